This design comes from an exercise in tuning for small area, a short achievable clock period and few clock cycles on the open sky130 flow, not from production work.
RTL that was checked went through simulation tests only; none was proved equivalent to the original.
Order is by start time. A run may have started before the one above it ended, and the first run may already hold edits.
Not every run is shown, and edits may drop behaviour that the tests do not exercise.
Only the layout flow was run in runs 2, 3, 5, 7 and 8; the RTL was not checked for function there.
No activity file was given, so power comes from the tool's default toggle rates.

==> design.v <==
`timescale 1ns / 1ps
module Mips16(clk, reset, imem_addr, imem_data, dmem_addr, dmem_wdata, dmem_we,
              dmem_rdata, dout, wb_en, wb_reg, halted);
input clk, reset;
input [15:0] imem_data, dmem_rdata;
output [8:0] imem_addr, dmem_addr;
output [15:0] dmem_wdata, dout;
output dmem_we, wb_en, halted;
output [2:0] wb_reg;
wire [15:0] inst_if_id, write_data, rd1, rd2, alu_result, sign_ext;
wire [8:0] pc1_if_id;
wire valid_if_id;
wire zero, pc_src, stall, stop;
wire regwrite, alusrc, branch, bne, memwrite, memtoreg, halt, use_rs, use_rt;
wire [2:0] dest, rs, rt;
wire [8:0] branch_target;
reg [2:0] write_reg_mem_wb;
reg regwrite_mem_wb;
reg stop_fetch;
IF i_f(
	.clk(clk),
	.reset(reset),
	.pc_src(pc_src),
	.branch_address(branch_target),
	.stall(stall),
	.stop(stop),
	.flush(pc_src),
	.imem_addr(imem_addr),
	.imem_data(imem_data),
	.inst_if_id(inst_if_id),
	.pc1_if_id(pc1_if_id),
	.valid_if_id(valid_if_id));
ID i_d(
	.clk(clk),
	.reset(reset),
	.sign_ext(sign_ext),
	.rd_data1(rd1),
	.rd_data2(rd2),
	.instin(inst_if_id),
	.valid(valid_if_id),
	.writedata(write_data),
	.regwrite_in(regwrite_mem_wb),
	.write_reg(write_reg_mem_wb),
	.regwrite(regwrite),
	.dest(dest),
	.alusrc(alusrc),
	.branch(branch),
	.bne(bne),
	.memwrite(memwrite),
	.memtoreg(memtoreg),
	.halt(halt),
	.use_rs(use_rs),
	.use_rt(use_rt),
	.rs(rs),
	.rt(rt));
reg [15:0] sign_ext_id_ex, rd1_id_ex, rd2_id_ex;
reg [8:0] pc1_id_ex;
reg [3:0] funtc;
reg [2:0] opc;
reg [2:0] rs_id_ex, rt_id_ex, write_reg_id_ex;
reg alusrc_id_ex, regwrite_id_ex, branch_id_ex, bne_id_ex, memwrite_id_ex,
    memtoreg_id_ex, halt_id_ex, use_rs_id_ex, use_rt_id_ex;
assign stall = memtoreg_id_ex && regwrite_id_ex &&
               ((use_rs && rs == write_reg_id_ex) || (use_rt && rt == write_reg_id_ex));
assign stop = stop_fetch || (halt && !pc_src);
always @(posedge clk) begin
	if (reset || pc_src || stall) begin
		regwrite_id_ex <= 1'b0;
		branch_id_ex <= 1'b0;
		memwrite_id_ex <= 1'b0;
		memtoreg_id_ex <= 1'b0;
		halt_id_ex <= 1'b0;
	end
	else begin
		regwrite_id_ex <= regwrite;
		branch_id_ex <= branch;
		memwrite_id_ex <= memwrite;
		memtoreg_id_ex <= memtoreg;
		halt_id_ex <= halt;
	end
	sign_ext_id_ex <= sign_ext;
	rd1_id_ex <= rd1;
	rd2_id_ex <= rd2;
	pc1_id_ex <= pc1_if_id;
	opc <= inst_if_id[15:13];
	funtc <= inst_if_id[3:0];
	alusrc_id_ex <= alusrc;
	bne_id_ex <= bne;
	use_rs_id_ex <= use_rs;
	use_rt_id_ex <= use_rt;
	rs_id_ex <= rs;
	rt_id_ex <= rt;
	write_reg_id_ex <= dest;
end
always @(posedge clk) begin
	if (reset)
		stop_fetch <= 1'b0;
	else if (stop)
		stop_fetch <= 1'b1;
end
wire [1:0] fwdALU1, fwdALU2;  
reg [2:0] write_reg_ex_mem;
reg regwrite_ex_mem;
reg [15:0] aluresult_ex_mem;
forwarding_unit fwd (.regwrite_ex_mem(regwrite_ex_mem),
							.regwrite_mem_wb(regwrite_mem_wb),
							.rs_id_ex(rs_id_ex),
							.rt_id_ex(rt_id_ex),
							.rd_ex_mem(write_reg_ex_mem),
							.rd_mem_wb(write_reg_mem_wb),
							.fwdALU1(fwdALU1),
							.fwdALU2(fwdALU2));
reg [15:0] data_1, data_2, rd_2;
always @* begin
	data_1 = rd1_id_ex;
	rd_2 = rd2_id_ex;
	if (use_rs_id_ex && fwdALU1 == 1)
		data_1 = aluresult_ex_mem;
	else if (use_rs_id_ex && fwdALU1 == 2)
		data_1 = write_data;
	if (use_rt_id_ex && fwdALU2 == 1)
		rd_2 = aluresult_ex_mem;
	else if (use_rt_id_ex && fwdALU2 == 2)
		rd_2 = write_data;
	data_2 = rd_2;
	if (alusrc_id_ex)
		data_2 = sign_ext_id_ex;
end
ALU alu(
	.data_1(data_1),
	.data_2(data_2),
	.opcode(opc),
	.funct(funtc),
	.alu_result(alu_result),
	.zero(zero)
	);
assign pc_src = branch_id_ex & (zero ^ bne_id_ex);
assign branch_target = pc1_id_ex + sign_ext_id_ex[8:0];
reg [15:0] rd2_ex_mem;
reg memwrite_ex_mem, memtoreg_ex_mem, halt_ex_mem;
always @(posedge clk) begin
	if (reset) begin
		regwrite_ex_mem <= 1'b0;
		memwrite_ex_mem <= 1'b0;
		memtoreg_ex_mem <= 1'b0;
		halt_ex_mem <= 1'b0;
	end
	else begin
		regwrite_ex_mem <= regwrite_id_ex;
		memwrite_ex_mem <= memwrite_id_ex;
		memtoreg_ex_mem <= memtoreg_id_ex;
		halt_ex_mem <= halt_id_ex;
	end
	write_reg_ex_mem <= write_reg_id_ex;
	aluresult_ex_mem <= alu_result;
	rd2_ex_mem <= rd_2;
end
assign dmem_addr = aluresult_ex_mem[8:0];
assign dmem_wdata = rd2_ex_mem;
assign dmem_we = memwrite_ex_mem;
reg [15:0] memdata_mem_wb, aluresult_mem_wb;
reg memtoreg_mem_wb, halted_r;
always @(posedge clk) begin
	if (reset) begin
		regwrite_mem_wb <= 1'b0;
		halted_r <= 1'b0;
	end
	else begin
		regwrite_mem_wb <= regwrite_ex_mem;
		if (halt_ex_mem)
			halted_r <= 1'b1;
	end
	memdata_mem_wb <= dmem_rdata;
	aluresult_mem_wb <= aluresult_ex_mem;
	write_reg_mem_wb <= write_reg_ex_mem;
	memtoreg_mem_wb <= memtoreg_ex_mem;
end
WB w_b(
	.memtoreg(memtoreg_mem_wb),
	.rd_data_mem(memdata_mem_wb),
	.rd_data_alu(aluresult_mem_wb),
	.write_data(write_data));
assign dout = write_data;
assign wb_en = regwrite_mem_wb;
assign wb_reg = write_reg_mem_wb;
assign halted = halted_r;
endmodule
`timescale 1ns / 1ps
module IF(clk, reset, pc_src, branch_address, stall, stop, flush,
          imem_addr, imem_data, inst_if_id, pc1_if_id, valid_if_id);
	input clk, reset, pc_src, stall, stop, flush;
	input [8:0] branch_address;
	input [15:0] imem_data;
	output [8:0] imem_addr;
	output [15:0] inst_if_id;
	output [8:0] pc1_if_id;
	output valid_if_id;
	reg [8:0] counter;
	reg [15:0] inst_if_id;
	reg [8:0] pc1_if_id;
	reg valid_if_id;
	wire [8:0] next_address = counter + 9'd1;
	assign imem_addr = counter;
	always @(posedge clk) begin
		if (reset)
			counter <= 9'b000000000;
		else if (pc_src)
			counter <= branch_address;
		else if (!(stall || stop))
			counter <= next_address;
	end
	always @(posedge clk) begin
		if (reset || flush || (stop && !stall)) begin
			valid_if_id <= 1'b0;
			inst_if_id <= 16'h0000;
		end
		else if (!stall) begin
			valid_if_id <= 1'b1;
			inst_if_id <= imem_data;
			pc1_if_id <= next_address;
		end
	end
endmodule
`timescale 1ns / 1ps
module ID(
	clk,
	reset,
	sign_ext,
	rd_data1,
	rd_data2,
	instin,
	valid,
	writedata,
	regwrite_in,
	write_reg,
	regwrite,
	dest,
	alusrc,
	branch,
	bne,
	memwrite,
	memtoreg,
	halt,
	use_rs,
	use_rt,
	rs,
	rt);
input clk, reset, regwrite_in, valid;
input [15:0] instin;
input [15:0] writedata;
input [2:0] write_reg;
output [15:0] sign_ext;
output [15:0] rd_data1, rd_data2;
output regwrite, alusrc, branch, bne, memwrite, memtoreg, halt, use_rs, use_rt;
output [2:0] dest, rs, rt;
wire [2:0] op, rd;
wire [3:0] func;
wire [6:0] immediate;
reg [15:0] regdata, regdata2;
reg [15:0] sign_ext, rd_data1, rd_data2;
reg regwrite, alusrc, branch, bne, memwrite, memtoreg, halt, use_rs, use_rt;
reg [2:0] dest;
reg [15:0] a, b, c, d, e, f, g;
assign op = instin[15:13];
assign rs = instin[12:10];
assign rt = instin[9:7];
assign rd = instin[6:4];
assign func = instin[3:0];
assign immediate = instin[6:0];
always @* begin
	sign_ext[15:7] = 9'b000000000;
	sign_ext[6:0] = immediate;
	if(immediate[6] == 1)
		sign_ext[15:7] = 9'b111111111;
end
always @* begin
	regdata = 16'h0000;
	regdata2 = 16'h0000;
	case(rs)
		3'b000: regdata = 16'h0000;
		3'b001: regdata = a;
		3'b010: regdata = b;
		3'b011: regdata = c;
		3'b100: regdata = d;
		3'b101: regdata = e;
		3'b110: regdata = f;
		3'b111: regdata = g;
	endcase
	case(rt)
		3'b000: regdata2 = 16'h0000;
		3'b001: regdata2 = a;
		3'b010: regdata2 = b;
		3'b011: regdata2 = c;
		3'b100: regdata2 = d;
		3'b101: regdata2 = e;
		3'b110: regdata2 = f;
		3'b111: regdata2 = g;
	endcase
	if (regwrite_in && write_reg != 3'b000 && write_reg == rs)
		regdata = writedata;
	if (regwrite_in && write_reg != 3'b000 && write_reg == rt)
		regdata2 = writedata;
end
always @* begin
	rd_data1 = regdata;
	rd_data2 = regdata2;
	if(op == 3'b000 && (func == 4'b0000 || func == 4'b0111)) begin
		rd_data1[15:3] = 13'b0000000000000;
		rd_data1[2:0] = rs;
	end
end
always @(posedge clk) begin
	if(reset) begin
		a <= 16'h0000;
		b <= 16'h0000;
		c <= 16'h0000;
		d <= 16'h0000;
		e <= 16'h0000;
		f <= 16'h0000;
		g <= 16'h0000;
	end
	else if(regwrite_in == 1) begin
		case(write_reg)
			3'b001: a <= writedata;
			3'b010: b <= writedata;
			3'b011: c <= writedata;
			3'b100: d <= writedata;
			3'b101: e <= writedata;
			3'b110: f <= writedata;
			3'b111: g <= writedata;
			default: ;
		endcase
	end
end
always @* begin
	regwrite = 0;
	alusrc = 0;
	branch = 0;
	bne = 0;
	memwrite = 0;
	memtoreg = 0;
	halt = 0;
	use_rs = 0;
	use_rt = 0;
	dest = rt;
	case(op)
		3'b000: begin
			dest = rd;
			if (func == 4'b1111)
				halt = 1;
			else begin
				regwrite = 1;
				use_rt = !func[3];
				use_rs = !func[3] && !(func == 4'b0000 || func == 4'b0111);
			end
		end
		3'b001, 3'b010, 3'b011: begin
			alusrc = 1;
			regwrite = 1;
			use_rs = 1;
		end
		3'b100, 3'b101: begin
			branch = 1;
			bne = op[0];
			use_rs = 1;
			use_rt = 1;
		end
		3'b110: begin
			alusrc = 1;
			regwrite = 1;
			memtoreg = 1;
			use_rs = 1;
		end
		3'b111: begin
			alusrc = 1;
			memwrite = 1;
			use_rs = 1;
			use_rt = 1;
		end
	endcase
	if (!valid) begin
		regwrite = 0;
		branch = 0;
		memwrite = 0;
		memtoreg = 0;
		halt = 0;
		use_rs = 0;
		use_rt = 0;
	end
	if (dest == 3'b000)
		regwrite = 0;
end
endmodule
`timescale 1ns / 1ps
module ALU(data_1, data_2, opcode, funct, alu_result, zero);
input [15:0] data_1, data_2;
input [2:0] opcode;
input [3:0] funct;
output [15:0] alu_result;
output zero;
reg add;
always @* begin
	add = 0;
	if ((opcode == 3'b000 && funct == 4'b0001) || (opcode == 3'b001) || (opcode == 3'b110) || (opcode == 3'b111)) begin
		add = 1;
	end
end
wire [15:0] adder_out = add ? (data_1 + data_2) : (data_1 - data_2);
wire [15:0] mem_adder_out = data_1 + data_2;
reg [15:0] alu_result;
always @* begin
	alu_result = 16'h0000;
	if ((opcode == 3'b000 && (funct == 4'b0001 || funct == 4'b0010)) || (opcode == 3'b001) || (opcode == 3'b100) || (opcode == 3'b101)) begin
		alu_result = adder_out;
	end
	else if (opcode == 3'b000 && funct == 4'b0011) begin
		alu_result = (data_1 & data_2);
	end
	else if ((opcode == 3'b000 && funct == 4'b0100) || (opcode == 3'b010)) begin
		alu_result = (data_1 | data_2);
	end
	else if (opcode == 3'b000 && funct == 4'b0101) begin
		alu_result = (data_1 ^ data_2);
	end
	else if ((opcode == 3'b000 && funct == 4'b0110) || (opcode == 3'b011)) begin
		if (data_1 < data_2) begin
			alu_result = 16'h0001;
		end
		else begin
			alu_result = 16'h0000;
		end
	end
	else if (opcode == 3'b000 && funct == 4'b0000) begin
		alu_result = (data_2 << data_1);
	end
	else if (opcode == 3'b000 && funct == 4'b0111) begin
		alu_result = (data_2 >> data_1);
	end
	else if (opcode == 3'b110 || opcode == 3'b111) begin
		alu_result = mem_adder_out;
	end
end
reg zero;
always @* begin
	zero = 1'b0;
	if (alu_result == 16'h0000) begin
		zero = 1'b1;
	end
end
endmodule
`timescale 1ns / 1ps
module WB(
	memtoreg,
	rd_data_mem,
	rd_data_alu,
	write_data
    );
input memtoreg;
input [15:0] rd_data_mem, rd_data_alu;
output [15:0] write_data;
reg[15:0] write_data;
always @* begin
	write_data = rd_data_alu;
	case(memtoreg)
		1'b1:
			write_data = rd_data_mem;
	endcase
end
endmodule
`timescale 1ns / 1ps
module forwarding_unit(regwrite_ex_mem, regwrite_mem_wb, rs_id_ex, rt_id_ex,
                       rd_ex_mem, rd_mem_wb, fwdALU1, fwdALU2);
input regwrite_ex_mem, regwrite_mem_wb;
input [2:0] rs_id_ex, rt_id_ex, rd_ex_mem, rd_mem_wb;
output [1:0] fwdALU1, fwdALU2;
reg [1:0] fwdALU1, fwdALU2;
always @* begin
	fwdALU1 = 2'd0;
	fwdALU2 = 2'd0;
	if (regwrite_ex_mem && rd_ex_mem != 3'b000 && rd_ex_mem == rs_id_ex)
		fwdALU1 = 2'd1;
	else if (regwrite_mem_wb && rd_mem_wb != 3'b000 && rd_mem_wb == rs_id_ex)
		fwdALU1 = 2'd2;
	if (regwrite_ex_mem && rd_ex_mem != 3'b000 && rd_ex_mem == rt_id_ex)
		fwdALU2 = 2'd1;
	else if (regwrite_mem_wb && rd_mem_wb != 3'b000 && rd_mem_wb == rt_id_ex)
		fwdALU2 = 2'd2;
end
endmodule
==> run.sh <==
#!/bin/bash
# synth_recipe.tcl (not shown) runs the flow's synth.tcl, then flattens the netlist and writes it again
# the make line also repeats each setting of config.mk as NAME=value (left out here)
make -C /OpenROAD-flow-scripts/flow DESIGN_CONFIG=/design/flow/config.mk WORK_HOME=/design/flow/orfs CLKGATE_MAP_FILE= SYNTH_SCRIPT=/design/flow/synth_recipe.tcl finish
==> config.mk <==
export PLATFORM = sky130hd
export DESIGN_NAME = Mips16
export DESIGN_NICKNAME = Mips16
export VERILOG_FILES = /design/flow/design.v
export SDC_FILE = /design/flow/constraint.sdc
export NUM_CORES = 4
export LEC_CHECK = 0
export CAP_MARGIN = 20
export CORE_MARGIN = 2
export CORE_UTILIZATION = 40
export SLEW_MARGIN = 20
==> constraint.sdc <==
create_clock -name core_clock -period 7.0 [get_ports {clk}]
set_input_delay 1.4000 -clock core_clock [delete_from_list [all_inputs] [get_ports {clk}]]
set_output_delay 1.4000 -clock core_clock [all_outputs]
set_load 0.01 [all_outputs]
==> results.txt, run 1 <==
* Mean Syn Cell Area at 8.74 um2
* GPL Wtd Cong at 0.993
* Net Sw Frac at 0.315
* CTS max path bufs at 3
* Crit path largest cell delay at 0.61 ns
* CTS tree: yes
* DRT Wirelength at 66200 um
* FF-to-FF setup slack at 0.44 ns
* DIE HEIGHT at 212 um
* Fin nets at 2104
* Ys flop type: dfxtp_1
* Iteration-0 DRC Markers at 1853
* MaxCap Viol Count at 0
* Worst reg2reg endpoint: i_f.counter[2]$_SDFFE_PP0P_
* Synth cell types at 100
* Internal power at 3.19 mW
* Leak Pwr at 7.28 nW
* Flop pwr share at 0.402
* Mapped Area at 17300 um2
* CP startpoint kind: flop
* R2r startpoint: write_reg_ex_mem[2]$_DFF_P_
* Fmax at 153 MHz
* Antenna fix cells at 0
* CTS Root Cell: clkbuf_16
* Clock power share at 0.392
* Initial DRT Pass Iterations at 7
* Comb power frac at 0.207
* Starting Density at 0.403
* CP Max Fanout at 16
* Fillcell total at 4080
* Number of flops mapped to enable cells by yosys at 9
* RSZ-0062 raised after global routing: no
* Synth area leader: dfxtp_1
* Worst-Skew Late Latency at 0.54 ns
* Die area at 44900 um2
* WS Path Type: flop to flop
* Drt wl/cell at 25.3 um
* Number of global-route vias before repair at 15100
* H-tree levels at 2
* Area grow syn2layout at 15.2%
* CP max-delay cell: o31ai_2
* Largest net degree at the start of global routing at 92
* Post-route minimum period at 6.56 ns
* HP Class: flop to flop
* DRC at 0
* Syn Inst Count at 1977
* Hold path endpoint: pc1_id_ex[1]$_DFF_P_
* Antenna violations before repair at 1
* Clock-pin slew on the worst setup and hold paths at 0.06 ns
* Hold path depth at 0
* Final Hold Fails at 0
* Hold Buf Count CTS at 0
* Cell Count, Final, Fillers Out at 2618
* Gr usage total at 0.291
* Synth Net Count at 2071
* Worst vdd ir at 0.162 mV
* Required @ worst endpoint at 7.42 ns
* Port bufs at 89
* Post-DP HPWL at 48200 um
* Crit-path cells: xor2_1 -> or4_1 -> a31oi_1 -> o31ai_2 -> inv_1 -> fa_1 -> nor2b_1 -> o2111ai_1 -> nand3b_1 -> or3_1 -> o211ai_1 -> o21ai_0 -> a21o_1 -> a211oi_1 -> o21ai_1 -> nor3_1 -> and4_1 -> nand4b_2 -> mux2i_4 -> buf_4 -> mux2_2
* Synth async-reset ratio at 0
* Fin crit share at 0.936
* PD cells at 234 nW/um2
* Critical Path AT at 6.98 ns
* Detail Route Antenna Nets at 0
* Via count at 16000
* Total grt overflow at 0
* Min-Delay Startpoint: i_f.pc1_if_id[1]$_DFFE_PP_
* Setup violations, final at 0
* Io pins at 90
* Worst Setup End Kind: flop
* Fin. max-slew vios at 0
* Vias/cell at 6.11
* Die W at 212 um
* Seq/Total Area, Yosys at 0.346
* Synth area leaders: dfxtp_1 (33%), a211oi_1 (5.4%), nor2_1 (5.1%), ha_1 (4.2%), mux2i_1 (4.0%)
* Worst rel slew slack at 0.252
* Final Skew at 0.0164 ns
* Total core area at 42900 um2
* CTS Buf Count at 35
* Yosys reg bits at 294
* FP Rows at 76
* Placed Cells at 2558
* First-pass GRT wire length at 98400 um
* Setup tns final at 0 ns
* Synthesis Warnings at 6
* Status: complete, no violations
* Worst-Margin Slew at 1.12 ns
* Total power at 4.66 mW
* Share of layout cells above drive strength 1 at 0.136
* Post-synth top area share at 0.330
* R2R depth at 21
* NetSw at 1.47 mW
* CTS sink count at 294
## metrics by stage
| step | util | hold WS (ns) | setup slack (ns) | instance area [um2] |
|---|---|---|---|---|
| floorplan | - | 0.310 | 0.472 | 17300 |
| global placement | 0.438 | 0.326 | 0.694 | 18800 |
| detailed placement | 0.438 | 0.332 | 0.522 | 18800 |
| CTS | 0.464 | 0.345 | 0.487 | 19900 |
| global route | 0.464 | 0.349 | 0.0408 | 19900 |
| finish | 0.464 | 0.343 | 0.445 | 19900 |
## power by group through the flow
stage | Clock [mW] | Combinational (mW) | Sequential, mW
after global routing | 1.93 | 1.02 | 1.88
after global placement | 0 | 0.941 | 1.91
after detailed placement | 0 | 0.935 | 1.91
final | 1.83 | 0.963 | 1.87
after CTS | 1.86 | 0.941 | 1.87
after floorplan | 0 | 0.571 | 1.85
## worst max path at each step
stage,from,to,slack [ns]
floorplan,write_reg_ex_mem[1]$_DFF_P_,i_f.pc1_if_id[0]$_DFFE_PP_,0.47
global placement,memtoreg_mem_wb$_DFF_P_,i_f.counter[2]$_SDFFE_PP0P_,0.69
detailed placement,write_reg_mem_wb[2]$_DFF_P_,i_f.counter[1]$_SDFFE_PP0P_,0.52
CTS,write_reg_mem_wb[2]$_DFF_P_,i_f.counter[1]$_SDFFE_PP0P_,0.49
global route,write_reg_mem_wb[2]$_DFF_P_,i_f.pc1_if_id[4]$_DFFE_PP_,0.04
finish,write_reg_ex_mem[2]$_DFF_P_,i_f.counter[2]$_SDFFE_PP0P_,0.44
## per-layer routing
layer | vias to the layer above | GRT usage | share of wire
li1 | 7380 | - | -
met1 | 7722 | 0.399 | 0.43
met2 | 737 | 0.445 | 0.44
met3 | 152 | 0.0558 | 0.080
met4 | 0 | 0.130 | 0.049
met5 | - | 0 | 0
## Yosys cell counts (9+ instances only)
| cell | count |
|---|---|
| mux4_2 | 19 |
| mux2_2 | 35 |
| o31ai_1 | 28 |
| mux2i_1 | 69 |
| a31oi_1 | 46 |
| a22oi_1 | 39 |
| nor2_1 | 236 |
| ha_1 | 58 |
| nand4_1 | 10 |
| nand3_1 | 22 |
| nor4_1 | 32 |
| o22ai_1 | 30 |
| a22o_1 | 9 |
| buf_4 | 13 |
| nor4_2 | 22 |
| o21ai_0 | 86 |
| nand2b_1 | 17 |
| a21o_1 | 16 |
| and3_1 | 13 |
| buf_2 | 22 |
| inv_1 | 78 |
| a211oi_1 | 125 |
| a221oi_1 | 21 |
| o211ai_1 | 15 |
| and2_1 | 14 |
| a21oi_1 | 79 |
| xor2_1 | 21 |
| nor2b_1 | 25 |
| dfxtp_1 | 285 |
| buf_1 | 17 |
| edfxtp_1 | 9 |
| nor3_1 | 26 |
| nand2_1 | 120 |
| xnor2_1 | 42 |
| clkbuf_1 | 103 |
## cell usage in the layout, fill, tap and decap left out, types with 10 or more instances in the layout
cell type / count
mux2i_1: 69
xnor2_1: 42
clkbuf_16: 35
nor2_1: 229
nand4_1: 10
a21o_1: 16
nand3_1: 22
a211oi_1: 124
nand2b_1: 17
and2_1: 14
a21oi_1: 79
mux4_2: 19
xor2_1: 21
o21ai_0: 86
o31ai_1: 27
and3_1: 13
a31oi_1: 46
clkdlybuf4s50_1: 88
o211ai_1: 15
nor4_1: 31
nor3_1: 25
nor4_2: 23
a22oi_1: 39
inv_1: 78
o22ai_1: 30
mux2_2: 35
ha_1: 58
dfxtp_1: 281
nor2b_1: 24
nand2_1: 120
buf_4: 70
a221oi_1: 21
## logic make-up after synthesis
group,synth area share
AO/OA/AOI/OAI,0.245
XOR/XNOR,0.0319
adder cells (fa/ha/maj),0.0443
buffers and inverters,0.0603
flip-flops,0.346
multiplexers,0.106
AND/OR/NAND/NOR,0.167
## flip-flops by register name, summed over array words and instances (netlist names), 4 cells and up
| signal | cells |
|---|---|
| i_d.d | 16 |
| memdata_mem_wb | 16 |
| i_d.f | 16 |
| i_d.c | 16 |
| i_d.e | 16 |
| i_f.pc1_if_id | 9 |
| pc1_id_ex | 9 |
| rd2_ex_mem | 16 |
| sign_ext_id_ex | 4 |
| i_d.g | 16 |
| i_f.counter | 9 |
| i_f.inst_if_id | 16 |
| rd1_id_ex | 16 |
| aluresult_mem_wb | 16 |
| i_d.a | 16 |
| rd2_id_ex | 16 |
| aluresult_ex_mem | 16 |
| i_d.b | 16 |
## critical path: cells and delay by family (launching register included)
kind | cells | cell delay [ns]
buffers and inverters | 2 | 0.48
AND/OR/NAND/NOR | 7 | 1.85
multiplexers | 2 | 0.61
AO/OA/AOI/OAI | 8 | 2.13
adder cells (fa/ha/maj) | 1 | 0.50
XOR/XNOR | 1 | 0.32
flip-flops | 1 | 0.52
## area by class of cell
| type | count | area [um2] | area share |
|---|---|---|---|
| sequential | 294 | 5980 | 0.300 |
| inverter | 83 | 312 | 0.0156 |
| multi-input combinational | 1438 | 10300 | 0.520 |
| clock inverter | 11 | 124 | 0.00622 |
| timing repair buffer | 158 | 1410 | 0.0706 |
| tap | 585 | 732 | 0.0368 |
| clock buffer | 49 | 1010 | 0.0506 |
## repair_timing
action                                  4_1_cts  5_1_grt
resized for setup                             0        2
setup buffers                                 0        0
endpoints found under the setup margin        0       11
Testbench counts, summed over its fixed seeds: cycles 18,817.
==> inputs of run 2 (changes only) <==
==> design.v (replaced) <==
`timescale 1ns / 1ps
module Mips16(clk, reset, imem_addr, imem_data, dmem_addr, dmem_wdata, dmem_we,
              dmem_rdata, dout, wb_en, wb_reg, halted);
input clk, reset;
input [15:0] imem_data, dmem_rdata;
output [8:0] imem_addr, dmem_addr;
output [15:0] dmem_wdata, dout;
output dmem_we, wb_en, halted;
output [2:0] wb_reg;
localparam FN_ZERO = 4'd0, FN_SUM = 4'd1, FN_AND = 4'd2, FN_OR = 4'd3, FN_XOR = 4'd4,
           FN_SLT = 4'd5, FN_SLL = 4'd6, FN_SRL = 4'd7, FN_LW = 4'd8;
reg [8:0]  pc;           
reg        halted_r;
reg [15:0] e_a, e_b;     
reg [6:0]  e_imm;        
reg [3:0]  e_fn;
reg        e_sub, e_we, e_sw, e_br, e_bne, e_pred, e_halt;
reg [2:0]  e_dst;
reg [8:0]  e_alt;        
reg        wb_en_r;
reg [2:0]  wb_reg_r;
reg [15:0] dout_r;
reg [15:0] rf [1:7];
reg [7:1]  rf_ok;
wire [16:0] sum = {1'b0, e_a} + {1'b0, e_sub ? ~e_b : e_b} + {16'h0000, e_sub};
wire        ltu = !sum[16];
reg  [15:0] res;
always @* begin
	case (e_fn)
		FN_SUM: res = sum[15:0];
		FN_AND: res = e_a & e_b;
		FN_OR:  res = e_a | e_b;
		FN_XOR: res = e_a ^ e_b;
		FN_SLT: res = {15'h0000, ltu};
		FN_SLL: res = e_b << e_imm[2:0];
		FN_SRL: res = e_b >> e_imm[2:0];
		FN_LW:  res = dmem_rdata;
		default: res = 16'h0000;
	endcase
end
assign dmem_addr  = e_a[8:0] + {{2{e_imm[6]}}, e_imm};
assign dmem_wdata = e_b;
assign dmem_we    = e_sw;
wire br_taken = (e_a == e_b) ^ e_bne;
wire redirect = e_br && (br_taken != e_pred);
wire kill     = redirect || e_halt || halted_r;
wire [2:0] f_op   = imem_data[15:13];
wire [2:0] f_rs   = imem_data[12:10];
wire [2:0] f_rt   = imem_data[9:7];
wire [2:0] f_rd   = imem_data[6:4];
wire [3:0] f_func = imem_data[3:0];
wire [6:0] f_imm  = imem_data[6:0];
wire       f_isr  = (f_op == 3'b000);
wire       f_halt = f_isr && (f_func == 4'b1111);
wire       f_isimm = (f_op == 3'b001) || (f_op == 3'b010) || (f_op == 3'b011);
wire       f_lw   = (f_op == 3'b110);
wire       f_br   = (f_op[2:1] == 2'b10);
wire [2:0] f_dst  = f_isr ? f_rd : f_rt;
wire       f_we   = ((f_isr && !f_halt) || f_isimm || f_lw) && (f_dst != 3'b000);
wire       f_pred = f_br && ((f_rs == f_rt) ? !f_op[0] : (f_imm[6] | f_op[0]));
wire [8:0] f_off  = {{2{f_imm[6]}}, f_imm};
wire [8:0] f_pc1  = pc + 9'd1;
wire [8:0] f_tgt  = f_pc1 + f_off;
reg  [3:0] f_fn;
always @* begin
	case (f_op)
		3'b000: case (f_func)
			4'd0: f_fn = FN_SLL;
			4'd1, 4'd2: f_fn = FN_SUM;
			4'd3: f_fn = FN_AND;
			4'd4: f_fn = FN_OR;
			4'd5: f_fn = FN_XOR;
			4'd6: f_fn = FN_SLT;
			4'd7: f_fn = FN_SRL;
			default: f_fn = FN_ZERO;
		endcase
		3'b001: f_fn = FN_SUM;
		3'b010: f_fn = FN_OR;
		3'b011: f_fn = FN_SLT;
		3'b110: f_fn = FN_LW;
		default: f_fn = FN_ZERO;
	endcase
end
wire f_sub = f_isr ? f_func[1] : (f_op == 3'b011);
reg [15:0] f_a, f_b;
integer i;
always @* begin
	f_a = 16'h0000;
	f_b = 16'h0000;
	for (i = 1; i < 8; i = i + 1) begin
		if (f_rs == i && rf_ok[i]) f_a = f_a | rf[i];
		if (f_rt == i && rf_ok[i]) f_b = f_b | rf[i];
	end
	if (e_we && e_dst == f_rs) f_a = res;
	if (e_we && e_dst == f_rt) f_b = res;
	if (f_isimm) f_b = {{9{f_imm[6]}}, f_imm};
end
always @(posedge clk) begin
	if (reset) begin
		pc <= 9'd0;
		halted_r <= 1'b0;
		e_we <= 1'b0;
		e_sw <= 1'b0;
		e_br <= 1'b0;
		e_halt <= 1'b0;
		wb_en_r <= 1'b0;
		rf_ok <= 7'd0;
	end else begin
		if (redirect)
			pc <= e_alt;
		else if (!kill)
			pc <= f_pred ? f_tgt : f_pc1;
		if (e_halt)
			halted_r <= 1'b1;
		e_we <= f_we && !kill;
		e_sw <= (f_op == 3'b111) && !kill;
		e_br <= f_br && !kill;
		e_halt <= f_halt && !kill;
		wb_en_r <= e_we;
		if (e_we)
			rf_ok[e_dst] <= 1'b1;
	end
	e_a <= f_a;
	e_b <= f_b;
	e_imm <= f_isr ? {4'b0000, f_rs} : f_imm;
	e_fn <= f_fn;
	e_sub <= f_sub;
	e_bne <= f_op[0];
	e_pred <= f_pred;
	e_dst <= f_dst;
	e_alt <= f_pred ? f_pc1 : f_tgt;
	wb_reg_r <= e_dst;
	dout_r <= res;
	if (e_we)
		rf[e_dst] <= res;
end
assign imem_addr = pc;
assign dout = dout_r;
assign wb_en = wb_en_r;
assign wb_reg = wb_reg_r;
assign halted = halted_r;
endmodule
==> flow/run.sh (new file) <==
#!/bin/bash
# Layout flow: the standard flow (standard synthesis unchanged), with the
# port buffers made from sky130_fd_sc_hd__buf_2 instead of the default cell.
# Each step's full output goes to its own log in this folder.
set -euo pipefail
export BUFFER_PORTS_ARGS="-buffer_cell sky130_fd_sc_hd__buf_2"
bash standard.sh synth > synth.log 2>&1
bash standard.sh > layout.log 2>&1
==> standard.sh (new file) <==
#!/bin/bash
# synth_recipe.tcl (not shown) runs the flow's synth.tcl, then flattens the netlist and writes it again
# the make line also repeats each setting of config.mk as NAME=value (left out here)
make -C /OpenROAD-flow-scripts/flow DESIGN_CONFIG=/design/flow/config.mk WORK_HOME=/design/flow/orfs CLKGATE_MAP_FILE= SYNTH_SCRIPT=/design/flow/synth_recipe.tcl "${@:-finish}"
--- a/config.mk
+++ b/config.mk
@@ -8,4 +8,5 @@
 export CAP_MARGIN = 20
 export CORE_MARGIN = 2
 export CORE_UTILIZATION = 40
+export SETUP_SLACK_MARGIN = 2.5
 export SLEW_MARGIN = 20
removed: run.sh
==> run 2 against run 1 <==
Net effect: setup slack improved by 2.4 ns; die area shrank 26%; total power shrank 27%; synthesized cell count down 37%; clock skew about the same; sequential power decreased by about 20%; first-iteration DRC count fell by 23%.
==> results.txt, run 2 <==
* Ys flop type: edfxtp_1
* CTS Root Cell: clkbuf_16
* CTS Buf Count at 24
* Die W at 183 um
* CP Max Fanout at 36
* R2r startpoint: e_b[12]$_DFF_P_
* Most common cell after layout, fill and taps aside: edfxtp_1
* Fin. max-slew vios at 0
* Fin nets at 1386
* Crit path largest cell delay at 0.40 ns
* Min-Delay Startpoint: e_alt[1]$_DFF_P_
* First-pass GRT wire length at 60700 um
* Via count at 10700
* Crit-path cells: buf_12 -> ha_1 -> inv_1 -> fa_1 -> nor2b_1 -> o21ai_0 -> a21boi_1 -> o21ai_0 -> a21oi_1 -> xnor2_1 -> buf_2
* Synth top cells by count: edfxtp_1 (112), dfxtp_1 (99), ha_1 (76)
* Share of layout cells above drive strength 1 at 0.165
* CP Launch Point: e_imm[0]$_DFF_P_
* CP dominant cell by count: o21ai_0
* Largest net degree at the start of global routing at 37
* Seq/Total Area, Yosys at 0.418
* Detail Route Antenna Nets at 0
* Synth async-reset ratio at 0
* Post-Place Setup Slack at 3.03 ns
* Fin crit share at 0.601
* Initial DRT Pass Iterations at 10
* Critical Path AT at 2.80 ns
* Largest register FFs at 112
* Most frequent cells in the layout: edfxtp_1 (112), dfxtp_1 (97), buf_2 (89), ha_1 (76), nor2_1 (74)
* WS Path Type: flop to output port
* Worst vdd ir at 0.175 mV
* Iteration-0 DRC Markers at 1424
* CP Buf/Inv Count at 3
* Clock-pin slew on the worst setup and hold paths at 0.06 ns
* Clock power share at 0.370
* Drt wl/cell at 23.6 um
* Post-route minimum period at 4.20 ns
* Yosys reg bits at 211
* Setup tns final at 0 ns
* DRT Wirelength at 39900 um
* HP Class: flop to flop
* Setup violations, final at 0
* CP max-delay cell: fa_1
* CP startpoint kind: flop
* Worst Setup End Kind: output port
* CTS max path bufs at 3
* H-tree levels at 1
* NetSw at 0.987 mW
* Gr usage total at 0.235
* Antenna violations before repair at 1
* FP Rows at 65
* Slack of the critical path at 2.80 ns
* Synth area leader: edfxtp_1
* Syn Inst Count at 1238
* Worst rel slew slack at 0.251
* CTS sink count at 211
* DIE HEIGHT at 183 um
* Synth Net Count at 1351
* Synth area leaders: edfxtp_1 (26%), dfxtp_1 (16%), ha_1 (7.4%), a22oi_1 (3.2%), mux4_2 (3.2%)
* Number of flops mapped to enable cells by yosys at 112
* Worst-Margin Slew at 1.12 ns
* PD cells at 238 nW/um2
* Required @ worst endpoint at 5.60 ns
* Final Skew at 0.0164 ns
* Mean Syn Cell Area at 10.3 um2
* Internal power at 2.42 mW
* Port bufs at 89
* Placed Cells at 1649
* Net Sw Frac at 0.290
* Final Hold Fails at 0
* Vias/cell at 6.33
* Post-DP HPWL at 27500 um
* CP top delay family: compound AO/OA/AOI/OAI gates
* Total power at 3.41 mW
* GPL Wtd Cong at 0.911
* Die area at 33400 um2
* Post-synth top area share at 0.263
* Flop pwr share at 0.438
* Mapped Area at 12800 um2
* CTS tree: yes
* Io pins at 90
* Status: complete, no violations
* Synth cell types at 94
* Total grt overflow at 0
* MaxCap Viol Count at 0
* Worst-Skew Late Latency at 0.53 ns
* Area grow syn2layout at 12.1%
* Hold Buf Count CTS at 0
* Starting Density at 0.406
* Synthesis Warnings at 1
* Leak Pwr at 5.53 nW
* Reg with most FFs: rf
* DRC at 0
* Cell Count, Final, Fillers Out at 1693
* Total core area at 31500 um2
* RSZ-0062 raised after global routing: no
* Count leader, synth: edfxtp_1
* Number of global-route vias before repair at 10200
* Comb power frac at 0.192
* Antenna fix cells at 0
* Fmax at 238 MHz
==> run 2: area by class of cell <==
type                       instances  area, um2
clock buffer                      31        668
clock inverter                    13        130
inverter                          63        236
sequential                       211       5350
fill                            2937      17200
timing repair buffer             115        653
multi-input combinational        858       6790
tap                              402        503
==> run 2: cells by family (layout without fill, tap and decap cells) <==
group                      after synthesis  in the layout  synth area share
AOI/OAI and AO/OA                      352            352             0.206
and+or+nand+nor                        318            318             0.135
DFF                                    211            211             0.418
buffers and inverters                  169            222            0.0546
adders and majority gates               79             79            0.0791
muxes                                   55             55            0.0703
xor gates and xnor gates                54             54            0.0370
==> run 2: layer usage <==
layer,up-vias,wire (um),track usage
li1,4864,-,-
met1,5198,17000,0.324
met2,575,18500,0.383
met3,86,3360,0.0313
met4,0,1100,0.0761
met5,-,0,0
==> run 2: path summary, 6_finish.rpt <==
| kind | to | slack (ns) | cells after the start |
|---|---|---|---|
| min | pc[1]$_SDFFE_PP0P_ | 0.44 | 2 |
| min reg2reg | pc[1]$_SDFFE_PP0P_ | 0.44 | 2 |
| max | dmem_addr[8] | 2.80 | 11 |
| max reg2reg | pc[7]$_SDFFE_PP0P_ | 3.44 | 8 |
==> run 2: power groups by stage <==
stage               Clock [mW]  Combinational, mW  Sequential, mW
finish                    1.26              0.652            1.49
detailed placement           0              0.643            1.52
CTS                       1.27              0.647            1.49
floorplan                    0              0.454            1.49
global placement             0              0.635            1.52
global route              1.32              0.716            1.50
==> run 2: worst min-delay path, stage by stage, from the launching register on <==
cell,delay [ns]
dfxtp_1,0.29
nand2_1,0.05
a21oi_1,0.05
==> run 2: through the flow <==
step | cell area [um2] | hold WS, ns | util
4_1_cts | 14300 | 0.436 | 0.455
5_1_grt | 14300 | 0.446 | 0.455
3_3_place_gp | 13500 | 0.425 | 0.429
2_1_floorplan | 12800 | 0.329 | -
6_report | 14300 | 0.437 | 0.455
3_5_place_dp | 13500 | 0.428 | 0.429
==> run 2: repair_timing <==
action	4_1_cts	5_1_grt
gates resized for setup	2	4
buffers inserted	0	0
endpoints found under the hold margin	0	0
setup endpoints to repair	1	2
==> inputs of run 3 (changes only) <==
==> run.sh (new file) <==
#!/bin/bash
# synth_recipe.tcl (not shown) runs the flow's synth.tcl, then flattens the netlist and writes it again
# the make line also repeats each setting of config.mk as NAME=value (left out here)
make -C /OpenROAD-flow-scripts/flow DESIGN_CONFIG=/design/flow/config.mk WORK_HOME=/design/flow/orfs CLKGATE_MAP_FILE= SYNTH_SCRIPT=/design/flow/synth_recipe.tcl finish
removed: flow/run.sh
removed: standard.sh
==> run 3 against run 2 <==
Net effect: largest power group unchanged; register-to-register slack worse by 0.10 ns; synthesized area unchanged; global-route usage shrank 0.052 points; setup slack worse by 0.10 ns; clock skew up 0.0011 ns; still clean; highest routed layer unchanged; synthesized cell count did not move; sequential power about the same.
==> results.txt, run 3 <==
* Post-layout util at 0.471
* FP Rows at 65
* Most common cell after layout, fill and taps aside: edfxtp_1
* WS Path Type: flop to output port
* Comb power frac at 0.202
* Die W at 183 um
* Total core area at 31500 um2
* Synthesis Warnings at 1
* Io pins at 90
* Ys flop type: edfxtp_1
* Synth area leader: edfxtp_1
* Synth area leaders: edfxtp_1 (26%), dfxtp_1 (16%), ha_1 (7.4%), a22oi_1 (3.2%), mux4_2 (3.2%)
* PD cells at 234 nW/um2
* Largest register FFs at 112
* CTS Root Cell: clkbuf_16
* Worst vdd ir at 0.172 mV
* Area grow syn2layout at 16.0%
* Vias/cell at 6.27
* CP startpoint kind: flop
* CTS Buf Count at 24
* Leak Pwr at 5.54 nW
* GPL Wtd Cong at 0.916
* CTS sink count at 211
* Critical Path AT at 2.91 ns
* Drt wl/cell at 23.6 um
* Die area at 33400 um2
* Antenna fix cells at 0
* Setup tns final at 0 ns
* Final Skew at 0.0175 ns
* HP Class: flop to flop
* Clock-pin slew on the worst setup and hold paths at 0.06 ns
* Mapped Area at 12800 um2
* MaxCap Viol Count at 0
* CTS max path bufs at 3
* Via count at 10600
* Reg with most FFs: rf
* Starting Density at 0.406
* Fin crit share at 0.615
* DRC at 0
* Largest net degree at the start of global routing at 35
* DIE HEIGHT at 183 um
* First-pass GRT wire length at 61000 um
* RSZ-0062 raised after global routing: no
* R2r startpoint: e_b[12]$_DFF_P_
* Synth Net Count at 1351
* Synth top cells by count: edfxtp_1 (112), dfxtp_1 (99), ha_1 (76)
* Iteration-0 DRC Markers at 1548
* H-tree levels at 1
* Count leader, synth: edfxtp_1
* Net Sw Frac at 0.280
* Setup violations, final at 0
* Clock power share at 0.366
* Number of flops mapped to enable cells by yosys at 112
* Synth cell types at 94
* CP Max Fanout at 13
* Fin nets at 1387
* Initial DRT Pass Iterations at 9
* Antenna violations before repair at 0
* Syn Inst Count at 1238
* NetSw at 0.971 mW
* Internal power at 2.49 mW
* Mean Syn Cell Area at 10.3 um2
* Required @ worst endpoint at 5.60 ns
* Detail Route Antenna Nets at 0
* CP Launch Point: e_imm[1]$_DFF_P_
* Port bufs at 89
* Post-route minimum period at 4.31 ns
* Share of layout cells above drive strength 1 at 0.0967
* Min-Delay Startpoint: e_alt[3]$_DFF_P_
* Yosys reg bits at 211
* Worst Setup End Kind: output port
* Total grt overflow at 0
* Fmax at 232 MHz
* Seq/Total Area, Yosys at 0.418
* Most frequent cells in the layout: edfxtp_1 (112), dfxtp_1 (96), clkdlybuf4s50_1 (87), ha_1 (76), nor2_1 (74)
* Post-synth top area share at 0.263
* Post-DP HPWL at 27200 um
* Synth async-reset ratio at 0
* Worst-Skew Late Latency at 0.52 ns
* CTS tree: yes
* DRT Wirelength at 40000 um
* Final Hold Fails at 0
* Flop pwr share at 0.433
* Status: complete, no violations
* Number of global-route vias before repair at 10200
* Worst rel slew slack at 0.311
* Gr usage total at 0.234
* Worst-Margin Slew at 1.03 ns
* Fin. max-slew vios at 0
[run 3: cells by family after synthesis]
| group | after synthesis | share of synthesized area |
|---|---|---|
| AO/OA/AOI/OAI | 352 | 0.206 |
| AND/OR/NAND/NOR | 318 | 0.135 |
| flip-flops | 211 | 0.418 |
| buffers and inverters | 169 | 0.0546 |
| adder cells (fa/ha/maj) | 79 | 0.0791 |
| multiplexers | 55 | 0.0703 |
| XOR/XNOR | 54 | 0.0370 |
[run 3: per-stage QoR]
step                      hold slack [ns]  setup slack, ns  instances  power (mW)  cell area, um2
after floorplan                     0.329             3.28       1238        1.94           12800
after global placement              0.423             2.71       1647        2.20           13900
after detailed placement            0.427             2.67       1647        2.20           13900
after CTS                           0.436             2.56       1693        3.47           14800
after global routing                0.448             2.56       1694        3.60           14800
final                               0.433             2.69       1694        3.46           14800
[run 3: per-layer routing]
metal	vias to the layer above	global-route usage	part of all wire
li1	4856	-	-
met1	5162	0.320	0.42
met2	524	0.383	0.46
met3	79	0.0395	0.094
met4	0	0.0684	0.025
met5	-	0	0
[run 3: worst max-delay path: stages, from the launching register on]
cell	delay, ns
dfxtp_2	0.49
ha_1	0.29
a21o_1	0.18
a21oi_1	0.19
nand2b_1	0.13
a21boi_0	0.10
o211ai_1	0.22
xnor2_1	0.19
clkdlybuf4s50_1	0.60
[run 3: repair_timing]
action,CTS,global route
pin swaps,0,2
hold buffers,0,0
resized for setup,5,4
buffers inserted,1,1
endpoints found under the setup margin,4,2
cloned,1,0
[run 3: final timing paths]
kind | cells past startpoint | to | slack [ns]
setup / recovery | 8 | dmem_addr[7] | 2.69
hold / removal | 2 | pc[3]$_SDFFE_PP0P_ | 0.43
setup reg to reg | 8 | pc[7]$_SDFFE_PP0P_ | 3.34
hold reg to reg | 2 | pc[3]$_SDFFE_PP0P_ | 0.43
[run 3: power groups by stage]
stage | logic (mW) | clock network [mW] | registers, mW
after floorplan | 0.454 | 0 | 1.49
after global placement | 0.680 | 0 | 1.52
after detailed placement | 0.685 | 0 | 1.52
after CTS | 0.696 | 1.28 | 1.50
after global routing | 0.766 | 1.33 | 1.51
final | 0.700 | 1.27 | 1.50
[run 3: layout make-up]
class	instances	area, um2
clock buffers	34	701
clock inverters	10	109
fillers	2872	16700
inverters	63	236
multi-input cells	858	6790
flip-flops and latches	211	5350
well taps	402	503
repair buffers	116	1140
==> inputs of run 4 (changes only) <==
--- a/design.v
+++ b/design.v
@@ -13,6 +13,7 @@
 reg        halted_r;
 reg [15:0] e_a, e_b;     
 reg [6:0]  e_imm;        
+reg [2:0]  e_sh;         
 reg [3:0]  e_fn;
 reg        e_sub, e_we, e_sw, e_br, e_bne, e_pred, e_halt;
 reg [2:0]  e_dst;
@@ -22,7 +23,7 @@
 reg [15:0] dout_r;
 reg [15:0] rf [1:7];
 reg [7:1]  rf_ok;
-wire [16:0] sum = {1'b0, e_a} + {1'b0, e_sub ? ~e_b : e_b} + {16'h0000, e_sub};
+wire [16:0] sum = {1'b0, e_a} + {1'b0, e_b} + {16'h0000, e_sub};
 wire        ltu = !sum[16];
 reg  [15:0] res;
 always @* begin
@@ -32,8 +33,8 @@
 		FN_OR:  res = e_a | e_b;
 		FN_XOR: res = e_a ^ e_b;
 		FN_SLT: res = {15'h0000, ltu};
-		FN_SLL: res = e_b << e_imm[2:0];
-		FN_SRL: res = e_b >> e_imm[2:0];
+		FN_SLL: res = e_b << e_sh;
+		FN_SRL: res = e_b >> e_sh;
 		FN_LW:  res = dmem_rdata;
 		default: res = 16'h0000;
 	endcase
@@ -81,7 +82,7 @@
 		default: f_fn = FN_ZERO;
 	endcase
 end
-wire f_sub = f_isr ? f_func[1] : (f_op == 3'b011);
+wire f_sub = (f_isr && (f_func == 4'd2 || f_func == 4'd6)) || (f_op == 3'b011);
 reg [15:0] f_a, f_b;
 integer i;
 always @* begin
@@ -94,6 +95,7 @@
 	if (e_we && e_dst == f_rs) f_a = res;
 	if (e_we && e_dst == f_rt) f_b = res;
 	if (f_isimm) f_b = {{9{f_imm[6]}}, f_imm};
+	if (f_sub) f_b = ~f_b;
 end
 always @(posedge clk) begin
 	if (reset) begin
@@ -122,7 +124,8 @@
 	end
 	e_a <= f_a;
 	e_b <= f_b;
-	e_imm <= f_isr ? {4'b0000, f_rs} : f_imm;
+	e_imm <= f_imm;
+	e_sh <= f_rs;
 	e_fn <= f_fn;
 	e_sub <= f_sub;
 	e_bne <= f_op[0];
==> flow/run.sh (new file) <==
#!/bin/bash
# Layout flow: the standard flow (standard synthesis unchanged), with the
# port buffers made from sky130_fd_sc_hd__buf_2 instead of the default cell.
# Each step's full output goes to its own log in this folder.
set -euo pipefail
export BUFFER_PORTS_ARGS="-buffer_cell sky130_fd_sc_hd__buf_2"
bash standard.sh synth > synth.log 2>&1
bash standard.sh > layout.log 2>&1
==> standard.sh (new file) <==
#!/bin/bash
# synth_recipe.tcl (not shown) runs the flow's synth.tcl, then flattens the netlist and writes it again
# the make line also repeats each setting of config.mk as NAME=value (left out here)
make -C /OpenROAD-flow-scripts/flow DESIGN_CONFIG=/design/flow/config.mk WORK_HOME=/design/flow/orfs CLKGATE_MAP_FILE= SYNTH_SCRIPT=/design/flow/synth_recipe.tcl "${@:-finish}"
--- a/config.mk
+++ b/config.mk
@@ -8,5 +8,6 @@
 export CAP_MARGIN = 20
 export CORE_MARGIN = 2
 export CORE_UTILIZATION = 40
-export SETUP_SLACK_MARGIN = 2.5
+export CTS_BUF_LIST = sky130_fd_sc_hd__clkbuf_8
+export SETUP_SLACK_MARGIN = 3
 export SLEW_MARGIN = 20
removed: run.sh
==> run 4 against run 3 <==
Net effect: still clean on timing, DRC and antenna; sequential share of layout area increased by 2.8 points; synthesized cell count decreased by 2.1%; hold slack improved by 0.027 ns; final area decreased by 6.2%; critical path depth increased by 3; via count decreased by 1.3%; total power decreased by 5.4%; non-clock buffer count decreased by 6; count of clock-buffer cells in the layout increased by 3; final cell count decreased by 0.41%; global-route usage decreased by 0.14 points; critical path type unchanged; highest routed layer unchanged.
==> results.txt, run 4 <==
* Most common cell after layout, fill and taps aside: edfxtp_1
* Count leader, synth: edfxtp_1
* Synth async-reset ratio at 0
* Crit path largest cell delay at 0.37 ns
* Hold Buf Count CTS at 0
* Io pins at 90
* Drt wl/cell at 23.1 um
* Fin crit share at 0.554
* Worst-Margin Slew at 1.13 ns
* Synth area leader: edfxtp_1
* Total power at 3.28 mW
* Post-DP HPWL at 26900 um
* Slack of the critical path at 3.12 ns
* Ys flop type: edfxtp_1
* Largest net degree at the start of global routing at 35
* Die W at 180 um
* Final Skew at 0.0242 ns
* Post-layout util at 0.455
* Critical Path AT at 2.48 ns
* Internal power at 2.31 mW
* Detail Route Antenna Nets at 0
* Crit-path cells: ha_4 -> inv_1 -> fa_2 -> inv_2 -> a21oi_1 -> o21bai_1 -> a21o_1 -> a21oi_2 -> o21ai_1 -> xnor2_1 -> buf_2
* Fin nets at 1366
* Fillcell total at 2891
* Setup violations, final at 0
* Cell Count, Final, Fillers Out at 1687
* Die area at 32500 um2
* Placed Cells at 1620
* Total core area at 30600 um2
* Yosys reg bits at 214
* Status: complete, no violations
* Number of global-route vias before repair at 10100
* CP max-delay cell: fa_2
* CTS tree: yes
* MaxCap Viol Count at 0
* Most frequent cells in the layout: edfxtp_1 (112), dfxtp_1 (100), buf_2 (89), nor2_1 (73), nand2_1 (72)
* HP Class: flop to flop
* Worst Setup End Kind: output port
* RSZ-0062 raised after global routing: yes
* Worst rel slew slack at 0.241
* Largest register FFs at 112
* First-pass GRT wire length at 59900 um
* Setup tns final at 0 ns
* WS Path Type: flop to output port
* Mean Syn Cell Area at 10.2 um2
* Post-route cell area at 13900 um2
* Reg with most FFs: rf
* DRT Wirelength at 38900 um
* DIE HEIGHT at 180 um
* Synth area leaders: edfxtp_1 (27%), dfxtp_1 (16%), ha_1 (6.2%), mux4_2 (3.8%), xnor2_1 (3.0%)
* NetSw at 0.972 mW
* Share of layout cells above drive strength 1 at 0.173
* Placed Instance Area at 13100 um2
* Vias/cell at 6.21
* CTS Root Cell: clkbuf_8
* CTS max path bufs at 3
* Fin. max-slew vios at 0
* Worst vdd ir at 0.149 mV
* Synth top cells by count: edfxtp_1 (112), dfxtp_1 (102), nor2_1 (73)
* Worst-Skew Late Latency at 0.54 ns
* Post-synth top area share at 0.271
* Post-Place Setup Slack at 3.11 ns
* Syn Inst Count at 1212
* Comb power frac at 0.185
* Fmax at 258 MHz
* Total grt overflow at 0
* DRC at 0
* Clock power share at 0.354
* Gr usage total at 0.233
* Synth Net Count at 1312
* CP startpoint kind: flop
* Required @ worst endpoint at 5.60 ns
* Port bufs at 89
* Starting Density at 0.406
* Iteration-0 DRC Markers at 1545
* Net Sw Frac at 0.296
* Hold slack final at 0.460 ns
* PD cells at 236 nW/um2
* Area grow syn2layout at 12.0%
* CP Max Fanout at 2
* Via count at 10500
* Leak Pwr at 5.33 nW
* H-tree levels at 2
* Mapped Area at 12400 um2
* CTS Buf Count at 37
* Post-route minimum period at 3.88 ns
* CTS sink count at 214
* Initial DRT Pass Iterations at 6
* Final Hold Fails at 0
* Antenna violations before repair at 2
* Synthesis Warnings at 1
* GPL Wtd Cong at 0.910
* Flop pwr share at 0.461
* Seq/Total Area, Yosys at 0.435
* Clock-pin slew on the worst setup and hold paths at 0.05 ns
* Number of flops mapped to enable cells by yosys at 112
* FP Rows at 64
* Synth cell types at 82
==> run 4: changes by cell type in the layout (fill, tap and decap cells not counted), sizes merged, moves of 9 or more <==
| cell | change |
|---|---|
| and3 | +14 |
| buf | +84 |
| clkdlybuf4s50 | -87 |
| ha | -14 |
| inv | +9 |
| nand2 | +17 |
| o21ai | -9 |
| xnor2 | +14 |
| xor2 | -16 |
==> run 4: worst max-delay path: cells and delay by family (launching register included) <==
kind | cells | cell delay (ns)
flip-flops | 1 | 0.36
AO/OA/AOI/OAI | 5 | 0.71
XOR/XNOR | 1 | 0.13
adder cells (fa/ha/maj) | 2 | 0.50
buffers and inverters | 3 | 0.26
==> run 4: cell families (layout without fill, tap and decap cells) <==
group,count (synthesis),in the layout,synth area share
AO/OA/AOI/OAI,355,355,0.210
XOR/XNOR,52,52,0.0367
adder cells (fa/ha/maj),66,66,0.0689
buffers and inverters,155,232,0.0525
flip-flops,214,214,0.435
multiplexers,44,44,0.0571
other,0,2,0
AND/OR/NAND/NOR,326,326,0.139
==> run 4: metal layers <==
metal  global-route usage  up-vias  share of wire
met5                    0        -              0
met4               0.0835        0          0.029
met3               0.0426       97          0.089
met2                0.369      556           0.46
met1                0.320     5036           0.42
li1                     -     4794              -
==> run 4: power by group through the flow <==
stage | clock (mW) | sequential (mW) | combinational [mW]
after floorplan | 0 | 1.51 | 0.410
after global placement | 0 | 1.53 | 0.588
after detailed placement | 0 | 1.53 | 0.592
after CTS | 1.19 | 1.51 | 0.597
after global routing | 1.24 | 1.52 | 0.667
final | 1.16 | 1.51 | 0.607
==> run 4: cell type report <==
type	instances	area (um2)	area share
timing repair buffer	110	603	0.0434
sequential	214	5410	0.389
tap	396	495	0.0356
inverter	60	225	0.0162
clock inverter	25	233	0.0167
multi-input combinational	843	6430	0.462
clock buffer	37	509	0.0366
antenna	2	5.00	0.000360
==> run 4: timing repair <==
item,CTS,global route
pin swaps,3,6
buffers inserted,1,2
endpoints found under the setup margin,3,2
resized for setup,6,5
==> run 4: path summary, 6_finish.rpt <==
path	cells past startpoint	to	slack (ns)	start
worst min register to register	2	pc[3]$_SDFFE_PP0P_	0.46	e_alt[3]$_DFF_P_
worst min-delay path	2	pc[3]$_SDFFE_PP0P_	0.46	e_alt[3]$_DFF_P_
worst max-delay path	11	dmem_addr[8]	3.12	e_a[0]$_DFF_P_
worst max register to register	10	e_a[8]$_DFF_P_	3.31	e_b[0]$_DFF_P_
Testbench counts for the RTL of run 4, summed over its fixed seeds: cycles 15,823.
==> inputs of run 5 (changes only) <==
--- a/design.v
+++ b/design.v
@@ -39,7 +39,7 @@
 		default: res = 16'h0000;
 	endcase
 end
-assign dmem_addr  = e_a[8:0] + {{2{e_imm[6]}}, e_imm};
+ALU_addr agen(.base(e_a[8:0]), .off(e_imm), .addr(dmem_addr));
 assign dmem_wdata = e_b;
 assign dmem_we    = e_sw;
 wire br_taken = (e_a == e_b) ^ e_bne;
@@ -143,3 +143,10 @@
 assign wb_reg = wb_reg_r;
 assign halted = halted_r;
 endmodule
+`timescale 1ns / 1ps
+module ALU_addr(base, off, addr);
+input  [8:0] base;
+input  [6:0] off;
+output [8:0] addr;
+assign addr = base + {{2{off[6]}}, off};
+endmodule
==> flow/run.sh (replaced) <==
#!/bin/bash
# Layout flow: the standard synthesis (standard.sh synth, unchanged), then
# the standard ORFS layout with two changes: port buffers made from
# sky130_fd_sc_hd__buf_2, and the resizer allowed to change a cell's footprint
# when it sizes cells for timing (MATCH_CELL_FOOTPRINT=0).
# Each step's full output goes to its own log in this folder.
set -euo pipefail
export BUFFER_PORTS_ARGS="-buffer_cell sky130_fd_sc_hd__buf_2"
bash standard.sh synth > synth.log 2>&1
sed 's/ CLKGATE_MAP_FILE= / CLKGATE_MAP_FILE= MATCH_CELL_FOOTPRINT=0 /' standard.sh > standard_layout.sh
grep -q 'MATCH_CELL_FOOTPRINT=0' standard_layout.sh
bash standard_layout.sh > layout.log 2>&1
--- a/config.mk
+++ b/config.mk
@@ -11,3 +11,4 @@
 export CTS_BUF_LIST = sky130_fd_sc_hd__clkbuf_8
 export SETUP_SLACK_MARGIN = 3
 export SLEW_MARGIN = 20
+export SYNTH_HIERARCHICAL = 1
==> run 5 against run 4 <==
Net effect: still clean; register-to-register slack better by 0.38 ns; maximum frequency is 0.30% lower; first-iteration DRC count is 7.9% lower; synthesized cell count is 2.5% lower; critical endpoint is now dmem_addr[6]; largest power group unchanged.
==> results.txt, run 5 <==
* Multiplexer share of the synthesized area at 0.0656
* R2R depth at 9
* Seq/Total Area, Yosys at 0.436
* Slack of the critical path at 3.11 ns
* H-tree levels at 2
* Synth Net Count at 1279
* Io pins at 90
* Number of global-route vias before repair at 9953
* Total core area at 30600 um2
* Leak Pwr at 5.44 nW
* Min-Delay Startpoint: e_alt[4]$_DFF_P_
* Largest net degree at the start of global routing at 36
* Fin nets at 1332
* Worst-Margin Slew at 1.09 ns
* Final Hold Fails at 0
* Antenna fix cells at 0
* Fmax at 257 MHz
* Post-Synth Adder-Cell Area at 0.0660
* Mean Syn Cell Area at 10.5 um2
* Starting Density at 0.405
* R2r startpoint: e_b[13]$_DFF_P_
* Detail Route Antenna Nets at 0
* Synth cell types at 86
* Initial DRT Pass Iterations at 6
* Number of post-CTS setup repair buffers at 0
* CTS tree: yes
* Worst rel slew slack at 0.276
* Iteration-0 DRC Markers at 1423
* Fillcell total at 2910
* Synth area leaders: edfxtp_1 (27%), dfxtp_1 (16%), ha_1 (6.0%), a22oi_1 (3.0%), mux4_2 (2.7%)
* CTS Buf Count at 37
* Register Area at 5410 um2
* Required @ worst endpoint at 5.60 ns
* Compound-Gate Fraction of Synth Area at 0.209
* Hold path depth at 2
* FF-to-FF setup slack at 3.69 ns
* Ys flop type: edfxtp_1
* Most frequent cells in the layout: edfxtp_1 (112), dfxtp_1 (101), buf_2 (89), nor2_1 (64), inv_1 (60)
* First-pass GRT wire length at 59500 um
* Count leader, synth: edfxtp_1
* Die area at 32400 um2
* Main combinational cell family by area after synthesis: compound AO/OA/AOI/OAI gates
* DRT Wirelength at 38900 um
* Critical Path AT at 2.49 ns
* Multi-input gate area at 6450 um2
* CP startpoint kind: flop
* Hold path endpoint: pc[4]$_SDFFE_PP0P_
* Antenna violations before repair at 0
* Total grt overflow at 0
* Worst vdd ir at 0.160 mV
* WS Path Type: flop to output port
* FP Rows at 64
* Reg with most FFs: rf
* Post-route minimum period at 3.89 ns
* Worst Setup End Kind: output port
* DRC at 0
* Simple-gate share of the synthesized area at 0.138
* MaxCap Viol Count at 0
* PD cells at 238 nW/um2
* RSZ-0062 raised after global routing: no
* Drt wl/cell at 23.4 um
* Post-synth top area share at 0.271
* Number of flops mapped to enable cells by yosys at 112
* Worst reg2reg endpoint: pc[8]$_SDFFE_PP0P_
* Post-Place Setup Slack at 3.46 ns
* Synth area leader: edfxtp_1
* CTS sink count at 214
* Vias/cell at 6.19
* Share of layout cells above drive strength 1 at 0.168
* Port bufs at 89
* Via count at 10300
* Hold slack final at 0.464 ns
* Setup tns final at 0 ns
* Synth top cells by count: edfxtp_1 (112), dfxtp_1 (102), nor2_1 (65)
* Synth Area in XOR/XNOR at 0.0360
* Synthesis Warnings at 7
* HP Class: flop to flop
* Gr usage total at 0.232
* Fin. max-slew vios at 0
* Area grow syn2layout at 11.8%
* Worst-Skew Late Latency at 0.55 ns
* GPL Wtd Cong at 0.982
* Clock-pin slew on the worst setup and hold paths at 0.06 ns
* Most common cell after layout, fill and taps aside: edfxtp_1
* Yosys reg bits at 214
* Setup violations, final at 0
* DIE HEIGHT at 180 um
* Final Skew at 0.0335 ns
* Syn Inst Count at 1182
* Die W at 180 um
* Synth async-reset ratio at 0
* Largest register FFs at 112
* CP Max Fanout at 4
* CTS max path bufs at 3
* Post-DP HPWL at 26600 um
* Status: complete, no violations
* Fin crit share at 0.556
* CTS Root Cell: clkbuf_8
* Mapped Area at 12400 um2
* Hold Buf Count CTS at 0
==> run 5: kinds of logic (layout without fill, tap and decap cells) <==
group | Yosys count | after routing
fa+ha+maj | 63 | 63
mux | 50 | 50
xor+xnor | 51 | 51
compound gates | 352 | 352
simple gates | 307 | 307
flops | 214 | 214
buf+inv | 145 | 225
==> run 5: critical path, stage by stage (launching register included) <==
cell and delay [ns]:
dfxtp_1 0.39, ha_1 0.28, fa_1 0.40, a21o_2 0.25, a21oi_4 0.19, o21ai_0 0.13
xor2_1 0.16, buf_2 0.15
==> run 5: stage by stage <==
stage	instances	total power, mW	utilization	area, um2
finish	1658	3.30	0.453	13900
global route	1658	3.45	0.453	13900
CTS	1658	3.32	0.453	13900
detailed placement	1592	2.17	0.428	13100
global placement	1592	2.16	0.428	13100
floorplan	1182	1.95	-	12400
==> run 5: worst max-delay path by stage <==
stage | start | to | slack [ns] | cells past startpoint
2_1_floorplan | imem_data[0] | pc[8]$_SDFFE_PP0P_ | 3.82 | 9
3_3_place_gp | imem_data[0] | pc[8]$_SDFFE_PP0P_ | 3.47 | 10
3_5_place_dp | imem_data[0] | pc[8]$_SDFFE_PP0P_ | 3.46 | 10
4_1_cts | e_a[0]$_DFF_P_ | dmem_addr[6] | 3.09 | 7
5_1_grt | e_a[0]$_DFF_P_ | dmem_addr[6] | 3.02 | 7
6_report | e_a[0]$_DFF_P_ | dmem_addr[6] | 3.11 | 7
==> run 5: per-module statistics from Yosys, one instance, submodules excluded <==
module,copies in the design,area [um2],cells,flip-flops and latches
ALU_addr,1,345,41,0
Mips16,1,12100,1141,214
==> run 5: what timing repair did <==
action / in CTS / in global routing
endpoints found under the hold margin: 0 / 0
resized for setup: 0 / 1
setup endpoints to repair: 0 / 1
==> run 5: area by class of cell <==
| type | instances | share of cell area |
|---|---|---|
| Multi-Input combinational cell | 823 | 0.465 |
| Sequential cell | 214 | 0.390 |
| Clock buffer | 42 | 0.0417 |
| Timing Repair Buffer | 105 | 0.0408 |
| Tap cell | 396 | 0.0357 |
| Inverter | 54 | 0.0146 |
| Clock inverter | 24 | 0.0122 |
==> run 5: layer usage <==
metal / track usage / share of wire
met1: 0.321 / 0.43
met2: 0.366 / 0.45
met3: 0.0396 / 0.087
met4: 0.0861 / 0.029
met5: 0 / 0
==> run 5: report_power, final <==
group | leakage (nW) | total [mW] | internal (mW) | switching (mW)
Sequential | 1.88 | 1.52 | 1.43 | 0.0938
Combinational | 3.15 | 0.632 | 0.253 | 0.379
Clock | 0.404 | 1.14 | 0.628 | 0.516
Total | 5.44 | 3.30 | 2.31 | 0.988
==> inputs of run 6 (changes only) <==
--- a/design.v
+++ b/design.v
@@ -12,7 +12,7 @@
 reg [8:0]  pc;           
 reg        halted_r;
 reg [15:0] e_a, e_b;     
-reg [6:0]  e_imm;        
+reg [8:0]  e_addr;       
 reg [2:0]  e_sh;         
 reg [3:0]  e_fn;
 reg        e_sub, e_we, e_sw, e_br, e_bne, e_pred, e_halt;
@@ -39,12 +39,13 @@
 		default: res = 16'h0000;
 	endcase
 end
-ALU_addr agen(.base(e_a[8:0]), .off(e_imm), .addr(dmem_addr));
+assign dmem_addr  = e_addr;
 assign dmem_wdata = e_b;
 assign dmem_we    = e_sw;
 wire br_taken = (e_a == e_b) ^ e_bne;
 wire redirect = e_br && (br_taken != e_pred);
 wire kill     = redirect || e_halt || halted_r;
+wire stall;
 wire [2:0] f_op   = imem_data[15:13];
 wire [2:0] f_rs   = imem_data[12:10];
 wire [2:0] f_rt   = imem_data[9:7];
@@ -60,6 +61,8 @@
 wire       f_we   = ((f_isr && !f_halt) || f_isimm || f_lw) && (f_dst != 3'b000);
 wire       f_pred = f_br && ((f_rs == f_rt) ? !f_op[0] : (f_imm[6] | f_op[0]));
 wire [8:0] f_off  = {{2{f_imm[6]}}, f_imm};
+wire       f_mem  = (f_op[2:1] == 2'b11);
+assign     stall  = f_mem && e_we && (e_dst == f_rs);
 wire [8:0] f_pc1  = pc + 9'd1;
 wire [8:0] f_tgt  = f_pc1 + f_off;
 reg  [3:0] f_fn;
@@ -83,20 +86,23 @@
 	endcase
 end
 wire f_sub = (f_isr && (f_func == 4'd2 || f_func == 4'd6)) || (f_op == 3'b011);
-reg [15:0] f_a, f_b;
+reg [15:0] f_ra, f_a, f_b;
 integer i;
 always @* begin
-	f_a = 16'h0000;
+	f_ra = 16'h0000;
 	f_b = 16'h0000;
 	for (i = 1; i < 8; i = i + 1) begin
-		if (f_rs == i && rf_ok[i]) f_a = f_a | rf[i];
+		if (f_rs == i && rf_ok[i]) f_ra = f_ra | rf[i];
 		if (f_rt == i && rf_ok[i]) f_b = f_b | rf[i];
 	end
+	f_a = f_ra;
 	if (e_we && e_dst == f_rs) f_a = res;
 	if (e_we && e_dst == f_rt) f_b = res;
 	if (f_isimm) f_b = {{9{f_imm[6]}}, f_imm};
 	if (f_sub) f_b = ~f_b;
 end
+wire [8:0] f_addr;
+ALU_addr agen(.base(f_ra[8:0]), .off(f_imm), .addr(f_addr));
 always @(posedge clk) begin
 	if (reset) begin
 		pc <= 9'd0;
@@ -110,12 +116,12 @@
 	end else begin
 		if (redirect)
 			pc <= e_alt;
-		else if (!kill)
+		else if (!kill && !stall)
 			pc <= f_pred ? f_tgt : f_pc1;
 		if (e_halt)
 			halted_r <= 1'b1;
-		e_we <= f_we && !kill;
-		e_sw <= (f_op == 3'b111) && !kill;
+		e_we <= f_we && !kill && !stall;
+		e_sw <= (f_op == 3'b111) && !kill && !stall;
 		e_br <= f_br && !kill;
 		e_halt <= f_halt && !kill;
 		wb_en_r <= e_we;
@@ -124,7 +130,7 @@
 	end
 	e_a <= f_a;
 	e_b <= f_b;
-	e_imm <= f_imm;
+	e_addr <= f_addr;
 	e_sh <= f_rs;
 	e_fn <= f_fn;
 	e_sub <= f_sub;
==> run 6 against run 5 <==
Net effect: hold slack lost 0.040 ns; flip-flop and latch count grew 2; critical endpoint is now e_addr[6]$_DFF_P_; non-clock buffer count grew 7; via count grew 1.1%; core utilization grew 0.45 points; combinational power shrank 5.1%.
==> results.txt, run 6 <==
* CP Max Fanout at 16
* Final Skew at 0.0220 ns
* Detail Route Antenna Nets at 0
* DRC at 0
* Number of flops mapped to enable cells by yosys at 112
* Post-layout util at 0.458
* Synth Net Count at 1289
* Hold Buf Count CTS at 0
* Fmax at 261 MHz
* Main combinational cell family by area after synthesis: compound AO/OA/AOI/OAI gates
* Reg with most FFs: rf
* CTS Root Cell: clkbuf_8
* First-pass GRT wire length at 58500 um
* Worst-Skew Late Latency at 0.54 ns
* Compound-Gate Fraction of Synth Area at 0.212
* Synthesis Warnings at 7
* Number of global-route vias before repair at 9963
* Synth top cells by count: edfxtp_1 (112), dfxtp_1 (104), nand2_1 (77)
* Setup violations, final at 0
* CTS sink count at 216
* Synth async-reset ratio at 0
* Die W at 181 um
* MaxCap Viol Count at 0
* Required @ worst endpoint at 7.41 ns
* Number of post-CTS setup repair buffers at 0
* CP startpoint kind: primary input
* Drt wl/cell at 22.9 um
* Post-synth top area share at 0.270
* WS Path Type: primary input to flop
* CTS tree: yes
* Most common cell after layout, fill and taps aside: edfxtp_1
* Leak Pwr at 5.42 nW
* Io pins at 90
* Most frequent cells in the layout: edfxtp_1 (112), dfxtp_1 (103), buf_2 (89), nand2_1 (77), nor2_1 (74)
* Fin nets at 1349
* Yosys reg bits at 216
* Fillcell total at 2912
* Synth cell types at 88
* Antenna violations before repair at 0
* Antenna fix cells at 0
* Synth area leader: edfxtp_1
* Vias/cell at 6.20
* Share of layout cells above drive strength 1 at 0.183
* Port bufs at 89
* Final Hold Fails at 0
* Worst Setup End Kind: flop
* Ys flop type: edfxtp_1
* Largest register FFs at 112
* CTS Buf Count at 38
* Iteration-0 DRC Markers at 1272
* Status: complete, no violations
* Total core area at 30700 um2
* Mean Syn Cell Area at 10.5 um2
* Post-Synth Adder-Cell Area at 0.0656
* Initial DRT Pass Iterations at 8
* Post-route minimum period at 3.83 ns
* Setup tns final at 0 ns
* CTS max path bufs at 3
* # resized after CTS at 0
* Mapped Area at 12500 um2
* Syn Inst Count at 1192
* Critical Path AT at 4.24 ns
* Area grow syn2layout at 12.5%
* Worst-Margin Slew at 1.09 ns
* Worst rel slew slack at 0.269
* Placed Instance Area at 13200 um2
* Fin. max-slew vios at 0
* RSZ-0062 raised after global routing: no
* Synth area leaders: edfxtp_1 (27%), dfxtp_1 (17%), ha_1 (5.9%), a22oi_1 (4.0%), mux4_2 (3.2%)
* Total grt overflow at 0
* HP Class: flop to flop
* Gr usage total at 0.228
* Largest net degree at the start of global routing at 35
* Starting Density at 0.407
* GPL Wtd Cong at 0.930
* Via count at 10400
* Hold slack final at 0.424 ns
* Count leader, synth: edfxtp_1
* Synth Area in XOR/XNOR at 0.0351
* Fin crit share at 0.547
* H-tree levels at 2
* Post-DP HPWL at 26400 um
* Total power at 3.35 mW
* FP Rows at 64
* Seq/Total Area, Yosys at 0.437
* DIE HEIGHT at 181 um
* Clock-pin slew on the worst setup and hold paths at 0.06 ns
* PD cells at 239 nW/um2
* Post-route cell area at 14000 um2
* Die area at 32600 um2
* Multiplexer share of the synthesized area at 0.0693
* DRT Wirelength at 38300 um
* Worst vdd ir at 0.111 mV
* Simple-gate share of the synthesized area at 0.129
==> run 6: final timing paths <==
path | depth (start not counted) | endpoint | slack, ns | from
hold / removal | 2 | pc[2]$_SDFFE_PP0P_ | 0.42 | e_alt[2]$_DFF_P_
hold reg to reg | 2 | pc[2]$_SDFFE_PP0P_ | 0.42 | e_alt[2]$_DFF_P_
setup reg to reg | 9 | e_a[0]$_DFF_P_ | 3.31 | e_b[0]$_DFF_P_
setup / recovery | 10 | e_addr[6]$_DFF_P_ | 3.17 | imem_data[10]
==> run 6: power by group <==
part	total [mW]	internal (mW)	switching, mW	leakage, nW
Combinational	0.600	0.239	0.360	3.07
Sequential	1.52	1.44	0.0856	1.89
Clock	1.23	0.710	0.521	0.458
Total	3.35	2.39	0.967	5.42
==> run 6: critical path, cell delays in order <==
cell,delay (ns)
buf_2,0.22
and4b_1,0.50
a222oi_1,0.50
nand3_1,0.18
ha_1,0.28
fa_1,0.41
a21o_2,0.23
a21oi_2,0.21
o21ai_0,0.15
xor2_1,0.16
==> run 6: metal layers <==
metal | track usage | up-vias | part of all wire
met5 | 0 | - | 0
met4 | 0.0803 | 0 | 0.032
met3 | 0.0374 | 95 | 0.080
met2 | 0.369 | 532 | 0.46
met1 | 0.308 | 5020 | 0.43
li1 | - | 4740 | -
==> run 6: cell type report <==
| type | count | area, um2 | share of cell area |
|---|---|---|---|
| Sequential cell | 216 | 5450 | 0.388 |
| Timing Repair Buffer | 112 | 622 | 0.0443 |
| Inverter | 63 | 236 | 0.0168 |
| Clock inverter | 21 | 176 | 0.0126 |
| Clock buffer | 46 | 633 | 0.0451 |
| Multi-Input combinational cell | 821 | 6430 | 0.458 |
| Tap cell | 396 | 495 | 0.0353 |
==> run 6: Yosys stat by module (local to each module, per instance) <==
module,times used,flip-flops and latches
Mips16,1,216
ALU_addr,1,0
==> run 6: cells by family (layout without fill, tap and decap cells) <==
group                      after synthesis  in the layout
muxes                                   51             51
AOI/OAI and AO/OA                      344            344
and+or+nand+nor                        313            313
DFF                                    216            216
xor gates and xnor gates                50             50
buffers and inverters                  155            242
adders and majority gates               63             63
==> run 6: through the flow <==
stage                     instances  setup slack, ns
final                          1675             3.17
after floorplan                1192             3.10
after detailed placement       1606             2.72
after global placement         1606             2.78
after CTS                      1673             3.25
after global routing           1675             3.08
Testbench counts for the RTL of run 6, summed over its fixed seeds: cycles 15,929.
==> inputs of run 7 (changes only) <==
--- a/design.v
+++ b/design.v
@@ -12,7 +12,7 @@
 reg [8:0]  pc;           
 reg        halted_r;
 reg [15:0] e_a, e_b;     
-reg [8:0]  e_addr;       
+reg [6:0]  e_imm;        
 reg [2:0]  e_sh;         
 reg [3:0]  e_fn;
 reg        e_sub, e_we, e_sw, e_br, e_bne, e_pred, e_halt;
@@ -39,13 +39,12 @@
 		default: res = 16'h0000;
 	endcase
 end
-assign dmem_addr  = e_addr;
+ALU_addr agen(.base(e_a[8:0]), .off(e_imm), .addr(dmem_addr));
 assign dmem_wdata = e_b;
 assign dmem_we    = e_sw;
 wire br_taken = (e_a == e_b) ^ e_bne;
 wire redirect = e_br && (br_taken != e_pred);
 wire kill     = redirect || e_halt || halted_r;
-wire stall;
 wire [2:0] f_op   = imem_data[15:13];
 wire [2:0] f_rs   = imem_data[12:10];
 wire [2:0] f_rt   = imem_data[9:7];
@@ -61,8 +60,6 @@
 wire       f_we   = ((f_isr && !f_halt) || f_isimm || f_lw) && (f_dst != 3'b000);
 wire       f_pred = f_br && ((f_rs == f_rt) ? !f_op[0] : (f_imm[6] | f_op[0]));
 wire [8:0] f_off  = {{2{f_imm[6]}}, f_imm};
-wire       f_mem  = (f_op[2:1] == 2'b11);
-assign     stall  = f_mem && e_we && (e_dst == f_rs);
 wire [8:0] f_pc1  = pc + 9'd1;
 wire [8:0] f_tgt  = f_pc1 + f_off;
 reg  [3:0] f_fn;
@@ -86,23 +83,20 @@
 	endcase
 end
 wire f_sub = (f_isr && (f_func == 4'd2 || f_func == 4'd6)) || (f_op == 3'b011);
-reg [15:0] f_ra, f_a, f_b;
+reg [15:0] f_a, f_b;
 integer i;
 always @* begin
-	f_ra = 16'h0000;
+	f_a = 16'h0000;
 	f_b = 16'h0000;
 	for (i = 1; i < 8; i = i + 1) begin
-		if (f_rs == i && rf_ok[i]) f_ra = f_ra | rf[i];
+		if (f_rs == i && rf_ok[i]) f_a = f_a | rf[i];
 		if (f_rt == i && rf_ok[i]) f_b = f_b | rf[i];
 	end
-	f_a = f_ra;
 	if (e_we && e_dst == f_rs) f_a = res;
 	if (e_we && e_dst == f_rt) f_b = res;
 	if (f_isimm) f_b = {{9{f_imm[6]}}, f_imm};
 	if (f_sub) f_b = ~f_b;
 end
-wire [8:0] f_addr;
-ALU_addr agen(.base(f_ra[8:0]), .off(f_imm), .addr(f_addr));
 always @(posedge clk) begin
 	if (reset) begin
 		pc <= 9'd0;
@@ -116,12 +110,12 @@
 	end else begin
 		if (redirect)
 			pc <= e_alt;
-		else if (!kill && !stall)
+		else if (!kill)
 			pc <= f_pred ? f_tgt : f_pc1;
 		if (e_halt)
 			halted_r <= 1'b1;
-		e_we <= f_we && !kill && !stall;
-		e_sw <= (f_op == 3'b111) && !kill && !stall;
+		e_we <= f_we && !kill;
+		e_sw <= (f_op == 3'b111) && !kill;
 		e_br <= f_br && !kill;
 		e_halt <= f_halt && !kill;
 		wb_en_r <= e_we;
@@ -130,7 +124,7 @@
 	end
 	e_a <= f_a;
 	e_b <= f_b;
-	e_addr <= f_addr;
+	e_imm <= f_imm;
 	e_sh <= f_rs;
 	e_fn <= f_fn;
 	e_sub <= f_sub;
--- a/config.mk
+++ b/config.mk
@@ -7,8 +7,8 @@
 export LEC_CHECK = 0
 export CAP_MARGIN = 20
 export CORE_MARGIN = 2
-export CORE_UTILIZATION = 40
-export CTS_BUF_LIST = sky130_fd_sc_hd__clkbuf_8
+export CORE_UTILIZATION = 55
+export CTS_BUF_LIST = sky130_fd_sc_hd__clkbuf_4
 export SETUP_SLACK_MARGIN = 3
 export SLEW_MARGIN = 20
 export SYNTH_HIERARCHICAL = 1
==> run 7 against run 6 <==
Net effect: die area decreased by 27%; clock skew increased by 0.068 ns; largest cell class unchanged; setup slack got worse by 0.040 ns; register-to-register slack improved by 0.37 ns; highest routed layer unchanged; synthesized cell count decreased by 0.84%; final area decreased by 2.5%; largest power group unchanged; core utilization increased by 17 points; count of clock-buffer cells in the layout increased by 35; first-iteration DRC count increased by 10%; synthesized area decreased by 0.60%; flip-flop and latch count decreased by 2; combinational power increased by 6.2%.
==> results.txt, run 7 <==
* H-tree levels at 2
* NetSw at 0.987 mW
* CTS tree: yes
* Crit path largest cell delay at 0.40 ns
* Vias/cell at 6.71
* Clock-pin slew on the worst setup and hold paths at 0.06 ns
* Synth top cells by count: edfxtp_1 (112), dfxtp_1 (102), nor2_1 (65)
* Worst-Skew Late Latency at 0.72 ns
* Critical Path AT at 2.47 ns
* Crit-path cells: ha_2 -> fa_1 -> a21o_2 -> a21oi_4 -> o21ai_1 -> xor2_1 -> buf_2
* Total grt overflow at 0
* Post-DP HPWL at 26700 um
* Initial DRT Pass Iterations at 8
* Die area at 23800 um2
* CTS sink count at 214
* Io pins at 90
* Flop pwr share at 0.476
* CP startpoint kind: flop
* Setup tns final at 0 ns
* Seq/Total Area, Yosys at 0.436
* Mapped Area at 12400 um2
* Multi-input gate area at 6430 um2
* Number of post-CTS setup repair buffers at 0
* DRT Wirelength at 39300 um
* Required @ worst endpoint at 5.60 ns
* CP Max Fanout at 4
* Fin nets at 1355
* DIE HEIGHT at 154 um
* Internal power at 2.22 mW
* Total power at 3.20 mW
* Die W at 154 um
* Port bufs at 89
* Post-route minimum period at 3.87 ns
* Starting Density at 0.565
* First-pass GRT wire length at 59700 um
* Reg with most FFs: rf
* HP Class: flop to flop
* Synth Net Count at 1279
* Fillcell total at 1894
* FP Rows at 54
* Setup violations, final at 0
* Via count at 10600
* Ys flop type: edfxtp_1
* CTS Buf Count at 56
* WS Path Type: flop to output port
* CTS Root Cell: clkbuf_4
* Share of layout cells above drive strength 1 at 0.189
* Largest net degree at the start of global routing at 36
* Yosys reg bits at 214
* Largest register FFs at 112
* Drt wl/cell at 24.8 um
* Detail Route Antenna Nets at 0
* Most frequent cells in the layout: edfxtp_1 (112), dfxtp_1 (100), buf_2 (89), clkbuf_4 (81), nor2_1 (65)
* Antenna violations before repair at 1
* Final Skew at 0.0900 ns
* DRC at 0
* Synth cell types at 86
* Syn Inst Count at 1182
* Hold Buf Count CTS at 0
* Most common cell after layout, fill and taps aside: edfxtp_1
* MaxCap Viol Count at 0
* Worst-Margin Slew at 1.06 ns
* Fin crit share at 0.553
* Fin. max-slew vios at 0
* Count leader, synth: edfxtp_1
* CP max-delay cell: fa_1
* Number of flops mapped to enable cells by yosys at 112
* Worst rel slew slack at 0.294
* Status: complete, no violations
* Synthesis Warnings at 7
* Final Hold Fails at 0
* Worst vdd ir at 0.173 mV
* Synth async-reset ratio at 0
* Total core area at 22000 um2
* Mean Syn Cell Area at 10.5 um2
* Synth area leaders: edfxtp_1 (27%), dfxtp_1 (16%), ha_1 (6.0%), a22oi_1 (3.0%), mux4_2 (2.7%)
* RSZ-0062 raised after global routing: yes
* Gr usage total at 0.328
* Number of global-route vias before repair at 9948
* Register Area at 5410 um2
* Leak Pwr at 5.46 nW
* Worst Setup End Kind: output port
* CTS max path bufs at 3
* GPL Wtd Cong at 0.935
* PD cells at 234 nW/um2
* Comb power frac at 0.199
* Net Sw Frac at 0.308
* Clock power share at 0.326
* Synth area leader: edfxtp_1
* Iteration-0 DRC Markers at 1404
* Fmax at 258 MHz
* Post-synth top area share at 0.271
* Area grow syn2layout at 10.4%
-- run 7: cell types whose count changed in the layout (fill, tap and decap cells not counted), sizes merged, moves of 11 or more --
cell / delta
clkbuf: +35
nand2: -21
a22oi: -17
nand3: -11
o21ai: +12
inv: -19
a22o: +12
-- run 7: kinds of logic (layout without fill, tap and decap cells) --
group / Yosys count / after routing / share of synthesized area
other cells: 0 / 3 / 0
mux: 50 / 50 / 0.0656
fa+ha+maj: 63 / 63 / 0.0660
simple gates: 307 / 307 / 0.138
flops: 214 / 214 / 0.436
buf+inv: 145 / 261 / 0.0501
xor+xnor: 51 / 51 / 0.0360
compound gates: 352 / 352 / 0.209
-- run 7: per-module statistics from Yosys, one instance, submodules excluded --
module / copies in the design / cell area, um2 / cells / flops+latches
Mips16: 1 / 12100 / 1141 / 214
ALU_addr: 1 / 345 / 41 / 0
-- run 7: metrics by stage --
stage                     area, um2   util  setup WS (ns)  hold slack, ns  instances
after floorplan               12400      -           3.82           0.326       1182
after detailed placement      13000  0.591           3.41           0.452       1480
final                         13700  0.624           3.13           0.468       1581
after CTS                     13700  0.623           3.01           0.474       1578
after global routing          13700  0.623           2.98           0.502       1580
after global placement        13000  0.591           3.48           0.446       1480
-- run 7: what timing repair did --
item	in CTS	in global routing
resized for setup	2	2
pin swaps	0	1
setup endpoints to repair	2	3
-- run 7: layer usage --
metal / GRT usage / share of wire / vias to the layer above
met5: 0 / 0 / -
met4: 0.132 / 0.033 / 0
met3: 0.0530 / 0.097 / 108
met2: 0.498 / 0.44 / 647
met1: 0.470 / 0.42 / 5071
li1: - / - / 4787
-- run 7: worst max-delay path: cells and delay by family, from the launching register on --
family | cells | cell delay [ns]
xor+xnor | 1 | 0.16
buf+inv | 1 | 0.14
flops | 1 | 0.36
fa+ha+maj | 2 | 0.63
compound gates | 3 | 0.51
-- run 7: final timing paths --
| check | start | end | slack (ns) | cells past startpoint |
|---|---|---|---|---|
| max reg2reg | e_b[10]$_DFF_P_ | pc[8]$_SDFFE_PP0P_ | 3.68 | 9 |
| max | e_a[0]$_DFF_P_ | dmem_addr[6] | 3.13 | 7 |
| min | e_alt[1]$_DFF_P_ | pc[1]$_SDFFE_PP0P_ | 0.47 | 2 |
| min reg2reg | e_alt[1]$_DFF_P_ | pc[1]$_SDFFE_PP0P_ | 0.47 | 2 |
-- run 7: final cells by class --
| cell class | instances | area share |
|---|---|---|
| inverter | 54 | 0.0148 |
| antenna | 3 | 0.000548 |
| multi-input combinational | 823 | 0.470 |
| sequential | 214 | 0.395 |
| tap | 280 | 0.0256 |
| timing repair buffer | 109 | 0.0435 |
| clock inverter | 17 | 0.00640 |
| clock buffer | 81 | 0.0444 |
-- run 7: power groups by stage --
stage               clock, mW  sequential [mW]  combinational [mW]
floorplan                   0             1.52               0.426
CTS                      1.07             1.52               0.628
global placement            0             1.55               0.620
finish                   1.04             1.52               0.637
global route             1.13             1.53               0.696
detailed placement          0             1.55               0.624
==> inputs of run 8 (changes only) <==
--- a/config.mk
+++ b/config.mk
@@ -7,8 +7,8 @@
 export LEC_CHECK = 0
 export CAP_MARGIN = 20
 export CORE_MARGIN = 2
-export CORE_UTILIZATION = 55
-export CTS_BUF_LIST = sky130_fd_sc_hd__clkbuf_4
-export SETUP_SLACK_MARGIN = 3
+export CORE_UTILIZATION = 50
+export CTS_BUF_LIST = sky130_fd_sc_hd__clkbuf_8
+export SETUP_SLACK_MARGIN = 3.6
 export SLEW_MARGIN = 20
 export SYNTH_HIERARCHICAL = 1
==> run 8 against run 7 <==
Net effect: still clean; die area increased by 9.7%; via count decreased by 1.5%; sequential power about the same; final cell count increased by 0.82%; flip-flop and latch count unchanged; sequential share of layout area decreased by 0.56 points; highest routed layer is now met5.
==> results.txt, run 8 <==
* Worst rel slew slack at 0.306
* Number of global-route vias before repair at 10000
* Share of layout cells above drive strength 1 at 0.183
* Synth Net Count at 1279
* Mean Syn Cell Area at 10.5 um2
* CTS Root Cell: clkbuf_8
* Post-layout util at 0.572
* Post-synth top area share at 0.271
* Setup violations, final at 0
* CTS Buf Count at 37
* CP Max Fanout at 3
* R2R depth at 9
* Reg with most FFs: rf
* Io pins at 90
* CP startpoint kind: flop
* RSZ-0062 raised after global routing: yes
* Hold path depth at 2
* Fin nets at 1339
* Clock-pin slew on the worst setup and hold paths at 0.06 ns
* Synth cell types at 86
* Antenna fix cells at 0
* Port bufs at 89
* Hold slack final at 0.461 ns
* Ys flop type: edfxtp_1
* CTS tree: yes
* First-pass GRT wire length at 60100 um
* Worst Setup End Kind: output port
* Fin. max-slew vios at 0
* DIE HEIGHT at 161 um
* HP Class: flop to flop
* WS Path Type: flop to output port
* Leak Pwr at 5.49 nW
* FP Rows at 57
* Starting Density at 0.510
* Cell Count, Final, Fillers Out at 1594
* Worst-Margin Slew at 1.04 ns
* Seq/Total Area, Yosys at 0.436
* Area grow syn2layout at 12.3%
* Drt wl/cell at 25.0 um
* Number of flops mapped to enable cells by yosys at 112
* Iteration-0 DRC Markers at 1382
* Placed Instance Area at 13000 um2
* Synth area leaders: edfxtp_1 (27%), dfxtp_1 (16%), ha_1 (6.0%), a22oi_1 (3.0%), mux4_2 (2.7%)
* Post-DP HPWL at 26900 um
* Yosys reg bits at 214
* Crit-path cells: ha_4 -> fa_2 -> a21o_4 -> a21oi_4 -> buf_4 -> xnor2_1 -> buf_2
* Hold Buf Count CTS at 0
* Detail Route Antenna Nets at 0
* Initial DRT Pass Iterations at 7
* Final Skew at 0.0429 ns
* Die area at 26100 um2
* Worst vdd ir at 0.137 mV
* DRT Wirelength at 39800 um
* Setup tns final at 0 ns
* Fmax at 271 MHz
* Post-route minimum period at 3.69 ns
* Critical Path AT at 2.29 ns
* Synth top cells by count: edfxtp_1 (112), dfxtp_1 (102), nor2_1 (65)
* GPL Wtd Cong at 0.930
* Vias/cell at 6.56
* MaxCap Viol Count at 0
* Synthesis Warnings at 7
* Crit path largest cell delay at 0.37 ns
* H-tree levels at 2
* Total core area at 24300 um2
* Largest register FFs at 112
* Fin crit share at 0.528
* CTS max path bufs at 3
* Syn Inst Count at 1182
* PD cells at 232 nW/um2
* Mapped Area at 12400 um2
* Count leader, synth: edfxtp_1
* Status: complete, no violations
* Final Hold Fails at 0
* Total grt overflow at 0
* Post-route cell area at 13900 um2
* Most frequent cells in the layout: edfxtp_1 (112), dfxtp_1 (95), buf_2 (89), inv_1 (71), nor2_1 (64)
* Worst-Skew Late Latency at 0.54 ns
* Synth async-reset ratio at 0
* Placed Cells at 1521
* Largest net degree at the start of global routing at 36
* DRC at 0
* Most common cell after layout, fill and taps aside: edfxtp_1
* Die W at 161 um
* CP max-delay cell: dfxtp_4
* Gr usage total at 0.301
* Required @ worst endpoint at 5.60 ns
* Antenna violations before repair at 1
* CTS sink count at 214
* Via count at 10500
* Synth area leader: edfxtp_1
==> run 8: cell families after synthesis <==
family	share of synthesized area
AOI/OAI and AO/OA	0.209
xor gates and xnor gates	0.0360
adders and majority gates	0.0660
buffers and inverters	0.0501
DFF	0.436
muxes	0.0656
and+or+nand+nor	0.138
==> run 8: worst max-delay path, delay by kind of cell (launching register included) <==
kind	cells	cell delay, ns
adder cells (fa/ha/maj)	2	0.51
AO/OA/AOI/OAI	2	0.42
flip-flops	1	0.37
buffers and inverters	2	0.31
XOR/XNOR	1	0.13
==> run 8: per-stage QoR <==
step | setup slack [ns] | total power, mW
5_1_grt | 3.25 | 3.37
6_report | 3.31 | 3.23
3_3_place_gp | 3.40 | 2.17
4_1_cts | 3.30 | 3.24
2_1_floorplan | 3.82 | 1.95
3_5_place_dp | 3.35 | 2.17
==> run 8: routing by layer <==
metal  vias up  part of all wire  GRT usage
li1       4723                 -          -
met1      5036              0.43      0.427
met2       608              0.45      0.459
met3        86             0.094     0.0603
met4         4             0.029      0.103
met5         -           0.00093    0.00947
==> run 8: path summary, 6_finish.rpt <==
path,start,endpoint,slack [ns]
worst max-delay path,e_a[0]$_DFF_P_,dmem_addr[4],3.31
worst min-delay path,e_alt[1]$_DFF_P_,pc[1]$_SDFFE_PP0P_,0.46
worst max register to register,e_b[11]$_DFF_P_,e_b[14]$_DFF_P_,3.69
worst min register to register,e_alt[1]$_DFF_P_,pc[1]$_SDFFE_PP0P_,0.46
==> run 8: layout make-up <==
class	count	area, um2
Timing Repair Buffer	112	622
Sequential cell	214	5420
Clock buffer	42	578
Clock inverter	25	114
Tap cell	324	405
Inverter	54	203
Fill cell	2135	10400
Multi-Input combinational cell	823	6580
==> run 8: timing repair <==
action	in CTS	in global routing
gates resized for setup	25	8
setup endpoints to repair	5	19
pin swaps	13	4
setup buffers	5	1
==> run 8: power by group <==
| part | internal (mW) | switching, mW | total (mW) |
|---|---|---|---|
| sequential | 1.43 | 0.0965 | 1.53 |
| clock | 0.551 | 0.502 | 1.05 |
| combinational | 0.260 | 0.391 | 0.651 |
| total | 2.24 | 0.990 | 3.23 |
==> run 8: Yosys stat by module (local to each module, per instance) <==
module | flops+latches | copies in the design | cell area (um2) | cells inside
ALU_addr | 0 | 1 | 345 | 41
Mips16 | 214 | 1 | 12100 | 1141
==> inputs of run 9 (changes only) <==
--- a/design.v
+++ b/design.v
@@ -12,7 +12,7 @@
 reg [8:0]  pc;           
 reg        halted_r;
 reg [15:0] e_a, e_b;     
-reg [6:0]  e_imm;        
+reg [8:0]  e_addr;       
 reg [2:0]  e_sh;         
 reg [3:0]  e_fn;
 reg        e_sub, e_we, e_sw, e_br, e_bne, e_pred, e_halt;
@@ -39,12 +39,13 @@
 		default: res = 16'h0000;
 	endcase
 end
-ALU_addr agen(.base(e_a[8:0]), .off(e_imm), .addr(dmem_addr));
+assign dmem_addr  = e_addr;
 assign dmem_wdata = e_b;
 assign dmem_we    = e_sw;
 wire br_taken = (e_a == e_b) ^ e_bne;
 wire redirect = e_br && (br_taken != e_pred);
 wire kill     = redirect || e_halt || halted_r;
+wire stall;
 wire [2:0] f_op   = imem_data[15:13];
 wire [2:0] f_rs   = imem_data[12:10];
 wire [2:0] f_rt   = imem_data[9:7];
@@ -60,6 +61,8 @@
 wire       f_we   = ((f_isr && !f_halt) || f_isimm || f_lw) && (f_dst != 3'b000);
 wire       f_pred = f_br && ((f_rs == f_rt) ? !f_op[0] : (f_imm[6] | f_op[0]));
 wire [8:0] f_off  = {{2{f_imm[6]}}, f_imm};
+wire       f_mem  = (f_op[2:1] == 2'b11);
+assign     stall  = f_mem && e_we && (e_dst == f_rs);
 wire [8:0] f_pc1  = pc + 9'd1;
 wire [8:0] f_tgt  = f_pc1 + f_off;
 reg  [3:0] f_fn;
@@ -83,20 +86,23 @@
 	endcase
 end
 wire f_sub = (f_isr && (f_func == 4'd2 || f_func == 4'd6)) || (f_op == 3'b011);
-reg [15:0] f_a, f_b;
+reg [15:0] f_ra, f_a, f_b;
 integer i;
 always @* begin
-	f_a = 16'h0000;
+	f_ra = 16'h0000;
 	f_b = 16'h0000;
 	for (i = 1; i < 8; i = i + 1) begin
-		if (f_rs == i && rf_ok[i]) f_a = f_a | rf[i];
+		if (f_rs == i && rf_ok[i]) f_ra = f_ra | rf[i];
 		if (f_rt == i && rf_ok[i]) f_b = f_b | rf[i];
 	end
+	f_a = f_ra;
 	if (e_we && e_dst == f_rs) f_a = res;
 	if (e_we && e_dst == f_rt) f_b = res;
 	if (f_isimm) f_b = {{9{f_imm[6]}}, f_imm};
 	if (f_sub) f_b = ~f_b;
 end
+wire [8:0] f_addr;
+ALU_addr agen(.base(f_ra[8:0]), .off(f_imm), .addr(f_addr));
 always @(posedge clk) begin
 	if (reset) begin
 		pc <= 9'd0;
@@ -110,12 +116,12 @@
 	end else begin
 		if (redirect)
 			pc <= e_alt;
-		else if (!kill)
+		else if (!kill && !stall)
 			pc <= f_pred ? f_tgt : f_pc1;
 		if (e_halt)
 			halted_r <= 1'b1;
-		e_we <= f_we && !kill;
-		e_sw <= (f_op == 3'b111) && !kill;
+		e_we <= f_we && !kill && !stall;
+		e_sw <= (f_op == 3'b111) && !kill && !stall;
 		e_br <= f_br && !kill;
 		e_halt <= f_halt && !kill;
 		wb_en_r <= e_we;
@@ -124,7 +130,7 @@
 	end
 	e_a <= f_a;
 	e_b <= f_b;
-	e_imm <= f_imm;
+	e_addr <= f_addr;
 	e_sh <= f_rs;
 	e_fn <= f_fn;
 	e_sub <= f_sub;
--- a/config.mk
+++ b/config.mk
@@ -9,6 +9,6 @@
 export CORE_MARGIN = 2
 export CORE_UTILIZATION = 50
 export CTS_BUF_LIST = sky130_fd_sc_hd__clkbuf_8
-export SETUP_SLACK_MARGIN = 3.6
+export SETUP_SLACK_MARGIN = 4.0
 export SLEW_MARGIN = 20
 export SYNTH_HIERARCHICAL = 1
==> run 9 against run 8 <==
Net effect: core utilization grew 2.9 points; still clean; maximum frequency is 15% higher; via count is 3.0% higher; synthesized area grew 0.61%; final area grew 5.3%; setup slack better by 0.49 ns; sequential share of layout area down 1.6 points; sequential power is essentially flat.
==> results.txt, run 9 <==
* Status: complete, no violations
* Post-synth top area share at 0.270
* Initial DRT Pass Iterations at 7
* Vias/cell at 6.59
* CTS tree: yes
* Antenna fix cells at 0
* CP startpoint kind: primary input
* DRT Wirelength at 40000 um
* Yosys reg bits at 216
* Mapped Area at 12500 um2
* Fin crit share at 0.458
* Synthesis Warnings at 7
* Reg with most FFs: rf
* Fin. max-slew vios at 0
* CTS Root Cell: clkbuf_8
* Fin nets at 1381
* Number of global-route vias before repair at 10200
* Via count at 10800
* DRC at 0
* Largest register FFs at 112
* Synth cell types at 88
* Worst-Skew Late Latency at 0.54 ns
* Io pins at 90
* Setup tns final at 0 ns
* CTS max path bufs at 3
* Worst-Margin Slew at 1.16 ns
* HP Class: flop to flop
* Synth async-reset ratio at 0
* Final Skew at 0.0265 ns
* MaxCap Viol Count at 0
* Hold Buf Count CTS at 0
* Die W at 162 um
* Iteration-0 DRC Markers at 1502
* Synth top cells by count: edfxtp_1 (112), dfxtp_1 (104), nand2_1 (77)
* Area grow syn2layout at 17.5%
* H-tree levels at 2
* Port bufs at 89
* CP Max Fanout at 5
* Detail Route Antenna Nets at 0
* Synth area leader: edfxtp_1
* Gr usage total at 0.303
* Most common cell after layout, fill and taps aside: edfxtp_1
* CTS Buf Count at 38
* CTS sink count at 216
* Share of layout cells above drive strength 1 at 0.252
* Setup violations, final at 0
* Required @ worst endpoint at 7.41 ns
* WS Path Type: primary input to flop
* Antenna violations before repair at 0
* Most frequent cells in the layout: edfxtp_1 (112), buf_2 (86), dfxtp_1 (85), nand2_1 (75)
* Syn Inst Count at 1192
* Hold slack final at 0.424 ns
* Final Hold Fails at 0
* Synth area leaders: edfxtp_1 (27%), dfxtp_1 (17%), ha_1 (5.9%), a22oi_1 (4.0%), mux4_2 (3.2%)
* Ys flop type: edfxtp_1
* Starting Density at 0.511
* Fillcell total at 2078
* First-pass GRT wire length at 61300 um
* Drt wl/cell at 24.5 um
* Largest net degree at the start of global routing at 35
* Synth Net Count at 1289
* FP Rows at 57
* PD cells at 230 nW/um2
* Number of flops mapped to enable cells by yosys at 112
* Total core area at 24400 um2
* Die area at 26200 um2
* GPL Wtd Cong at 0.930
* Post-route minimum period at 3.20 ns
* DIE HEIGHT at 162 um
* Clock-pin slew on the worst setup and hold paths at 0.06 ns
* Worst vdd ir at 0.176 mV
* Leak Pwr at 5.65 nW
* Critical Path AT at 3.61 ns
* Mean Syn Cell Area at 10.5 um2
* Worst rel slew slack at 0.224
* Post-DP HPWL at 27100 um
* Fmax at 312 MHz
* Total grt overflow at 0
* Seq/Total Area, Yosys at 0.437
* RSZ-0062 raised after global routing: yes
* Worst Setup End Kind: flop
* Count leader, synth: edfxtp_1
## run 9: final cells by class
type | instances | area [um2] | share of cell area
inverters | 63 | 244 | 0.0166
repair buffers | 144 | 1000 | 0.0685
clock buffers | 45 | 619 | 0.0423
multi-input cells | 821 | 6770 | 0.462
flip-flops and latches | 216 | 5470 | 0.373
clock inverters | 22 | 145 | 0.00990
well taps | 324 | 405 | 0.0277
## run 9: critical path, cell delays in order
cell and delay (ns):
buf_12 0.10, and4b_4 0.22, a222oi_1 0.38, nand3_1 0.25, ha_4 0.23, fa_2 0.36
a21o_4 0.23, a21oi_4 0.20, o31ai_4 0.10, xnor2_1 0.14
## run 9: logic make-up (layout without fill, tap and decap cells)
kind of cell               count (synthesis)  after routing  synth area share
AOI/OAI and AO/OA                        344            344             0.212
and+or+nand+nor                          313            313             0.129
DFF                                      216            216             0.437
buffers and inverters                    155            274            0.0528
adders and majority gates                 63             63            0.0656
muxes                                     51             51            0.0693
xor gates and xnor gates                  50             50            0.0351
## run 9: worst paths after layout
path | startpoint | end | slack, ns | depth (start not counted)
setup / recovery | imem_data[10] | e_addr[8]$_DFF_P_ | 3.80 | 10
hold / removal | e_alt[3]$_DFF_P_ | pc[3]$_SDFFE_PP0P_ | 0.42 | 2
setup reg to reg | e_b[0]$_DFF_P_ | e_a[0]$_DFF_P_ | 4.10 | 9
hold reg to reg | e_alt[3]$_DFF_P_ | pc[3]$_SDFFE_PP0P_ | 0.42 | 2
## run 9: modules after synthesis (local to each module, per instance)
module	cell area (um2)	cells
ALU_addr	345	41
Mips16	12100	1151
## run 9: what timing repair did
item                       4_1_cts  5_1_grt
resized for setup               61       37
hold endpoints to repair         0        0
gates cloned                     3        0
buffers inserted                24        4
pin swaps                       11       14
setup endpoints to repair      105       86
## run 9: power breakdown
part / internal (mW) / total, mW / switching [mW]
Clock: 0.657 / 1.17 / 0.515
Combinational: 0.277 / 0.659 / 0.382
Sequential: 1.44 / 1.53 / 0.0929
## run 9: stage by stage
step	instance area (um2)	instances	total power, mW	util	setup slack (ns)
floorplan	12600	1192	1.94	-	3.50
global placement	13200	1537	2.14	0.542	2.95
detailed placement	13200	1537	2.15	0.542	2.87
CTS	14500	1631	3.35	0.593	3.89
global route	14700	1635	3.51	0.601	3.72
finish	14700	1635	3.37	0.601	3.80
## run 9: metal layers
metal | share of wire | track usage
met5 | 0 | 0
met1 | 0.45 | 0.453
met3 | 0.093 | 0.0480
met4 | 0.025 | 0.0877
met2 | 0.44 | 0.454
Testbench counts for the RTL of run 9, summed over its fixed seeds: cycles 15,929.
==> inputs of run 10 (changes only) <==
--- a/config.mk
+++ b/config.mk
@@ -9,6 +9,6 @@
 export CORE_MARGIN = 2
 export CORE_UTILIZATION = 50
 export CTS_BUF_LIST = sky130_fd_sc_hd__clkbuf_8
-export SETUP_SLACK_MARGIN = 4.0
+export SETUP_SLACK_MARGIN = 4.4
 export SLEW_MARGIN = 20
 export SYNTH_HIERARCHICAL = 1
==> run 10 against run 9 <==
Net effect: still clean on timing, DRC and antenna; non-clock buffer count is 98 higher; via count increased by 6.2%; final cell count is 6.5% higher; global-route usage is 1.1 points higher; synthesized area did not move; register-to-register slack improved by 0.22 ns; die area did not move; core utilization is 8.0 points higher; routed wire length grew 9.4%; setup slack improved by 0.11 ns; first-iteration DRC count is 10% higher; maximum frequency up 3.5%; largest power group unchanged.
==> results.txt, run 10 <==
* Comb power frac at 0.238
* Worst vdd ir at 0.233 mV
* Clock power share at 0.332
* RSZ-0062 raised after global routing: yes
* Synth cell types at 88
* Area grow syn2layout at 33.0%
* Synth async-reset ratio at 0
* Placed Cells at 1530
* Seq/Total Area, Yosys at 0.437
* Post-synth top area share at 0.270
* Post-Place Setup Slack at 2.88 ns
* FP Rows at 57
* Detail Route Antenna Nets at 0
* Worst reg2reg endpoint: e_a[0]$_DFF_P_
* Count leader, synth: edfxtp_1
* Post-route minimum period at 3.09 ns
* Setup tns final at 0 ns
* Final Skew at 0.0375 ns
* Synth area leader: edfxtp_1
* Total grt overflow at 0
* NetSw at 1.08 mW
* Flop pwr share at 0.430
* Final Hold Fails at 0
* Port bufs at 89
* Mapped Area at 12500 um2
* CP Buf/Inv Count at 2
* Synth top cells by count: edfxtp_1 (112), dfxtp_1 (104), nand2_1 (77)
* Gr usage total at 0.314
* H-tree levels at 2
* Net Sw Frac at 0.303
* DRT Wirelength at 43800 um
* Reg with most FFs: rf
* CTS tree: yes
* Fin nets at 1486
* Worst-Skew Late Latency at 0.55 ns
* Yosys reg bits at 216
* CP Max Fanout at 8
* Total power at 3.57 mW
* Syn Inst Count at 1192
* CTS Buf Count at 38
* CP startpoint kind: primary input
* CP top delay family: compound AO/OA/AOI/OAI gates
* Worst rel slew slack at 0.315
* Crit-path cells: buf_12 -> nor4b_4 -> buf_6 -> a222oi_1 -> nand3_2 -> ha_4 -> fa_2 -> a21o_4 -> a21oi_4 -> o21ai_2 -> xor2_1
* Hold path depth at 2
* Synth area leaders: edfxtp_1 (27%), dfxtp_1 (17%), ha_1 (5.9%), a22oi_1 (4.0%), mux4_2 (3.2%)
* WS Path Type: primary input to flop
* Fin. max-slew vios at 0
* CTS Root Cell: clkbuf_8
* Drt wl/cell at 25.1 um
* CTS max path bufs at 3
* Leak Pwr at 6.48 nW
* Via count at 11400
* Number of global-route vias before repair at 10500
* Fmax at 323 MHz
* Post-layout util at 0.680
* Setup violations, final at 0
* GPL Wtd Cong at 0.905
* First-pass GRT wire length at 63000 um
* Critical Path AT at 3.53 ns
* DRC at 0
* Min-Delay Startpoint: e_alt[2]$_DFF_P_
* Clock-pin slew on the worst setup and hold paths at 0.06 ns
* R2r startpoint: e_a[0]$_DFF_P_
* Most frequent cells in the layout: buf_4 (115), edfxtp_1 (112), dfxtp_1 (80), buf_2 (77)
* Most common cell after layout, fill and taps aside: buf_4
* Worst Setup End Kind: flop
* Io pins at 90
* Largest net degree at the start of global routing at 35
* Total core area at 24400 um2
* Cell Count, Final, Fillers Out at 1742
* Iteration-0 DRC Markers at 1658
* PD cells at 215 nW/um2
* Die area at 26200 um2
* HP Class: flop to flop
* CP max-delay cell: fa_2
* Slack of the critical path at 3.91 ns
* Synth Net Count at 1289
* Internal power at 2.49 mW
* Required @ worst endpoint at 7.43 ns
* Vias/cell at 6.57
* Hold path endpoint: pc[2]$_SDFFE_PP0P_
* Starting Density at 0.511
* Largest register FFs at 112
* Post-DP HPWL at 27300 um
* R2R depth at 10
* Die W at 162 um
* Number of flops mapped to enable cells by yosys at 112
* Antenna fix cells at 0
* Worst-Margin Slew at 1.03 ns
* Initial DRT Pass Iterations at 7
* Fin crit share at 0.442
* Crit path largest cell delay at 0.38 ns
* Synthesis Warnings at 7
* DIE HEIGHT at 162 um
* MaxCap Viol Count at 0
* Mean Syn Cell Area at 10.5 um2
* FF-to-FF setup slack at 4.32 ns
* Share of layout cells above drive strength 1 at 0.389
* Status: complete, no violations
* Ys flop type: edfxtp_1
* Antenna violations before repair at 0
* CTS sink count at 216
[run 10: cell counts after synthesis]
Identical to the previous run, type by type.
[run 10: kinds of logic after synthesis]
logic type,share of synthesized area
simple gates,0.129
buf+inv,0.0528
fa+ha+maj,0.0656
compound gates,0.212
flops,0.437
mux,0.0693
xor+xnor,0.0351
[run 10: routing by layer]
metal	GRT usage	vias to the layer above	part of all wire
met5	0	-	0
met4	0.126	0	0.041
met3	0.0580	112	0.098
met2	0.488	708	0.46
met1	0.436	5574	0.40
li1	-	5043	-
[run 10: layout make-up]
cell class	instances	area (um2)
fill	1881	7790
multi-input combinational	828	7700
clock buffer	48	661
clock inverter	21	124
sequential	216	5520
inverter	63	245
timing repair buffer	242	1940
tap	324	405
[run 10: worst max-delay path by stage]
stage,end,cells after the start,start
2_1_floorplan,e_addr[6]$_DFF_P_,11,imem_data[11]
3_3_place_gp,e_addr[8]$_DFF_P_,10,imem_data[10]
3_5_place_dp,e_addr[8]$_DFF_P_,10,imem_data[10]
4_1_cts,e_addr[8]$_DFF_P_,11,imem_data[12]
5_1_grt,e_addr[6]$_DFF_P_,11,imem_data[12]
6_report,e_addr[6]$_DFF_P_,11,imem_data[12]
[run 10: worst reg2reg max path, delay by kind of cell (launching register included)]
| kind | cells | cell delay, ns |
|---|---|---|
| compound gates | 3 | 0.77 |
| fa+ha+maj | 2 | 0.57 |
| flops | 1 | 0.36 |
| mux | 1 | 0.35 |
| simple gates | 2 | 0.26 |
| buf+inv | 2 | 0.24 |
[run 10: power by group through the flow]
stage	Clock [mW]	Sequential [mW]	Combinational [mW]
3_3_place_gp	0	1.55	0.631
2_1_floorplan	0	1.53	0.441
5_1_grt	1.26	1.54	0.906
6_report	1.18	1.53	0.849
3_5_place_dp	0	1.55	0.635
4_1_cts	1.20	1.53	0.732
[run 10: stage by stage]
| step | hold WS, ns | area [um2] |
|---|---|---|
| after floorplan | 0.371 | 13000 |
| after global placement | 0.410 | 13400 |
| after detailed placement | 0.417 | 13400 |
| after CTS | 0.444 | 15500 |
| after global routing | 0.465 | 16600 |
| final | 0.434 | 16600 |
[run 10: Yosys stat by module, one instance, submodules excluded]
module	flip-flops and latches	copies in the design	area [um2]	cells inside
Mips16	216	1	12100	1151
ALU_addr	0	1	345	41
[run 10: what timing repair did]
action                     in CTS  in global routing
setup endpoints to repair     192                117
pin swaps                      40                 89
hold buffers                    0                  0
gates resized for setup       170                126
cloned                          3                  7
buffers inserted               71                 62
==> inputs of run 11 (changes only) <==
--- a/config.mk
+++ b/config.mk
@@ -9,6 +9,6 @@
 export CORE_MARGIN = 2
 export CORE_UTILIZATION = 50
 export CTS_BUF_LIST = sky130_fd_sc_hd__clkbuf_8
-export SETUP_SLACK_MARGIN = 4.4
+export SETUP_SLACK_MARGIN = 3.6
 export SLEW_MARGIN = 20
 export SYNTH_HIERARCHICAL = 1
==> run 11 against run 10 <==
Net effect: final cell count is 7.3% lower; core utilization is 10 points lower; die area unchanged; flip-flop and latch count unchanged; via count shrank 8.0%; register-to-register slack lost 0.54 ns; setup slack lost 0.24 ns; still clean; final area fell by 15%; critical path type unchanged; clock skew is 0.012 ns lower; routed wire length shrank 10%.
==> results.txt, run 11 <==
* Synth area leaders: edfxtp_1 (27%), dfxtp_1 (17%), ha_1 (5.9%), a22oi_1 (4.0%), mux4_2 (3.2%)
* Post-route minimum period at 3.33 ns
* FP Rows at 57
* Setup tns final at 0 ns
* Die W at 162 um
* DRC at 0
* RSZ-0062 raised after global routing: yes
* Worst Setup End Kind: flop
* WS Path Type: primary input to flop
* Via count at 10500
* Mapped Area at 12500 um2
* Crit path largest cell delay at 0.38 ns
* Largest net degree at the start of global routing at 35
* Setup violations, final at 0
* Antenna violations before repair at 0
* R2R depth at 9
* CP Max Fanout at 16
* Die area at 26200 um2
* Total core area at 24400 um2
* Total grt overflow at 0
* H-tree levels at 2
* Number of global-route vias before repair at 9887
* Slack of the critical path at 3.67 ns
* Worst rel slew slack at 0.324
* Worst Setup EP: e_addr[6]$_DFF_P_
* Leak Pwr at 5.44 nW
* PD cells at 239 nW/um2
* MaxCap Viol Count at 0
* Yosys reg bits at 216
* Total power at 3.37 mW
* FF-to-FF setup slack at 3.78 ns
* Worst-Margin Slew at 1.01 ns
* Synth cell types at 88
* Vias/cell at 6.52
* Count leader, synth: edfxtp_1
* CTS Buf Count at 37
* Number of flops mapped to enable cells by yosys at 112
* Detail Route Antenna Nets at 0
* Drt wl/cell at 24.4 um
* Fillcell total at 2114
* GPL Wtd Cong at 0.924
* NetSw at 0.994 mW
* Final Skew at 0.0252 ns
* Antenna fix cells at 0
* Fmax at 300 MHz
* Worst-Skew Late Latency at 0.55 ns
* Starting Density at 0.511
* CTS sink count at 216
* DRT Wirelength at 39300 um
* Hold Buf Count CTS at 0
* HP Class: flop to flop
* Flop pwr share at 0.452
* First-pass GRT wire length at 59000 um
* Post-Place Setup Slack at 2.87 ns
* Fin. max-slew vios at 0
* Gr usage total at 0.295
* Comb power frac at 0.184
* Synth area leader: edfxtp_1
* Worst reg2reg endpoint: e_a[9]$_DFF_P_
* Reg with most FFs: rf
* CP startpoint kind: primary input
* Synth Net Count at 1289
* Io pins at 90
* Worst vdd ir at 0.144 mV
* Share of layout cells above drive strength 1 at 0.205
* Iteration-0 DRC Markers at 1675
* CP Buf/Inv Count at 2
* CTS tree: yes
* CP top delay family: compound AO/OA/AOI/OAI gates
* Fin crit share at 0.476
* Clock-pin slew on the worst setup and hold paths at 0.06 ns
* CP max-delay cell: fa_2
* Ys flop type: edfxtp_1
* Critical Path AT at 3.76 ns
* Post-DP HPWL at 27100 um
* Most common cell after layout, fill and taps aside: edfxtp_1
* Net Sw Frac at 0.295
* Synth async-reset ratio at 0
* Crit-path cells: buf_2 -> nor4bb_2 -> buf_4 -> a222oi_1 -> nand3_1 -> ha_2 -> fa_2 -> a21o_2 -> a21oi_4 -> o21ai_1 -> xor2_1
* CTS Root Cell: clkbuf_8
* Required @ worst endpoint at 7.42 ns
* Largest register FFs at 112
* Port bufs at 89
* Initial DRT Pass Iterations at 7
* Fin nets at 1358
* R2r startpoint: e_b[1]$_DFF_P_
* Internal power at 2.38 mW
* Final Hold Fails at 0
* Post-synth top area share at 0.270
* CTS max path bufs at 3
* Syn Inst Count at 1192
* Synthesis Warnings at 7
* DIE HEIGHT at 162 um
* Seq/Total Area, Yosys at 0.437
* Area grow syn2layout at 13.2%
* Stages on worst setup path at 11
* CP Launch Point: imem_data[11]
* Mean Syn Cell Area at 10.5 um2
* Most frequent cells in the layout: edfxtp_1 (112), dfxtp_1 (102), buf_2 (89), nand2_1 (76), nor2_1 (73)
* Synth top cells by count: edfxtp_1 (112), dfxtp_1 (104), nand2_1 (77)
* Clock power share at 0.364
* Status: complete, no violations
run 11: power by group through the flow:
| stage | logic (mW) | registers, mW | clock network (mW) |
|---|---|---|---|
| 2_1_floorplan | 0.403 | 1.53 | 0 |
| 3_3_place_gp | 0.593 | 1.54 | 0 |
| 3_5_place_dp | 0.598 | 1.55 | 0 |
| 4_1_cts | 0.607 | 1.52 | 1.25 |
| 5_1_grt | 0.675 | 1.53 | 1.30 |
| 6_report | 0.621 | 1.52 | 1.23 |
run 11: logic make-up (layout without fill, tap and decap cells):
logic type | Yosys count | in the layout | share of synthesized area
AO/OA/AOI/OAI | 344 | 344 | 0.212
XOR/XNOR | 50 | 50 | 0.0351
adder cells (fa/ha/maj) | 63 | 63 | 0.0656
buffers and inverters | 155 | 253 | 0.0528
flip-flops | 216 | 216 | 0.437
multiplexers | 51 | 51 | 0.0693
AND/OR/NAND/NOR | 313 | 313 | 0.129
run 11: metal layers:
| layer | GRT usage | share of wire | up-vias |
|---|---|---|---|
| met5 | 0 | 0 | - |
| met4 | 0.102 | 0.027 | 0 |
| met3 | 0.0508 | 0.10 | 77 |
| met2 | 0.440 | 0.43 | 608 |
| met1 | 0.433 | 0.44 | 5081 |
| li1 | - | - | 4756 |
run 11: per-module statistics from Yosys (local to each module, per instance):
| module | times used | area (um2) |
|---|---|---|
| Mips16 | 1 | 12100 |
| ALU_addr | 1 | 345 |
run 11: through the flow:
| step | hold WS [ns] | instance area [um2] | utilization | cells |
|---|---|---|---|---|
| after global routing | 0.454 | 14100 | 0.579 | 1614 |
| after CTS | 0.429 | 14000 | 0.575 | 1607 |
| after global placement | 0.407 | 13200 | 0.540 | 1537 |
| final | 0.425 | 14100 | 0.579 | 1614 |
| after detailed placement | 0.421 | 13200 | 0.540 | 1537 |
| after floorplan | 0.371 | 12600 | - | 1192 |
run 11: worst min-delay path by stage:
stage | depth (start not counted) | from | to
floorplan | 0 | e_dst[1]$_DFF_P_ | wb_reg_r[1]$_DFF_P_
global placement | 2 | e_alt[2]$_DFF_P_ | pc[2]$_SDFFE_PP0P_
detailed placement | 2 | e_alt[2]$_DFF_P_ | pc[2]$_SDFFE_PP0P_
CTS | 2 | e_alt[2]$_DFF_P_ | pc[2]$_SDFFE_PP0P_
global route | 2 | e_alt[7]$_DFF_P_ | pc[7]$_SDFFE_PP0P_
finish | 2 | e_alt[2]$_DFF_P_ | pc[2]$_SDFFE_PP0P_
run 11: tightest hold or removal path: stages (launching register included):
cell     delay [ns]
dfxtp_1        0.30
nand2_1        0.04
nand2_1        0.05
run 11: cell type report:
cell class	count	area (um2)	share of cell area
flip-flops and latches	216	5450	0.386
repair buffers	122	693	0.0491
clock buffers	47	647	0.0458
inverters	63	240	0.0170
well taps	324	405	0.0287
multi-input cells	821	6520	0.462
clock inverters	21	174	0.0123
run 11: timing repair:
action / in CTS / in global routing
resized for setup: 3 / 13
setup buffers: 2 / 7
setup endpoints to repair: 16 / 22
gates cloned: 0 / 0
pin swaps: 1 / 0
==> inputs of run 12 (changes only) <==
--- a/config.mk
+++ b/config.mk
@@ -8,7 +8,9 @@
 export CAP_MARGIN = 20
 export CORE_MARGIN = 2
 export CORE_UTILIZATION = 50
-export CTS_BUF_LIST = sky130_fd_sc_hd__clkbuf_8
+export CTS_BUF_LIST = sky130_fd_sc_hd__clkbuf_16
+export CTS_CLUSTER_DIAMETER = 80
+export CTS_CLUSTER_SIZE = 24
 export SETUP_SLACK_MARGIN = 3.6
 export SLEW_MARGIN = 20
 export SYNTH_HIERARCHICAL = 1
==> run 12 against run 11 <==
Net effect: setup slack about the same; highest routed layer unchanged; first-iteration DRC count down 5.4%; non-clock buffer count up 1; critical path depth down 4; synthesized area unchanged; global-route usage down 0.56 points; register-to-register slack worse by 0.02 ns.
==> results.txt, run 12 <==
* FP Rows at 57
* Total core area at 24400 um2
* Hold Buf Count CTS at 0
* Min-Delay Startpoint: e_alt[3]$_DFF_P_
* Detail Route Antenna Nets at 0
* Multiplexer share of the synthesized area at 0.0693
* Io pins at 90
* Fin crit share at 0.476
* Starting Density at 0.511
* Compound-Gate Fraction of Synth Area at 0.212
* Fin. max-slew vios at 0
* Antenna violations before repair at 0
* Synth top cells by count: edfxtp_1 (112), dfxtp_1 (104), nand2_1 (77)
* Post-route minimum period at 3.33 ns
* Via count at 10400
* Worst Setup End Kind: flop
* Post-DP HPWL at 27100 um
* Status: complete, no violations
* Synthesis Warnings at 7
* Area grow syn2layout at 10.5%
* Iteration-0 DRC Markers at 1585
* Hold slack final at 0.429 ns
* Largest register FFs at 112
* Main combinational cell family by area after synthesis: compound AO/OA/AOI/OAI gates
* Gr usage total at 0.289
* Synth area leaders: edfxtp_1 (27%), dfxtp_1 (17%), ha_1 (5.9%), a22oi_1 (4.0%), mux4_2 (3.2%)
* Die W at 162 um
* CP Max Fanout at 17
* Fin nets at 1336
* Final Skew at 0.0241 ns
* Synth Net Count at 1289
* Hold path depth at 2
* MaxCap Viol Count at 0
* Most frequent cells in the layout: edfxtp_1 (112), dfxtp_1 (102), buf_2 (89), nand2_1 (76), nor2_1 (73)
* Simple-gate share of the synthesized area at 0.129
* Synth Area in XOR/XNOR at 0.0351
* GPL Wtd Cong at 0.924
* Die area at 26200 um2
* Post-layout util at 0.565
* Reg with most FFs: rf
* Vias/cell at 6.61
* HP Class: flop to flop
* WS Path Type: primary input to flop
* Port bufs at 89
* Ys flop type: edfxtp_1
* Clock-pin slew on the worst setup and hold paths at 0.09 ns
* Mean Syn Cell Area at 10.5 um2
* Worst rel slew slack at 0.320
* DRT Wirelength at 38800 um
* Drt wl/cell at 24.7 um
* Worst-Skew Late Latency at 0.50 ns
* Number of flops mapped to enable cells by yosys at 112
* Post-Synth Adder-Cell Area at 0.0656
* PD cells at 217 nW/um2
* Syn Inst Count at 1192
* DRC at 0
* Synth async-reset ratio at 0
* Initial DRT Pass Iterations at 8
* CTS tree: yes
* Number of global-route vias before repair at 9657
* Setup violations, final at 0
* Share of layout cells above drive strength 1 at 0.184
* FF-to-FF setup slack at 3.76 ns
* Mapped Area at 12500 um2
* CTS sink count at 216
* Yosys reg bits at 216
* CTS max path bufs at 3
* Worst vdd ir at 0.232 mV
* Largest net degree at the start of global routing at 35
* Setup tns final at 0 ns
* Fillcell total at 2128
* H-tree levels at 1
* R2R depth at 9
* Critical Path AT at 3.71 ns
* Worst reg2reg endpoint: e_a[9]$_DFF_P_
* Synth area leader: edfxtp_1
* Worst-Margin Slew at 1.02 ns
* Total grt overflow at 0
* CP startpoint kind: primary input
* RSZ-0062 raised after global routing: yes
* Hold path endpoint: pc[3]$_SDFFE_PP0P_
* DIE HEIGHT at 162 um
* First-pass GRT wire length at 58300 um
* Fmax at 300 MHz
* Post-synth top area share at 0.270
* Required @ worst endpoint at 7.38 ns
* Seq/Total Area, Yosys at 0.437
* CTS Buf Count at 14
* Leak Pwr at 5.24 nW
* Final Hold Fails at 0
* Count leader, synth: edfxtp_1
* Most common cell after layout, fill and taps aside: edfxtp_1
* R2r startpoint: e_b[1]$_DFF_P_
* Synth cell types at 88
* CTS Root Cell: clkbuf_16
==> run 12: cell counts after synthesis <==
Identical to the previous run, type by type.
==> run 12: final cells by class <==
class                      instances  area, um2  share of cell area
sequential                       216       5450               0.395
tap                              324        405              0.0294
clock buffer                      15        375              0.0272
timing repair buffer             123        701              0.0508
inverter                          63        244              0.0177
antenna                            1       2.50            0.000182
multi-input combinational        821       6540               0.474
clock inverter                     9       70.1             0.00508
==> run 12: worst max path at each step <==
stage,cells after the start,to,slack [ns],from
after detailed placement,10,e_addr[6]$_DFF_P_,2.87,imem_data[10]
after global routing,7,pc[0]$_SDFFE_PP0P_,3.53,imem_data[11]
after global placement,7,pc[0]$_SDFFE_PP0P_,2.86,imem_data[10]
final,7,pc[0]$_SDFFE_PP0P_,3.67,imem_data[11]
after CTS,9,e_addr[5]$_DFF_P_,3.60,imem_data[11]
after floorplan,11,e_addr[6]$_DFF_P_,3.50,imem_data[11]
==> run 12: cells by family after synthesis <==
family,Yosys count
and+or+nand+nor,313
buffers and inverters,155
muxes,51
xor gates and xnor gates,50
AOI/OAI and AO/OA,344
adders and majority gates,63
DFF,216
==> run 12: Yosys stat by module, one instance, submodules excluded <==
module    area [um2]  times used  cells inside  flops+latches
Mips16         12100           1          1151            216
ALU_addr         345           1            41              0
==> run 12: worst max-delay path, cell delays in order <==
cell and delay, ns:
buf_2 0.24, xnor2_1 0.15, nand4_1 0.74, o21ai_4 0.74, nor3_1 0.11, a211oi_1 0.25
nor3_1 0.07
==> run 12: report_power, final <==
part / switching [mW] / internal, mW / total [mW]
sequential: 0.0844 / 1.44 / 1.52
clock: 0.446 / 0.405 / 0.851
combinational: 0.373 / 0.247 / 0.620
total: 0.904 / 2.09 / 2.99
==> run 12: stage by stage <==
stage                     worst slack [ns]  power (mW)  area [um2]  instances
after floorplan                       3.50        1.94       12600       1192
after global routing                  3.53        3.11       13800       1571
after global placement                2.86        2.14       13200       1537
final                                 3.67        2.99       13800       1572
after detailed placement              2.87        2.14       13200       1537
after CTS                             3.60        2.99       13700       1563
==> run 12: per-layer routing <==
layer / track usage / vias up / routed length (um)
li1: - / 4705 / -
met4: 0.0809 / 0 / 877
met5: 0 / - / 0
met3: 0.0475 / 66 / 3450
met1: 0.426 / 5070 / 17600
met2: 0.440 / 550 / 16900
==> run 12: repair_timing <==
action	in CTS	in global routing
endpoints found under the hold margin	0	0
pin swaps	1	2
setup buffers	2	8
resized for setup	5	14
endpoints found under the setup margin	16	30
==> inputs of run 13 (changes only) <==
==> config.mk (replaced) <==
export PLATFORM = sky130hd
export DESIGN_NAME = Mips16
export DESIGN_NICKNAME = Mips16
export VERILOG_FILES = /design/flow/design.v
export SDC_FILE = /design/flow/constraint.sdc
export NUM_CORES = 4
export LEC_CHECK = 0
export CAP_MARGIN = 20
export CORE_MARGIN = 2
export CORE_UTILIZATION = 65
export CTS_BUF_LIST = sky130_fd_sc_hd__clkbuf_8
export CTS_CLUSTER_DIAMETER = 60
export CTS_CLUSTER_SIZE = 16
export PLACE_DENSITY = 0.72
export SETUP_SLACK_MARGIN = 3.6
export SLEW_MARGIN = 20
export SYNTH_HIERARCHICAL = 1
==> run 13 against run 12 <==
Net effect: non-clock buffer count decreased by 9; final area decreased by 1.5%; hold slack got worse by 0.0049 ns; combinational power decreased by 3%; sequential share of layout area increased by 0.64 points; count of clock-buffer cells in the layout increased by 6; critical path type unchanged; largest power group unchanged.
==> results.txt, run 13 <==
* Main combinational cell family by area after synthesis: compound AO/OA/AOI/OAI gates
* CTS Root Cell: clkbuf_8
* Total power at 2.95 mW
* Area grow syn2layout at 8.77%
* CTS max path bufs at 3
* First-pass GRT wire length at 53800 um
* Port bufs at 89
* FP Rows at 50
* Antenna fix cells at 0
* CTS tree: yes
* Mapped Area at 12500 um2
* HP Class: flop to flop
* Largest register FFs at 112
* Post-route cell area at 13600 um2
* PD cells at 217 nW/um2
* Share of layout cells above drive strength 1 at 0.178
* Critical Path AT at 3.78 ns
* Gr usage total at 0.346
* Starting Density at 0.665
* Seq/Total Area, Yosys at 0.437
* Detail Route Antenna Nets at 0
* Final Hold Fails at 0
* Number of flops mapped to enable cells by yosys at 112
* RSZ-0062 raised after global routing: no
* CP Max Fanout at 16
* Count leader, synth: edfxtp_1
* Yosys reg bits at 216
* Worst-Skew Late Latency at 0.55 ns
* Mean Syn Cell Area at 10.5 um2
* Met2 Track Usage GR at 0.514
* Hold slack final at 0.424 ns
* Worst-Margin Slew at 1.05 ns
* R2r startpoint: e_b[0]$_DFF_P_
* Comb power frac at 0.205
* Drt wl/cell at 24.3 um
* Min-Delay Startpoint: e_alt[2]$_DFF_P_
* Synth top cells by count: edfxtp_1 (112), dfxtp_1 (104), nand2_1 (77)
* Die area at 20300 um2
* Post-synth top area share at 0.270
* Multiplexer share of the synthesized area at 0.0693
* Most frequent cells in the layout: edfxtp_1 (112), dfxtp_1 (102), buf_2 (89), nand2_1 (76), nor2_1 (74)
* Total grt overflow at 0
* NetSw at 0.896 mW
* Worst Setup End Kind: flop
* Net Sw Frac at 0.304
* Synth area leaders: edfxtp_1 (27%), dfxtp_1 (17%), ha_1 (5.9%), a22oi_1 (4.0%), mux4_2 (3.2%)
* Fin crit share at 0.479
* Number of global-route vias before repair at 9239
* Setup violations, final at 0
* Flop pwr share at 0.517
* Placed Instance Area at 13000 um2
* Clock power share at 0.278
* Fin nets at 1333
* Hold Buf Count CTS at 0
* CTS sink count at 216
* Slack of the critical path at 3.64 ns
* MaxCap Viol Count at 0
* CP Launch Point: imem_data[10]
* Syn Inst Count at 1192
* Worst vdd ir at 0.212 mV
* DRC at 0
* Fmax at 298 MHz
* Iteration-0 DRC Markers at 1578
* Post-route minimum period at 3.36 ns
* CP startpoint kind: primary input
* H-tree levels at 1
* Leak Pwr at 5.22 nW
* Fin. max-slew vios at 0
* Ys flop type: edfxtp_1
* Status: complete, no violations
* DIE HEIGHT at 143 um
* Largest net degree at the start of global routing at 35
* Io pins at 90
* Via count at 10400
* Post-DP HPWL at 25100 um
* Antenna violations before repair at 0
* WS Path Type: primary input to flop
* Synth Net Count at 1289
* Required @ worst endpoint at 7.43 ns
* Die W at 143 um
* Final Skew at 0.0398 ns
* Synth Area in XOR/XNOR at 0.0351
* GR peak layer: met1
* Setup tns final at 0 ns
* DRT Wirelength at 36000 um
* Compound-Gate Fraction of Synth Area at 0.212
* Post-Place Setup Slack at 2.96 ns
* Grt met3 use at 0.0569
* Vias/cell at 6.98
* Post-Synth Adder-Cell Area at 0.0656
* Synth area leader: edfxtp_1
* GPL Wtd Cong at 0.964
* Total core area at 18800 um2
* Internal power at 2.05 mW
* Simple-gate share of the synthesized area at 0.129
* Fillcell total at 1373
* Register Area at 5450 um2
* Worst rel slew slack at 0.297
* Initial DRT Pass Iterations at 9
* Synth cell types at 88
* Synthesis Warnings at 7
* Synth async-reset ratio at 0
* Clock-pin slew on the worst setup and hold paths at 0.09 ns
* Multi-input gate area at 6500 um2
* Reg with most FFs: rf
* CTS Buf Count at 20
* Most common cell after layout, fill and taps aside: edfxtp_1
* GR Layer Usage met1 at 0.523
-- run 13: per-layer routing --
layer | part of all wire | up-vias
li1 | - | 4698
met1 | 0.42 | 4916
met2 | 0.45 | 675
met3 | 0.11 | 72
met4 | 0.024 | 0
met5 | 0 | -
-- run 13: cells by family after synthesis --
logic type                 Yosys count
and+or+nand+nor                    313
xor gates and xnor gates            50
DFF                                216
buffers and inverters              155
muxes                               51
adders and majority gates           63
AOI/OAI and AO/OA                  344
-- run 13: cell type report --
| class | instances | share of cell area |
|---|---|---|
| Multi-Input combinational cell | 821 | 0.479 |
| Sequential cell | 216 | 0.402 |
| Timing Repair Buffer | 114 | 0.0476 |
| Tap cell | 234 | 0.0216 |
| Clock buffer | 21 | 0.0213 |
| Inverter | 63 | 0.0174 |
| Clock inverter | 15 | 0.0115 |
-- run 13: worst paths after layout --
path / end / slack (ns) / depth (start not counted)
hold / removal: pc[2]$_SDFFE_PP0P_ / 0.42 / 2
hold reg to reg: pc[2]$_SDFFE_PP0P_ / 0.42 / 2
setup reg to reg: e_a[0]$_DFF_P_ / 3.75 / 9
setup / recovery: e_addr[6]$_DFF_P_ / 3.64 / 10
-- run 13: power groups by stage --
stage / Combinational [mW] / Sequential (mW) / Clock (mW)
CTS: 0.585 / 1.52 / 0.831
global placement: 0.570 / 1.55 / 0
global route: 0.655 / 1.53 / 0.875
detailed placement: 0.582 / 1.55 / 0
finish: 0.603 / 1.53 / 0.819
floorplan: 0.403 / 1.53 / 0
-- run 13: metrics by stage --
step,std cells,utilization
6_report,1484,0.723
5_1_grt,1484,0.723
4_1_cts,1481,0.719
3_5_place_dp,1445,0.695
3_3_place_gp,1445,0.695
2_1_floorplan,1192,-
-- run 13: what timing repair did --
action / 4_1_cts / 5_1_grt
pin swaps: 0 / 2
endpoints found under the setup margin: 10 / 19
gates resized for setup: 2 / 12
hold endpoints to repair: 0 / 0
buffers inserted: 0 / 3
-- run 13: Yosys stat by module (local to each module, per instance) --
| module | times used | cell area, um2 |
|---|---|---|
| Mips16 | 1 | 12100 |
| ALU_addr | 1 | 345 |
-- run 13: critical path, cell delays in order --
cell and delay, ns:
buf_2 0.25, and4b_4 0.33, a222oi_1 0.35, nand3_1 0.19, ha_2 0.25, fa_2 0.37, a21o_2 0.22, a21oi_4 0.17
o21ai_1 0.09, xor2_1 0.15
==> inputs of run 14 (changes only) <==
--- a/config.mk
+++ b/config.mk
@@ -7,11 +7,10 @@
 export LEC_CHECK = 0
 export CAP_MARGIN = 20
 export CORE_MARGIN = 2
-export CORE_UTILIZATION = 65
+export CORE_UTILIZATION = 50
 export CTS_BUF_LIST = sky130_fd_sc_hd__clkbuf_8
 export CTS_CLUSTER_DIAMETER = 60
 export CTS_CLUSTER_SIZE = 16
-export PLACE_DENSITY = 0.72
 export SETUP_SLACK_MARGIN = 3.6
 export SLEW_MARGIN = 20
 export SYNTH_HIERARCHICAL = 1
==> run 14 against run 13 <==
Net effect: still clean on timing, DRC and antenna; total power down 0.68%; first-iteration DRC count up 5.1%; sequential power about the same; flip-flop and latch count unchanged; final cell count up 6.3%; clock power down 3.9%; largest power group unchanged; highest routed layer unchanged.
==> results.txt, run 14 <==
* Status: complete, no violations
* Area grow syn2layout at 9.82%
* Crit-path cells: buf_2 -> and4b_4 -> a222oi_1 -> nand3_1 -> ha_2 -> fa_2 -> a21o_2 -> a21oi_4 -> o21ai_1 -> xor2_1
* Number of flops mapped to enable cells by yosys at 112
* GPL Wtd Cong at 0.924
* Post-DP HPWL at 27100 um
* Cell Count, Final, Fillers Out at 1578
* Final Skew at 0.0492 ns
* Fin nets at 1340
* Clock-pin slew on the worst setup and hold paths at 0.11 ns
* Number of global-route vias before repair at 9695
* DRT Wirelength at 39000 um
* CTS sink count at 216
* Vias/cell at 6.61
* Most frequent cells in the layout: edfxtp_1 (112), dfxtp_1 (101), buf_2 (89), nand2_1 (76), nor2_1 (73)
* Worst-Skew Late Latency at 0.56 ns
* Die W at 162 um
* Largest register FFs at 112
* Io pins at 90
* Antenna fix cells at 0
* Initial DRT Pass Iterations at 9
* Starting Density at 0.511
* Synthesis Warnings at 7
* Synth Net Count at 1289
* CTS Root Cell: clkbuf_8
* Synth area leader: edfxtp_1
* Worst Setup End Kind: flop
* Critical Path AT at 3.79 ns
* Mean Syn Cell Area at 10.5 um2
* Yosys reg bits at 216
* CP Max Fanout at 16
* Fmax at 300 MHz
* Ys flop type: edfxtp_1
* Synth top cells by count: edfxtp_1 (112), dfxtp_1 (104), nand2_1 (77)
* Synth async-reset ratio at 0
* CTS max path bufs at 3
* Mapped Area at 12500 um2
* FP Rows at 57
* Gr usage total at 0.291
* Placed Cells at 1537
* H-tree levels at 1
* Detail Route Antenna Nets at 0
* Post-route cell area at 13700 um2
* CP startpoint kind: primary input
* Fin. max-slew vios at 0
* Worst vdd ir at 0.135 mV
* Leak Pwr at 5.22 nW
* Setup violations, final at 0
* Required @ worst endpoint at 7.46 ns
* MaxCap Viol Count at 0
* Setup tns final at 0 ns
* Iteration-0 DRC Markers at 1658
* Worst rel slew slack at 0.312
* CTS Buf Count at 20
* CTS tree: yes
* Reg with most FFs: rf
* Total grt overflow at 0
* Post-route minimum period at 3.33 ns
* First-pass GRT wire length at 58600 um
* Largest net degree at the start of global routing at 35
* Total power at 2.93 mW
* Post-synth top area share at 0.270
* Crit path largest cell delay at 0.39 ns
* Port bufs at 89
* Syn Inst Count at 1192
* RSZ-0062 raised after global routing: yes
* Worst-Margin Slew at 1.03 ns
* Fin crit share at 0.475
* Most common cell after layout, fill and taps aside: edfxtp_1
* Placed Instance Area at 13200 um2
* DIE HEIGHT at 162 um
* WS Path Type: primary input to flop
* Total core area at 24400 um2
* Share of layout cells above drive strength 1 at 0.186
* CP max-delay cell: fa_2
* Final Hold Fails at 0
* Seq/Total Area, Yosys at 0.437
* Via count at 10400
* HP Class: flop to flop
* Count leader, synth: edfxtp_1
* Synth cell types at 88
* Antenna violations before repair at 0
* PD cells at 214 nW/um2
* Synth area leaders: edfxtp_1 (27%), dfxtp_1 (17%), ha_1 (5.9%), a22oi_1 (4.0%), mux4_2 (3.2%)
* Drt wl/cell at 24.7 um
* DRC at 0
* Die area at 26200 um2
* Hold slack final at 0.418 ns
[run 14: cell counts after synthesis]
Identical to the previous run, type by type.
[run 14: kinds of logic after synthesis]
group	share of synthesized area
compound gates	0.212
simple gates	0.129
flops	0.437
buf+inv	0.0528
fa+ha+maj	0.0656
mux	0.0693
xor+xnor	0.0351
[run 14: cell type report]
cell class              count  area [um2]
multi-input cells         821        6520
fillers                  2148       10700
well taps                 324         405
inverters                  63         240
clock buffers              21         289
repair buffers            121         686
flip-flops and latches    216        5450
clock inverters            12         113
[run 14: path summary, 6_finish.rpt]
| check | startpoint | endpoint | slack, ns | cells past startpoint |
|---|---|---|---|---|
| worst max-delay path | imem_data[10] | e_addr[6]$_DFF_P_ | 3.67 | 10 |
| worst max register to register | e_b[1]$_DFF_P_ | e_a[9]$_DFF_P_ | 3.76 | 9 |
| worst min-delay path | e_alt[3]$_DFF_P_ | pc[3]$_SDFFE_PP0P_ | 0.42 | 2 |
| worst min register to register | e_alt[3]$_DFF_P_ | pc[3]$_SDFFE_PP0P_ | 0.42 | 2 |
[run 14: per-layer routing]
layer	wire, um	GRT usage	part of all wire	vias to the layer above
li1	-	-	-	4706
met1	17500	0.432	0.45	5089
met2	17100	0.443	0.44	562
met3	3550	0.0447	0.091	69
met4	828	0.0805	0.021	0
met5	0	0	0	-
[run 14: power by group]
part	total, mW	switching (mW)	internal (mW)
Combinational	0.620	0.374	0.246
Clock	0.787	0.456	0.332
Sequential	1.52	0.0849	1.44
Total	2.93	0.914	2.01
[run 14: what timing repair did]
item	in CTS	in global routing
pin swaps	1	0
cloned	0	0
buffers inserted	2	6
setup endpoints to repair	16	41
hold buffers	0	0
gates resized for setup	4	12
[run 14: stage by stage]
step / util / setup WS (ns)
3_3_place_gp: 0.540 / 2.86
2_1_floorplan: - / 3.50
3_5_place_dp: 0.540 / 2.87
4_1_cts: 0.558 / 3.64
5_1_grt: 0.562 / 3.58
6_report: 0.562 / 3.67
[run 14: per-module statistics from Yosys, one instance, submodules excluded]
module / cells inside / copies in the design / area (um2) / flip-flops and latches
ALU_addr: 41 / 1 / 345 / 0
Mips16: 1151 / 1 / 12100 / 216
[run 14: worst max-delay path: cells and delay by family]
kind / cells / cell delay [ns]
buffers and inverters: 1 / 0.23
and+or+nand+nor: 2 / 0.53
xor gates and xnor gates: 1 / 0.15
AOI/OAI and AO/OA: 4 / 0.83
adders and majority gates: 2 / 0.65
==> inputs of run 15 (changes only) <==
--- a/config.mk
+++ b/config.mk
@@ -11,6 +11,6 @@
 export CTS_BUF_LIST = sky130_fd_sc_hd__clkbuf_8
 export CTS_CLUSTER_DIAMETER = 60
 export CTS_CLUSTER_SIZE = 16
-export SETUP_SLACK_MARGIN = 3.6
+export SETUP_SLACK_MARGIN = 3.8
 export SLEW_MARGIN = 20
 export SYNTH_HIERARCHICAL = 1
==> run 15 against run 14 <==
Net effect: still clean; count of clock-buffer cells in the layout increased by 1; sequential share of layout area decreased by 0.76 points; core utilization increased by 1.2 points; global-route usage decreased by 0.26 points; largest cell class unchanged; first-iteration DRC count decreased by 4.8%; largest power group unchanged; register-to-register slack improved by 0.13 ns; routed wire length decreased by 1.1%; critical path type unchanged; critical path depth unchanged; combinational power increased by 2%.
==> results.txt, run 15 <==
* Status: complete, no violations
* HP Class: flop to flop
* Reg with most FFs: rf
* Final Hold Fails at 0
* CP Max Fanout at 16
* Worst Setup End Kind: flop
* Drt wl/cell at 24.2 um
* DIE HEIGHT at 162 um
* Iteration-0 DRC Markers at 1578
* Worst-Skew Late Latency at 0.57 ns
* Die W at 162 um
* CTS sink count at 216
* PD cells at 213 nW/um2
* Number of global-route vias before repair at 9565
* Worst reg2reg endpoint: e_a[11]$_DFF_P_
* Number of flops mapped to enable cells by yosys at 112
* Clock-pin slew on the worst setup and hold paths at 0.10 ns
* Met3 wire length at 3520 um
* FF-to-FF setup slack at 3.89 ns
* Via count at 10400
* Worst rel slew slack at 0.222
* Clock power share at 0.278
* Synth area leaders: edfxtp_1 (27%), dfxtp_1 (17%), ha_1 (5.9%), a22oi_1 (4.0%), mux4_2 (3.2%)
* Cell Count, Final, Fillers Out at 1591
* Synth top cells by count: edfxtp_1 (112), dfxtp_1 (104), nand2_1 (77)
* Die area at 26200 um2
* Mean Syn Cell Area at 10.5 um2
* Fin crit share at 0.462
* CP startpoint kind: primary input
* Metal1 wirelength at 17100 um
* Multi-input gate area at 6620 um2
* Fillcell total at 2143
* Leak Pwr at 5.34 nW
* Seq/Total Area, Yosys at 0.437
* Total grt overflow at 0
* Most frequent cells in the layout: edfxtp_1 (112), dfxtp_1 (93), buf_2 (86), nand2_1 (75), nor2_1 (73)
* R2r startpoint: e_fn[0]$_DFF_P_
* Synthesis Warnings at 7
* Synth cell types at 88
* Detail Route Antenna Nets at 0
* DRT Wirelength at 38600 um
* Syn Inst Count at 1192
* NetSw at 0.913 mW
* Critical Path AT at 3.69 ns
* Starting Density at 0.511
* CTS Root Cell: clkbuf_8
* Synth Net Count at 1289
* Fmax at 309 MHz
* Worst-Margin Slew at 1.16 ns
* Flop pwr share at 0.510
* Setup violations, final at 0
* Hold path depth at 2
* Vias/cell at 6.52
* RSZ-0062 raised after global routing: yes
* Io pins at 90
* CTS tree: yes
* Ys flop type: edfxtp_1
* Most common cell after layout, fill and taps aside: edfxtp_1
* WS Path Type: primary input to flop
* Placed Cells at 1538
* FP Rows at 57
* Fin. max-slew vios at 0
* Hold path endpoint: pc[2]$_SDFFE_PP0P_
* Port bufs at 89
* Register Area at 5460 um2
* Post-synth top area share at 0.270
* Hold Buf Count CTS at 0
* Yosys reg bits at 216
* Setup tns final at 0 ns
* Antenna violations before repair at 0
* Min-Delay Startpoint: e_alt[2]$_DFF_P_
* DRC at 0
* Post-DP HPWL at 27000 um
* Fin nets at 1350
* Area grow syn2layout at 12.2%
* Metal2 WL at 17000 um
* H-tree levels at 1
* GPL Wtd Cong at 0.926
* R2R depth at 8
* Mapped Area at 12500 um2
* Synth area leader: edfxtp_1
* Required @ worst endpoint at 7.46 ns
* Final Skew at 0.0506 ns
* Internal power at 2.08 mW
* Largest net degree at the start of global routing at 35
* Comb power frac at 0.211
* Largest register FFs at 112
* Count leader, synth: edfxtp_1
* First-pass GRT wire length at 58300 um
* Gr usage total at 0.288
* Net Sw Frac at 0.306
* Total core area at 24400 um2
* Synth async-reset ratio at 0
* Share of layout cells above drive strength 1 at 0.207
* Post-route minimum period at 3.23 ns
* DR top layer: met4
* CTS max path bufs at 3
* Worst vdd ir at 0.162 mV
* CTS Buf Count at 20
* Antenna fix cells at 0
* MaxCap Viol Count at 0
* Initial DRT Pass Iterations at 6
[run 15: worst max path at each step]
stage | start | end | slack, ns | cells past startpoint
floorplan | imem_data[11] | e_addr[6]$_DFF_P_ | 3.50 | 11
global placement | imem_data[10] | e_addr[6]$_DFF_P_ | 2.93 | 10
detailed placement | imem_data[10] | e_addr[6]$_DFF_P_ | 2.85 | 10
CTS | e_b[0]$_DFF_P_ | e_a[0]$_DFF_P_ | 3.73 | 9
global route | pc[1]$_SDFFE_PP0P_ | pc[7]$_SDFFE_PP0P_ | 3.78 | 12
finish | imem_data[12] | e_addr[6]$_DFF_P_ | 3.77 | 10
[run 15: modules after synthesis, one instance, submodules excluded]
| module | cells | times used |
|---|---|---|
| Mips16 | 1151 | 1 |
| ALU_addr | 41 | 1 |
[run 15: kinds of logic (layout without fill, tap and decap cells)]
family | Yosys count | in the layout | synth area share
compound gates | 344 | 344 | 0.212
xor+xnor | 50 | 50 | 0.0351
fa+ha+maj | 63 | 63 | 0.0656
buf+inv | 155 | 230 | 0.0528
flops | 216 | 216 | 0.437
mux | 51 | 51 | 0.0693
simple gates | 313 | 313 | 0.129
[run 15: final cells by class]
type | instances | area share
multi-input cells | 821 | 0.473
inverters | 63 | 0.0174
clock inverters | 14 | 0.0101
repair buffers | 131 | 0.0589
flip-flops and latches | 216 | 0.390
clock buffers | 22 | 0.0216
well taps | 324 | 0.0290
[run 15: timing repair]
item	CTS	global route
endpoints found under the setup margin	31	96
setup buffers	7	10
gates resized for setup	16	39
pin swaps	4	7
[run 15: power by group through the flow]
stage          Sequential, mW  Clock [mW]  Combinational (mW)
2_1_floorplan            1.53           0               0.404
3_3_place_gp             1.55           0               0.589
3_5_place_dp             1.55           0               0.593
4_1_cts                  1.52       0.846               0.606
5_1_grt                  1.54       0.899               0.684
6_report                 1.53       0.832               0.631
[run 15: stage by stage]
stage | worst slack (ns) | power [mW] | util | hold slack (ns) | instance area [um2]
floorplan | 3.50 | 1.94 | - | 0.371 | 12600
global placement | 2.93 | 2.14 | 0.541 | 0.411 | 13200
detailed placement | 2.85 | 2.14 | 0.541 | 0.415 | 13200
CTS | 3.73 | 2.97 | 0.565 | 0.438 | 13800
global route | 3.78 | 3.12 | 0.574 | 0.470 | 14000
finish | 3.77 | 2.99 | 0.574 | 0.435 | 14000
[run 15: critical path, stage by stage]
cell and delay (ns):
buf_6 0.12, and4_2 0.37, a22oi_1 0.29, nand3_2 0.21
ha_4 0.23, fa_2 0.40, a21o_4 0.24, a21oi_4 0.19
o21ai_2 0.09, xor2_1 0.13
[run 15: layer usage]
layer / vias up / GRT usage
li1: 4735 / -
met1: 5004 / 0.436
met2: 574 / 0.440
met3: 68 / 0.0350
met4: 0 / 0.0744
met5: - / 0
==> inputs of run 16 (changes only) <==
==> flow/run.sh (replaced) <==
#!/bin/bash
# Layout flow: the standard synthesis (standard.sh synth, unchanged), then
# the standard ORFS layout with two changes: port buffers made from
# sky130_fd_sc_hd__buf_1, and the resizer allowed to change a cell's footprint
# when it sizes cells for timing (MATCH_CELL_FOOTPRINT=0).
# Each step's full output goes to its own log in this folder.
set -euo pipefail
export BUFFER_PORTS_ARGS="-buffer_cell sky130_fd_sc_hd__buf_1"
bash standard.sh synth > synth.log 2>&1
sed 's/ CLKGATE_MAP_FILE= / CLKGATE_MAP_FILE= MATCH_CELL_FOOTPRINT=0 /' standard.sh > standard_layout.sh
grep -q 'MATCH_CELL_FOOTPRINT=0' standard_layout.sh
bash standard_layout.sh > layout.log 2>&1
--- a/config.mk
+++ b/config.mk
@@ -11,6 +11,6 @@
 export CTS_BUF_LIST = sky130_fd_sc_hd__clkbuf_8
 export CTS_CLUSTER_DIAMETER = 60
 export CTS_CLUSTER_SIZE = 16
-export SETUP_SLACK_MARGIN = 3.8
+export SETUP_SLACK_MARGIN = 3.6
 export SLEW_MARGIN = 20
 export SYNTH_HIERARCHICAL = 1
==> run 16 against run 15 <==
Net effect: still clean; largest cell class unchanged; critical path type unchanged; first-iteration DRC count fell by 18%; sequential power barely moved; synthesized area did not move; register-to-register slack got worse by 0.13 ns; routed wire length fell by 0.85%; core utilization fell by 1.7 points; sequential share of layout area rose by 1.1 points.
==> results.txt, run 16 <==
* Slack of the critical path at 3.68 ns
* Placed Cells at 1539
* Synth area leaders: edfxtp_1 (27%), dfxtp_1 (17%), ha_1 (5.9%), a22oi_1 (4.0%), mux4_2 (3.2%)
* Synth cell types at 88
* Starting Density at 0.511
* Port bufs at 89
* Setup violations, final at 0
* Synth area leader: edfxtp_1
* Vias/cell at 6.51
* Worst Setup End Kind: flop
* Syn Inst Count at 1192
* Synth Net Count at 1289
* Ys flop type: edfxtp_1
* DIE HEIGHT at 162 um
* Fmax at 301 MHz
* CTS max path bufs at 3
* Post-route cell area at 13600 um2
* Metal1 wirelength at 17700 um
* DRC at 0
* Synthesis Warnings at 7
* CTS Root Cell: clkbuf_8
* Leak Pwr at 4.97 nW
* H-tree levels at 1
* First-pass GRT wire length at 57500 um
* Antenna violations before repair at 0
* Iteration-0 DRC Markers at 1289
* Synth top cells by count: edfxtp_1 (112), dfxtp_1 (104), nand2_1 (77)
* Worst-Margin Slew at 1.06 ns
* Gr usage total at 0.285
* Most frequent cells in the layout: edfxtp_1 (112), dfxtp_1 (102), buf_1 (86), nand2_1 (77), nor2_1 (73)
* Total core area at 24400 um2
* Area grow syn2layout at 8.92%
* Number of flops mapped to enable cells by yosys at 112
* Fin nets at 1341
* Seq/Total Area, Yosys at 0.437
* Reg with most FFs: rf
* Post-layout util at 0.557
* Post-DP HPWL at 26700 um
* Worst rel slew slack at 0.293
* Fin. max-slew vios at 0
* Number of global-route vias before repair at 9598
* CTS sink count at 216
* Largest register FFs at 112
* CTS Buf Count at 20
* Yosys reg bits at 216
* DR top layer: met4
* Metal2 WL at 16600 um
* Antenna fix cells at 0
* Critical Path AT at 3.78 ns
* Post-Place Setup Slack at 2.62 ns
* Post-synth top area share at 0.270
* Detail Route Antenna Nets at 0
* Count leader, synth: edfxtp_1
* Io pins at 90
* Cell Count, Final, Fillers Out at 1582
* Fin crit share at 0.475
* Share of layout cells above drive strength 1 at 0.118
* Setup tns final at 0 ns
* Die area at 26200 um2
* Hold Buf Count CTS at 0
* Final Skew at 0.0456 ns
* Total grt overflow at 0
* CP startpoint kind: primary input
* RSZ-0062 raised after global routing: no
* HP Class: flop to flop
* Total power at 2.87 mW
* DRT Wirelength at 38200 um
* CP Max Fanout at 16
* Mean Syn Cell Area at 10.5 um2
* Clock-pin slew on the worst setup and hold paths at 0.10 ns
* Placed Instance Area at 13100 um2
* FP Rows at 57
* Drt wl/cell at 24.2 um
* Mapped Area at 12500 um2
* Die W at 162 um
* Final Hold Fails at 0
* Largest net degree at the start of global routing at 35
* Hold slack final at 0.432 ns
* Post-route minimum period at 3.32 ns
* Worst-Skew Late Latency at 0.56 ns
* Synth async-reset ratio at 0
* Most common cell after layout, fill and taps aside: edfxtp_1
* Via count at 10300
* MaxCap Viol Count at 0
* Initial DRT Pass Iterations at 8
* Required @ worst endpoint at 7.45 ns
* PD cells at 212 nW/um2
* WS Path Type: primary input to flop
* Status: complete, no violations
* GPL Wtd Cong at 0.929
* Worst vdd ir at 0.146 mV
* CTS tree: yes
* Met3 wire length at 3100 um
run 16: cell types whose count changed in the layout (fill, tap and decap cells not counted), moves of 4 or more:
cell      change
clkinv_2      +4
dfxtp_2       -8
dfxtp_1       +9
buf_2        -84
buf_1        +86
buf_4         -6
run 16: layer usage:
metal  vias up  GRT usage
li1       4714          -
met4         0     0.0792
met5         -          0
met2       454      0.425
met3        73     0.0455
met1      5065      0.429
run 16: critical path: stages:
cell	delay, ns
buf_2	0.17
nor4b_2	0.18
buf_4	0.23
a222oi_1	0.33
nand3_1	0.20
ha_2	0.25
fa_2	0.38
a21o_2	0.22
a21oi_4	0.16
o21ai_1	0.10
xor2_1	0.15
run 16: kinds of logic (layout without fill, tap and decap cells):
logic type,Yosys count,count (layout),share of synthesized area
XOR/XNOR,50,50,0.0351
AO/OA/AOI/OAI,344,344,0.212
AND/OR/NAND/NOR,313,313,0.129
buffers and inverters,155,221,0.0528
multiplexers,51,51,0.0693
adder cells (fa/ha/maj),63,63,0.0656
flip-flops,216,216,0.437
run 16: worst paths after layout:
kind / start / end / slack [ns] / cells after the start
worst max-delay path: imem_data[12] / e_addr[6]$_DFF_P_ / 3.68 / 11
worst min-delay path: e_alt[2]$_DFF_P_ / pc[2]$_SDFFE_PP0P_ / 0.43 / 2
worst max register to register: e_sh[0]$_DFF_P_ / rf[4][5]$_DFFE_PP_ / 3.76 / 6
worst min register to register: e_alt[2]$_DFF_P_ / pc[2]$_SDFFE_PP0P_ / 0.43 / 2
run 16: what timing repair did:
item                                    4_1_cts  5_1_grt
endpoints found under the setup margin       29       29
setup buffers                                 2        5
pin swaps                                     1        4
resized for setup                            10       12
run 16: final cells by class:
class,instances,area (um2)
Clock buffer,21,289
Clock inverter,15,93.8
Fill cell,2194,10800
Inverter,63,240
Multi-Input combinational cell,821,6510
Sequential cell,216,5450
Tap cell,324,405
Timing Repair Buffer,122,601
run 16: modules after synthesis (local to each module, per instance):
| module | copies in the design | flops+latches | cells inside | cell area, um2 |
|---|---|---|---|---|
| Mips16 | 1 | 216 | 1151 | 12100 |
| ALU_addr | 1 | 0 | 41 | 345 |
run 16: report_power, final:
part	switching [mW]	leakage, nW	internal (mW)
Combinational	0.368	2.85	0.236
Sequential	0.0887	1.89	1.44
Clock	0.452	0.219	0.294

[static timing again, ports no longer ideal]
No port has a modelled driver above. Below, the same layouts with a new extraction and two added sets of constraints. Step 1, drivers: a clkbuf_16 drives clk and a buf_2 each remaining input, both assumed. Step 2 moves the port delays by t, midway between the first and last clock arrival at a register: inputs arrive t later, outputs are due t later. That takes back most of the time a late clock gives input paths. Three values: ideal ports, drivers, drivers and shift; two values: the first two.
| run | t (ns) | setup WS [ns] | worst data-port slew with drivers (ns) | pins driven straight from the clock port |
|---|---|---|---|---|
| run 1 | 0.595 | 0.445 / 0.445 / 0.445 | 0.07 | 1 |
| run 2 | 0.567 | 2.796 / 2.746 / 3.313 | 0.05 | 1 |
| run 3 | 0.565 | 2.694 / 2.642 / 2.943 | 0.04 | 1 |
| run 4 | 0.578 | 3.123 / 3.076 / 3.047 | 0.06 | 1 |
| run 5 | 0.577 | 3.111 / 3.067 / 3.445 | 0.03 | 1 |
| run 6 | 0.576 | 3.168 / 3.161 / 2.585 | 0.06 | 1 |
| run 7 | 0.718 | 3.129 / 3.087 / 3.364 | 0.04 | 1 |
| run 8 | 0.565 | 3.305 / 3.261 / 3.309 | 0.04 | 1 |
| run 9 | 0.568 | 3.797 / 3.693 / 3.125 | 0.15 | 1 |
| run 10 | 0.576 | 3.905 / 3.890 / 3.314 | 0.08 | 1 |
| run 11 | 0.581 | 3.667 / 3.692 / 3.111 | 0.05 | 1 |
| run 12 | 0.534 | 3.667 / 3.693 / 3.160 | 0.04 | 1 |
| run 13 | 0.581 | 3.644 / 3.669 / 3.088 | 0.03 | 1 |
| run 14 | 0.586 | 3.672 / 3.689 / 3.103 | 0.05 | 1 |
| run 15 | 0.587 | 3.766 / 3.762 / 3.175 | 0.07 | 1 |
| run 16 | 0.577 | 3.678 / 3.687 / 3.110 | 0.05 | 1 |
After both steps setup and hold are still met in every run listed. The setup slack of run 9, which loses most, moves by -0.104 ns with the drivers and by -0.672 ns with both steps.
